Background: an optimization exercise with open tools, aiming at small area, a short achievable clock period and few clock cycles. Do not read the settings as production practice.
At most, simulation tests tie the RTL to the original design; equivalence was not proved.
The runs stand in the order in which they began. Some may have run side by side, so a run need not build on the results above it, and the first need not be the original design.
Some runs may be left out. An edit can pass the tests and still lose a function that they never use.
The RTL of runs 3 to 9, 16, 19, 26 and 27 was laid out without a check of its function.
No activity file was given, so power comes from the tool's default toggle rates.

==> design/flow/design.v <==
module drawing_rectangle( input  wire        clk,
                      input  wire        rst,
                      input  wire        req,
                      output wire         ack,
                      output wire        busy,
                      input  wire [15:0] r0,  
                      input  wire [15:0] r1,  
                      input  wire [15:0] r2,  
                      input  wire [15:0] r3,  
                      input  wire [15:0] r4,  
                      input  wire [15:0] r5,
                      input  wire [15:0] r6,
                      input  wire [15:0] r7,
                      output wire        de_req,
                      input  wire        de_ack,
                      output reg [17:0] de_addr,
                      output reg  [3:0] de_nbyte,
                      output wire        de_rnw,
                      output reg [31:0] de_w_data,
                      input  wire [31:0] de_r_data );
reg [3:0] state;
reg [15:0] cur_y;
reg [15:0] end_y;
reg [17:0] word_startln;
reg [17:0] word_endln;
reg [7:0] color_and, color_xor;
reg [3:0] nbyte_start, nbyte_end;
wire [31:0] x_color_and, x_color_xor;
wire [19:0] pix_start = ({4'b0, r1} << 9) + ({4'b0, r1} << 7) + {4'b0, r0};
wire [19:0] pix_end = pix_start + {4'b0, r2} - 20'd1;
wire [3:0] mask_start = ~(4'b1111 >> (r0 - ((r0 >> 2) << 2)));
wire [3:0] mask_end = (4'b1111 >> ({1'b0, pix_end[1:0]} + 3'd1));
wire [3:0] mask_first = (pix_start[19:2] == pix_end[19:2]) ? (mask_start | mask_end) : mask_start;
assign ack = (state == 1);
assign busy = (state > 0);
assign de_req = (state == 2 || state == 5);
assign de_rnw = (state < 5);
assign x_color_and = {color_and, color_and, color_and, color_and};
assign x_color_xor = {color_xor, color_xor, color_xor, color_xor};
always @ (posedge clk)  
begin
	if (state == 4)
	begin
		de_w_data <= (de_r_data & x_color_and) ^ x_color_xor;
	end	
end
always @ (posedge clk)
begin
	if (rst) state <= 0; else
	case(state)
		0: if (req) state <= 1;
		1: begin
			state <= 2;
			de_addr <= pix_start[19:2];
			word_startln <= pix_start[19:2];
			word_endln <= pix_end[19:2];
			cur_y <= r1;
			end_y <= r1 + r3 - 1; 
			color_and <= ((r4 >> 8) & 8'hFF);  
			color_xor <= (r4 & 8'hFF);	 
			nbyte_start <= mask_first;
			nbyte_end <= mask_end;
			de_nbyte <= mask_first;
		end
		2: if (de_ack) state <= 3;
		3: state <= 4;
		4: state <= 5;
		5: if (de_ack) state <= 6;
		6: begin
			if (de_addr == word_endln) begin
				if (cur_y == end_y) state <= 0; else
				begin
					cur_y <= cur_y + 1;
					de_addr <= (word_startln + 160);
					word_startln <= word_startln + 160;
					word_endln <= word_endln + 160;
					de_nbyte <= nbyte_start;
					state <= 2;
				end		
			end else
 begin
				if (de_addr + 1 == word_endln)
					de_nbyte <= nbyte_end;
				else
					de_nbyte <= 4'b0000;  
				de_addr <= de_addr + 1;
				state <= 2;
			end
		end
		default: state <= 0;
	endcase
end 
endmodule
==> design/flow/run.sh <==
#!/bin/bash
# synth_recipe.tcl (not shown) runs the flow's synth.tcl, then flattens the netlist and writes it again
# the make line also repeats each setting of config.mk as NAME=value (left out here)
make -C /OpenROAD-flow-scripts/flow DESIGN_CONFIG=/design/flow/config.mk WORK_HOME=/design/flow/orfs CLKGATE_MAP_FILE= SYNTH_SCRIPT=/design/flow/synth_recipe.tcl finish
==> design/flow/config.mk <==
export PLATFORM = sky130hd
export DESIGN_NAME = drawing_rectangle
export DESIGN_NICKNAME = drawing_rectangle
export VERILOG_FILES = /design/flow/design.v
export SDC_FILE = /design/flow/constraint.sdc
export NUM_CORES = 4
export LEC_CHECK = 0
export CAP_MARGIN = 20
export CORE_MARGIN = 2
export CORE_UTILIZATION = 40
export SLEW_MARGIN = 20
==> design/flow/constraint.sdc <==
create_clock -name core_clock -period 5.5 [get_ports {clk}]
set_input_delay 1.1000 -clock core_clock [delete_from_list [all_inputs] [get_ports {clk}]]
set_output_delay 1.1000 -clock core_clock [all_outputs]
set_load 0.01 [all_outputs]
==> flow_summary.yaml, run 1 <==
finish:
  layout-drive-gt1-share_pct: 15.2
  multi_input_area_um2: 6370
  final_common_cell: "clkdlybuf4s50_1"
  n_antenna_cell: 0
  final_cell_mix: "clkdlybuf4s50_1 (166), edfxtp_1 (145), nand2_1 (141), inv_1 (127), xnor2_1 (124)"
  final_util_pct: 55.2
  area_growth_pct: 34.8
  seq_area_um2: 4410
  fill_cells: 2451
  nets: 1686
clocking:
  cts_hold_repair.buffers: 0
  htreeDepth: 4
  clk_latency_ns: 0.42
  clockBufferDepth: 2
  cts_root_buf: "clkbuf_16"
  clk_pin_slew_ns: 0.07
  cts_num_sinks: 148
  cts_tree: "done"
  numCtsBuffers: 17
floorplanning:
  start_util_pct: 40.9
  die_y_um: 171
  ios: 222
  die-width_um: 171
  rows: 60
  core-area_um2: 27100
  die-area_um2: 29100
critical_path:
  crit_fanout: 3
  cp-end-kind: "flip-flop"
  start_kind: "input port"
  worstPathArrival_ns: 5.59
  crit_type: "in2reg"
  required_ns: 5.76
global_route:
  use_met3_pct: 2.91
  antenna_found_initial: 0
  grt_max_degree: 87
  top_usage_layer: "met2"
  grt_pass1_wl_um: 43200
  grtUsageMet2_pct: 30.0
  grt_pass1_vias: 8644
  use_met1_pct: 26.6
  grt-ovfl-total: 0
  grt_usage_pct: 18.7
synthesis:
  ys.warnings.count: 1
  ys_types: 67
  synth.cell_area_um2: 11100
  synthCells: 1179
  synth_fp_nets: 1433
  synth_async_sr_flop_share_pct: 0
  synth_top_area_share_pct: 39.2
  ys.flop_type: "edfxtp_1"
  yosys.area.top_type: "edfxtp_1"
  syn-mean-instance-area_um2: 9.41
  ys_top_cells_by_area: "edfxtp_1 (39%), xnor2_1 (10%), ha_1 (9.0%)"
  synth-edff-count: 145
  yosysSeqAreaShare_pct: 39.8
  ys_seq_elements: 148
route:
  drt_iter0_markers: 535
  drt-total-wl_um: 27200
  vias_per_cell: 4.97
  dr.pass1.iters: 5
  drcViolationCount: 0
  routed-via-count: 9030
  wl_per_cell_um: 15.0
  ant_nets: 0
sta:
  tightest_slew_ns: 1.01
  holdWs_ns: 0.560
  clock-skew-final_ns: 0.0132
  fin_crit_sh_pct: 96.9
  fmax_mhz: 188
  hold_violations: 0
  finalSetupViolCount: 0
  final-max-slew-violation-count: 0
  period_needed_ns: 5.33
  max_slew_margin_pct: 32.5
pwr:
  power_leakage_nw: 6.06
  power_density_nw_per_um2: 351
  peakVddDrop_mv: 0.241
status:
  outcome: "finished clean"
hold_path:
  hp-class: "reg2reg"
placement:
  dp_hpwl_um: 21000
  port_buffers: 173
  gp_congestion: 0.944
flow_run:
  drv_cap: 0
-- area by class of cell --
type | count | share of cell area (%)
multi-input combinational | 851 | 42.6
sequential | 148 | 29.5
timing repair buffer | 279 | 17.2
inverter | 135 | 3.39
tap | 372 | 3.11
clock buffer | 17 | 2.85
clock inverter | 15 | 1.39
-- final timing paths --
check	start	to	slack, ns	depth (start not counted)
setup / recovery	r0[8]	de_nbyte[1]	0.17	21
setup reg to reg	de_addr[3]	word_startln[8]	2.03	8
hold reg to reg	state[1]	state[2]	0.56	2
hold / removal	state[1]	state[2]	0.56	2
-- synthesized netlist by cell type (12+ instances only) --
master and n:
xor2_1 54, nand3_1 33, nor2_1 80, clkbuf_1 41, xnor2_1 128, a31oi_1 12
ha_1 80, and3_1 16, inv_1 135, a21oi_1 38, nand4_1 14, nor3_1 16
o21ai_0 70, edfxtp_1 145, nand2_1 142
-- registers in the layout, summed over array words and instances, names as in the netlist, 4 cells and up --
name,cells
de_nbyte,4
word_endln,18
word_startln,18
cur_y,16
nbyte_start,4
color_and,8
de_w_data,32
end_y,16
color_xor,8
de_addr,18
-- what timing repair did --
action | in CTS | in global routing
pin swaps | 15 | 30
setup buffers | 5 | 7
endpoints found under the hold margin | 0 | 0
endpoints found under the setup margin | 6 | 6
resized for setup | 21 | 53
gates cloned | 0 | 0
-- through the flow --
step           setup slack (ns)  total power, mW  instances  setup TNS [ns]  area [um2]
2_1_floorplan           0.00713             2.81       1179               0       11100
3_3_place_gp             -0.594             3.64       1773           -3.01       13900
3_5_place_dp             -0.656             3.67       1773           -3.30       13900
4_1_cts                 0.00581             5.05       1810               0       14700
5_1_grt                 -0.0145             5.58       1817         -0.0145       15000
6_report                  0.169             5.25       1817               0       15000
-- where the power goes --
group	leakage (nW)	switching, mW	internal (mW)
Sequential	1.34	0.0727	1.39
Combinational	4.40	1.22	1.32
Clock	0.313	0.516	0.738
-- layer usage --
metal	routed length (um)	vias up	share of wire, %
met5	0	-	0
met4	329	0	1.2
met3	1340	25	4.9
met2	12400	234	46
met1	13100	4190	48
li1	-	4581	-
-- logic make-up after synthesis --
group / after synthesis / share of synthesized area, %
simple gates: 367 / 15.7
compound gates: 196 / 11.3
xor+xnor: 186 / 15.2
buf+inv: 180 / 6.17
flops: 148 / 39.8
fa+ha+maj: 90 / 10.8
mux: 12 / 1.09
-- critical path, stage by stage --
cell             delay [ns]
clkdlybuf4s50_1        0.40
ha_1                   0.30
ha_1                   0.24
fa_2                   0.41
buf_6                  0.13
xor2_2                 0.14
inv_2                  0.07
ha_4                   0.26
inv_2                  0.04
ha_4                   0.22
buf_4                  0.14
a21oi_4                0.14
nor2b_1                0.10
a311oi_4               0.30
o21ai_2                0.11
buf_4                  0.14
a31oi_1                0.19
xnor2_1                0.22
xnor2_2                0.15
or4_4                  0.56
a31oi_1                0.20
Testbench counts, summed over its fixed seeds: cycles 4,257,343.
==> run 2, diff against run 1 <==
==> design/flow/design.v (replaced) <==
module drawing_rectangle( input  wire        clk,
                      input  wire        rst,
                      input  wire        req,
                      output wire        ack,
                      output wire        busy,
                      input  wire [15:0] r0,  
                      input  wire [15:0] r1,  
                      input  wire [15:0] r2,  
                      input  wire [15:0] r3,  
                      input  wire [15:0] r4,  
                      input  wire [15:0] r5,
                      input  wire [15:0] r6,
                      input  wire [15:0] r7,
                      output wire        de_req,
                      input  wire        de_ack,
                      output wire [17:0] de_addr,
                      output wire  [3:0] de_nbyte,
                      output wire        de_rnw,
                      output wire [31:0] de_w_data,
                      input  wire [31:0] de_r_data );
reg        run;         
reg        ack_r;       
reg        rnw;         
reg [17:0] addr;        
reg  [7:0] cnt;         
reg  [7:0] n1;          
reg  [8:0] rows;        
reg        first;       
reg  [1:0] xs, xe;      
reg  [7:0] c_and, c_xor;
wire fill = (c_and == 8'd0);
wire last_word = (cnt == 8'd0);
wire last_row = (rows == 9'd1);
wire  [8:0] y = r1[8:0];
wire  [9:0] x = r0[9:0];
wire  [9:0] w = r2[9:0];
wire [11:0] y5 = {3'b000, y} + {1'b0, y, 2'b00};
wire [11:0] ys = y5 + {9'd0, x[9:7]};
wire [17:0] start_addr = {1'b0, ys, x[6:2]};
wire  [9:0] wx = w + {8'd0, x[1:0]} - 10'd1;
wire step = run & de_ack;
wire done = step & ~rnw & last_word & last_row;
wire cap  = req & (~run | done);
assign ack = ack_r;
assign busy = run;
assign de_req = run;
assign de_rnw = rnw;
assign de_addr = addr;
wire [3:0] ms = 4'b1111 << (3'd4 - {1'b0, xs});    
wire [3:0] me = 4'b1111 >> ({1'b0, xe} + 3'd1);    
assign de_nbyte = (first ? ms : 4'b0000) | (last_word ? me : 4'b0000);
assign de_w_data = (de_r_data & {4{c_and}}) ^ {4{c_xor}};
always @(posedge clk) begin
	if (rst) begin
		run <= 1'b0;
		ack_r <= 1'b0;
	end else begin
		ack_r <= cap;
		if (cap) run <= 1'b1;
		else if (done) run <= 1'b0;
	end
end
always @(posedge clk) begin
	if (cap) begin
		addr <= start_addr;
		n1 <= wx[9:2];
		cnt <= wx[9:2];
		rows <= r3[8:0];
		first <= 1'b1;
		xs <= x[1:0];
		xe <= wx[1:0];
		c_and <= r4[15:8];
		c_xor <= r4[7:0];
		rnw <= (r4[15:8] != 8'd0);
	end else if (step) begin
		if (rnw) rnw <= 1'b0;
		else begin
			rnw <= ~fill;
			if (last_word) begin
				rows <= rows - 9'd1;
				cnt <= n1;
				first <= 1'b1;
				addr <= addr + {10'd0, 8'd160 - n1};
			end else begin
				cnt <= cnt - 8'd1;
				first <= 1'b0;
				addr <= addr + 18'd1;
			end
		end
	end
end
endmodule
==> flow_summary.yaml, run 2 <==
synthesis:
  ys_seq_elements: 67
  synthSimpleGateAreaFrac_pct: 17.2
  ys.warnings.count: 1
  synthAdderAreaFrac_pct: 11.4
  synth-xor-area-share_pct: 11.4
  synthCells: 525
  ys_types: 56
  synth_compound_area_share_pct: 15.0
  synth.cell_area_um2: 5000
  synth_top_area_share_pct: 37.9
  yosys-top-cells-count: "nand2_1 (69), edfxtp_1 (63), xnor2_1 (47)"
  synth_async_sr_flop_share_pct: 0
  yosys.area.top_type: "edfxtp_1"
  yosysSeqAreaShare_pct: 39.5
  synth_fp_nets: 732
  yosysMostFrequentCell: "nand2_1"
  synth-edff-count: 63
  synth_top_family_by_area: "simple AND/OR/NAND/NOR gates"
  syn-mean-instance-area_um2: 9.52
  muxShareOfSynthArea_pct: 0.601
  ys_top_cells_by_area: "edfxtp_1 (38%), ha_1 (9.8%), xnor2_1 (8.2%)"
  ys.flop_type: "edfxtp_1"
hold_path:
  hp-class: "reg2reg"
sta:
  finalSetupViolCount: 0
  tns_ns: 0
  fmax_mhz: 251
  period_needed_ns: 3.99
  max_slew_margin_pct: 56.5
  holdWs_ns: 0.488
  final-max-slew-violation-count: 0
  fin_crit_sh_pct: 72.5
  clock-skew-final_ns: 0.0117
  hold_violations: 0
  rsz0062_at_grt: "false"
  tightest_slew_ns: 0.646
critical_path:
  start_kind: "flip-flop"
  cp-end-kind: "output port"
  crit_type: "reg2out"
  worstPathArrival_ns: 2.89
  required_ns: 4.40
  crit_fanout: 19
route:
  drt-total-wl_um: 12500
  dr.pass1.iters: 4
  wl_per_cell_um: 14.8
  ant_nets: 0
  vias_per_cell: 5.16
  routed-via-count: 4345
  drcViolationCount: 0
  drt_iter0_markers: 203
clocking:
  cts_num_sinks: 67
  clockBufferDepth: 2
  post_cts_resized: 0
  clk_latency_ns: 0.34
  cts_setup_buffers: 0
  clk_pin_slew_ns: 0.06
  cts_tree: "done"
  cts_hold_repair.buffers: 0
  numCtsBuffers: 9
  htreeDepth: 3
  cts_root_buf: "clkbuf_16"
placement:
  port_buffers: 147
  gp_congestion: 0.824
  dp_hpwl_um: 9940
finish:
  final_common_cell: "clkdlybuf4s50_1"
  nets: 876
  area_growth_pct: 39.1
  final_cell_mix: "clkdlybuf4s50_1 (147), nand2_1 (69), edfxtp_1 (63), xnor2_1 (47), ha_1 (39)"
  fill_cells: 1115
  n_antenna_cell: 0
  largest_reg_flops: 18
  layout-drive-gt1-share_pct: 4.45
  top_regs: "addr: 18 flops, rows: 9 flops"
  top_register: "addr"
global_route:
  top_usage_layer: "met2"
  grt_max_degree: 39
  use_met1_pct: 23.9
  grt_pass1_vias: 4176
  grt_pass1_wl_um: 19900
  use_met3_pct: 2.98
  grt-ovfl-total: 0
  grt_usage_pct: 18.8
  antenna_found_initial: 0
  grtUsageMet2_pct: 32.4
floorplanning:
  ios: 222
  core-area_um2: 12100
  start_util_pct: 41.3
  rows: 40
  die-width_um: 116
  die_y_um: 116
  die-area_um2: 13400
flow_run:
  drv_cap: 0
pwr:
  peakVddDrop_mv: 0.138
  power_leakage_nw: 2.69
  power_density_nw_per_um2: 256
status:
  outcome: "finished clean"
-- run 2: cell count changes after synthesis, moves of 41 or more --
cell / delta
edfxtp_1: -82
ha_1: -41
inv_1: -97
nand2_1: -73
nor2_1: -47
o21ai_0: -47
xnor2_1: -81
-- run 2: metrics by stage --
stage / instances / cell area [um2] / setup slack, ns / power [mW] / util (%)
6_report: 842 / 6950 / 1.51 / 1.78 / 57.4
5_1_grt: 842 / 6950 / 1.39 / 1.87 / 57.4
4_1_cts: 842 / 6950 / 1.48 / 1.79 / 57.4
3_5_place_dp: 826 / 6630 / 1.62 / 1.16 / 54.7
3_3_place_gp: 826 / 6630 / 1.64 / 1.15 / 54.7
2_1_floorplan: 525 / 5000 / 1.86 / 0.943 / -
-- run 2: cells by family after synthesis --
kind of cell / after synthesis
compound gates: 114
fa+ha+maj: 43
flops: 67
buf+inv: 59
mux: 3
xor+xnor: 65
simple gates: 174
-- run 2: metal layers --
layer  part of all wire, %  wire length, um
met1                    45             5560
met2                    48             6050
met3                   5.8              725
met4                   1.1              142
met5                     0                0
-- run 2: area by class of cell --
| type | instances | area [um2] | share of cell area, % |
|---|---|---|---|
| Timing Repair Buffer | 153 | 1520 | 21.8 |
| Multi-Input combinational cell | 399 | 2780 | 40.0 |
| Tap cell | 168 | 210 | 3.02 |
| Inverter | 39 | 148 | 2.12 |
| Clock inverter | 7 | 100 | 1.44 |
| Clock buffer | 9 | 225 | 3.24 |
| Sequential cell | 67 | 1970 | 28.4 |
-- run 2: worst max-delay path, cell delays in order, from the launching register on --
cell and delay [ns]:
edfxtp_1 0.45, or4_4 0.61, or3_1 0.62, o31ai_1 0.30, clkdlybuf4s50_1 0.58
-- run 2: power by group --
group | leakage [nW] | total (mW) | internal [mW] | switching [mW]
combinational | 1.90 | 0.473 | 0.256 | 0.217
clock | 0.160 | 0.628 | 0.400 | 0.228
sequential | 0.636 | 0.676 | 0.626 | 0.0501
-- run 2: worst paths after layout --
path,from,endpoint,slack [ns],cells past startpoint
setup / recovery,cnt[3],de_nbyte[2],1.51,4
hold / removal,addr[17],addr[17],0.49,2
setup reg to reg,cnt[0],addr[12],1.69,13
hold reg to reg,addr[17],addr[17],0.49,2
Testbench counts for the RTL of run 2, summed over its fixed seeds: cycles 1,855,022.
==> run 3, diff against run 2 <==
--- a/design/flow/design.v
+++ b/design/flow/design.v
@@ -21,31 +21,33 @@
 reg        run;         
 reg        ack_r;       
 reg        rnw;         
-reg [17:0] addr;        
+reg [16:0] addr;        
 reg  [7:0] cnt;         
-reg  [7:0] n1;          
 reg  [8:0] rows;        
 reg        first;       
-reg  [1:0] xs, xe;      
-reg  [7:0] c_and, c_xor;
+wire  [8:0] y = r1[8:0];
+wire  [9:0] x = r0[9:0];
+wire  [9:0] w = r2[9:0];
+wire  [7:0] c_and = r4[15:8];
+wire  [7:0] c_xor = r4[7:0];
+wire [11:0] y5 = {3'b000, y} + {1'b0, y, 2'b00};
+wire [11:0] ys = y5 + {9'd0, x[9:7]};
+wire [16:0] start_addr = {ys, x[6:2]};
+wire  [9:0] wx = w + {8'd0, x[1:0]} - 10'd1;
+wire  [7:0] n1 = wx[9:2];               
+wire  [1:0] xs = x[1:0];
+wire  [1:0] xe = wx[1:0];
 wire fill = (c_and == 8'd0);
 wire last_word = (cnt == 8'd0);
 wire last_row = (rows == 9'd1);
-wire  [8:0] y = r1[8:0];
-wire  [9:0] x = r0[9:0];
-wire  [9:0] w = r2[9:0];
-wire [11:0] y5 = {3'b000, y} + {1'b0, y, 2'b00};
-wire [11:0] ys = y5 + {9'd0, x[9:7]};
-wire [17:0] start_addr = {1'b0, ys, x[6:2]};
-wire  [9:0] wx = w + {8'd0, x[1:0]} - 10'd1;
 wire step = run & de_ack;
 wire done = step & ~rnw & last_word & last_row;
-wire cap  = req & (~run | done);
+wire start = req & ~run & ~ack_r;
 assign ack = ack_r;
 assign busy = run;
 assign de_req = run;
 assign de_rnw = rnw;
-assign de_addr = addr;
+assign de_addr = {1'b0, addr};
 wire [3:0] ms = 4'b1111 << (3'd4 - {1'b0, xs});    
 wire [3:0] me = 4'b1111 >> ({1'b0, xe} + 3'd1);    
 assign de_nbyte = (first ? ms : 4'b0000) | (last_word ? me : 4'b0000);
@@ -55,23 +57,18 @@
 		run <= 1'b0;
 		ack_r <= 1'b0;
 	end else begin
-		ack_r <= cap;
-		if (cap) run <= 1'b1;
+		ack_r <= done;
+		if (start) run <= 1'b1;
 		else if (done) run <= 1'b0;
 	end
 end
 always @(posedge clk) begin
-	if (cap) begin
+	if (start) begin
 		addr <= start_addr;
-		n1 <= wx[9:2];
-		cnt <= wx[9:2];
+		cnt <= n1;
 		rows <= r3[8:0];
 		first <= 1'b1;
-		xs <= x[1:0];
-		xe <= wx[1:0];
-		c_and <= r4[15:8];
-		c_xor <= r4[7:0];
-		rnw <= (r4[15:8] != 8'd0);
+		rnw <= ~fill;
 	end else if (step) begin
 		if (rnw) rnw <= 1'b0;
 		else begin
@@ -80,11 +77,11 @@
 				rows <= rows - 9'd1;
 				cnt <= n1;
 				first <= 1'b1;
-				addr <= addr + {10'd0, 8'd160 - n1};
+				addr <= addr + {9'd0, 8'd160 - n1};
 			end else begin
 				cnt <= cnt - 8'd1;
 				first <= 1'b0;
-				addr <= addr + 18'd1;
+				addr <= addr + 17'd1;
 			end
 		end
 	end
--- a/design/flow/config.mk
+++ b/design/flow/config.mk
@@ -8,4 +8,5 @@
 export CAP_MARGIN = 20
 export CORE_MARGIN = 2
 export CORE_UTILIZATION = 40
+export SETUP_SLACK_MARGIN = 2.5
 export SLEW_MARGIN = 20
==> flow_summary.yaml, run 3 <==
status:
  outcome: "finished clean"
floorplanning:
  start_util_pct: 41.6
  rows: 35
  ios: 222
  die-width_um: 103
  die_y_um: 103
  die-area_um2: 10500
  core-area_um2: 9330
sta:
  rsz0062_at_grt: "true"
  hold_violations: 0
  tightest_slew_ns: 1.04
  clock-skew-final_ns: 0.0113
  tns_ns: 0
  finalSetupViolCount: 0
  final-max-slew-violation-count: 0
  max_slew_margin_pct: 30.3
  fmax_mhz: 223
  fin_crit_sh_pct: 81.4
  holdWs_ns: 0.566
  period_needed_ns: 4.47
synthesis:
  synth-xor-area-share_pct: 16.9
  syn-mean-instance-area_um2: 8.56
  ys_top_cells_by_area: "edfxtp_1 (27%), xnor2_1 (13%), ha_1 (13%)"
  synth_top_area_share_pct: 27.1
  synth_fp_nets: 661
  yosysSeqAreaShare_pct: 28.6
  yosys-top-cells-count: "nand2_1 (63), xnor2_1 (56), nor2_1 (40)"
  ys_types: 55
  synthSimpleGateAreaFrac_pct: 17.9
  synthAdderAreaFrac_pct: 14.6
  ys_seq_elements: 38
  synthCells: 454
  synth.cell_area_um2: 3880
  synth_async_sr_flop_share_pct: 0
  synth_top_family_by_area: "simple AND/OR/NAND/NOR gates"
  yosys.area.top_type: "edfxtp_1"
  yosysMostFrequentCell: "nand2_1"
  ys.flop_type: "edfxtp_1"
  ys.warnings.count: 1
  synth-edff-count: 35
  synth_compound_area_share_pct: 16.3
  muxShareOfSynthArea_pct: 1.03
hold_path:
  hp-class: "reg2reg"
  hold_end: "first"
  min_path_cells: 2
  min-delay-start: "first"
critical_path:
  required_ns: 5.55
  crit_fanout: 5
  r2r_setup_slack_ns: 1.94
  r2r_start: "cnt[0]"
  reg2reg_depth: 13
  reg2reg_to: "addr[7]"
  worstPathArrival_ns: 4.52
  startpoint: "r0[1]"
  cp-end-kind: "flip-flop"
  start_kind: "input port"
  crit_type: "in2reg"
clocking:
  cts_tree: "done"
  cts_num_sinks: 38
  clk_latency_ns: 0.30
  htreeDepth: 2
  clk_pin_slew_ns: 0.08
  clockBufferDepth: 2
  numCtsBuffers: 5
  cts_root_buf: "clkbuf_8"
global_route:
  grt_pass1_wl_um: 17900
  grt_usage_pct: 21.6
  grt_max_degree: 37
  antenna_found_initial: 0
  grt_pass1_vias: 3938
  grt-ovfl-total: 0
finish:
  nets: 830
  layout-drive-gt1-share_pct: 25.3
  n_antenna_cell: 0
  top_regs: "addr: 17 flops, rows: 9 flops, cnt: 8 flops"
  final_cell_mix: "nand2_1 (56), clkdlybuf4s50_1 (54), xnor2_1 (46), dlygate4sd2_1 (42), nor2_1 (36)"
  area_growth_pct: 55.9
  top_register: "addr"
  largest_reg_flops: 17
  fill_cells: 825
  final_common_cell: "nand2_1"
route:
  dr.pass1.iters: 4
  routed-via-count: 3852
  drcViolationCount: 0
  drt_iter0_markers: 124
  drt-total-wl_um: 11700
  vias_per_cell: 5.12
  ant_nets: 0
  wl_per_cell_um: 15.5
pwr:
  power_leakage_nw: 2.63
  power_density_nw_per_um2: 209
  peakVddDrop_mv: 0.115
placement:
  port_buffers: 146
  dp_hpwl_um: 8850
  gp_congestion: 0.869
flow_run:
  drv_cap: 0
-- run 3: cell types whose count changed after synthesis, moves of 4 or more --
cell	delta
or3_1	-4
inv_1	-11
xnor2_1	+9
a211oi_1	-8
o21ai_0	-6
edfxtp_1	-28
nor2_1	+7
nand2_1	-6
clkbuf_1	+4
o211ai_1	-6
-- run 3: critical path, cell delays in order --
cell and delay (ns):
buf_12 0.08, inv_8 0.03, ha_4 0.24, inv_2 0.03
ha_4 0.15, fa_2 0.38, a21o_1 0.25, a221oi_2 0.34
xnor2_2 0.21, buf_4 0.18, xnor2_2 0.11, nor2_1 0.06
ha_1 0.37, o21a_1 0.20, o21a_1 0.22, a2111o_1 0.42
o221ai_1 0.07, nor2_1 0.05
-- run 3: what timing repair did --
item                       in CTS  in global routing
setup endpoints to repair      93                 67
gates resized for setup       253                 40
hold endpoints to repair        0                  0
hold buffers                    0                  0
setup buffers                  23                  8
pin swaps                      62                 38
-- run 3: stage by stage --
stage	setup slack, ns	area (um2)	util [%]	cells	total power [mW]
after floorplan	1.05	3970	-	454	0.689
after global placement	0.197	5540	59.4	714	0.905
after detailed placement	0.140	5540	59.4	714	0.911
after CTS	1.11	5860	62.8	745	1.24
after global routing	0.895	6060	64.9	753	1.34
final	1.03	6060	64.9	753	1.27
-- run 3: final cells by class --
class	count	area, um2	area share (%)
Clock buffer	5	68.8	1.14
Clock inverter	3	68.8	1.14
Inverter	27	114	1.88
Multi-Input combinational cell	371	3000	49.5
Sequential cell	38	1110	18.3
Tap cell	129	161	2.67
Timing Repair Buffer	180	1540	25.4
-- run 3: cell families after synthesis --
kind of cell,Yosys count
AOI/OAI and AO/OA,95
xor gates and xnor gates,75
adders and majority gates,43
buffers and inverters,45
DFF,38
muxes,4
other,1
and+or+nand+nor,153
-- run 3: routing by layer --
metal | GRT usage [%] | vias up | wire length [um]
met1 | 24.0 | 1793 | 4780
met3 | 5.83 | 16 | 786
met2 | 40.7 | 119 | 5920
li1 | - | 1924 | -
met5 | 0 | - | 0
met4 | 5.23 | 0 | 189
-- run 3: worst max-delay path by stage --
| stage | slack [ns] | cells past startpoint | endpoint |
|---|---|---|---|
| floorplan | 1.05 | 17 | addr[11] |
| global placement | 0.20 | 18 | addr[11] |
| detailed placement | 0.14 | 18 | addr[11] |
| CTS | 1.11 | 19 | addr[11] |
| global route | 0.89 | 18 | addr[13] |
| finish | 1.03 | 18 | addr[11] |
-- run 3: where the power goes --
| part | switching [mW] | total, mW | internal, mW | leakage [nW] |
|---|---|---|---|---|
| clock | 0.111 | 0.293 | 0.182 | 0.0683 |
| sequential | 0.0307 | 0.392 | 0.362 | 0.356 |
| combinational | 0.282 | 0.580 | 0.298 | 2.21 |
| total | 0.424 | 1.27 | 0.841 | 2.63 |
==> run 4, diff against run 3 <==
--- a/design/flow/design.v
+++ b/design/flow/design.v
@@ -22,6 +22,7 @@
 reg        ack_r;       
 reg        rnw;         
 reg [16:0] addr;        
+reg  [7:0] stride;      
 reg  [7:0] cnt;         
 reg  [8:0] rows;        
 reg        first;       
@@ -33,16 +34,17 @@
 wire [11:0] y5 = {3'b000, y} + {1'b0, y, 2'b00};
 wire [11:0] ys = y5 + {9'd0, x[9:7]};
 wire [16:0] start_addr = {ys, x[6:2]};
-wire  [9:0] wx = w + {8'd0, x[1:0]} - 10'd1;
-wire  [7:0] n1 = wx[9:2];               
+wire  [9:0] sw = (10'd644 - {8'd0, x[1:0]}) - w;
 wire  [1:0] xs = x[1:0];
-wire  [1:0] xe = wx[1:0];
+wire  [1:0] xe = x[1:0] + w[1:0] - 2'd1;
 wire fill = (c_and == 8'd0);
-wire last_word = (cnt == 8'd0);
+wire last_word = (cnt == 8'd160);
 wire last_row = (rows == 9'd1);
 wire step = run & de_ack;
 wire done = step & ~rnw & last_word & last_row;
 wire start = req & ~run & ~ack_r;
+wire  [7:0] inc = last_word ? stride : 8'd1;
+wire [16:0] addr_next = addr + {9'd0, inc};
 assign ack = ack_r;
 assign busy = run;
 assign de_req = run;
@@ -65,7 +67,8 @@
 always @(posedge clk) begin
 	if (start) begin
 		addr <= start_addr;
-		cnt <= n1;
+		stride <= sw[9:2];
+		cnt <= sw[9:2];
 		rows <= r3[8:0];
 		first <= 1'b1;
 		rnw <= ~fill;
@@ -73,16 +76,10 @@
 		if (rnw) rnw <= 1'b0;
 		else begin
 			rnw <= ~fill;
-			if (last_word) begin
-				rows <= rows - 9'd1;
-				cnt <= n1;
-				first <= 1'b1;
-				addr <= addr + {9'd0, 8'd160 - n1};
-			end else begin
-				cnt <= cnt - 8'd1;
-				first <= 1'b0;
-				addr <= addr + 17'd1;
-			end
+			first <= last_word;
+			addr <= addr_next;
+			cnt <= last_word ? stride : cnt + 8'd1;
+			if (last_word) rows <= rows - 9'd1;
 		end
 	end
 end
==> flow_summary.yaml, run 4 <==
critical_path:
  crit_type: "reg2out"
  start_kind: "flip-flop"
  crit_fanout: 6
  worstPathArrival_ns: 2.05
  reg2reg_to: "addr[8]"
  cp-end-kind: "output port"
  required_ns: 4.40
  reg2reg_depth: 14
  r2r_start: "cnt[1]"
  r2r_setup_slack_ns: 2.37
synthesis:
  synth_top_area_share_pct: 32.4
  syn-mean-instance-area_um2: 8.96
  yosys-top-cells-count: "nand2_1 (73), xnor2_1 (54), edfxtp_1 (43)"
  yosysMostFrequentCell: "nand2_1"
  ys.warnings.count: 1
  yosysSeqAreaShare_pct: 34.0
  ys.flop_type: "edfxtp_1"
  synth.cell_area_um2: 3980
  synth_async_sr_flop_share_pct: 0
  yosys.area.top_type: "edfxtp_1"
  synthCells: 444
  ys_seq_elements: 46
  ys_top_cells_by_area: "edfxtp_1 (32%), ha_1 (12%), xnor2_1 (12%)"
  synth-edff-count: 43
  ys_types: 49
  synth_fp_nets: 651
clocking:
  clk_latency_ns: 0.32
  htreeDepth: 2
  cts_num_sinks: 46
  cts_root_buf: "clkbuf_8"
  cts_tree: "done"
  clk_pin_slew_ns: 0.10
  clockBufferDepth: 2
  numCtsBuffers: 5
  cts_hold_repair.buffers: 0
hold_path:
  min-delay-start: "run"
  min_path_cells: 2
  hp-class: "reg2reg"
  hold_end: "run"
finish:
  final_common_cell: "nand2_1"
  largest_reg_flops: 17
  top_register: "addr"
  finalInstanceArea_um2: 5970
  final_cell_mix: "nand2_1 (72), xnor2_1 (53), clkdlybuf4s50_1 (51), edfxtp_1 (43), dlygate4sd2_1 (40)"
  top_regs: "addr: 17 flops, rows: 9 flops"
  nets: 808
  area_growth_pct: 50.1
  layout-drive-gt1-share_pct: 22.4
flow_run:
  drv_cap: 0
floorplanning:
  die-area_um2: 10800
  rows: 36
  die-width_um: 104
  die_y_um: 104
  ios: 222
  core-area_um2: 9730
  start_util_pct: 40.9
global_route:
  antenna_found_initial: 2
  grt-ovfl-total: 0
  grt_max_degree: 57
  grt_pass1_vias: 3810
  grt_usage_pct: 20.6
  grt_pass1_wl_um: 18100
route:
  drt_iter0_markers: 89
  ant_nets: 0
  drt-total-wl_um: 11200
  drcViolationCount: 0
  vias_per_cell: 5.05
  wl_per_cell_um: 15.2
  routed-via-count: 3716
  dr.pass1.iters: 4
sta:
  hold_violations: 0
  holdWs_ns: 0.574
  tns_ns: 0
  finalSetupViolCount: 0
  fmax_mhz: 318
  tightest_slew_ns: 0.663
  rsz0062_at_grt: "true"
  clock-skew-final_ns: 0.0147
  max_slew_margin_pct: 55.6
  period_needed_ns: 3.15
  fin_crit_sh_pct: 57.2
  final-max-slew-violation-count: 0
placement:
  place_area_um2: 5580
  dp_hpwl_um: 8630
  port_buffers: 146
  gp_congestion: 0.790
status:
  outcome: "finished clean"
pwr:
  power_density_nw_per_um2: 202
  power_leakage_nw: 2.53
  peakVddDrop_mv: 0.114
## run 4: per-stage QoR
stage / utilization, % / total power [mW] / std cells / setup WS (ns)
2_1_floorplan: - / 0.722 / 444 / 2.32
3_3_place_gp: 57.4 / 0.926 / 705 / 1.40
3_5_place_dp: 57.4 / 0.933 / 705 / 1.41
4_1_cts: 59.0 / 1.19 / 728 / 2.37
5_1_grt: 61.4 / 1.28 / 735 / 2.22
6_report: 61.4 / 1.21 / 736 / 2.35
## run 4: logic make-up after synthesis
| family | after synthesis | share of synthesized area [%] |
|---|---|---|
| xor gates and xnor gates | 67 | 14.7 |
| buffers and inverters | 45 | 4.65 |
| AOI/OAI and AO/OA | 103 | 16.3 |
| adders and majority gates | 43 | 14.3 |
| and+or+nand+nor | 137 | 15.5 |
| other | 1 | 0.0942 |
| muxes | 2 | 0.503 |
| DFF | 46 | 34.0 |
## run 4: critical path, cell delays in order, from the launching register on
cell and delay, ns:
edfxtp_1 0.41, inv_1 0.08, ha_2 0.18, nand4b_1 0.18
nor4_4 0.28, buf_4 0.20, buf_6 0.11, a32o_1 0.15
buf_2 0.13
## run 4: what timing repair did
item	in CTS	in global routing
pin swaps	49	33
setup endpoints to repair	101	54
setup buffers	15	7
resized for setup	265	45
hold endpoints to repair	0	0
## run 4: cell type report
cell class | instances | area, um2
clock inverters | 3 | 43.8
multi-input cells | 353 | 2780
diodes | 1 | 2.50
fillers | 898 | 3760
clock buffers | 5 | 68.8
well taps | 133 | 166
flip-flops and latches | 46 | 1350
repair buffers | 170 | 1450
inverters | 25 | 111
## run 4: metal layers
layer	vias up	share of wire, %	GRT usage, %
met4	2	1.7	4.54
met1	1728	40	22.9
met2	97	53	38.5
met3	21	5.7	6.10
li1	1868	-	-
met5	-	0.14	0
## run 4: power by group
group | switching, mW | internal (mW) | total (mW)
Clock | 0.133 | 0.137 | 0.270
Sequential | 0.0381 | 0.440 | 0.478
Combinational | 0.225 | 0.237 | 0.461
Total | 0.396 | 0.814 | 1.21
## run 4: worst max path at each step
stage / start / end / slack (ns)
final: cnt[1] / de_nbyte[2] / 2.35
after global routing: cnt[1] / addr[16] / 2.22
after CTS: cnt[0] / de_nbyte[0] / 2.37
after detailed placement: r1[2] / addr[14] / 1.41
after global placement: r1[2] / addr[14] / 1.40
after floorplan: r1[2] / addr[14] / 2.32
==> run 5, diff against run 4 <==
--- a/design/flow/design.v
+++ b/design/flow/design.v
@@ -25,7 +25,8 @@
 reg  [7:0] stride;      
 reg  [7:0] cnt;         
 reg  [8:0] rows;        
-reg        first;       
+reg        lw;          
+reg  [3:0] nb;          
 wire  [8:0] y = r1[8:0];
 wire  [9:0] x = r0[9:0];
 wire  [9:0] w = r2[9:0];
@@ -38,7 +39,8 @@
 wire  [1:0] xs = x[1:0];
 wire  [1:0] xe = x[1:0] + w[1:0] - 2'd1;
 wire fill = (c_and == 8'd0);
-wire last_word = (cnt == 8'd160);
+wire last_word = lw;
+wire single = (stride == 8'd160);           
 wire last_row = (rows == 9'd1);
 wire step = run & de_ack;
 wire done = step & ~rnw & last_word & last_row;
@@ -52,7 +54,7 @@
 assign de_addr = {1'b0, addr};
 wire [3:0] ms = 4'b1111 << (3'd4 - {1'b0, xs});    
 wire [3:0] me = 4'b1111 >> ({1'b0, xe} + 3'd1);    
-assign de_nbyte = (first ? ms : 4'b0000) | (last_word ? me : 4'b0000);
+assign de_nbyte = nb;
 assign de_w_data = (de_r_data & {4{c_and}}) ^ {4{c_xor}};
 always @(posedge clk) begin
 	if (rst) begin
@@ -70,13 +72,20 @@
 		stride <= sw[9:2];
 		cnt <= sw[9:2];
 		rows <= r3[8:0];
-		first <= 1'b1;
+		lw <= (sw[9:2] == 8'd160);
+		nb <= ms | ((sw[9:2] == 8'd160) ? me : 4'b0000);
 		rnw <= ~fill;
 	end else if (step) begin
 		if (rnw) rnw <= 1'b0;
 		else begin
 			rnw <= ~fill;
-			first <= last_word;
+			if (last_word) begin
+				lw <= single;
+				nb <= ms | (single ? me : 4'b0000);
+			end else begin
+				lw <= (cnt == 8'd159);
+				nb <= (cnt == 8'd159) ? me : 4'b0000;
+			end
 			addr <= addr_next;
 			cnt <= last_word ? stride : cnt + 8'd1;
 			if (last_word) rows <= rows - 9'd1;
==> flow_summary.yaml, run 5 <==
status:
  outcome: "finished clean"
sta:
  fmax_mhz: 325
  final-max-slew-violation-count: 0
  holdWs_ns: 0.601
  rsz0062_at_grt: "true"
  fin_crit_sh_pct: 56.0
  period_needed_ns: 3.08
  max_slew_margin_pct: 67.1
  tns_ns: 0
  tightest_slew_ns: 0.489
  clock-skew-final_ns: 0.0108
  finalSetupViolCount: 0
  hold_violations: 0
route:
  drcViolationCount: 0
  wl_met3_um: 967
  wl_per_cell_um: 16.9
  drt-total-wl_um: 13000
  met1_length_um: 5230
  drt_iter0_markers: 163
  highest_layer: "met4"
  routed-via-count: 4034
  wl_met2_um: 6630
  ant_nets: 0
  vias_per_cell: 5.22
  dr.pass1.iters: 4
clocking:
  cts_tree: "done"
  clk_latency_ns: 0.31
  cts_root_buf: "clkbuf_8"
  numCtsBuffers: 5
  cts_num_sinks: 50
  htreeDepth: 2
  clockBufferDepth: 2
  clk_pin_slew_ns: 0.09
synthesis:
  synth.cell_area_um2: 4290
  yosysMostFrequentCell: "nand2_1"
  yosys.area.top_type: "edfxtp_1"
  yosysSeqAreaShare_pct: 34.5
  ys.flop_type: "edfxtp_1"
  ys_types: 55
  syn-mean-instance-area_um2: 9.04
  synth_fp_nets: 681
  synth-edff-count: 48
  ys_top_cells_by_area: "edfxtp_1 (34%), ha_1 (11%), xnor2_1 (10%)"
  ys_seq_elements: 50
  synthCells: 475
  synth_top_area_share_pct: 33.6
  yosys-top-cells-count: "nand2_1 (77), xnor2_1 (51), edfxtp_1 (48)"
  ys.warnings.count: 1
  synth_async_sr_flop_share_pct: 0
floorplanning:
  rows: 37
  core-area_um2: 10400
  die-width_um: 108
  start_util_pct: 41.4
  ios: 222
  die_y_um: 108
  die-area_um2: 11600
critical_path:
  crit_family: "adder cells"
  start_kind: "input port"
  critical_path.slowest_cell: "or4b_1"
  crit_fanout: 2
  cp_cell_sequence: "buf_6 > fa_1 > ha_1 > a21o_1 > a21oi_4 > o31ai_4 > mux2i_1 > or4b_1 > a21oi_2"
  crit_buf_inv: 1
  cpPeakStageDelay_ns: 0.52
  required_ns: 5.67
  crit_type: "in2reg"
  cp-end-kind: "flip-flop"
  worstPathArrival_ns: 3.25
finish:
  final_common_cell: "nand2_1"
  area_growth_pct: 49.3
  finalInstanceArea_um2: 6410
  fill_cells: 907
  layout-drive-gt1-share_pct: 21.9
  seq_area_um2: 1480
  largest_reg_flops: 17
  final_cell_mix: "nand2_1 (74), edfxtp_1 (48), dlygate4sd2_1 (48), xnor2_1 (47), clkdlybuf4s50_1 (45)"
  top_register: "addr"
  multi_input_area_um2: 3090
  nets: 841
  final_cells: 773
  top_regs: "addr: 17 flops, rows: 9 flops"
pwr:
  switching_share_pct: 34.7
  peakVddDrop_mv: 0.108
  finalPower_mw: 1.37
  p_comb_share_pct: 46.1
  power.share.clock_pct: 15.3
  switching_power_mw: 0.474
  power_leakage_nw: 2.66
  power_density_nw_per_um2: 213
  seq_power_share_pct: 38.6
  p_int_mw: 0.892
placement:
  port_buffers: 146
  gp_congestion: 0.812
  dp_hpwl_um: 9620
  place_area_um2: 5920
  dpl.cell_count: 741
global_route:
  grt-ovfl-total: 0
  grt_pass1_wl_um: 19700
  grt_pass1_vias: 4060
  antenna_found_initial: 1
  grt_usage_pct: 22.0
  grt_max_degree: 29
flow_run:
  drv_cap: 0
hold_path:
  hp-class: "reg2reg"
-- run 5: changes by cell type after synthesis, moves of 4 or more --
cell      before  now
a211oi_1      10    4
a21oi_1       18   29
edfxtp_1      43   48
nand2_1       73   77
nand3_1        8   12
nor3_1         3    8
o21ai_0       38   26
xor2_1        13   19
-- run 5: logic make-up after synthesis --
| group | Yosys count | share of synthesized area [%] |
|---|---|---|
| adder cells (fa/ha/maj) | 42 | 12.9 |
| other | 1 | 0.0874 |
| buffers and inverters | 47 | 4.37 |
| XOR/XNOR | 70 | 14.3 |
| AO/OA/AOI/OAI | 95 | 14.0 |
| multiplexers | 5 | 1.17 |
| AND/OR/NAND/NOR | 165 | 18.6 |
| flip-flops | 50 | 34.5 |
-- run 5: area by class of cell --
| class | count | area share, % |
|---|---|---|
| clock buffers | 8 | 1.25 |
| well taps | 136 | 2.65 |
| repair buffers | 172 | 23.1 |
| diodes | 1 | 0.0390 |
| flip-flops and latches | 50 | 23.1 |
| inverters | 27 | 1.64 |
| multi-input cells | 379 | 48.2 |
-- run 5: metrics by stage --
step	utilization, %	setup slack (ns)
after floorplan	-	2.33
after global placement	57.1	1.57
after detailed placement	57.1	1.55
after CTS	60.1	2.33
after global routing	61.8	2.34
final	61.8	2.42
-- run 5: path summary, 6_finish.rpt --
kind,start,end,slack [ns],depth (start not counted)
min reg2reg,rows[8],ack_r,0.60,2
max,r1[0],addr[15],2.42,9
min,rows[8],ack_r,0.60,2
max reg2reg,lw,addr[16],2.65,11
-- run 5: worst min-delay path: cells and delay by family (launching register included) --
kind	cells	cell delay (ns)
flip-flops	1	0.36
AND/OR/NAND/NOR	2	0.20
-- run 5: repair_timing --
action | 4_1_cts | 5_1_grt
setup buffers | 20 | 2
cloned | 1 | 0
pin swaps | 52 | 35
hold buffers | 0 | 0
gates resized for setup | 263 | 46
endpoints found under the setup margin | 93 | 25
-- run 5: routing by layer --
layer,up-vias,global-route usage [%]
met5,-,0
met4,0,5.22
met3,19,5.63
met2,149,40.1
met1,1880,25.7
li1,1986,-
-- run 5: power by group through the flow --
stage	Combinational, mW	Clock [mW]	Sequential [mW]
global route	0.688	0.227	0.533
finish	0.629	0.209	0.527
detailed placement	0.561	0	0.535
CTS	0.596	0.212	0.527
global placement	0.555	0	0.534
floorplan	0.315	0	0.535
==> run 6, diff against run 5 <==
--- a/design/flow/design.v
+++ b/design/flow/design.v
@@ -25,8 +25,7 @@
 reg  [7:0] stride;      
 reg  [7:0] cnt;         
 reg  [8:0] rows;        
-reg        lw;          
-reg  [3:0] nb;          
+reg        first;       
 wire  [8:0] y = r1[8:0];
 wire  [9:0] x = r0[9:0];
 wire  [9:0] w = r2[9:0];
@@ -39,8 +38,7 @@
 wire  [1:0] xs = x[1:0];
 wire  [1:0] xe = x[1:0] + w[1:0] - 2'd1;
 wire fill = (c_and == 8'd0);
-wire last_word = lw;
-wire single = (stride == 8'd160);           
+wire last_word = (cnt == 8'd160);
 wire last_row = (rows == 9'd1);
 wire step = run & de_ack;
 wire done = step & ~rnw & last_word & last_row;
@@ -54,7 +52,7 @@
 assign de_addr = {1'b0, addr};
 wire [3:0] ms = 4'b1111 << (3'd4 - {1'b0, xs});    
 wire [3:0] me = 4'b1111 >> ({1'b0, xe} + 3'd1);    
-assign de_nbyte = nb;
+assign de_nbyte = (first ? ms : 4'b0000) | (last_word ? me : 4'b0000);
 assign de_w_data = (de_r_data & {4{c_and}}) ^ {4{c_xor}};
 always @(posedge clk) begin
 	if (rst) begin
@@ -72,20 +70,13 @@
 		stride <= sw[9:2];
 		cnt <= sw[9:2];
 		rows <= r3[8:0];
-		lw <= (sw[9:2] == 8'd160);
-		nb <= ms | ((sw[9:2] == 8'd160) ? me : 4'b0000);
+		first <= 1'b1;
 		rnw <= ~fill;
 	end else if (step) begin
 		if (rnw) rnw <= 1'b0;
 		else begin
 			rnw <= ~fill;
-			if (last_word) begin
-				lw <= single;
-				nb <= ms | (single ? me : 4'b0000);
-			end else begin
-				lw <= (cnt == 8'd159);
-				nb <= (cnt == 8'd159) ? me : 4'b0000;
-			end
+			first <= last_word;
 			addr <= addr_next;
 			cnt <= last_word ? stride : cnt + 8'd1;
 			if (last_word) rows <= rows - 9'd1;
==> design/flow/flow/run.sh (new file) <==
#!/bin/bash
set -e
export BUFFER_PORTS_ARGS="-buffer_cell sky130_fd_sc_hd__buf_1"
bash standard.sh finish > standard.log 2>&1
==> design/flow/standard.sh (new file) <==
#!/bin/bash
# synth_recipe.tcl (not shown) runs the flow's synth.tcl, then flattens the netlist and writes it again
# the make line also repeats each setting of config.mk as NAME=value (left out here)
make -C /OpenROAD-flow-scripts/flow DESIGN_CONFIG=/design/flow/config.mk WORK_HOME=/design/flow/orfs CLKGATE_MAP_FILE= SYNTH_SCRIPT=/design/flow/synth_recipe.tcl "${@:-finish}"
removed: design/flow/run.sh
==> flow_summary.yaml, run 6 <==
clocking:
  clk_pin_slew_ns: 0.09
  cts_tree: "done"
  cts_hold_repair.buffers: 0
  clk_latency_ns: 0.31
  htreeDepth: 2
  cts_root_buf: "clkbuf_8"
  clockBufferDepth: 2
  numCtsBuffers: 5
  cts_num_sinks: 46
critical_path:
  required_ns: 4.40
  reg2reg_depth: 14
  r2r_start: "cnt[0]"
  cp_common_cell: "buf_6"
  cpPeakStageDelay_ns: 0.41
  crit_family: "buffers and inverters"
  worstPathArrival_ns: 2.08
  cp_cell_sequence: "inv_1 > ha_2 > nand4b_1 > nor4_4 > buf_4 > buf_6 > buf_6 > a32o_1 > buf_2"
  r2r_setup_slack_ns: 2.41
  critical_path.slowest_cell: "edfxtp_1"
  reg2reg_to: "addr[15]"
  crit_fanout: 3
  cp-end-kind: "output port"
  start_kind: "flip-flop"
  crit_buf_inv: 5
  crit_type: "reg2out"
placement:
  gp_congestion: 0.767
  place_area_um2: 4670
  port_buffers: 146
  dp_hpwl_um: 7500
sta:
  period_needed_ns: 3.18
  clock-skew-final_ns: 0.00683
  holdWs_ns: 0.572
  finalSetupViolCount: 0
  max_slew_margin_pct: 56.2
  rsz0062_at_grt: "true"
  tightest_slew_ns: 0.655
  tns_ns: 0
  fmax_mhz: 315
  fin_crit_sh_pct: 57.8
  hold_violations: 0
  final-max-slew-violation-count: 0
route:
  dr.pass1.iters: 4
  drcViolationCount: 0
  vias_per_cell: 5.05
  wl_per_cell_um: 13.6
  routed-via-count: 3695
  drt-total-wl_um: 9920
  drt_iter0_markers: 131
  ant_nets: 0
floorplanning:
  die_y_um: 104
  start_util_pct: 40.9
  rows: 36
  die-area_um2: 10800
  core-area_um2: 9730
  die-width_um: 104
  ios: 222
synthesis:
  synthSimpleGateAreaFrac_pct: 15.5
  muxShareOfSynthArea_pct: 0.503
  synthCells: 444
  ys_seq_elements: 46
  synth-edff-count: 43
  yosysSeqAreaShare_pct: 34.0
  syn-mean-instance-area_um2: 8.96
  yosys-top-cells-count: "nand2_1 (73), xnor2_1 (54), edfxtp_1 (43)"
  yosys.area.top_type: "edfxtp_1"
  synth_fp_nets: 651
  ys.flop_type: "edfxtp_1"
  ys.warnings.count: 1
  ys_top_cells_by_area: "edfxtp_1 (32%), ha_1 (12%), xnor2_1 (12%)"
  synth_async_sr_flop_share_pct: 0
  synth.cell_area_um2: 3980
  synth_top_family_by_area: "compound AO/OA/AOI/OAI gates"
  synth_compound_area_share_pct: 16.3
  ys_types: 49
  synth-xor-area-share_pct: 14.7
  synth_top_area_share_pct: 32.4
  synthAdderAreaFrac_pct: 14.3
  yosysMostFrequentCell: "nand2_1"
global_route:
  grt_pass1_wl_um: 16400
  grt-ovfl-total: 0
  antenna_found_initial: 1
  grt_max_degree: 57
  grt_usage_pct: 18.2
  grt_pass1_vias: 3690
finish:
  final_common_cell: "buf_1"
  seq_area_um2: 1350
  final_cell_mix: "buf_1 (138), nand2_1 (72), xnor2_1 (53), edfxtp_1 (43), o21ai_0 (30)"
  finalInstanceArea_um2: 5200
  multi_input_area_um2: 2720
  fill_cells: 947
  area_growth_pct: 30.8
  top_regs: "addr: 17 flops, rows: 9 flops"
  top_register: "addr"
  layout-drive-gt1-share_pct: 14.7
  largest_reg_flops: 17
  nets: 803
hold_path:
  hold_end: "run"
  min-delay-start: "run"
  min_path_cells: 2
  hp-class: "reg2reg"
pwr:
  power_leakage_nw: 1.98
  peakVddDrop_mv: 0.0929
  finalPower_mw: 1.14
  power_density_nw_per_um2: 220
status:
  outcome: "finished clean"
flow_run:
  drv_cap: 0
## run 6: how the worst max path moves through the flow
stage                   to  slack (ns)    from  cells past startpoint
3_3_place_gp      addr[14]        1.83   r1[2]                     11
5_1_grt        de_nbyte[2]        2.21  cnt[1]                      9
2_1_floorplan     addr[14]        2.32   r1[2]                     10
3_5_place_dp      addr[14]        1.77   r1[2]                     11
4_1_cts           addr[16]        2.36  cnt[0]                     13
6_report       de_nbyte[2]        2.32  cnt[0]                      9
## run 6: cell families after synthesis
group | count (synthesis)
and+or+nand+nor | 137
adders and majority gates | 43
buffers and inverters | 45
xor gates and xnor gates | 67
DFF | 46
AOI/OAI and AO/OA | 103
muxes | 2
other | 1
## run 6: what timing repair did
action	CTS	global route
pin swaps	22	26
hold endpoints to repair	0	0
setup buffers	8	9
setup endpoints to repair	17	22
resized for setup	39	26
## run 6: where the power goes
part           total (mW)  leakage [nW]  switching, mW  internal [mW]
Combinational       0.392          1.48          0.216          0.176
Clock               0.272        0.0563          0.133          0.139
Sequential          0.479         0.439         0.0390          0.440
## run 6: layer usage
metal	part of all wire, %	up-vias	wire [um]	track usage (%)
met5	0	-	0	0
li1	-	1852	-	-
met4	1.4	0	140	4.15
met3	4.7	13	467	3.90
met2	51	89	5020	33.5
met1	43	1741	4300	21.8
## run 6: area by class of cell
type | instances | area share (%)
Timing Repair Buffer | 165 | 14.2
Antenna cell | 1 | 0.0481
Sequential cell | 46 | 26.0
Tap cell | 133 | 3.20
Clock buffer | 5 | 1.32
Multi-Input combinational cell | 353 | 52.3
Inverter | 25 | 2.00
Clock inverter | 3 | 0.938
## run 6: through the flow
| step | cells | util, % | setup slack (ns) |
|---|---|---|---|
| 2_1_floorplan | 444 | - | 2.32 |
| 3_3_place_gp | 705 | 48.0 | 1.83 |
| 3_5_place_dp | 705 | 48.0 | 1.77 |
| 4_1_cts | 721 | 51.6 | 2.36 |
| 5_1_grt | 730 | 53.5 | 2.21 |
| 6_report | 731 | 53.5 | 2.32 |
## run 6: worst min-delay path: cells and delay by family, from the launching register on
family | cells | cell delay [ns]
flip-flops | 1 | 0.37
AO/OA/AOI/OAI | 1 | 0.13
AND/OR/NAND/NOR | 1 | 0.04
==> run 7, diff against run 6 <==
--- a/design/flow/design.v
+++ b/design/flow/design.v
@@ -18,6 +18,7 @@
                       output wire        de_rnw,
                       output wire [31:0] de_w_data,
                       input  wire [31:0] de_r_data );
+reg        pre;         
 reg        run;         
 reg        ack_r;       
 reg        rnw;         
@@ -25,61 +26,73 @@
 reg  [7:0] stride;      
 reg  [7:0] cnt;         
 reg  [8:0] rows;        
-reg        first;       
-wire  [8:0] y = r1[8:0];
+reg        lw;          
+reg  [3:0] nb;          
 wire  [9:0] x = r0[9:0];
 wire  [9:0] w = r2[9:0];
 wire  [7:0] c_and = r4[15:8];
 wire  [7:0] c_xor = r4[7:0];
-wire [11:0] y5 = {3'b000, y} + {1'b0, y, 2'b00};
-wire [11:0] ys = y5 + {9'd0, x[9:7]};
+wire [11:0] ys = {3'b000, rows} + {1'b0, rows, 2'b00} + {9'd0, x[9:7]};
 wire [16:0] start_addr = {ys, x[6:2]};
 wire  [9:0] sw = (10'd644 - {8'd0, x[1:0]}) - w;
 wire  [1:0] xs = x[1:0];
 wire  [1:0] xe = x[1:0] + w[1:0] - 2'd1;
 wire fill = (c_and == 8'd0);
-wire last_word = (cnt == 8'd160);
+wire single = (stride == 8'd160);           
+wire last_word = lw;
 wire last_row = (rows == 9'd1);
 wire step = run & de_ack;
 wire done = step & ~rnw & last_word & last_row;
-wire start = req & ~run & ~ack_r;
+wire start = req & ~pre & ~run & ~ack_r;
 wire  [7:0] inc = last_word ? stride : 8'd1;
 wire [16:0] addr_next = addr + {9'd0, inc};
 assign ack = ack_r;
-assign busy = run;
+assign busy = pre | run;
 assign de_req = run;
 assign de_rnw = rnw;
 assign de_addr = {1'b0, addr};
 wire [3:0] ms = 4'b1111 << (3'd4 - {1'b0, xs});    
 wire [3:0] me = 4'b1111 >> ({1'b0, xe} + 3'd1);    
-assign de_nbyte = (first ? ms : 4'b0000) | (last_word ? me : 4'b0000);
+assign de_nbyte = nb;
 assign de_w_data = (de_r_data & {4{c_and}}) ^ {4{c_xor}};
 always @(posedge clk) begin
 	if (rst) begin
+		pre <= 1'b0;
 		run <= 1'b0;
 		ack_r <= 1'b0;
 	end else begin
 		ack_r <= done;
-		if (start) run <= 1'b1;
+		pre <= start;
+		if (pre) run <= 1'b1;
 		else if (done) run <= 1'b0;
 	end
 end
 always @(posedge clk) begin
 	if (start) begin
+		stride <= sw[9:2];
+		rows <= r1[8:0];
+	end else if (pre) begin
 		addr <= start_addr;
-		stride <= sw[9:2];
-		cnt <= sw[9:2];
+		cnt <= stride;
 		rows <= r3[8:0];
-		first <= 1'b1;
+		lw <= single;
+		nb <= ms | (single ? me : 4'b0000);
 		rnw <= ~fill;
 	end else if (step) begin
 		if (rnw) rnw <= 1'b0;
 		else begin
 			rnw <= ~fill;
-			first <= last_word;
 			addr <= addr_next;
-			cnt <= last_word ? stride : cnt + 8'd1;
-			if (last_word) rows <= rows - 9'd1;
+			if (last_word) begin
+				cnt <= stride;
+				rows <= rows - 9'd1;
+				lw <= single;
+				nb <= ms | (single ? me : 4'b0000);
+			end else begin
+				cnt <= cnt + 8'd1;
+				lw <= (cnt == 8'd159);
+				nb <= (cnt == 8'd159) ? me : 4'b0000;
+			end
 		end
 	end
 end
--- a/design/flow/config.mk
+++ b/design/flow/config.mk
@@ -5,8 +5,9 @@
 export SDC_FILE = /design/flow/constraint.sdc
 export NUM_CORES = 4
 export LEC_CHECK = 0
+export ABC_CLOCK_PERIOD_IN_PS = 2700
 export CAP_MARGIN = 20
 export CORE_MARGIN = 2
 export CORE_UTILIZATION = 40
-export SETUP_SLACK_MARGIN = 2.5
+export SETUP_SLACK_MARGIN = 2.8
 export SLEW_MARGIN = 20
==> flow_summary.yaml, run 7 <==
clocking:
  cts_root_buf: "clkbuf_8"
  cts_tree: "done"
  clk_pin_slew_ns: 0.10
  clk_latency_ns: 0.31
  clockBufferDepth: 2
  cts_num_sinks: 51
  numCtsBuffers: 5
  htreeDepth: 2
critical_path:
  required_ns: 5.55
  startpoint: "r0[9]"
  cp-end-kind: "flip-flop"
  critical_path.slowest_cell: "fa_1"
  crit_type: "in2reg"
  cp_cell_sequence: "buf_8 > inv_8 > fa_1 > inv_2 > fa_2 > a211oi_4 > o21ai_1 > a31o_2 > xnor2_2 > mux2i_1"
  crit_fanout: 3
  start_kind: "input port"
  r2r_start: "rows[0]"
  worstPathArrival_ns: 3.00
  cpPeakStageDelay_ns: 0.48
hold_path:
  min-delay-start: "run"
  hp-class: "reg2reg"
route:
  dr.pass1.iters: 4
  drcViolationCount: 0
  drt-total-wl_um: 10200
  routed-via-count: 3739
  drt_iter0_markers: 116
  ant_nets: 0
  vias_per_cell: 5.06
  wl_per_cell_um: 13.7
synthesis:
  ys_seq_elements: 51
  ys_top_cells_by_area: "edfxtp_1 (33%), ha_1 (11%), xnor2_1 (10%)"
  yosys.area.top_type: "edfxtp_1"
  ys.warnings.count: 1
  synth_fp_nets: 665
  synthCells: 459
  yosys-top-cells-count: "nand2_1 (70), xnor2_1 (50), edfxtp_1 (48)"
  ys.flop_type: "edfxtp_1"
  yosysMostFrequentCell: "nand2_1"
  yosysSeqAreaShare_pct: 34.8
  synth_async_sr_flop_share_pct: 0
  ys_types: 56
  synth-edff-count: 48
  synth_top_area_share_pct: 33.4
  synth.cell_area_um2: 4320
  syn-mean-instance-area_um2: 9.40
sta:
  period_needed_ns: 2.94
  fmax_mhz: 340
  tightest_slew_ns: 0.563
  clock-skew-final_ns: 0.00947
  fin_crit_sh_pct: 53.5
  tns_ns: 0
  final-max-slew-violation-count: 0
  max_slew_margin_pct: 62.4
  hold_violations: 0
  rsz0062_at_grt: "true"
  finalSetupViolCount: 0
finish:
  final_cells: 739
  nets: 808
  final_cell_mix: "buf_1 (95), nand2_1 (54), edfxtp_1 (48), xnor2_1 (39), ha_1 (35)"
  layout-drive-gt1-share_pct: 23.1
  n_antenna_cell: 0
  top_register: "addr"
  area_growth_pct: 26.7
  top_regs: "addr: 17 flops, rows: 9 flops"
  fill_cells: 979
  final_common_cell: "buf_1"
  largest_reg_flops: 17
pwr:
  switching_share_pct: 37.1
  power.share.clock_pct: 17.0
  switching_power_mw: 0.494
  peakVddDrop_mv: 0.114
  power_density_nw_per_um2: 243
  seq_power_share_pct: 39.6
  p_comb_share_pct: 43.3
  p_int_mw: 0.838
  power_leakage_nw: 2.19
placement:
  dp_hpwl_um: 7850
  port_buffers: 146
  dpl.cell_count: 724
  gp_congestion: 0.819
floorplanning:
  rows: 37
  die-area_um2: 11600
  die-width_um: 108
  die_y_um: 108
  start_util_pct: 41.4
  core-area_um2: 10400
  ios: 222
status:
  outcome: "finished clean"
global_route:
  grt_pass1_wl_um: 16400
  grt_pass1_vias: 3685
  grt-ovfl-total: 0
  grt_usage_pct: 17.5
  antenna_found_initial: 0
  grt_max_degree: 34
flow_run:
  drv_cap: 0
run 7: cell count changes after synthesis, sizes merged, moves of 4 or more:
| cell | previous run | this run |
|---|---|---|
| o211ai | 1 | 11 |
| nand3 | 8 | 15 |
| mux2i | 2 | 9 |
| a211oi | 10 | 6 |
| xnor2 | 54 | 50 |
| nor2 | 25 | 17 |
| a21oi | 19 | 30 |
| edfxtp | 43 | 48 |
| xor2 | 13 | 18 |
| a21o | 7 | 1 |
| o21ai | 38 | 34 |
run 7: final cells by class:
type                       instances  area [um2]  area share, %
timing repair buffer             154         739           13.5
clock inverter                     3        23.8          0.435
multi-input combinational        363        2850           52.0
tap                              136         170           3.11
inverter                          27         121           2.22
clock buffer                       5        68.8           1.26
sequential                        51        1500           27.4
run 7: routing by layer:
| layer | wire length, um | track usage (%) |
|---|---|---|
| met4 | 86 | 3.57 |
| met3 | 431 | 2.42 |
| met5 | 0 | 0 |
| met1 | 4760 | 23.7 |
| met2 | 4870 | 29.7 |
run 7: power groups by stage:
stage	Clock (mW)	Sequential, mW	Combinational, mW
2_1_floorplan	0	0.531	0.374
3_3_place_gp	0	0.536	0.487
3_5_place_dp	0	0.538	0.500
4_1_cts	0.233	0.529	0.530
5_1_grt	0.244	0.535	0.647
6_report	0.227	0.528	0.577
run 7: worst max-delay path: cells and delay by family:
family                     cells  cell delay, ns
adders and majority gates      2            0.85
AOI/OAI and AO/OA              3            0.69
buffers and inverters          3            0.16
xor gates and xnor gates       1            0.12
muxes                          1            0.08
run 7: final timing paths:
kind	to	slack (ns)	cells past startpoint
setup / recovery	addr[14]	2.56	10
hold / removal	run	0.56	2
setup reg to reg	addr[14]	2.78	9
hold reg to reg	run	0.56	2
run 7: repair_timing:
action | in CTS | in global routing
pin swaps | 11 | 31
endpoints found under the hold margin | 0 | 0
buffers inserted | 1 | 5
endpoints found under the setup margin | 49 | 43
gates resized for setup | 46 | 76
hold buffers | 0 | 0
run 7: cell families (layout without fill, tap and decap cells):
group / Yosys count / count (layout) / synth area share, %
DFF: 51 / 51 / 34.8
buffers and inverters: 45 / 189 / 5.01
AOI/OAI and AO/OA: 94 / 94 / 14.0
muxes: 12 / 12 / 2.87
adders and majority gates: 42 / 42 / 12.9
other: 1 / 1 / 0.0869
and+or+nand+nor: 146 / 146 / 16.6
xor gates and xnor gates: 68 / 68 / 13.8
run 7: metrics by stage:
step / setup WS [ns] / total power, mW / hold WS, ns / cell area (um2) / util, %
CTS: 2.57 / 1.29 / 0.572 / 5220 / 50.1
floorplan: 2.45 / 0.905 / 0.527 / 4390 / -
detailed placement: 2.06 / 1.04 / 0.562 / 5010 / 48.1
global route: 2.49 / 1.43 / 0.618 / 5470 / 52.5
finish: 2.56 / 1.33 / 0.564 / 5470 / 52.5
global placement: 2.08 / 1.02 / 0.533 / 5010 / 48.1
==> run 8, diff against run 7 <==
--- a/design/flow/config.mk
+++ b/design/flow/config.mk
@@ -5,7 +5,6 @@
 export SDC_FILE = /design/flow/constraint.sdc
 export NUM_CORES = 4
 export LEC_CHECK = 0
-export ABC_CLOCK_PERIOD_IN_PS = 2700
 export CAP_MARGIN = 20
 export CORE_MARGIN = 2
 export CORE_UTILIZATION = 40
==> flow_summary.yaml, run 8 <==
status:
  outcome: "finished clean"
route:
  ant_nets: 0
  wl_per_cell_um: 13.7
  drt-total-wl_um: 10200
  drt_iter0_markers: 116
  vias_per_cell: 5.06
  routed-via-count: 3739
  dr.pass1.iters: 4
  drcViolationCount: 0
synthesis:
  yosys.area.top_type: "edfxtp_1"
  synth_fp_nets: 665
  synth_top_area_share_pct: 33.4
  yosysSeqAreaShare_pct: 34.8
  ys.flop_type: "edfxtp_1"
  ys.warnings.count: 1
  synth.cell_area_um2: 4320
  ys_top_cells_by_area: "edfxtp_1 (33%), ha_1 (11%), xnor2_1 (10%)"
  ys_seq_elements: 51
  yosysMostFrequentCell: "nand2_1"
  syn-mean-instance-area_um2: 9.40
  yosys-top-cells-count: "nand2_1 (70), xnor2_1 (50), edfxtp_1 (48)"
  synthCells: 459
  ys_types: 56
  synth_async_sr_flop_share_pct: 0
  synth-edff-count: 48
global_route:
  grt-ovfl-total: 0
  grt_pass1_vias: 3685
  grt_max_degree: 34
  antenna_found_initial: 0
  grt_usage_pct: 17.5
  grt_pass1_wl_um: 16400
sta:
  max_slew_margin_pct: 62.4
  rsz0062_at_grt: "true"
  fin_crit_sh_pct: 53.5
  finalSetupViolCount: 0
  period_needed_ns: 2.94
  fmax_mhz: 340
  tns_ns: 0
  holdWs_ns: 0.564
  final-max-slew-violation-count: 0
  clock-skew-final_ns: 0.00947
  tightest_slew_ns: 0.563
  hold_violations: 0
critical_path:
  cp-end-kind: "flip-flop"
  crit_type: "in2reg"
  start_kind: "input port"
  crit_buf_inv: 3
  crit_fanout: 3
  crit_family: "adder cells"
  worstPathArrival_ns: 3.00
  cpPeakStageDelay_ns: 0.48
  cp_cell_sequence: "buf_8 > inv_8 > fa_1 > inv_2 > fa_2 > a211oi_4 > o21ai_1 > a31o_2 > xnor2_2 > mux2i_1"
  critical_path.slowest_cell: "fa_1"
  required_ns: 5.55
finish:
  largest_reg_flops: 17
  n_antenna_cell: 0
  top_regs: "addr: 17 flops, rows: 9 flops"
  final_cell_mix: "buf_1 (95), nand2_1 (54), edfxtp_1 (48), xnor2_1 (39), ha_1 (35)"
  fill_cells: 979
  layout-drive-gt1-share_pct: 23.1
  top_register: "addr"
  area_growth_pct: 26.7
  final_util_pct: 52.5
  final_common_cell: "buf_1"
  nets: 808
floorplanning:
  die-area_um2: 11600
  ios: 222
  die_y_um: 108
  rows: 37
  die-width_um: 108
  start_util_pct: 41.4
  core-area_um2: 10400
pwr:
  seq_power_share_pct: 39.6
  switching_power_mw: 0.494
  finalPower_mw: 1.33
  power_leakage_nw: 2.19
  peakVddDrop_mv: 0.114
  p_int_mw: 0.838
  p_comb_share_pct: 43.3
  switching_share_pct: 37.1
  power.share.clock_pct: 17.0
  power_density_nw_per_um2: 243
clocking:
  cts_hold_repair.buffers: 0
  cts_num_sinks: 51
  numCtsBuffers: 5
  cts_tree: "done"
  clockBufferDepth: 2
  clk_latency_ns: 0.31
  cts_root_buf: "clkbuf_8"
  clk_pin_slew_ns: 0.10
  htreeDepth: 2
flow_run:
  drv_cap: 0
placement:
  gp_congestion: 0.819
  dp_hpwl_um: 7850
  port_buffers: 146
hold_path:
  hp-class: "reg2reg"
[run 8: cell counts after synthesis]
No cell type changed its count.
[run 8: power by group through the flow]
stage / clock network [mW] / registers, mW / logic, mW
2_1_floorplan: 0 / 0.531 / 0.374
3_3_place_gp: 0 / 0.536 / 0.487
3_5_place_dp: 0 / 0.538 / 0.500
4_1_cts: 0.233 / 0.529 / 0.530
5_1_grt: 0.244 / 0.535 / 0.647
6_report: 0.227 / 0.528 / 0.577
[run 8: logic make-up (layout without fill, tap and decap cells)]
kind of cell               after synthesis  count (layout)  share of synthesized area, %
buffers and inverters                   45             189                          5.01
muxes                                   12              12                          2.87
and+or+nand+nor                        146             146                          16.6
xor gates and xnor gates                68              68                          13.8
DFF                                     51              51                          34.8
other                                    1               1                        0.0869
AOI/OAI and AO/OA                       94              94                          14.0
adders and majority gates               42              42                          12.9
[run 8: layout make-up]
class	count	area, um2	share of cell area (%)
clock buffers	5	68.8	1.26
clock inverters	3	23.8	0.435
inverters	27	121	2.22
multi-input cells	363	2850	52.0
flip-flops and latches	51	1500	27.4
well taps	136	170	3.11
repair buffers	154	739	13.5
[run 8: what timing repair did]
item | in CTS | in global routing
pin swaps | 11 | 31
setup endpoints to repair | 49 | 43
gates cloned | 0 | 0
resized for setup | 46 | 76
buffers inserted | 1 | 5
[run 8: path summary, 6_finish.rpt]
check / cells after the start / startpoint / slack [ns] / end
max reg2reg: 9 / rows[0] / 2.78 / addr[14]
min: 2 / run / 0.56 / run
min reg2reg: 2 / run / 0.56 / run
max: 10 / r0[9] / 2.56 / addr[14]
[run 8: stage by stage]
stage / instance area, um2 / instances / worst slack, ns
2_1_floorplan: 4390 / 459 / 2.45
3_3_place_gp: 5010 / 724 / 2.08
3_5_place_dp: 5010 / 724 / 2.06
4_1_cts: 5220 / 733 / 2.57
5_1_grt: 5470 / 739 / 2.49
6_report: 5470 / 739 / 2.56
[run 8: worst min-delay path, stage by stage, from the launching register on]
cell     delay, ns
dfxtp_1       0.35
a21oi_1       0.13
nor2_1        0.04
[run 8: per-layer routing]
layer  routed length [um]  GRT usage, %  up-vias
met2                 4870          29.7      102
met1                 4760          23.7     1715
met4                   86          3.57        0
li1                     -             -     1916
met3                  431          2.42        6
met5                    0             0        -
==> run 9, diff against run 8 <==
--- a/design/flow/design.v
+++ b/design/flow/design.v
@@ -20,7 +20,6 @@
                       input  wire [31:0] de_r_data );
 reg        pre;         
 reg        run;         
-reg        ack_r;       
 reg        rnw;         
 reg [16:0] addr;        
 reg  [7:0] stride;      
@@ -28,40 +27,40 @@
 reg  [8:0] rows;        
 reg        lw;          
 reg  [3:0] nb;          
+reg  [1:0] xs, xe;      
+reg  [7:0] c_and, c_xor;
 wire  [9:0] x = r0[9:0];
 wire  [9:0] w = r2[9:0];
-wire  [7:0] c_and = r4[15:8];
-wire  [7:0] c_xor = r4[7:0];
 wire [11:0] ys = {3'b000, rows} + {1'b0, rows, 2'b00} + {9'd0, x[9:7]};
 wire [16:0] start_addr = {ys, x[6:2]};
 wire  [9:0] sw = (10'd644 - {8'd0, x[1:0]}) - w;
-wire  [1:0] xs = x[1:0];
-wire  [1:0] xe = x[1:0] + w[1:0] - 2'd1;
+wire  [1:0] xs_in = x[1:0];
+wire  [1:0] xe_in = x[1:0] + w[1:0] - 2'd1;
 wire fill = (c_and == 8'd0);
 wire single = (stride == 8'd160);           
 wire last_word = lw;
 wire last_row = (rows == 9'd1);
 wire step = run & de_ack;
 wire done = step & ~rnw & last_word & last_row;
-wire start = req & ~pre & ~run & ~ack_r;
+wire start = req & ~pre & (~run | done);
 wire  [7:0] inc = last_word ? stride : 8'd1;
 wire [16:0] addr_next = addr + {9'd0, inc};
-assign ack = ack_r;
+assign ack = pre;
 assign busy = pre | run;
 assign de_req = run;
 assign de_rnw = rnw;
 assign de_addr = {1'b0, addr};
 wire [3:0] ms = 4'b1111 << (3'd4 - {1'b0, xs});    
 wire [3:0] me = 4'b1111 >> ({1'b0, xe} + 3'd1);    
+wire [3:0] ms_in = 4'b1111 << (3'd4 - {1'b0, xs_in});
+wire [3:0] me_in = 4'b1111 >> ({1'b0, xe_in} + 3'd1);
 assign de_nbyte = nb;
 assign de_w_data = (de_r_data & {4{c_and}}) ^ {4{c_xor}};
 always @(posedge clk) begin
 	if (rst) begin
 		pre <= 1'b0;
 		run <= 1'b0;
-		ack_r <= 1'b0;
 	end else begin
-		ack_r <= done;
 		pre <= start;
 		if (pre) run <= 1'b1;
 		else if (done) run <= 1'b0;
@@ -76,8 +75,12 @@
 		cnt <= stride;
 		rows <= r3[8:0];
 		lw <= single;
-		nb <= ms | (single ? me : 4'b0000);
-		rnw <= ~fill;
+		nb <= ms_in | (single ? me_in : 4'b0000);
+		xs <= xs_in;
+		xe <= xe_in;
+		c_and <= r4[15:8];
+		c_xor <= r4[7:0];
+		rnw <= (r4[15:8] != 8'd0);
 	end else if (step) begin
 		if (rnw) rnw <= 1'b0;
 		else begin
==> flow_summary.yaml, run 9 <==
synthesis:
  synth.cell_area_um2: 4980
  synthCells: 509
  ys_seq_elements: 70
  ys.warnings.count: 1
  synth_async_sr_flop_share_pct: 0
  syn-mean-instance-area_um2: 9.79
  yosysMostFrequentCell: "nand2_1"
  synth_fp_nets: 715
  ys_types: 60
  yosys.area.top_type: "edfxtp_1"
  yosys-top-cells-count: "nand2_1 (77), edfxtp_1 (68), xnor2_1 (50)"
  yosysSeqAreaShare_pct: 41.8
  ys.flop_type: "edfxtp_1"
  synth-edff-count: 68
  ys_top_cells_by_area: "edfxtp_1 (41%), ha_1 (9.5%), xnor2_1 (8.8%)"
  synth_top_area_share_pct: 41.0
sta:
  period_needed_ns: 3.31
  hold_violations: 0
  fmax_mhz: 302
  final-max-slew-violation-count: 0
  tns_ns: 0
  clock-skew-final_ns: 0.00695
  finalSetupViolCount: 0
  rsz0062_at_grt: "true"
  fin_crit_sh_pct: 60.1
finish:
  layout-drive-gt1-share_pct: 16.3
  nets: 875
  final_common_cell: "buf_1"
  area_growth_pct: 28.2
  top_register: "addr"
  n_antenna_cell: 0
  final_cell_mix: "buf_1 (130), nand2_1 (76), edfxtp_1 (68), xnor2_1 (48), o21ai_0 (33)"
  top_regs: "addr: 17 flops, rows: 9 flops"
  largest_reg_flops: 17
clocking:
  htreeDepth: 3
  cts_root_buf: "clkbuf_16"
  clockBufferDepth: 2
  numCtsBuffers: 9
  clk_latency_ns: 0.34
  cts_tree: "done"
  cts_hold_repair.buffers: 0
  clk_pin_slew_ns: 0.06
  cts_num_sinks: 70
placement:
  port_buffers: 146
  dp_hpwl_um: 9220
  gp_congestion: 0.857
critical_path:
  start_kind: "input port"
  reg2reg_to: "addr[10]"
  crit_end: "addr[10]"
  crit_cells: 16
  reg2reg_depth: 16
  r2r_setup_slack_ns: 2.40
  startpoint: "r0[8]"
  worstPathArrival_ns: 3.39
  required_ns: 5.58
  r2r_start: "rows[2]"
  crit_buf_inv: 8
  crit_fanout: 3
  critical_path.slowest_cell: "fa_2"
  crit_family: "adder cells"
  cpPeakStageDelay_ns: 0.41
  cp_cell_sequence: "buf_1 > ha_1 > ha_4 > fa_2 > a21oi_4 > buf_6 > buf_4 > buf_4 > buf_4 > buf_4 > buf_4 > buf_4 > nor2b_1 > nor3_2 > o21ai_1 > a21boi_2"
  crit_type: "in2reg"
  cp-end-kind: "flip-flop"
  cp_common_cell: "buf_4"
flow_run:
  drv_cap: 0
route:
  ant_nets: 0
  wl_per_cell_um: 15.0
  vias_per_cell: 5.01
  dr.pass1.iters: 4
  routed-via-count: 4217
  drt-total-wl_um: 12600
  drt_iter0_markers: 161
  drcViolationCount: 0
hold_path:
  hp-class: "reg2reg"
pwr:
  power_leakage_nw: 2.36
  finalPower_mw: 1.96
  power_density_nw_per_um2: 307
  peakVddDrop_mv: 0.133
floorplanning:
  core-area_um2: 12100
  die-area_um2: 13400
  rows: 40
  die_y_um: 116
  ios: 222
  start_util_pct: 41.3
  die-width_um: 116
global_route:
  grt_max_degree: 63
  grt_usage_pct: 18.9
  grt_pass1_vias: 4034
  grt_pass1_wl_um: 19400
  antenna_found_initial: 0
  grt-ovfl-total: 0
status:
  outcome: "finished clean"
-- run 9: metal layers --
metal  up-vias  track usage [%]  wire, um
met3        19             3.45       817
met5         -                0         0
li1       2126                -         -
met2       152             32.5      6080
met4         0             9.00       300
met1      1920             22.9      5400
-- run 9: cells by family (layout without fill, tap and decap cells) --
| group | Yosys count | after routing | synth area share, % |
|---|---|---|---|
| AND/OR/NAND/NOR | 169 | 169 | 16.4 |
| AO/OA/AOI/OAI | 105 | 105 | 12.8 |
| flip-flops | 70 | 70 | 41.8 |
| XOR/XNOR | 68 | 68 | 12.0 |
| buffers and inverters | 47 | 212 | 4.27 |
| adder cells (fa/ha/maj) | 42 | 42 | 11.2 |
| multiplexers | 7 | 7 | 1.53 |
| other | 1 | 1 | 0.0753 |
-- run 9: cell type report --
class / count / area [um2]
clock buffer: 9 / 225
clock inverter: 7 / 88.8
fill: 1148 / 5680
inverter: 24 / 97.6
multi-input combinational: 392 / 2890
sequential: 70 / 2080
tap: 168 / 210
timing repair buffer: 172 / 793
-- run 9: power breakdown --
| part | switching, mW | leakage (nW) | internal [mW] |
|---|---|---|---|
| sequential | 0.0539 | 0.655 | 0.652 |
| combinational | 0.334 | 1.55 | 0.303 |
| clock | 0.222 | 0.159 | 0.394 |
| total | 0.610 | 2.36 | 1.35 |
-- run 9: worst min path at each step --
stage          slack (ns)  endpoint  cells after the start      start
4_1_cts              0.59    cnt[0]                      2  stride[0]
5_1_grt              0.63    cnt[0]                      2  stride[0]
6_report             0.60    cnt[0]                      2  stride[0]
3_5_place_dp         0.58    cnt[0]                      2  stride[0]
2_1_floorplan        0.53    cnt[0]                      2  stride[0]
3_3_place_gp         0.58    cnt[0]                      2  stride[0]
-- run 9: worst reg2reg max path: stages, from the launching register on --
cell	delay, ns
edfxtp_1	0.49
inv_1	0.10
fa_1	0.56
inv_2	0.05
fa_2	0.36
a21oi_4	0.16
buf_6	0.12
buf_4	0.10
buf_4	0.09
buf_4	0.09
buf_4	0.09
buf_4	0.09
buf_4	0.09
nor2b_1	0.05
nor3_2	0.15
o21ai_1	0.07
a21boi_2	0.17
-- run 9: timing repair --
action	4_1_cts	5_1_grt
buffers inserted	15	9
pin swaps	12	21
endpoints found under the hold margin	0	0
gates resized for setup	18	45
endpoints found under the setup margin	42	32
-- run 9: metrics by stage --
step,worst slack (ns),std cells,instance area (um2),hold WS [ns],utilization [%]
floorplan,2.15,509,5030,0.527,-
global placement,1.76,802,5680,0.577,47.1
detailed placement,1.70,802,5680,0.577,47.1
CTS,2.21,833,6180,0.594,51.3
global route,2.14,842,6380,0.627,52.9
finish,2.19,842,6380,0.600,52.9
==> run 10, diff against run 9 <==
--- a/design/flow/design.v
+++ b/design/flow/design.v
@@ -20,6 +20,7 @@
                       input  wire [31:0] de_r_data );
 reg        pre;         
 reg        run;         
+reg        ack_r;       
 reg        rnw;         
 reg [16:0] addr;        
 reg  [7:0] stride;      
@@ -27,40 +28,40 @@
 reg  [8:0] rows;        
 reg        lw;          
 reg  [3:0] nb;          
-reg  [1:0] xs, xe;      
-reg  [7:0] c_and, c_xor;
 wire  [9:0] x = r0[9:0];
 wire  [9:0] w = r2[9:0];
-wire [11:0] ys = {3'b000, rows} + {1'b0, rows, 2'b00} + {9'd0, x[9:7]};
+wire  [7:0] c_and = r4[15:8];
+wire  [7:0] c_xor = r4[7:0];
+wire [11:0] ys = {3'b000, rows} + {1'b0, rows, 2'b00} + {9'd0, cnt[2:0]};
 wire [16:0] start_addr = {ys, x[6:2]};
 wire  [9:0] sw = (10'd644 - {8'd0, x[1:0]}) - w;
-wire  [1:0] xs_in = x[1:0];
-wire  [1:0] xe_in = x[1:0] + w[1:0] - 2'd1;
+wire  [1:0] xs = x[1:0];
+wire  [1:0] xe = x[1:0] + w[1:0] - 2'd1;
 wire fill = (c_and == 8'd0);
 wire single = (stride == 8'd160);           
 wire last_word = lw;
 wire last_row = (rows == 9'd1);
 wire step = run & de_ack;
 wire done = step & ~rnw & last_word & last_row;
-wire start = req & ~pre & (~run | done);
+wire start = req & ~pre & ~run & ~ack_r;
 wire  [7:0] inc = last_word ? stride : 8'd1;
 wire [16:0] addr_next = addr + {9'd0, inc};
-assign ack = pre;
+assign ack = ack_r;
 assign busy = pre | run;
 assign de_req = run;
 assign de_rnw = rnw;
 assign de_addr = {1'b0, addr};
 wire [3:0] ms = 4'b1111 << (3'd4 - {1'b0, xs});    
 wire [3:0] me = 4'b1111 >> ({1'b0, xe} + 3'd1);    
-wire [3:0] ms_in = 4'b1111 << (3'd4 - {1'b0, xs_in});
-wire [3:0] me_in = 4'b1111 >> ({1'b0, xe_in} + 3'd1);
 assign de_nbyte = nb;
 assign de_w_data = (de_r_data & {4{c_and}}) ^ {4{c_xor}};
 always @(posedge clk) begin
 	if (rst) begin
 		pre <= 1'b0;
 		run <= 1'b0;
+		ack_r <= 1'b0;
 	end else begin
+		ack_r <= done;
 		pre <= start;
 		if (pre) run <= 1'b1;
 		else if (done) run <= 1'b0;
@@ -70,17 +71,14 @@
 	if (start) begin
 		stride <= sw[9:2];
 		rows <= r1[8:0];
+		cnt <= {5'd0, x[9:7]};
 	end else if (pre) begin
 		addr <= start_addr;
 		cnt <= stride;
 		rows <= r3[8:0];
 		lw <= single;
-		nb <= ms_in | (single ? me_in : 4'b0000);
-		xs <= xs_in;
-		xe <= xe_in;
-		c_and <= r4[15:8];
-		c_xor <= r4[7:0];
-		rnw <= (r4[15:8] != 8'd0);
+		nb <= ms | (single ? me : 4'b0000);
+		rnw <= ~fill;
 	end else if (step) begin
 		if (rnw) rnw <= 1'b0;
 		else begin
==> flow_summary.yaml, run 10 <==
critical_path:
  worstPathArrival_ns: 1.61
  required_ns: 4.40
  crit_buf_inv: 2
  crit_family: "buffers and inverters"
  start_kind: "input port"
  r2r_start: "cnt[2]"
  cpPeakStageDelay_ns: 0.19
  critical_path.slowest_cell: "xnor2_1"
  startpoint: "r4[0]"
  crit_type: "in2out"
  cp-end-kind: "output port"
  cp_cell_sequence: "buf_2 > xnor2_1 > clkbuf_2"
  crit_fanout: 4
pwr:
  power_density_nw_per_um2: 241
  peakVddDrop_mv: 0.131
  power_leakage_nw: 2.17
clocking:
  cts_hold_repair.buffers: 0
  clockBufferDepth: 2
  clk_latency_ns: 0.31
  cts_root_buf: "clkbuf_8"
  numCtsBuffers: 5
  cts_tree: "done"
  clk_pin_slew_ns: 0.10
  cts_num_sinks: 51
  htreeDepth: 2
floorplanning:
  start_util_pct: 41.5
  die-area_um2: 11700
  ios: 222
  core-area_um2: 10400
  rows: 37
  die_y_um: 108
  die-width_um: 108
sta:
  fin_crit_sh_pct: 49.3
  tns_ns: 0
  final-max-slew-violation-count: 0
  finalSetupViolCount: 0
  tightest_slew_ns: 0.731
  max_slew_margin_pct: 51.2
  rsz0062_at_grt: "true"
  fmax_mhz: 369
  period_needed_ns: 2.71
  clock-skew-final_ns: 0.0101
  hold_violations: 0
synthesis:
  yosysMostFrequentCell: "nand2_1"
  synth_async_sr_flop_share_pct: 0
  ys_seq_elements: 51
  syn-mean-instance-area_um2: 8.97
  yosys.area.top_type: "edfxtp_1"
  synth_top_area_share_pct: 29.9
  ys.warnings.count: 1
  ys.flop_type: "edfxtp_1"
  synthCells: 482
  synth-edff-count: 43
  synth_fp_nets: 688
  ys_types: 65
  yosysSeqAreaShare_pct: 33.6
  ys_top_cells_by_area: "edfxtp_1 (30%), ha_1 (11%), xnor2_1 (9.1%)"
  synth.cell_area_um2: 4320
  yosys-top-cells-count: "nand2_1 (64), xnor2_1 (45), edfxtp_1 (43)"
placement:
  port_buffers: 146
  dp_hpwl_um: 8860
  dpl.cell_count: 744
  gp_congestion: 0.795
route:
  wl_met3_um: 697
  drt-total-wl_um: 11400
  routed-via-count: 3987
  drcViolationCount: 0
  drt_iter0_markers: 205
  dr.pass1.iters: 5
  vias_per_cell: 5.22
  highest_layer: "met4"
  wl_per_cell_um: 14.9
  wl_met2_um: 5900
  met1_length_um: 4730
  ant_nets: 0
finish:
  top_regs: "addr: 17 flops, rows: 9 flops"
  fill_cells: 1044
  final_cells: 764
  layout-drive-gt1-share_pct: 18.0
  nets: 832
  area_growth_pct: 24.8
  final_common_cell: "buf_1"
  largest_reg_flops: 17
  final_util_pct: 51.8
  final_cell_mix: "buf_1 (97), nand2_1 (55), edfxtp_1 (43), xnor2_1 (40), ha_1 (36)"
  top_register: "addr"
hold_path:
  min-delay-start: "cnt[3]"
  hp-class: "reg2reg"
global_route:
  grt_max_degree: 42
  grt-ovfl-total: 0
  grt_pass1_wl_um: 18000
  antenna_found_initial: 0
  grt_pass1_vias: 3911
  grt_usage_pct: 19.2
flow_run:
  drv_cap: 0
status:
  outcome: "finished clean"
run 10: cell count changes in the layout (fill, tap and decap cells not counted), moves of 7 or more:
cell       previous run  this run
buf_1               130        97
buf_2                 5        31
clkbuf_16             9         0
dfxtp_1               1         8
edfxtp_1             68        43
ha_1                 29        36
nand2_1              76        55
nand2_2               1         8
nor2_1               24        31
o211ai_1              1        11
xnor2_1              48        40
run 10: path summary, 6_finish.rpt:
path | slack (ns) | endpoint | depth (start not counted)
setup / recovery | 2.79 | de_w_data[0] | 3
hold / removal | 0.53 | cnt[3] | 2
setup reg to reg | 2.87 | addr[14] | 9
hold reg to reg | 0.53 | cnt[3] | 2
run 10: final cells by class:
cell class | count | area [um2] | share of cell area, %
Multi-Input combinational cell | 381 | 2810 | 52.1
Sequential cell | 51 | 1450 | 26.9
Timing Repair Buffer | 159 | 757 | 14.0
Tap cell | 136 | 170 | 3.16
Inverter | 28 | 110 | 2.04
Clock buffer | 6 | 72.6 | 1.35
Clock inverter | 2 | 16.3 | 0.302
Antenna cell | 1 | 2.50 | 0.0464
run 10: what timing repair did:
action | 4_1_cts | 5_1_grt
pin swaps | 7 | 15
setup endpoints to repair | 72 | 33
resized for setup | 55 | 46
setup buffers | 4 | 7
run 10: cells by family (layout without fill, tap and decap cells):
group | after synthesis | after routing | share of synthesized area (%)
compound gates | 114 | 114 | 17.4
xor+xnor | 58 | 58 | 11.8
fa+ha+maj | 42 | 42 | 12.9
buf+inv | 50 | 195 | 4.72
flops | 51 | 51 | 33.6
mux | 6 | 6 | 1.45
other cells | 1 | 2 | 0.0868
simple gates | 160 | 160 | 18.1
run 10: metrics by stage:
| stage | hold slack (ns) | power (mW) | worst slack [ns] | instance area, um2 |
|---|---|---|---|---|
| final | 0.531 | 1.30 | 2.79 | 5390 |
| after global routing | 0.567 | 1.38 | 2.75 | 5390 |
| after CTS | 0.538 | 1.28 | 2.80 | 5250 |
| after detailed placement | 0.516 | 1.03 | 2.03 | 5000 |
| after global placement | 0.493 | 1.02 | 2.11 | 5000 |
| after floorplan | 0.477 | 0.886 | 2.76 | 4370 |
run 10: worst min-delay path, cell delays in order (launching register included):
cell	delay, ns
dfxtp_1	0.34
o21ai_0	0.07
o21ai_0	0.07
run 10: where the power goes:
group | switching (mW) | internal [mW] | leakage [nW]
clock network | 0.138 | 0.0919 | 0.0418
logic | 0.303 | 0.252 | 1.66
registers | 0.0375 | 0.474 | 0.472
run 10: per-layer routing:
metal / up-vias / track usage (%)
met5: - / 0
met4: 0 / 4.58
met3: 6 / 3.01
met2: 136 / 36.0
met1: 1832 / 22.9
li1: 2013 / -
Testbench counts for the RTL of run 10, summed over its fixed seeds: cycles 1,857,174.
==> run 11, diff against run 10 <==
--- a/design/flow/config.mk
+++ b/design/flow/config.mk
@@ -8,5 +8,5 @@
 export CAP_MARGIN = 20
 export CORE_MARGIN = 2
 export CORE_UTILIZATION = 40
-export SETUP_SLACK_MARGIN = 2.8
+export SETUP_SLACK_MARGIN = 3.2
 export SLEW_MARGIN = 20
==> flow_summary.yaml, run 11 <==
clocking:
  htreeDepth: 2
  cts_hold_repair.buffers: 0
  clockBufferDepth: 2
  clk_latency_ns: 0.33
  numCtsBuffers: 5
  cts_root_buf: "clkbuf_8"
  clk_pin_slew_ns: 0.11
  cts_num_sinks: 51
  cts_tree: "done"
synthesis:
  ys_top_cells_by_area: "edfxtp_1 (30%), ha_1 (11%), xnor2_1 (9.1%)"
  yosysSeqAreaShare_pct: 33.6
  syn-mean-instance-area_um2: 8.97
  synth_fp_nets: 688
  synth_compound_area_share_pct: 17.4
  yosys.area.top_type: "edfxtp_1"
  synthAdderAreaFrac_pct: 12.9
  yosys-top-cells-count: "nand2_1 (64), xnor2_1 (45), edfxtp_1 (43)"
  ys.flop_type: "edfxtp_1"
  muxShareOfSynthArea_pct: 1.45
  synthSimpleGateAreaFrac_pct: 18.1
  synth_top_family_by_area: "simple AND/OR/NAND/NOR gates"
  synth-xor-area-share_pct: 11.8
  synth_top_area_share_pct: 29.9
  synth-edff-count: 43
  ys_seq_elements: 51
  synth_async_sr_flop_share_pct: 0
  yosysMostFrequentCell: "nand2_1"
  synth.cell_area_um2: 4320
  ys.warnings.count: 1
  synthCells: 482
  ys_types: 65
finish:
  area_growth_pct: 71.2
  n_antenna_cell: 0
  top_regs: "addr: 17 flops, rows: 9 flops"
  top_register: "addr"
  final_cell_mix: "buf_1 (62), buf_4 (59), edfxtp_1 (43), buf_6 (34)"
  final_common_cell: "buf_1"
  largest_reg_flops: 17
  layout-drive-gt1-share_pct: 38.4
  nets: 856
pwr:
  p_int_mw: 0.981
  p_comb_share_pct: 51.7
  power_density_nw_per_um2: 213
  finalPower_mw: 1.58
  switching_share_pct: 37.7
  power.share.clock_pct: 15.6
  power_leakage_nw: 2.89
  peakVddDrop_mv: 0.131
  seq_power_share_pct: 32.8
  switching_power_mw: 0.594
floorplanning:
  core-area_um2: 10400
  start_util_pct: 41.5
  die-area_um2: 11700
  rows: 37
  ios: 222
  die_y_um: 108
  die-width_um: 108
critical_path:
  r2r_setup_slack_ns: 2.80
  start_kind: "flip-flop"
  cp-end-kind: "flip-flop"
  cpPeakStageDelay_ns: 0.52
  reg2reg_to: "addr[14]"
  worstPathArrival_ns: 2.76
  crit_fanout: 5
  cp_cell_sequence: "inv_2 > fa_1 > inv_2 > fa_2 > a21o_1 > a221o_1 > nand2_1 > xor2_1 > o211ai_1"
  critical_path.slowest_cell: "fa_1"
  reg2reg_depth: 9
  crit_type: "reg2reg"
  r2r_start: "rows[0]"
  cp_common_cell: "inv_2"
  required_ns: 5.56
global_route:
  grt-ovfl-total: 0
  grt_usage_pct: 22.6
  antenna_found_initial: 0
  grt_pass1_vias: 4267
  grt_max_degree: 21
  grt_pass1_wl_um: 20800
sta:
  fmax_mhz: 370
  fin_crit_sh_pct: 49.1
  rsz0062_at_grt: "true"
  tns_ns: 0
  tightest_slew_ns: 0.811
  hold_violations: 0
  max_slew_margin_pct: 45.9
  finalSetupViolCount: 0
  final-max-slew-violation-count: 0
  clock-skew-final_ns: 0.0100
  period_needed_ns: 2.70
route:
  routed-via-count: 4247
  dr.pass1.iters: 4
  vias_per_cell: 5.40
  wl_per_cell_um: 17.1
  ant_nets: 0
  drt_iter0_markers: 177
  drcViolationCount: 0
  drt-total-wl_um: 13500
placement:
  port_buffers: 146
  dp_hpwl_um: 8690
  gp_congestion: 0.809
hold_path:
  hp-class: "reg2reg"
  min-delay-start: "cnt[4]"
  min_path_cells: 2
  hold_end: "cnt[4]"
status:
  outcome: "finished clean"
flow_run:
  drv_cap: 0
## run 11: power groups by stage
stage	registers (mW)	clock network [mW]	logic [mW]
2_1_floorplan	0.517	0	0.465
3_3_place_gp	0.526	0	0.577
3_5_place_dp	0.528	0	0.590
4_1_cts	0.515	0.251	0.747
5_1_grt	0.521	0.262	0.883
6_report	0.516	0.245	0.814
## run 11: timing repair
item	in CTS	in global routing
gates resized for setup	281	41
buffers inserted	22	9
pin swaps	76	19
endpoints found under the setup margin	70	60
cloned	5	0
## run 11: per-stage QoR
| step | hold slack (ns) | cell area (um2) | setup WS [ns] | utilization, % | cells |
|---|---|---|---|---|---|
| 3_3_place_gp | 0.493 | 5730 | 2.36 | 55.0 | 743 |
| 4_1_cts | 0.523 | 7090 | 2.82 | 68.1 | 778 |
| 2_1_floorplan | 0.477 | 5280 | 2.76 | - | 482 |
| 5_1_grt | 0.570 | 7400 | 2.72 | 71.0 | 787 |
| 6_report | 0.527 | 7400 | 2.80 | 71.0 | 787 |
| 3_5_place_dp | 0.512 | 5730 | 2.33 | 55.0 | 743 |
## run 11: worst max path at each step
stage                       start  slack (ns)             to  depth (start not counted)
after floorplan             r2[1]        2.76      stride[7]                          8
after global placement      r4[6]        2.36  de_w_data[30]                          3
after detailed placement    r4[6]        2.33  de_w_data[14]                          3
after CTS                  r4[14]        2.82  de_w_data[14]                          4
after global routing      rows[0]        2.72       addr[14]                          9
final                     rows[0]        2.80       addr[14]                          9
## run 11: cells by family (layout without fill, tap and decap cells)
group,after synthesis,in the layout
AO/OA/AOI/OAI,114,114
XOR/XNOR,58,58
adder cells (fa/ha/maj),42,42
buffers and inverters,50,219
flip-flops,51,51
multiplexers,6,6
other,1,1
AND/OR/NAND/NOR,160,160
## run 11: layout make-up
cell class	instances	area (um2)
well taps	136	170
clock inverters	3	27.5
multi-input cells	381	4050
repair buffers	181	1500
repair inverters	2	12.5
clock buffers	5	68.8
flip-flops and latches	51	1460
inverters	28	116
fillers	767	3020
## run 11: worst max-delay path, delay by kind of cell, from the launching register on
| family | cells | cell delay, ns |
|---|---|---|
| adder cells (fa/ha/maj) | 2 | 0.86 |
| AO/OA/AOI/OAI | 3 | 0.65 |
| flip-flops | 1 | 0.51 |
| XOR/XNOR | 1 | 0.18 |
| buffers and inverters | 2 | 0.15 |
| AND/OR/NAND/NOR | 1 | 0.09 |
## run 11: per-layer routing
layer  wire length (um)  up-vias  part of all wire, %  global-route usage (%)
met3                573       15                  4.3                    3.44
met1               5180     2050                   38                    26.6
met2               7520      109                   56                    42.7
met4                201        0                  1.5                    5.40
met5                  0        -                    0                       0
li1                   -     2073                    -                       -
==> run 12, diff against run 11 <==
--- a/design/flow/config.mk
+++ b/design/flow/config.mk
@@ -7,6 +7,6 @@
 export LEC_CHECK = 0
 export CAP_MARGIN = 20
 export CORE_MARGIN = 2
-export CORE_UTILIZATION = 40
-export SETUP_SLACK_MARGIN = 3.2
+export CORE_UTILIZATION = 60
+export SETUP_SLACK_MARGIN = 2.8
 export SLEW_MARGIN = 20
==> flow_summary.yaml, run 12 <==
synthesis:
  yosysSeqAreaShare_pct: 33.6
  syn-mean-instance-area_um2: 8.97
  synth.cell_area_um2: 4320
  synth_async_sr_flop_share_pct: 0
  synth_fp_nets: 688
  yosys-top-cells-count: "nand2_1 (64), xnor2_1 (45), edfxtp_1 (43)"
  ys_seq_elements: 51
  ys_top_cells_by_area: "edfxtp_1 (30%), ha_1 (11%), xnor2_1 (9.1%)"
  synth_top_area_share_pct: 29.9
  ys.flop_type: "edfxtp_1"
  ys_types: 65
  yosysMostFrequentCell: "nand2_1"
  yosys.area.top_type: "edfxtp_1"
  ys.warnings.count: 1
  synth-edff-count: 43
  synthCells: 482
route:
  routed-via-count: 4143
  dr.pass1.iters: 4
  drt_iter0_markers: 181
  wl_per_cell_um: 16.2
  drcViolationCount: 0
  drt-total-wl_um: 11700
  ant_nets: 0
  vias_per_cell: 5.75
sta:
  final-max-slew-violation-count: 0
  rsz0062_at_grt: "true"
  hold_violations: 0
  max_slew_margin_pct: 52.1
  tns_ns: 0
  clock-skew-final_ns: 0.0142
  finalSetupViolCount: 0
  period_needed_ns: 2.72
  fmax_mhz: 368
  holdWs_ns: 0.520
  tightest_slew_ns: 0.718
  fin_crit_sh_pct: 49.5
pwr:
  finalPower_mw: 1.34
  switching_share_pct: 35.2
  switching_power_mw: 0.472
  seq_power_share_pct: 38.3
  power_density_nw_per_um2: 250
  power_leakage_nw: 2.20
  p_int_mw: 0.868
  p_comb_share_pct: 40.7
  peakVddDrop_mv: 0.118
  power.share.clock_pct: 20.9
clocking:
  cts_num_sinks: 51
  htreeDepth: 2
  cts_tree: "done"
  clk_pin_slew_ns: 0.10
  clk_latency_ns: 0.31
  numCtsBuffers: 5
  cts_root_buf: "clkbuf_8"
  clockBufferDepth: 2
floorplanning:
  die_y_um: 88.9
  rows: 30
  core-area_um2: 6870
  ios: 222
  die-width_um: 88.9
  start_util_pct: 62.9
  die-area_um2: 7900
critical_path:
  required_ns: 5.55
  start_kind: "input port"
  crit_buf_inv: 1
  crit_fanout: 4
  critical_path.slowest_cell: "fa_2"
  worstPathArrival_ns: 2.77
  crit_type: "in2reg"
  cp_cell_sequence: "buf_2 > ha_4 > nor2b_4 > fa_2 > a211oi_4 > o21ai_2 > a21oi_2 > or4_1 > nand3_2"
  crit_cells: 9
  reg2reg_depth: 9
  cp-end-kind: "flip-flop"
  crit_family: "adder cells"
  cpPeakStageDelay_ns: 0.37
finish:
  n_antenna_cell: 0
  finalInstanceArea_um2: 5370
  fill_cells: 499
  layout-drive-gt1-share_pct: 17.3
  area_growth_pct: 24.2
  final_cell_mix: "buf_1 (99), nand2_1 (57), edfxtp_1 (43), xnor2_1 (38), ha_1 (36)"
  largest_reg_flops: 17
  nets: 830
  top_regs: "addr: 17 flops, rows: 9 flops"
  final_cells: 721
  final_common_cell: "buf_1"
  top_register: "addr"
flow_run:
  drv_cap: 0
placement:
  dp_hpwl_um: 8700
  place_area_um2: 4950
  dpl.cell_count: 704
  gp_congestion: 0.891
  port_buffers: 146
global_route:
  grt-ovfl-total: 0
  antenna_found_initial: 1
  grt_pass1_vias: 4005
  grt_max_degree: 40
  grt_usage_pct: 28.8
  grt_pass1_wl_um: 17800
hold_path:
  min_path_cells: 2
  hp-class: "reg2reg"
status:
  outcome: "finished clean"
[run 12: cell counts after synthesis]
No cell type changed its count.
[run 12: area by class of cell]
class                           instances  area (um2)  area share, %
Timing Repair Buffer                  157         742           13.8
Sequential cell                        51        1450           27.0
Tap cell                               96         120           2.24
Clock buffer                            6        82.6           1.54
Clock inverter                          2        38.8          0.722
Inverter                               28         111           2.07
Multi-Input combinational cell        381        2820           52.6
[run 12: stage by stage]
| step | setup slack [ns] | util (%) |
|---|---|---|
| after floorplan | 2.76 | - |
| after global placement | 2.10 | 72.1 |
| after detailed placement | 2.10 | 72.1 |
| after CTS | 2.80 | 75.4 |
| after global routing | 2.75 | 78.2 |
| final | 2.78 | 78.2 |
[run 12: worst register-to-register path: cells and delay by family (launching register included)]
family | cells | cell delay, ns
buf+inv | 2 | 0.16
compound gates | 3 | 0.61
xor+xnor | 1 | 0.16
flops | 1 | 0.40
simple gates | 1 | 0.08
fa+ha+maj | 2 | 0.90
[run 12: kinds of logic (layout without fill, tap and decap cells)]
kind of cell	Yosys count	in the layout	share of synthesized area, %
adders and majority gates	42	42	12.9
xor gates and xnor gates	58	58	11.8
DFF	51	51	33.6
other	1	1	0.0868
buffers and inverters	50	193	4.72
and+or+nand+nor	160	160	18.1
muxes	6	6	1.45
AOI/OAI and AO/OA	114	114	17.4
[run 12: path summary, 6_finish.rpt]
check / startpoint / to / slack (ns)
setup / recovery: r0[1] / stride[7] / 2.78
hold / removal: cnt[4] / cnt[4] / 0.52
setup reg to reg: rows[0] / addr[14] / 2.91
hold reg to reg: cnt[4] / cnt[4] / 0.52
[run 12: what timing repair did]
action,4_1_cts,5_1_grt
gates resized for setup,42,54
pin swaps,5,17
hold buffers,0,0
endpoints found under the setup margin,71,39
buffers inserted,3,6
gates cloned,0,0
[run 12: routing by layer]
metal	GRT usage, %	part of all wire (%)	vias to the layer above
met5	0	0.10	-
met4	12.0	3.6	2
met3	4.76	6.4	37
met2	52.3	51	191
met1	33.4	39	1895
li1	-	-	2018
[run 12: power by group through the flow]
stage	combinational [mW]	clock [mW]	sequential, mW
6_report	0.546	0.281	0.514
5_1_grt	0.608	0.301	0.519
4_1_cts	0.517	0.284	0.513
3_5_place_dp	0.496	0	0.525
3_3_place_gp	0.484	0	0.523
2_1_floorplan	0.369	0	0.517
==> run 13, diff against run 12 <==
--- a/design/flow/design.v
+++ b/design/flow/design.v
@@ -20,7 +20,6 @@
                       input  wire [31:0] de_r_data );
 reg        pre;         
 reg        run;         
-reg        ack_r;       
 reg        rnw;         
 reg [16:0] addr;        
 reg  [7:0] stride;      
@@ -28,40 +27,40 @@
 reg  [8:0] rows;        
 reg        lw;          
 reg  [3:0] nb;          
+reg  [1:0] xs, xe;      
+reg  [7:0] c_and, c_xor;
 wire  [9:0] x = r0[9:0];
 wire  [9:0] w = r2[9:0];
-wire  [7:0] c_and = r4[15:8];
-wire  [7:0] c_xor = r4[7:0];
 wire [11:0] ys = {3'b000, rows} + {1'b0, rows, 2'b00} + {9'd0, cnt[2:0]};
 wire [16:0] start_addr = {ys, x[6:2]};
 wire  [9:0] sw = (10'd644 - {8'd0, x[1:0]}) - w;
-wire  [1:0] xs = x[1:0];
-wire  [1:0] xe = x[1:0] + w[1:0] - 2'd1;
+wire  [1:0] xs_in = x[1:0];
+wire  [1:0] xe_in = x[1:0] + w[1:0] - 2'd1;
 wire fill = (c_and == 8'd0);
 wire single = (stride == 8'd160);           
 wire last_word = lw;
 wire last_row = (rows == 9'd1);
 wire step = run & de_ack;
 wire done = step & ~rnw & last_word & last_row;
-wire start = req & ~pre & ~run & ~ack_r;
+wire start = req & ~pre & (~run | done);
 wire  [7:0] inc = last_word ? stride : 8'd1;
 wire [16:0] addr_next = addr + {9'd0, inc};
-assign ack = ack_r;
+assign ack = pre;
 assign busy = pre | run;
 assign de_req = run;
 assign de_rnw = rnw;
 assign de_addr = {1'b0, addr};
 wire [3:0] ms = 4'b1111 << (3'd4 - {1'b0, xs});    
 wire [3:0] me = 4'b1111 >> ({1'b0, xe} + 3'd1);    
+wire [3:0] ms_in = 4'b1111 << (3'd4 - {1'b0, xs_in});
+wire [3:0] me_in = 4'b1111 >> ({1'b0, xe_in} + 3'd1);
 assign de_nbyte = nb;
 assign de_w_data = (de_r_data & {4{c_and}}) ^ {4{c_xor}};
 always @(posedge clk) begin
 	if (rst) begin
 		pre <= 1'b0;
 		run <= 1'b0;
-		ack_r <= 1'b0;
 	end else begin
-		ack_r <= done;
 		pre <= start;
 		if (pre) run <= 1'b1;
 		else if (done) run <= 1'b0;
@@ -77,8 +76,12 @@
 		cnt <= stride;
 		rows <= r3[8:0];
 		lw <= single;
-		nb <= ms | (single ? me : 4'b0000);
-		rnw <= ~fill;
+		nb <= ms_in | (single ? me_in : 4'b0000);
+		xs <= xs_in;
+		xe <= xe_in;
+		c_and <= r4[15:8];
+		c_xor <= r4[7:0];
+		rnw <= (r4[15:8] != 8'd0);
 	end else if (step) begin
 		if (rnw) rnw <= 1'b0;
 		else begin
--- a/design/flow/config.mk
+++ b/design/flow/config.mk
@@ -7,6 +7,6 @@
 export LEC_CHECK = 0
 export CAP_MARGIN = 20
 export CORE_MARGIN = 2
-export CORE_UTILIZATION = 60
+export CORE_UTILIZATION = 40
 export SETUP_SLACK_MARGIN = 2.8
 export SLEW_MARGIN = 20
==> flow_summary.yaml, run 13 <==
status:
  outcome: "finished clean"
hold_path:
  hp-class: "reg2reg"
  hold_end: "cnt[7]"
  min-delay-start: "cnt[7]"
  min_path_cells: 2
critical_path:
  crit_family: "buffers and inverters"
  critical_path.slowest_cell: "xnor2_1"
  r2r_setup_slack_ns: 2.88
  cpPeakStageDelay_ns: 0.18
  reg2reg_to: "addr[16]"
  crit_type: "in2out"
  reg2reg_depth: 9
  cp-end-kind: "output port"
  crit_buf_inv: 2
  worstPathArrival_ns: 1.58
  crit_fanout: 1
  start_kind: "input port"
  r2r_start: "rows[2]"
  required_ns: 4.40
  cp_cell_sequence: "buf_1 > nand2_1 > xnor2_1 > buf_2"
finish:
  top_regs: "addr: 17 flops, rows: 9 flops"
  final_cells: 854
  fill_cells: 1196
  seq_area_um2: 2030
  multi_input_area_um2: 2910
  final_util_pct: 50.3
  layout-drive-gt1-share_pct: 12.0
  final_cell_mix: "buf_1 (127), nand2_1 (72), edfxtp_1 (63), xnor2_1 (44), ha_1 (36)"
  final_common_cell: "buf_1"
  nets: 883
  area_growth_pct: 23.9
  top_register: "addr"
  largest_reg_flops: 17
  n_antenna_cell: 0
synthesis:
  ys.warnings.count: 1
  synth_async_sr_flop_share_pct: 0
  yosys-top-cells-count: "nand2_1 (72), edfxtp_1 (63), xnor2_1 (45)"
  ys.flop_type: "edfxtp_1"
  ys_types: 65
  yosysMostFrequentCell: "nand2_1"
  yosysSeqAreaShare_pct: 40.0
  ys_seq_elements: 70
  synth_fp_nets: 736
  synth-edff-count: 63
  synth_top_area_share_pct: 37.3
  synth.cell_area_um2: 5080
  synthCells: 530
  ys_top_cells_by_area: "edfxtp_1 (37%), ha_1 (9.4%), xnor2_1 (7.8%)"
  syn-mean-instance-area_um2: 9.58
  yosys.area.top_type: "edfxtp_1"
placement:
  dp_hpwl_um: 9210
  dpl.cell_count: 823
  port_buffers: 146
  gp_congestion: 0.878
sta:
  clock-skew-final_ns: 0.00683
  rsz0062_at_grt: "true"
  tns_ns: 0
  fmax_mhz: 373
  tightest_slew_ns: 0.703
  hold_violations: 0
  final-max-slew-violation-count: 0
  max_slew_margin_pct: 53.0
  period_needed_ns: 2.68
  finalSetupViolCount: 0
  holdWs_ns: 0.522
  fin_crit_sh_pct: 48.8
route:
  wl_met3_um: 751
  drt_iter0_markers: 192
  ant_nets: 0
  wl_per_cell_um: 14.3
  vias_per_cell: 5.14
  dr.pass1.iters: 4
  drcViolationCount: 0
  met1_length_um: 5360
  routed-via-count: 4390
  wl_met2_um: 5900
  drt-total-wl_um: 12200
  highest_layer: "met4"
floorplanning:
  die_y_um: 117
  die-area_um2: 13600
  core-area_um2: 12500
  rows: 41
  die-width_um: 117
  ios: 222
  start_util_pct: 40.6
clocking:
  cts_root_buf: "clkbuf_16"
  clockBufferDepth: 2
  clk_latency_ns: 0.33
  clk_pin_slew_ns: 0.05
  cts_hold_repair.buffers: 0
  numCtsBuffers: 9
  cts_tree: "done"
  cts_num_sinks: 70
  htreeDepth: 3
pwr:
  p_int_mw: 1.30
  power_density_nw_per_um2: 296
  p_comb_share_pct: 29.0
  peakVddDrop_mv: 0.159
  power_leakage_nw: 2.45
  switching_share_pct: 30.2
  power.share.clock_pct: 33.3
  switching_power_mw: 0.563
  seq_power_share_pct: 37.7
global_route:
  grt_pass1_wl_um: 18200
  grt_usage_pct: 17.0
  antenna_found_initial: 0
  grt_max_degree: 42
  grt-ovfl-total: 0
  grt_pass1_vias: 3893
flow_run:
  drv_cap: 0
-- run 13: changes by cell type after synthesis, sizes merged, moves of 4 or more --
cell    before  now
edfxtp      43   63
nand2       64   72
a21oi       25   21
clkbuf      15   19
o21ai       31   35
-- run 13: kinds of logic after synthesis --
kind of cell / Yosys count / share of synthesized area [%]
compound gates: 124 / 16.3
other cells: 1 / 0.0738
xor+xnor: 56 / 9.66
flops: 70 / 40.0
simple gates: 172 / 16.5
buf+inv: 56 / 4.66
fa+ha+maj: 42 / 10.9
mux: 9 / 1.85
-- run 13: worst max path at each step --
stage                               end  cells after the start     startpoint
after floorplan               stride[7]                      8          r0[1]
after global placement        stride[7]                      9          r0[1]
after detailed placement      stride[7]                      9          r0[1]
after CTS                 de_w_data[16]                      4  de_r_data[16]
after global routing       de_w_data[9]                      4   de_r_data[9]
final                      de_w_data[9]                      4   de_r_data[9]
-- run 13: layout make-up --
type,count,share of cell area (%)
Timing Repair Buffer,163,11.3
Inverter,29,1.75
Clock buffer,12,3.92
Multi-Input combinational cell,404,46.2
Clock inverter,4,1.11
Tap cell,172,3.42
Sequential cell,70,32.3
-- run 13: worst register-to-register path, delay by kind of cell, from the launching register on --
kind	cells	cell delay [ns]
adder cells (fa/ha/maj)	2	0.88
AO/OA/AOI/OAI	5	0.87
flip-flops	1	0.45
buffers and inverters	2	0.16
-- run 13: power groups by stage --
stage | Sequential, mW | Clock (mW) | Combinational, mW
finish | 0.703 | 0.621 | 0.540
global route | 0.709 | 0.651 | 0.611
CTS | 0.702 | 0.631 | 0.519
detailed placement | 0.716 | 0 | 0.503
global placement | 0.713 | 0 | 0.494
floorplan | 0.695 | 0 | 0.386
-- run 13: layer usage --
layer / GRT usage (%) / vias to the layer above
met1: 20.5 / 2014
met4: 6.27 / 0
met2: 30.5 / 149
met3: 2.91 / 14
met5: 0 / -
li1: - / 2213
-- run 13: timing repair --
action / 4_1_cts / 5_1_grt
pin swaps: 3 / 8
endpoints found under the setup margin: 17 / 34
hold endpoints to repair: 0 / 0
buffers inserted: 7 / 8
cloned: 0 / 0
resized for setup: 6 / 37
-- run 13: through the flow --
| stage | area (um2) | total power, mW | setup WS [ns] |
|---|---|---|---|
| floorplan | 5110 | 1.08 | 2.67 |
| global placement | 5760 | 1.21 | 2.31 |
| detailed placement | 5760 | 1.22 | 2.25 |
| CTS | 6150 | 1.85 | 2.80 |
| global route | 6290 | 1.97 | 2.73 |
| finish | 6290 | 1.86 | 2.82 |
Testbench counts for the RTL of run 13, summed over its fixed seeds: cycles 1,855,742.
==> run 14, diff against run 13 <==
--- a/design/flow/design.v
+++ b/design/flow/design.v
@@ -20,6 +20,7 @@
                       input  wire [31:0] de_r_data );
 reg        pre;         
 reg        run;         
+reg        ack_r;       
 reg        rnw;         
 reg [16:0] addr;        
 reg  [7:0] stride;      
@@ -27,40 +28,40 @@
 reg  [8:0] rows;        
 reg        lw;          
 reg  [3:0] nb;          
-reg  [1:0] xs, xe;      
-reg  [7:0] c_and, c_xor;
 wire  [9:0] x = r0[9:0];
 wire  [9:0] w = r2[9:0];
+wire  [7:0] c_and = r4[15:8];
+wire  [7:0] c_xor = r4[7:0];
 wire [11:0] ys = {3'b000, rows} + {1'b0, rows, 2'b00} + {9'd0, cnt[2:0]};
 wire [16:0] start_addr = {ys, x[6:2]};
 wire  [9:0] sw = (10'd644 - {8'd0, x[1:0]}) - w;
-wire  [1:0] xs_in = x[1:0];
-wire  [1:0] xe_in = x[1:0] + w[1:0] - 2'd1;
+wire  [1:0] xs = x[1:0];
+wire  [1:0] xe = x[1:0] + w[1:0] - 2'd1;
 wire fill = (c_and == 8'd0);
 wire single = (stride == 8'd160);           
 wire last_word = lw;
 wire last_row = (rows == 9'd1);
 wire step = run & de_ack;
 wire done = step & ~rnw & last_word & last_row;
-wire start = req & ~pre & (~run | done);
+wire start = req & ~pre & ~run & ~ack_r;
 wire  [7:0] inc = last_word ? stride : 8'd1;
 wire [16:0] addr_next = addr + {9'd0, inc};
-assign ack = pre;
+assign ack = ack_r;
 assign busy = pre | run;
 assign de_req = run;
 assign de_rnw = rnw;
 assign de_addr = {1'b0, addr};
 wire [3:0] ms = 4'b1111 << (3'd4 - {1'b0, xs});    
 wire [3:0] me = 4'b1111 >> ({1'b0, xe} + 3'd1);    
-wire [3:0] ms_in = 4'b1111 << (3'd4 - {1'b0, xs_in});
-wire [3:0] me_in = 4'b1111 >> ({1'b0, xe_in} + 3'd1);
 assign de_nbyte = nb;
 assign de_w_data = (de_r_data & {4{c_and}}) ^ {4{c_xor}};
 always @(posedge clk) begin
 	if (rst) begin
 		pre <= 1'b0;
 		run <= 1'b0;
+		ack_r <= 1'b0;
 	end else begin
+		ack_r <= done;
 		pre <= start;
 		if (pre) run <= 1'b1;
 		else if (done) run <= 1'b0;
@@ -76,12 +77,8 @@
 		cnt <= stride;
 		rows <= r3[8:0];
 		lw <= single;
-		nb <= ms_in | (single ? me_in : 4'b0000);
-		xs <= xs_in;
-		xe <= xe_in;
-		c_and <= r4[15:8];
-		c_xor <= r4[7:0];
-		rnw <= (r4[15:8] != 8'd0);
+		nb <= ms | (single ? me : 4'b0000);
+		rnw <= ~fill;
 	end else if (step) begin
 		if (rnw) rnw <= 1'b0;
 		else begin
--- a/design/flow/config.mk
+++ b/design/flow/config.mk
@@ -8,5 +8,5 @@
 export CAP_MARGIN = 20
 export CORE_MARGIN = 2
 export CORE_UTILIZATION = 40
-export SETUP_SLACK_MARGIN = 2.8
+export SETUP_SLACK_MARGIN = 2.6
 export SLEW_MARGIN = 20
==> flow_summary.yaml, run 14 <==
status:
  outcome: "finished clean"
floorplanning:
  die-width_um: 108
  rows: 37
  start_util_pct: 41.5
  die-area_um2: 11700
  core-area_um2: 10400
  die_y_um: 108
  ios: 222
route:
  drt_iter0_markers: 178
  wl_per_cell_um: 14.4
  drcViolationCount: 0
  dr.pass1.iters: 4
  ant_nets: 0
  vias_per_cell: 5.20
  drt-total-wl_um: 11000
  routed-via-count: 3952
clocking:
  cts_num_sinks: 51
  numCtsBuffers: 5
  htreeDepth: 2
  cts_tree: "done"
  clockBufferDepth: 2
  cts_root_buf: "clkbuf_8"
  cts_hold_repair.buffers: 0
  clk_pin_slew_ns: 0.11
  clk_latency_ns: 0.32
global_route:
  grt-ovfl-total: 0
  grt_pass1_wl_um: 17600
  grt_pass1_vias: 3782
  antenna_found_initial: 0
  grt_max_degree: 41
  grt_usage_pct: 18.9
finish:
  final_common_cell: "buf_1"
  multi_input_area_um2: 2680
  layout-drive-gt1-share_pct: 5.93
  top_regs: "addr: 17 flops, rows: 9 flops"
  final_cell_mix: "buf_1 (142), nand2_1 (64), xnor2_1 (45), edfxtp_1 (43), ha_1 (38)"
  finalInstanceArea_um2: 5170
  fill_cells: 1036
  area_growth_pct: 19.6
  largest_reg_flops: 17
  top_register: "addr"
  final_util_pct: 49.6
  final_cells: 760
  seq_area_um2: 1450
  nets: 829
  n_antenna_cell: 0
critical_path:
  crit_type: "in2out"
  crit_fanout: 4
  worstPathArrival_ns: 1.73
  required_ns: 4.40
  start_kind: "input port"
  cp-end-kind: "output port"
sta:
  fmax_mhz: 354
  holdWs_ns: 0.528
  period_needed_ns: 2.83
  finalSetupViolCount: 0
  rsz0062_at_grt: "true"
  hold_violations: 0
  max_slew_margin_pct: 42.3
  fin_crit_sh_pct: 51.4
  tns_ns: 0
  setup_slack_ns: 2.67
  tightest_slew_ns: 0.865
  clock-skew-final_ns: 0.0133
  final-max-slew-violation-count: 0
synthesis:
  yosysSeqAreaShare_pct: 33.6
  ys_seq_elements: 51
  ys_top_cells_by_area: "edfxtp_1 (30%), ha_1 (11%), xnor2_1 (9.1%)"
  synth-edff-count: 43
  ys_types: 65
  synth_compound_area_share_pct: 17.4
  muxShareOfSynthArea_pct: 1.45
  synth_fp_nets: 688
  synth_async_sr_flop_share_pct: 0
  ys.flop_type: "edfxtp_1"
  ys.warnings.count: 1
  synth_top_area_share_pct: 29.9
  synthAdderAreaFrac_pct: 12.9
  synthCells: 482
  syn-mean-instance-area_um2: 8.97
  synth_top_family_by_area: "simple AND/OR/NAND/NOR gates"
  synth.cell_area_um2: 4320
  yosys-top-cells-count: "nand2_1 (64), xnor2_1 (45), edfxtp_1 (43)"
  yosys.area.top_type: "edfxtp_1"
  synthSimpleGateAreaFrac_pct: 18.1
  synth-xor-area-share_pct: 11.8
  yosysMostFrequentCell: "nand2_1"
pwr:
  power_density_nw_per_um2: 259
  peakVddDrop_mv: 0.107
  power_leakage_nw: 2.00
  finalPower_mw: 1.34
placement:
  dp_slack_ns: 2.29
  place_area_um2: 4970
  port_buffers: 146
  gp_congestion: 0.813
  dp_hpwl_um: 8760
  dpl.cell_count: 745
flow_run:
  drv_cap: 0
hold_path:
  hp-class: "reg2reg"
[run 14: cell types whose count changed in the layout (fill, tap and decap cells not counted), moves of 7 or more]
cell / change
buf_4: -7
nand2_1: -8
clkbuf_2: -9
buf_1: +15
clkbuf_16: -9
edfxtp_1: -20
[run 14: report_power, final]
group          switching (mW)  internal [mW]
combinational           0.287          0.221
clock                   0.137          0.182
sequential             0.0408          0.474
total                   0.464          0.877
[run 14: repair_timing]
item,in CTS,in global routing
setup buffers,0,7
endpoints found under the setup margin,0,16
gates resized for setup,0,6
[run 14: routing by layer]
| metal | GRT usage, % | vias up | part of all wire, % |
|---|---|---|---|
| met5 | 0 | - | 0 |
| met4 | 5.40 | 0 | 1.6 |
| met3 | 3.01 | 10 | 5.6 |
| met2 | 32.4 | 139 | 48 |
| met1 | 24.6 | 1793 | 45 |
| li1 | - | 2010 | - |
[run 14: final cells by class]
class	count	share of cell area (%)
clock buffers	5	1.33
clock inverters	3	1.31
inverters	28	2.03
multi-input cells	381	51.8
flip-flops and latches	51	28.1
well taps	136	3.29
repair buffers	156	12.1
[run 14: critical path: stages]
cell and delay [ns]:
buf_1 0.26, xnor2_1 0.16, buf_1 0.20
[run 14: final timing paths]
kind	startpoint	endpoint	slack [ns]	cells after the start
worst max-delay path	r4[2]	de_w_data[2]	2.67	3
worst min-delay path	cnt[4]	cnt[4]	0.53	2
worst max register to register	rows[2]	addr[14]	2.79	9
worst min register to register	cnt[4]	cnt[4]	0.53	2
[run 14: cells by family (layout without fill, tap and decap cells)]
| group | Yosys count | after routing |
|---|---|---|
| other | 1 | 1 |
| adders and majority gates | 42 | 42 |
| muxes | 6 | 6 |
| xor gates and xnor gates | 58 | 58 |
| AOI/OAI and AO/OA | 114 | 114 |
| and+or+nand+nor | 160 | 160 |
| buffers and inverters | 50 | 192 |
| DFF | 51 | 51 |
Testbench counts for the RTL of run 14, summed over its fixed seeds: cycles 1,857,174.
==> run 15, diff against run 14 <==
--- a/design/flow/config.mk
+++ b/design/flow/config.mk
@@ -8,5 +8,5 @@
 export CAP_MARGIN = 20
 export CORE_MARGIN = 2
 export CORE_UTILIZATION = 40
-export SETUP_SLACK_MARGIN = 2.6
+export SETUP_SLACK_MARGIN = 2.4
 export SLEW_MARGIN = 20
==> flow_summary.yaml, run 15 <==
floorplanning:
  ios: 222
  die_y_um: 108
  die-width_um: 108
  start_util_pct: 41.5
  die-area_um2: 11700
  core-area_um2: 10400
  rows: 37
finish:
  finalInstanceArea_um2: 5080
  final_cell_mix: "buf_1 (146), nand2_1 (64), xnor2_1 (45), edfxtp_1 (43), ha_1 (38)"
  final_util_pct: 48.8
  final_common_cell: "buf_1"
  area_growth_pct: 17.6
  nets: 821
  largest_reg_flops: 17
  n_antenna_cell: 0
  top_register: "addr"
  layout-drive-gt1-share_pct: 4.06
  top_regs: "addr: 17 flops, rows: 9 flops"
  final_cells: 752
synthesis:
  syn-mean-instance-area_um2: 8.97
  synth_fp_nets: 688
  yosys.area.top_type: "edfxtp_1"
  yosys-top-cells-count: "nand2_1 (64), xnor2_1 (45), edfxtp_1 (43)"
  synth_async_sr_flop_share_pct: 0
  ys_top_cells_by_area: "edfxtp_1 (30%), ha_1 (11%), xnor2_1 (9.1%)"
  yosysMostFrequentCell: "nand2_1"
  ys_seq_elements: 51
  synth.cell_area_um2: 4320
  synth_top_area_share_pct: 29.9
  synth-edff-count: 43
  ys.flop_type: "edfxtp_1"
  yosysSeqAreaShare_pct: 33.6
  synthCells: 482
  ys.warnings.count: 1
  ys_types: 65
critical_path:
  worstPathArrival_ns: 1.77
  cp_cell_sequence: "buf_1 > nand2_1 > xnor2_1 > buf_1"
  r2r_setup_slack_ns: 2.66
  cp-end-kind: "output port"
  crit_fanout: 5
  crit_type: "in2out"
  start_kind: "input port"
  cp_common_cell: "buf_1"
  startpoint: "r4[8]"
  r2r_start: "rows[0]"
  critical_path.slowest_cell: "buf_1"
  required_ns: 4.40
  cpPeakStageDelay_ns: 0.21
route:
  dr.pass1.iters: 4
  ant_nets: 0
  drcViolationCount: 0
  vias_per_cell: 5.24
  drt_iter0_markers: 251
  routed-via-count: 3939
  wl_per_cell_um: 14.3
  drt-total-wl_um: 10800
sta:
  tns_ns: 0
  hold_violations: 0
  fmax_mhz: 349
  holdWs_ns: 0.529
  setup_slack_ns: 2.63
  period_needed_ns: 2.87
  fin_crit_sh_pct: 52.1
  final-max-slew-violation-count: 0
  max_slew_margin_pct: 44.0
  tightest_slew_ns: 0.839
  rsz0062_at_grt: "false"
  clock-skew-final_ns: 0.0136
  finalSetupViolCount: 0
clocking:
  clockBufferDepth: 2
  clk_latency_ns: 0.32
  clk_pin_slew_ns: 0.10
  cts_num_sinks: 51
  cts_tree: "done"
  numCtsBuffers: 5
  cts_hold_repair.buffers: 0
  htreeDepth: 2
  cts_root_buf: "clkbuf_8"
placement:
  place_area_um2: 4960
  gp_congestion: 0.819
  port_buffers: 146
  dp_hpwl_um: 8580
  dp_slack_ns: 2.00
  dpl.cell_count: 744
pwr:
  switching_share_pct: 35.8
  p_int_mw: 0.826
  p_comb_share_pct: 38.4
  finalPower_mw: 1.29
  seq_power_share_pct: 40.3
  power_density_nw_per_um2: 253
  power_leakage_nw: 1.94
  peakVddDrop_mv: 0.123
  power.share.clock_pct: 21.4
  switching_power_mw: 0.461
hold_path:
  hp-class: "reg2reg"
  min-delay-start: "cnt[4]"
global_route:
  grt_pass1_wl_um: 17500
  grt_usage_pct: 18.5
  grt_max_degree: 41
  grt_pass1_vias: 3810
  antenna_found_initial: 0
  grt-ovfl-total: 0
flow_run:
  drv_cap: 0
status:
  outcome: "finished clean"
-- run 15: cell count changes in the layout (fill, tap and decap cells not counted), sizes merged --
cell / delta
buf: -4
bufinv: -1
inv: +1
clkbuf: -4
-- run 15: power groups by stage --
stage          Sequential [mW]  Clock, mW  Combinational [mW]
6_report                 0.518      0.275               0.494
5_1_grt                  0.524      0.289               0.557
4_1_cts                  0.517      0.279               0.496
3_5_place_dp             0.526          0               0.490
3_3_place_gp             0.525          0               0.485
2_1_floorplan            0.517          0               0.365
-- run 15: layout make-up --
class                   instances  area, um2
clock buffers                   5       68.8
well taps                     136        170
inverters                      28        106
flip-flops and latches         51       1450
multi-input cells             381       2680
clock inverters                 3       46.3
fillers                      1030       5340
repair buffers                148        563
-- run 15: kinds of logic after synthesis --
family                   count (synthesis)  synth area share (%)
AND/OR/NAND/NOR                        160                  18.1
AO/OA/AOI/OAI                          114                  17.4
XOR/XNOR                                58                  11.8
flip-flops                              51                  33.6
buffers and inverters                   50                  4.72
adder cells (fa/ha/maj)                 42                  12.9
multiplexers                             6                  1.45
other                                    1                0.0868
-- run 15: worst max-delay path, delay by kind of cell --
family / cells / cell delay [ns]
buf+inv: 2 / 0.38
xor+xnor: 1 / 0.18
simple gates: 1 / 0.10
-- run 15: repair_timing --
item,in CTS,in global routing
setup endpoints to repair,3,2
gates cloned,0,0
gates resized for setup,1,2
buffers inserted,0,0
-- run 15: metal layers --
metal,track usage [%],routed length [um]
met3,2.95,624
met2,32.8,5120
met5,0,0
met1,23.2,4820
met4,5.13,193
-- run 15: path summary, 6_finish.rpt --
check,endpoint,depth (start not counted)
max,de_w_data[8],4
min,cnt[4],2
max reg2reg,addr[14],9
min reg2reg,cnt[4],2
==> run 16, diff against run 15 <==
--- a/design/flow/design.v
+++ b/design/flow/design.v
@@ -23,7 +23,6 @@
 reg        ack_r;       
 reg        rnw;         
 reg [16:0] addr;        
-reg  [7:0] stride;      
 reg  [7:0] cnt;         
 reg  [8:0] rows;        
 reg        lw;          
@@ -35,16 +34,17 @@
 wire [11:0] ys = {3'b000, rows} + {1'b0, rows, 2'b00} + {9'd0, cnt[2:0]};
 wire [16:0] start_addr = {ys, x[6:2]};
 wire  [9:0] sw = (10'd644 - {8'd0, x[1:0]}) - w;
+wire  [7:0] stride = sw[9:2];
 wire  [1:0] xs = x[1:0];
 wire  [1:0] xe = x[1:0] + w[1:0] - 2'd1;
 wire fill = (c_and == 8'd0);
-wire single = (stride == 8'd160);           
+wire single = (cnt == 8'd160);              
 wire last_word = lw;
 wire last_row = (rows == 9'd1);
 wire step = run & de_ack;
 wire done = step & ~rnw & last_word & last_row;
 wire start = req & ~pre & ~run & ~ack_r;
-wire  [7:0] inc = last_word ? stride : 8'd1;
+wire  [7:0] inc = last_word ? cnt : 8'd1;
 wire [16:0] addr_next = addr + {9'd0, inc};
 assign ack = ack_r;
 assign busy = pre | run;
@@ -69,15 +69,14 @@
 end
 always @(posedge clk) begin
 	if (start) begin
-		stride <= sw[9:2];
 		rows <= r1[8:0];
 		cnt <= {5'd0, x[9:7]};
 	end else if (pre) begin
 		addr <= start_addr;
 		cnt <= stride;
 		rows <= r3[8:0];
-		lw <= single;
-		nb <= ms | (single ? me : 4'b0000);
+		lw <= (stride == 8'd160);
+		nb <= ms | ((stride == 8'd160) ? me : 4'b0000);
 		rnw <= ~fill;
 	end else if (step) begin
 		if (rnw) rnw <= 1'b0;
@@ -85,12 +84,11 @@
 			rnw <= ~fill;
 			addr <= addr_next;
 			if (last_word) begin
-				cnt <= stride;
 				rows <= rows - 9'd1;
 				lw <= single;
 				nb <= ms | (single ? me : 4'b0000);
 			end else begin
-				cnt <= cnt + 8'd1;
+				cnt <= (cnt == 8'd159) ? stride : cnt + 8'd1;
 				lw <= (cnt == 8'd159);
 				nb <= (cnt == 8'd159) ? me : 4'b0000;
 			end
--- a/design/flow/config.mk
+++ b/design/flow/config.mk
@@ -8,5 +8,5 @@
 export CAP_MARGIN = 20
 export CORE_MARGIN = 2
 export CORE_UTILIZATION = 40
-export SETUP_SLACK_MARGIN = 2.4
+export SETUP_SLACK_MARGIN = 2.6
 export SLEW_MARGIN = 20
==> flow_summary.yaml, run 16 <==
status:
  outcome: "finished clean"
global_route:
  grt_pass1_wl_um: 17100
  grt_usage_pct: 18.7
  antenna_found_initial: 0
  grt_max_degree: 59
  grt_pass1_vias: 3778
  grt-ovfl-total: 0
sta:
  fin_crit_sh_pct: 57.7
  tightest_slew_ns: 1.01
  finalSetupViolCount: 0
  rsz0062_at_grt: "true"
  period_needed_ns: 3.17
  max_slew_margin_pct: 32.3
  fmax_mhz: 315
  setup_slack_ns: 2.33
  holdWs_ns: 0.515
  tns_ns: 0
  final-max-slew-violation-count: 0
  hold_violations: 0
  clock-skew-final_ns: 0.00834
synthesis:
  yosysMostFrequentCell: "nand2_1"
  syn-mean-instance-area_um2: 8.52
  yosys-top-cells-count: "nand2_1 (66), xnor2_1 (49), ha_1 (39)"
  ys_types: 53
  ys_top_cells_by_area: "edfxtp_1 (26%), ha_1 (12%), xnor2_1 (10%)"
  synth-edff-count: 35
  yosys.area.top_type: "edfxtp_1"
  synth_fp_nets: 687
  ys_seq_elements: 43
  synth_top_area_share_pct: 25.7
  synth_async_sr_flop_share_pct: 0
  ys.flop_type: "edfxtp_1"
  synth.cell_area_um2: 4090
  ys.warnings.count: 1
  synthCells: 480
  yosysSeqAreaShare_pct: 29.6
clocking:
  cts_num_sinks: 43
  clockBufferDepth: 2
  cts_root_buf: "clkbuf_8"
  cts_tree: "done"
  htreeDepth: 2
  cts_hold_repair.buffers: 0
  clk_pin_slew_ns: 0.08
  clk_latency_ns: 0.30
  numCtsBuffers: 5
hold_path:
  hp-class: "reg2reg"
  min_path_cells: 2
finish:
  final_common_cell: "buf_1"
  final_cells: 762
  largest_reg_flops: 17
  layout-drive-gt1-share_pct: 8.90
  area_growth_pct: 24.9
  fill_cells: 1002
  top_register: "addr"
  n_antenna_cell: 0
  top_regs: "addr: 17 flops, rows: 9 flops, cnt: 8 flops"
  nets: 835
  final_cell_mix: "buf_1 (139), nand2_1 (66), xnor2_1 (47)"
route:
  drcViolationCount: 0
  drt-total-wl_um: 10400
  dr.pass1.iters: 4
  drt_iter0_markers: 242
  ant_nets: 0
  vias_per_cell: 5.08
  routed-via-count: 3870
  wl_per_cell_um: 13.6
pwr:
  power_density_nw_per_um2: 242
  power_leakage_nw: 1.94
  peakVddDrop_mv: 0.109
floorplanning:
  core-area_um2: 9860
  die_y_um: 105
  die-width_um: 105
  die-area_um2: 11100
  rows: 36
  ios: 222
  start_util_pct: 41.5
critical_path:
  reg2reg_depth: 8
  crit_type: "in2reg"
  start_kind: "input port"
  cp-end-kind: "flip-flop"
  worstPathArrival_ns: 3.31
  crit_fanout: 4
  required_ns: 5.64
placement:
  dp_hpwl_um: 7980
  gp_congestion: 0.899
  dpl.cell_count: 741
  port_buffers: 146
  dp_slack_ns: 1.82
flow_run:
  drv_cap: 0
run 16: changes by cell type after synthesis, sizes merged, moves of 6 or more:
cell,before,now
a21oi,25,35
nor3,7,13
o211ai,11,3
edfxtp,43,35
run 16: worst paths after layout:
path                               from       end  slack (ns)
worst max register to register  rows[2]  addr[15]        2.80
worst max-delay path              r0[1]     nb[2]        2.33
worst min-delay path                pre       run        0.52
worst min register to register      pre       run        0.52
run 16: stage by stage:
step                      area, um2  total power [mW]  util (%)
final                          5110              1.24      51.8
after global placement         4790             0.952      48.6
after CTS                      5000              1.22      50.7
after floorplan                4130             0.825         -
after detailed placement       4790             0.963      48.6
after global routing           5110              1.33      51.8
run 16: timing repair:
action / in CTS / in global routing
pin swaps: 11 / 10
buffers inserted: 5 / 8
gates cloned: 0 / 0
gates resized for setup: 18 / 9
endpoints found under the setup margin: 4 / 16
run 16: cells by family (layout without fill, tap and decap cells):
family / count (synthesis) / after routing / synth area share [%]
AOI/OAI and AO/OA: 109 / 109 / 16.8
xor gates and xnor gates: 67 / 67 / 14.3
adders and majority gates: 43 / 43 / 13.9
buffers and inverters: 47 / 196 / 4.40
DFF: 43 / 43 / 29.6
muxes: 7 / 7 / 1.77
other: 1 / 1 / 0.0917
and+or+nand+nor: 163 / 163 / 19.1
run 16: final cells by class:
cell class,instances,area [um2],share of cell area (%)
multi-input combinational,390,2830,55.4
sequential,43,1210,23.7
clock buffer,7,76.3,1.49
tap,133,166,3.26
timing repair buffer,161,688,13.5
inverter,27,104,2.03
clock inverter,1,30.0,0.588
run 16: where the power goes:
group	total, mW	switching [mW]	leakage, nW	internal (mW)
logic	0.541	0.294	1.49	0.247
registers	0.445	0.0423	0.399	0.403
clock network	0.250	0.114	0.0524	0.136
total	1.24	0.450	1.94	0.786
run 16: worst max-delay path, stage by stage:
cell	delay, ns
buf_6	0.10
ha_4	0.27
nor2b_4	0.04
fa_2	0.36
a211oi_4	0.33
or3b_4	0.20
a31oi_4	0.08
xnor2_2	0.16
o41a_1	0.46
o31ai_2	0.20
run 16: metal layers:
metal	track usage, %	part of all wire, %	vias up
li1	-	-	1984
met1	23.5	44	1773
met2	33.4	51	105
met3	2.43	3.8	8
met4	4.95	1.3	0
met5	0	0	-
==> run 17, diff against run 16 <==
--- a/design/flow/design.v
+++ b/design/flow/design.v
@@ -23,6 +23,7 @@
 reg        ack_r;       
 reg        rnw;         
 reg [16:0] addr;        
+reg  [7:0] stride;      
 reg  [7:0] cnt;         
 reg  [8:0] rows;        
 reg        lw;          
@@ -34,17 +35,16 @@
 wire [11:0] ys = {3'b000, rows} + {1'b0, rows, 2'b00} + {9'd0, cnt[2:0]};
 wire [16:0] start_addr = {ys, x[6:2]};
 wire  [9:0] sw = (10'd644 - {8'd0, x[1:0]}) - w;
-wire  [7:0] stride = sw[9:2];
 wire  [1:0] xs = x[1:0];
 wire  [1:0] xe = x[1:0] + w[1:0] - 2'd1;
 wire fill = (c_and == 8'd0);
-wire single = (cnt == 8'd160);              
+wire single = (stride == 8'd160);           
 wire last_word = lw;
 wire last_row = (rows == 9'd1);
 wire step = run & de_ack;
 wire done = step & ~rnw & last_word & last_row;
 wire start = req & ~pre & ~run & ~ack_r;
-wire  [7:0] inc = last_word ? cnt : 8'd1;
+wire  [7:0] inc = last_word ? stride : 8'd1;
 wire [16:0] addr_next = addr + {9'd0, inc};
 assign ack = ack_r;
 assign busy = pre | run;
@@ -69,14 +69,15 @@
 end
 always @(posedge clk) begin
 	if (start) begin
+		stride <= sw[9:2];
 		rows <= r1[8:0];
 		cnt <= {5'd0, x[9:7]};
 	end else if (pre) begin
 		addr <= start_addr;
 		cnt <= stride;
 		rows <= r3[8:0];
-		lw <= (stride == 8'd160);
-		nb <= ms | ((stride == 8'd160) ? me : 4'b0000);
+		lw <= single;
+		nb <= ms | (single ? me : 4'b0000);
 		rnw <= ~fill;
 	end else if (step) begin
 		if (rnw) rnw <= 1'b0;
@@ -84,11 +85,12 @@
 			rnw <= ~fill;
 			addr <= addr_next;
 			if (last_word) begin
+				cnt <= stride;
 				rows <= rows - 9'd1;
 				lw <= single;
 				nb <= ms | (single ? me : 4'b0000);
 			end else begin
-				cnt <= (cnt == 8'd159) ? stride : cnt + 8'd1;
+				cnt <= cnt + 8'd1;
 				lw <= (cnt == 8'd159);
 				nb <= (cnt == 8'd159) ? me : 4'b0000;
 			end
--- a/design/flow/config.mk
+++ b/design/flow/config.mk
@@ -5,8 +5,8 @@
 export SDC_FILE = /design/flow/constraint.sdc
 export NUM_CORES = 4
 export LEC_CHECK = 0
-export CAP_MARGIN = 20
+export CAP_MARGIN = 0
 export CORE_MARGIN = 2
 export CORE_UTILIZATION = 40
 export SETUP_SLACK_MARGIN = 2.6
-export SLEW_MARGIN = 20
+export SLEW_MARGIN = 0
==> flow_summary.yaml, run 17 <==
synthesis:
  synth_top_area_share_pct: 29.9
  ys.warnings.count: 1
  synth_fp_nets: 688
  ys_types: 65
  synth_async_sr_flop_share_pct: 0
  ys_top_cells_by_area: "edfxtp_1 (30%), ha_1 (11%), xnor2_1 (9.1%)"
  yosys.area.top_type: "edfxtp_1"
  synth.cell_area_um2: 4320
  syn-mean-instance-area_um2: 8.97
  ys_seq_elements: 51
  yosysMostFrequentCell: "nand2_1"
  ys.flop_type: "edfxtp_1"
  synth-edff-count: 43
  yosys-top-cells-count: "nand2_1 (64), xnor2_1 (45), edfxtp_1 (43)"
  synthCells: 482
  yosysSeqAreaShare_pct: 33.6
hold_path:
  hold_end: "cnt[4]"
  min_path_cells: 2
  hp-class: "reg2reg"
  min-delay-start: "cnt[4]"
floorplanning:
  start_util_pct: 41.5
  die-width_um: 108
  core-area_um2: 10400
  die-area_um2: 11700
  die_y_um: 108
  rows: 37
  ios: 222
clocking:
  cts_num_sinks: 51
  numCtsBuffers: 5
  htreeDepth: 2
  cts_hold_repair.buffers: 0
  cts_tree: "done"
  clk_pin_slew_ns: 0.11
  clk_latency_ns: 0.32
  clockBufferDepth: 2
  cts_root_buf: "clkbuf_8"
sta:
  finalSetupViolCount: 0
  hold_violations: 0
  tightest_slew_ns: 0.865
  setup_slack_ns: 2.67
  max_slew_margin_pct: 42.3
  fmax_mhz: 354
  rsz0062_at_grt: "true"
  clock-skew-final_ns: 0.0133
  period_needed_ns: 2.83
  final-max-slew-violation-count: 0
  tns_ns: 0
  fin_crit_sh_pct: 51.4
finish:
  area_growth_pct: 19.6
  top_register: "addr"
  n_antenna_cell: 0
  final_common_cell: "buf_1"
  layout-drive-gt1-share_pct: 5.93
  multi_input_area_um2: 2680
  nets: 829
  seq_area_um2: 1450
  fill_cells: 1036
  top_regs: "addr: 17 flops, rows: 9 flops"
  largest_reg_flops: 17
  final_cell_mix: "buf_1 (142), nand2_1 (64), xnor2_1 (45), edfxtp_1 (43), ha_1 (38)"
status:
  outcome: "finished clean"
route:
  drt-total-wl_um: 11000
  routed-via-count: 3952
  ant_nets: 0
  vias_per_cell: 5.20
  drcViolationCount: 0
  dr.pass1.iters: 4
  drt_iter0_markers: 178
  wl_per_cell_um: 14.4
global_route:
  grt_pass1_wl_um: 17600
  grt_pass1_vias: 3782
  grt-ovfl-total: 0
  antenna_found_initial: 0
  grt_usage_pct: 18.9
  grt_max_degree: 41
pwr:
  power_leakage_nw: 2.00
  power_density_nw_per_um2: 259
  peakVddDrop_mv: 0.107
placement:
  gp_congestion: 0.813
  dp_slack_ns: 2.29
  dp_hpwl_um: 8760
  port_buffers: 146
critical_path:
  start_kind: "input port"
  critical_path.slowest_cell: "buf_1"
  crit_type: "in2out"
  cpPeakStageDelay_ns: 0.26
  reg2reg_depth: 9
  cp_cell_sequence: "buf_1 > xnor2_1 > buf_1"
  crit_fanout: 4
  worstPathArrival_ns: 1.73
  reg2reg_to: "addr[14]"
  crit_buf_inv: 2
  crit_family: "buffers and inverters"
  r2r_start: "rows[2]"
  cp-end-kind: "output port"
  cp_common_cell: "buf_1"
  r2r_setup_slack_ns: 2.79
  required_ns: 4.40
flow_run:
  drv_cap: 0
-- run 17: where the power goes --
part	leakage [nW]	internal [mW]	switching (mW)
Clock	0.0644	0.182	0.137
Combinational	1.47	0.221	0.287
Sequential	0.472	0.474	0.0408
-- run 17: worst register-to-register path, stage by stage (launching register included) --
cell and delay, ns:
edfxtp_1 0.49, inv_1 0.09, fa_1 0.48, inv_1 0.07, fa_1 0.45, a21o_1 0.21
a221o_1 0.32, nand2_1 0.08, xor2_1 0.17, o211ai_1 0.09
-- run 17: cell type report --
class	instances	area share, %
sequential	51	28.1
inverter	28	2.03
tap	136	3.29
multi-input combinational	381	51.8
clock buffer	5	1.33
timing repair buffer	156	12.1
clock inverter	3	1.31
-- run 17: layer usage --
metal / global-route usage, % / up-vias / wire, um
li1: - / 2010 / -
met1: 24.6 / 1793 / 4910
met2: 32.4 / 139 / 5270
met3: 3.01 / 10 / 609
met4: 5.40 / 0 / 180
met5: 0 / - / 0
-- run 17: cell families after synthesis --
family	count (synthesis)	share of synthesized area, %
AND/OR/NAND/NOR	160	18.1
AO/OA/AOI/OAI	114	17.4
XOR/XNOR	58	11.8
flip-flops	51	33.6
buffers and inverters	50	4.72
adder cells (fa/ha/maj)	42	12.9
multiplexers	6	1.45
other	1	0.0868
-- run 17: how the worst max path moves through the flow --
stage,to,slack [ns],from,depth (start not counted)
floorplan,stride[7],2.65,r0[0],9
global placement,stride[7],2.35,r0[0],10
detailed placement,stride[7],2.29,r0[0],10
CTS,de_w_data[7],2.61,r4[15],4
global route,addr[14],2.57,rows[2],9
finish,de_w_data[2],2.67,r4[2],3
-- run 17: repair_timing --
item                       CTS  global route
setup endpoints to repair    0            16
setup buffers                0             7
gates resized for setup      0             6
-- run 17: metrics by stage --
stage / utilization, % / power [mW] / area (um2) / std cells / hold slack, ns
final: 49.6 / 1.34 / 5170 / 760 / 0.528
after global routing: 49.6 / 1.43 / 5170 / 760 / 0.543
after detailed placement: 47.7 / 1.02 / 4970 / 745 / 0.508
after floorplan: - / 0.883 / 4330 / 482 / 0.477
after CTS: 49.0 / 1.34 / 5100 / 753 / 0.523
after global placement: 47.7 / 1.01 / 4970 / 745 / 0.496
Testbench counts for the RTL of run 17, summed over its fixed seeds: cycles 1,857,174.
==> run 18, diff against run 17 <==
--- a/design/flow/config.mk
+++ b/design/flow/config.mk
@@ -5,8 +5,9 @@
 export SDC_FILE = /design/flow/constraint.sdc
 export NUM_CORES = 4
 export LEC_CHECK = 0
-export CAP_MARGIN = 0
+export CAP_MARGIN = 20
 export CORE_MARGIN = 2
 export CORE_UTILIZATION = 40
+export GPL_TIMING_DRIVEN = 0
 export SETUP_SLACK_MARGIN = 2.6
-export SLEW_MARGIN = 0
+export SLEW_MARGIN = 20
==> flow_summary.yaml, run 18 <==
clocking:
  htreeDepth: 2
  clk_latency_ns: 0.31
  cts_root_buf: "clkbuf_8"
  cts_tree: "done"
  clk_pin_slew_ns: 0.10
  cts_num_sinks: 51
  numCtsBuffers: 5
  clockBufferDepth: 2
route:
  drt_iter0_markers: 227
  wl_per_cell_um: 14.9
  met1_length_um: 5000
  highest_layer: "met4"
  routed-via-count: 4020
  drcViolationCount: 0
  dr.pass1.iters: 4
  wl_met2_um: 5520
  ant_nets: 0
  drt-total-wl_um: 11400
  vias_per_cell: 5.23
  wl_met3_um: 679
sta:
  max_slew_margin_pct: 44.5
  finalSetupViolCount: 0
  holdWs_ns: 0.537
  period_needed_ns: 2.85
  fin_crit_sh_pct: 51.9
  rsz0062_at_grt: "true"
  fmax_mhz: 350
  final-max-slew-violation-count: 0
  tns_ns: 0
  clock-skew-final_ns: 0.00566
  tightest_slew_ns: 0.827
  hold_violations: 0
finish:
  nets: 838
  area_growth_pct: 19.5
  n_antenna_cell: 0
  multi_input_area_um2: 2680
  finalInstanceArea_um2: 5170
  final_cell_mix: "buf_1 (134), nand2_1 (64), xnor2_1 (45), edfxtp_1 (43), ha_1 (38)"
  fill_cells: 1041
  top_register: "addr"
  layout-drive-gt1-share_pct: 6.64
  seq_area_um2: 1450
  final_common_cell: "buf_1"
  largest_reg_flops: 17
  top_regs: "addr: 17 flops, rows: 9 flops"
synthesis:
  synthCells: 482
  ys.flop_type: "edfxtp_1"
  synth_async_sr_flop_share_pct: 0
  yosys.area.top_type: "edfxtp_1"
  synth_top_area_share_pct: 29.9
  yosysMostFrequentCell: "nand2_1"
  synth.cell_area_um2: 4320
  yosys-top-cells-count: "nand2_1 (64), xnor2_1 (45), edfxtp_1 (43)"
  synth-edff-count: 43
  yosysSeqAreaShare_pct: 33.6
  ys.warnings.count: 1
  ys_top_cells_by_area: "edfxtp_1 (30%), ha_1 (11%), xnor2_1 (9.1%)"
  synth_fp_nets: 688
  ys_types: 65
  syn-mean-instance-area_um2: 8.97
  ys_seq_elements: 51
global_route:
  grt_pass1_wl_um: 18600
  grt_usage_pct: 19.9
  grt_pass1_vias: 4074
  antenna_found_initial: 0
  grt-ovfl-total: 0
  grt_max_degree: 30
placement:
  dp_hpwl_um: 9330
  port_buffers: 138
  place_area_um2: 5010
  gp_congestion: 0.853
critical_path:
  start_kind: "input port"
  cp-end-kind: "output port"
  crit_type: "in2out"
  required_ns: 4.40
  worstPathArrival_ns: 1.75
  crit_fanout: 5
status:
  outcome: "finished clean"
floorplanning:
  core-area_um2: 10400
  die-area_um2: 11700
  rows: 37
  start_util_pct: 41.5
  die_y_um: 108
  die-width_um: 108
  ios: 222
pwr:
  peakVddDrop_mv: 0.114
  power_density_nw_per_um2: 245
  power_leakage_nw: 2.00
hold_path:
  hp-class: "reg2reg"
flow_run:
  drv_cap: 0
[run 18: path summary, 6_finish.rpt]
| path | start | slack (ns) | depth (start not counted) | endpoint |
|---|---|---|---|---|
| setup / recovery | r4[14] | 2.65 | 4 | de_w_data[6] |
| hold / removal | cnt[3] | 0.54 | 2 | cnt[3] |
| setup reg to reg | rows[0] | 2.78 | 9 | addr[15] |
| hold reg to reg | cnt[3] | 0.54 | 2 | cnt[3] |
[run 18: layer usage]
| metal | up-vias | GRT usage, % |
|---|---|---|
| li1 | 2030 | - |
| met1 | 1817 | 24.6 |
| met4 | 0 | 6.50 |
| met5 | - | 0 |
| met2 | 154 | 35.1 |
| met3 | 19 | 3.56 |
[run 18: kinds of logic after synthesis]
kind of cell               count (synthesis)  synth area share (%)
AOI/OAI and AO/OA                        114                  17.4
buffers and inverters                     50                  4.72
adders and majority gates                 42                  12.9
and+or+nand+nor                          160                  18.1
xor gates and xnor gates                  58                  11.8
muxes                                      6                  1.45
other                                      1                0.0868
DFF                                       51                  33.6
[run 18: where the power goes]
part           total [mW]  internal, mW  leakage (nW)  switching [mW]
combinational       0.519         0.226          1.49           0.292
clock               0.231        0.0914        0.0408           0.139
sequential          0.515         0.475         0.472          0.0409
total                1.26         0.792          2.00           0.472
[run 18: stage by stage]
| step | power, mW | std cells | util (%) | setup slack (ns) |
|---|---|---|---|---|
| 4_1_cts | 1.26 | 764 | 49.1 | 2.61 |
| 5_1_grt | 1.36 | 769 | 49.6 | 2.59 |
| 6_report | 1.26 | 769 | 49.6 | 2.65 |
| 3_3_place_gp | 1.02 | 756 | 48.1 | 2.00 |
| 3_5_place_dp | 1.03 | 756 | 48.1 | 2.04 |
| 2_1_floorplan | 0.883 | 482 | - | 2.65 |
[run 18: final cells by class]
type	count	area share, %
Tap cell	136	3.29
Buffer	22	1.94
Timing Repair Buffer	143	10.9
Sequential cell	51	28.1
Clock inverter	3	0.460
Inverter	28	2.06
Clock buffer	5	1.33
Multi-Input combinational cell	381	51.9
[run 18: worst max-delay path, cell delays in order]
cell and delay [ns]:
buf_1 0.19, nand2_1 0.09, xnor2_1 0.20, buf_1 0.17
[run 18: repair_timing]
item                       CTS  global route
setup endpoints to repair   12            20
hold buffers                 0             0
pin swaps                    0             2
hold endpoints to repair     0             0
resized for setup            2            10
setup buffers                0             5
==> run 19, diff against run 18 <==
--- a/design/flow/design.v
+++ b/design/flow/design.v
@@ -54,7 +54,9 @@
 wire [3:0] ms = 4'b1111 << (3'd4 - {1'b0, xs});    
 wire [3:0] me = 4'b1111 >> ({1'b0, xe} + 3'd1);    
 assign de_nbyte = nb;
-assign de_w_data = (de_r_data & {4{c_and}}) ^ {4{c_xor}};
+reg [31:0] wd;
+always @(posedge clk) wd <= (de_r_data & {4{c_and}}) ^ {4{c_xor}};
+assign de_w_data = wd;
 always @(posedge clk) begin
 	if (rst) begin
 		pre <= 1'b0;
--- a/design/flow/config.mk
+++ b/design/flow/config.mk
@@ -8,6 +8,5 @@
 export CAP_MARGIN = 20
 export CORE_MARGIN = 2
 export CORE_UTILIZATION = 40
-export GPL_TIMING_DRIVEN = 0
-export SETUP_SLACK_MARGIN = 2.6
+export SETUP_SLACK_MARGIN = 3.2
 export SLEW_MARGIN = 20
==> flow_summary.yaml, run 19 <==
status:
  outcome: "finished clean"
critical_path:
  cp-end-kind: "flip-flop"
  reg2reg_to: "addr[14]"
  crit_fanout: 2
  worstPathArrival_ns: 2.64
  r2r_start: "rows[2]"
  crit_type: "reg2reg"
  start_kind: "flip-flop"
  required_ns: 5.57
  startpoint: "rows[2]"
  r2r_setup_slack_ns: 2.93
  reg2reg_depth: 9
clocking:
  cts_num_sinks: 83
  numCtsBuffers: 9
  cts_tree: "done"
  clk_latency_ns: 0.35
  clockBufferDepth: 2
  htreeDepth: 3
  clk_pin_slew_ns: 0.07
  cts_root_buf: "clkbuf_16"
synthesis:
  yosysSeqAreaShare_pct: 42.1
  ys.flop_type: "edfxtp_1"
  syn-mean-instance-area_um2: 9.68
  synthCells: 513
  synth_async_sr_flop_share_pct: 0
  synth_fp_nets: 719
  ys_top_cells_by_area: "edfxtp_1 (26%), dfxtp_1 (16%), ha_1 (9.6%)"
  ys.warnings.count: 1
  yosys.area.top_type: "edfxtp_1"
  synth.cell_area_um2: 4970
  ys_seq_elements: 83
  ys_types: 67
  yosysMostFrequentCell: "nand2_1"
  synth_top_area_share_pct: 26.0
  yosys-top-cells-count: "nand2_1 (64), xnor2_1 (45), edfxtp_1 (43)"
  synth-edff-count: 43
global_route:
  use_met1_pct: 21.9
  top_usage_layer: "met2"
  use_met3_pct: 5.65
  antenna_found_initial: 0
  grtUsageMet2_pct: 32.5
  grt_max_degree: 41
  grt_pass1_vias: 4294
  grt_usage_pct: 18.6
  grt_pass1_wl_um: 19700
  grt-ovfl-total: 0
route:
  drt-total-wl_um: 12400
  vias_per_cell: 5.16
  routed-via-count: 4403
  ant_nets: 0
  wl_per_cell_um: 14.5
  drt_iter0_markers: 165
  drcViolationCount: 0
  dr.pass1.iters: 6
finish:
  area_growth_pct: 31.2
  final_cell_mix: "buf_1 (143), nand2_1 (64), xnor2_1 (43), edfxtp_1 (43), dfxtp_1 (40)"
  top_regs: "wd: 32 flops, addr: 17 flops, rows: 9 flops"
  final_common_cell: "buf_1"
  nets: 887
  finalInstanceArea_um2: 6520
  layout-drive-gt1-share_pct: 16.0
  n_antenna_cell: 0
  top_register: "wd"
  final_cells: 854
  largest_reg_flops: 32
sta:
  max_slew_margin_pct: 46.8
  fmax_mhz: 389
  clock-skew-final_ns: 0.00933
  rsz0062_at_grt: "true"
  fin_crit_sh_pct: 46.7
  hold_violations: 0
  finalSetupViolCount: 0
  tns_ns: 0
  tightest_slew_ns: 0.796
  holdWs_ns: 0.546
  final-max-slew-violation-count: 0
  period_needed_ns: 2.57
hold_path:
  min_path_cells: 2
  hp-class: "reg2reg"
  min-delay-start: "cnt[4]"
  hold_end: "cnt[4]"
floorplanning:
  start_util_pct: 41.2
  die-width_um: 115
  ios: 222
  core-area_um2: 12100
  rows: 40
  die-area_um2: 13300
  die_y_um: 115
pwr:
  power_density_nw_per_um2: 312
  power_leakage_nw: 2.53
  peakVddDrop_mv: 0.153
placement:
  place_area_um2: 5750
  dp_hpwl_um: 9180
  port_buffers: 146
  gp_congestion: 0.830
  dpl.cell_count: 806
flow_run:
  drv_cap: 0
==> run 19: changes by cell type in the layout (fill, tap and decap cells not counted), sizes merged, moves of 2 or more <==
cell    before  now
dfxtp        8   40
nor2        32   36
buf        145  178
inv         28   26
a211oi       7    5
clkinv       1    5
clkbuf      25    9
o21ai       31   28
a22o         0    2
==> run 19: area by class of cell <==
type	instances	area (um2)
Clock buffer	9	225
Timing Repair inverter	1	7.51
Inverter	25	105
Clock inverter	7	51.3
Fill cell	1124	5550
Timing Repair Buffer	178	860
Sequential cell	83	2090
Tap cell	168	210
Multi-Input combinational cell	383	2960
==> run 19: where the power goes <==
part / leakage [nW] / internal [mW] / switching (mW) / total (mW)
clock network: 0.140 / 0.309 / 0.262 / 0.572
registers: 0.745 / 0.738 / 0.0542 / 0.793
logic: 1.65 / 0.317 / 0.352 / 0.668
==> run 19: layer usage <==
| metal | wire length [um] | share of wire, % |
|---|---|---|
| met1 | 5220 | 42 |
| met3 | 807 | 6.5 |
| met5 | 0 | 0 |
| met4 | 173 | 1.4 |
| met2 | 6220 | 50 |
==> run 19: cells by family (layout without fill, tap and decap cells) <==
group                    count (synthesis)  after routing  share of synthesized area (%)
adder cells (fa/ha/maj)                 42             42                           11.2
multiplexers                             6              6                           1.26
XOR/XNOR                                58             58                           10.2
AO/OA/AOI/OAI                          110            110                           14.8
AND/OR/NAND/NOR                        166            166                           16.4
other                                    1              1                         0.0755
buffers and inverters                   47            220                           3.88
flip-flops                              83             83                           42.1
==> run 19: worst max-delay path by stage <==
stage | endpoint
floorplan | stride[7]
finish | addr[14]
detailed placement | stride[7]
global route | addr[13]
CTS | addr[14]
global placement | stride[7]
==> run 19: per-stage QoR <==
step,setup WS [ns],utilization (%),total power [mW]
2_1_floorplan,2.76,-,1.21
3_3_place_gp,2.47,47.7,1.35
3_5_place_dp,2.46,47.7,1.36
4_1_cts,2.90,52.3,2.00
5_1_grt,2.84,54.0,2.16
6_report,2.93,54.0,2.03
==> run 19: worst max-delay path, stage by stage, from the launching register on <==
cell      delay [ns]
edfxtp_1        0.39
inv_2           0.05
fa_1            0.55
inv_2           0.06
fa_2            0.35
a21o_1          0.21
a221o_1         0.32
nand2_1         0.09
xor2_1          0.18
o211ai_1        0.10
==> run 19: timing repair <==
item / in CTS / in global routing
setup endpoints to repair: 33 / 18
resized for setup: 29 / 27
pin swaps: 25 / 22
hold buffers: 0 / 0
gates cloned: 1 / 0
setup buffers: 22 / 9
==> run 20, diff against run 19 <==
--- a/design/flow/design.v
+++ b/design/flow/design.v
@@ -54,9 +54,7 @@
 wire [3:0] ms = 4'b1111 << (3'd4 - {1'b0, xs});    
 wire [3:0] me = 4'b1111 >> ({1'b0, xe} + 3'd1);    
 assign de_nbyte = nb;
-reg [31:0] wd;
-always @(posedge clk) wd <= (de_r_data & {4{c_and}}) ^ {4{c_xor}};
-assign de_w_data = wd;
+assign de_w_data = (de_r_data & {4{c_and}}) ^ {4{c_xor}};
 always @(posedge clk) begin
 	if (rst) begin
 		pre <= 1'b0;
--- a/design/flow/config.mk
+++ b/design/flow/config.mk
@@ -8,5 +8,5 @@
 export CAP_MARGIN = 20
 export CORE_MARGIN = 2
 export CORE_UTILIZATION = 40
-export SETUP_SLACK_MARGIN = 3.2
+export SETUP_SLACK_MARGIN = 1.5
 export SLEW_MARGIN = 20
==> flow_summary.yaml, run 20 <==
route:
  dr.pass1.iters: 4
  ant_nets: 0
  wl_per_cell_um: 14.2
  drt_iter0_markers: 208
  routed-via-count: 3928
  drt-total-wl_um: 10700
  vias_per_cell: 5.22
  drcViolationCount: 0
clocking:
  clk_latency_ns: 0.32
  post_cts_resized: 0
  cts_setup_buffers: 0
  cts_hold_repair.buffers: 0
  clockBufferDepth: 2
  htreeDepth: 2
  numCtsBuffers: 5
  cts_tree: "done"
  clk_pin_slew_ns: 0.10
  cts_num_sinks: 51
  cts_root_buf: "clkbuf_8"
critical_path:
  start_kind: "input port"
  crit_fanout: 3
  required_ns: 5.57
  worstPathArrival_ns: 2.99
  cp-end-kind: "flip-flop"
  crit_type: "in2reg"
global_route:
  antenna_found_initial: 0
  grt_pass1_wl_um: 17500
  grt_max_degree: 41
  grt_usage_pct: 18.5
  grt-ovfl-total: 0
  grt_pass1_vias: 3810
finish:
  layout-drive-gt1-share_pct: 3.73
  top_register: "addr"
  nets: 822
  fill_cells: 1026
  final_cells: 753
  largest_reg_flops: 17
  area_growth_pct: 18.0
  final_cell_mix: "buf_1 (146), nand2_1 (64), xnor2_1 (45), edfxtp_1 (43), ha_1 (38)"
  final_common_cell: "buf_1"
  finalInstanceArea_um2: 5100
  n_antenna_cell: 0
  top_regs: "addr: 17 flops, rows: 9 flops"
synthesis:
  synth_top_area_share_pct: 29.9
  ys.warnings.count: 1
  syn-mean-instance-area_um2: 8.97
  yosys-top-cells-count: "nand2_1 (64), xnor2_1 (45), edfxtp_1 (43)"
  synth_fp_nets: 688
  synthCells: 482
  yosysMostFrequentCell: "nand2_1"
  synth_async_sr_flop_share_pct: 0
  yosys.area.top_type: "edfxtp_1"
  synth-edff-count: 43
  yosysSeqAreaShare_pct: 33.6
  synth.cell_area_um2: 4320
  ys.flop_type: "edfxtp_1"
  ys_types: 65
  ys_seq_elements: 51
  ys_top_cells_by_area: "edfxtp_1 (30%), ha_1 (11%), xnor2_1 (9.1%)"
floorplanning:
  die_y_um: 108
  core-area_um2: 10400
  ios: 222
  rows: 37
  start_util_pct: 41.5
  die-width_um: 108
  die-area_um2: 11700
placement:
  dp_hpwl_um: 8580
  place_area_um2: 4960
  dp_slack_ns: 2.00
  gp_congestion: 0.819
  dpl.cell_count: 744
  port_buffers: 146
sta:
  max_slew_margin_pct: 44.4
  rsz0062_at_grt: "false"
  tightest_slew_ns: 0.834
  period_needed_ns: 2.92
  final-max-slew-violation-count: 0
  hold_violations: 0
  fin_crit_sh_pct: 53.1
  finalSetupViolCount: 0
  tns_ns: 0
  setup_slack_ns: 2.58
  fmax_mhz: 342
  clock-skew-final_ns: 0.0128
pwr:
  finalPower_mw: 1.29
  power_leakage_nw: 1.95
  peakVddDrop_mv: 0.128
  power_density_nw_per_um2: 252
hold_path:
  hp-class: "reg2reg"
flow_run:
  drv_cap: 0
status:
  outcome: "finished clean"
run 20: path summary, 6_finish.rpt:
| path | cells after the start | endpoint | slack, ns | start |
|---|---|---|---|---|
| worst min-delay path | 2 | cnt[4] | 0.53 | cnt[4] |
| worst max register to register | 8 | addr[8] | 2.62 | lw |
| worst max-delay path | 10 | stride[7] | 2.58 | r0[0] |
| worst min register to register | 2 | cnt[4] | 0.53 | cnt[4] |
run 20: through the flow:
| stage | hold slack (ns) | utilization, % |
|---|---|---|
| floorplan | 0.477 | - |
| global placement | 0.495 | 47.6 |
| detailed placement | 0.509 | 47.6 |
| CTS | 0.525 | 48.7 |
| global route | 0.570 | 48.9 |
| finish | 0.530 | 48.9 |
run 20: kinds of logic after synthesis:
family / count (synthesis) / share of synthesized area [%]
other: 1 / 0.0868
XOR/XNOR: 58 / 11.8
adder cells (fa/ha/maj): 42 / 12.9
buffers and inverters: 50 / 4.72
multiplexers: 6 / 1.45
flip-flops: 51 / 33.6
AND/OR/NAND/NOR: 160 / 18.1
AO/OA/AOI/OAI: 114 / 17.4
run 20: routing by layer:
layer | part of all wire, % | track usage, % | up-vias | wire [um]
li1 | - | - | 1997 | -
met1 | 45 | 23.2 | 1780 | 4770
met2 | 48 | 32.8 | 140 | 5100
met3 | 6.0 | 2.95 | 11 | 642
met4 | 1.8 | 5.13 | 0 | 189
met5 | 0 | 0 | - | 0
run 20: final cells by class:
type	count	area, um2	area share, %
Sequential cell	51	1450	28.5
Inverter	28	105	2.06
Clock buffer	5	68.8	1.35
Timing Repair Buffer	149	591	11.6
Tap cell	136	170	3.34
Clock inverter	3	46.3	0.908
Multi-Input combinational cell	381	2670	52.3
run 20: where the power goes:
group          switching (mW)  leakage [nW]  internal, mW  total (mW)
clock network           0.137        0.0548         0.137       0.274
registers              0.0434         0.472         0.474       0.518
logic                   0.279          1.42         0.216       0.495
run 20: critical path, stage by stage:
cell and delay (ns):
buf_1 0.14, inv_1 0.08, ha_1 0.21, nor2b_1 0.14, fa_1 0.40, a211oi_1 0.32
o21ai_0 0.13, a21oi_1 0.25, or4_1 0.15, nand3_1 0.08
Testbench counts for the RTL of run 20, summed over its fixed seeds: cycles 1,857,174.
==> run 21, diff against run 20 <==
--- a/design/flow/config.mk
+++ b/design/flow/config.mk
@@ -7,6 +7,6 @@
 export LEC_CHECK = 0
 export CAP_MARGIN = 20
 export CORE_MARGIN = 2
-export CORE_UTILIZATION = 40
-export SETUP_SLACK_MARGIN = 1.5
+export CORE_UTILIZATION = 50
+export SETUP_SLACK_MARGIN = 2.6
 export SLEW_MARGIN = 20
==> flow_summary.yaml, run 21 <==
floorplanning:
  die-area_um2: 9400
  ios: 222
  start_util_pct: 52.1
  rows: 33
  die-width_um: 97.0
  core-area_um2: 8300
  die_y_um: 97.0
finish:
  nets: 826
  largest_reg_flops: 17
  final_common_cell: "buf_1"
  layout-drive-gt1-share_pct: 5.96
  n_antenna_cell: 0
  final_cell_mix: "buf_1 (141), nand2_1 (64), xnor2_1 (44), edfxtp_1 (43), ha_1 (38)"
  top_register: "addr"
  top_regs: "addr: 17 flops, rows: 9 flops"
  area_growth_pct: 17.5
synthesis:
  synth-xor-area-share_pct: 11.8
  ys_seq_elements: 51
  ys.warnings.count: 1
  yosysMostFrequentCell: "nand2_1"
  synth_compound_area_share_pct: 17.4
  yosys.area.top_type: "edfxtp_1"
  synthAdderAreaFrac_pct: 12.9
  syn-mean-instance-area_um2: 8.97
  synth_top_family_by_area: "simple AND/OR/NAND/NOR gates"
  yosysSeqAreaShare_pct: 33.6
  synth_async_sr_flop_share_pct: 0
  yosys-top-cells-count: "nand2_1 (64), xnor2_1 (45), edfxtp_1 (43)"
  synthSimpleGateAreaFrac_pct: 18.1
  synth-edff-count: 43
  ys_top_cells_by_area: "edfxtp_1 (30%), ha_1 (11%), xnor2_1 (9.1%)"
  muxShareOfSynthArea_pct: 1.45
  synth_top_area_share_pct: 29.9
  synth_fp_nets: 688
  ys_types: 65
  ys.flop_type: "edfxtp_1"
  synthCells: 482
  synth.cell_area_um2: 4320
global_route:
  antenna_found_initial: 0
  grt_usage_pct: 23.4
  grt-ovfl-total: 0
  grt_pass1_vias: 4032
  grt_pass1_wl_um: 18400
  grt_max_degree: 41
placement:
  dp_slack_ns: 2.27
  dp_hpwl_um: 8740
  gp_congestion: 0.830
  port_buffers: 146
pwr:
  power_leakage_nw: 1.97
  finalPower_mw: 1.26
  peakVddDrop_mv: 0.155
  power_density_nw_per_um2: 247
hold_path:
  min_path_cells: 2
  hp-class: "reg2reg"
  hold_end: "cnt[3]"
  min-delay-start: "cnt[3]"
critical_path:
  worstPathArrival_ns: 1.75
  crit_family: "buffers and inverters"
  reg2reg_to: "addr[14]"
  reg2reg_depth: 9
  r2r_setup_slack_ns: 2.76
  cpPeakStageDelay_ns: 0.21
  start_kind: "input port"
  critical_path.slowest_cell: "xnor2_1"
  crit_buf_inv: 2
  cp_common_cell: "buf_1"
  required_ns: 4.40
  crit_type: "in2out"
  cp-end-kind: "output port"
  crit_fanout: 5
  startpoint: "r4[9]"
  r2r_start: "rows[0]"
  cp_cell_sequence: "buf_1 > nand2_1 > xnor2_1 > buf_1"
sta:
  fmax_mhz: 351
  tightest_slew_ns: 0.791
  clock-skew-final_ns: 0.00655
  rsz0062_at_grt: "false"
  final-max-slew-violation-count: 0
  fin_crit_sh_pct: 51.8
  period_needed_ns: 2.85
  setup_slack_ns: 2.65
  finalSetupViolCount: 0
  max_slew_margin_pct: 47.2
  tns_ns: 0
  hold_violations: 0
route:
  routed-via-count: 3938
  drcViolationCount: 0
  drt-total-wl_um: 11000
  ant_nets: 0
  vias_per_cell: 5.42
  dr.pass1.iters: 5
  wl_per_cell_um: 15.1
  drt_iter0_markers: 136
clocking:
  cts_tree: "done"
  cts_num_sinks: 51
  clk_pin_slew_ns: 0.11
  numCtsBuffers: 5
  clk_latency_ns: 0.31
  cts_hold_repair.buffers: 0
  clockBufferDepth: 2
  htreeDepth: 2
  cts_root_buf: "clkbuf_8"
flow_run:
  drv_cap: 0
status:
  outcome: "finished clean"
[run 21: per-layer routing]
layer	global-route usage [%]	part of all wire (%)	vias up
met5	0	0	-
met4	6.61	1.6	0
met3	4.19	5.9	17
met2	42.9	51	133
met1	27.9	41	1788
li1	-	-	2000
[run 21: report_power, final]
group / leakage (nW) / switching (mW) / internal, mW
Sequential: 0.472 / 0.0406 / 0.474
Combinational: 1.45 / 0.284 / 0.220
Clock: 0.0452 / 0.144 / 0.0932
[run 21: stage by stage]
step                      instances  util (%)  hold slack [ns]  cell area, um2
after floorplan                 482         -            0.477            4330
after global placement          714      59.4            0.495            4930
after detailed placement        714      59.4            0.514            4930
after CTS                       722      60.7            0.529            5030
after global routing            726      61.2            0.585            5080
final                           726      61.2            0.533            5080
[run 21: how the worst max path moves through the flow]
stage                         end  slack [ns]  depth (start not counted)
global placement        stride[7]        2.27                         10
global route             addr[16]        2.58                          8
CTS                     stride[7]        2.61                         10
floorplan               stride[7]        2.65                          9
detailed placement      stride[7]        2.27                         10
finish              de_w_data[17]        2.65                          4
[run 21: worst reg2reg max path, cell delays in order (launching register included)]
cell and delay (ns):
edfxtp_1 0.45, inv_1 0.11, fa_1 0.50, inv_1 0.07
fa_1 0.45, a21o_1 0.20, a221o_1 0.33, nand2_1 0.08
xor2_1 0.18, o211ai_1 0.10
[run 21: final cells by class]
| type | count | area (um2) |
|---|---|---|
| clock buffers | 5 | 68.8 |
| fillers | 721 | 3220 |
| well taps | 105 | 131 |
| clock inverters | 3 | 25.0 |
| repair buffers | 153 | 607 |
| inverters | 28 | 109 |
| multi-input cells | 381 | 2690 |
| flip-flops and latches | 51 | 1450 |
[run 21: what timing repair did]
item,4_1_cts,5_1_grt
endpoints found under the setup margin,2,14
gates resized for setup,3,7
buffers inserted,0,4
pin swaps,1,2
gates cloned,0,0
[run 21: cell families after synthesis]
group,Yosys count
fa+ha+maj,42
xor+xnor,58
mux,6
buf+inv,50
simple gates,160
other cells,1
flops,51
compound gates,114
==> run 22, diff against run 21 <==
--- a/design/flow/config.mk
+++ b/design/flow/config.mk
@@ -7,6 +7,6 @@
 export LEC_CHECK = 0
 export CAP_MARGIN = 20
 export CORE_MARGIN = 2
-export CORE_UTILIZATION = 50
+export CORE_UTILIZATION = 30
 export SETUP_SLACK_MARGIN = 2.6
 export SLEW_MARGIN = 20
==> flow_summary.yaml, run 22 <==
placement:
  dp_slack_ns: 2.10
  port_buffers: 146
  gp_congestion: 0.767
  dp_hpwl_um: 8750
finish:
  final_common_cell: "buf_1"
  top_register: "addr"
  largest_reg_flops: 17
  nets: 824
  layout-drive-gt1-share_pct: 5.65
  final_cell_mix: "buf_1 (142), nand2_1 (64), xnor2_1 (43), edfxtp_1 (43), ha_1 (38)"
  area_growth_pct: 21.7
  n_antenna_cell: 0
  top_regs: "addr: 17 flops, rows: 9 flops"
synthesis:
  synth-xor-area-share_pct: 11.8
  yosys-top-cells-count: "nand2_1 (64), xnor2_1 (45), edfxtp_1 (43)"
  ys.warnings.count: 1
  synth_compound_area_share_pct: 17.4
  synth.cell_area_um2: 4320
  yosysSeqAreaShare_pct: 33.6
  muxShareOfSynthArea_pct: 1.45
  syn-mean-instance-area_um2: 8.97
  synth_top_area_share_pct: 29.9
  yosys.area.top_type: "edfxtp_1"
  yosysMostFrequentCell: "nand2_1"
  synthAdderAreaFrac_pct: 12.9
  ys_top_cells_by_area: "edfxtp_1 (30%), ha_1 (11%), xnor2_1 (9.1%)"
  synth-edff-count: 43
  ys_seq_elements: 51
  synth_top_family_by_area: "simple AND/OR/NAND/NOR gates"
  synth_fp_nets: 688
  synth_async_sr_flop_share_pct: 0
  synthSimpleGateAreaFrac_pct: 18.1
  synthCells: 482
  ys_types: 65
  ys.flop_type: "edfxtp_1"
global_route:
  grt-ovfl-total: 0
  grt_max_degree: 41
  grt_pass1_wl_um: 17600
  grt_pass1_vias: 3791
  antenna_found_initial: 0
  grt_usage_pct: 14.2
route:
  drt_iter0_markers: 186
  routed-via-count: 3902
  drcViolationCount: 0
  vias_per_cell: 4.88
  wl_per_cell_um: 13.7
  ant_nets: 0
  drt-total-wl_um: 11000
  dr.pass1.iters: 4
critical_path:
  worstPathArrival_ns: 1.73
  reg2reg_to: "addr[14]"
  start_kind: "input port"
  r2r_start: "cnt[2]"
  cp-end-kind: "output port"
  crit_type: "in2out"
  r2r_setup_slack_ns: 2.78
  reg2reg_depth: 9
  required_ns: 4.40
  crit_fanout: 5
clocking:
  clk_latency_ns: 0.29
  cts_num_sinks: 51
  clockBufferDepth: 2
  numCtsBuffers: 5
  htreeDepth: 2
  cts_root_buf: "clkbuf_16"
  cts_tree: "done"
  clk_pin_slew_ns: 0.07
sta:
  tightest_slew_ns: 0.732
  clock-skew-final_ns: 0.00704
  fmax_mhz: 354
  hold_violations: 0
  rsz0062_at_grt: "true"
  period_needed_ns: 2.83
  fin_crit_sh_pct: 51.4
  final-max-slew-violation-count: 0
  max_slew_margin_pct: 51.2
  tns_ns: 0
  finalSetupViolCount: 0
  setup_slack_ns: 2.67
pwr:
  power_leakage_nw: 2.01
  seq_power_share_pct: 36.3
  power.share.clock_pct: 28.3
  p_comb_share_pct: 35.4
  peakVddDrop_mv: 0.122
  switching_power_mw: 0.466
  switching_share_pct: 32.8
  p_int_mw: 0.955
  power_density_nw_per_um2: 270
floorplanning:
  die_y_um: 124
  die-area_um2: 15400
  core-area_um2: 14000
  rows: 43
  start_util_pct: 30.9
  ios: 222
  die-width_um: 124
status:
  outcome: "finished clean"
hold_path:
  min-delay-start: "cnt[4]"
  hp-class: "reg2reg"
  min_path_cells: 2
  hold_end: "cnt[4]"
flow_run:
  drv_cap: 0
-- run 22: cell type report --
cell class / count / area [um2]
Inverter: 28 / 110
Multi-Input combinational cell: 381 / 2690
Sequential cell: 51 / 1450
Clock inverter: 2 / 60.1
Fill cell: 1440 / 8730
Timing Repair Buffer: 151 / 591
Tap cell: 180 / 225
Clock buffer: 6 / 129
-- run 22: worst max path at each step --
stage	from	end	slack, ns	depth (start not counted)
finish	r4[8]	de_w_data[16]	2.67	4
global route	r0[0]	stride[7]	2.52	10
CTS	r4[15]	de_w_data[15]	2.61	4
detailed placement	de_ack	cnt[2]	2.10	6
global placement	de_ack	cnt[0]	2.14	6
floorplan	r0[0]	stride[7]	2.65	9
-- run 22: cells by family (layout without fill, tap and decap cells) --
logic type,count (synthesis),in the layout
AO/OA/AOI/OAI,114,114
XOR/XNOR,58,58
adder cells (fa/ha/maj),42,42
buffers and inverters,50,187
flip-flops,51,51
multiplexers,6,6
other,1,1
AND/OR/NAND/NOR,160,160
-- run 22: power by group through the flow --
stage,combinational (mW),clock [mW],sequential (mW)
6_report,0.503,0.403,0.515
5_1_grt,0.571,0.424,0.521
3_5_place_dp,0.493,0,0.526
4_1_cts,0.498,0.410,0.517
3_3_place_gp,0.482,0,0.525
2_1_floorplan,0.366,0,0.517
-- run 22: repair_timing --
item                                    4_1_cts  5_1_grt
resized for setup                             3        7
pin swaps                                     0        2
hold buffers                                  0        0
buffers inserted                              0        3
endpoints found under the setup margin       13       22
-- run 22: worst max-delay path, stage by stage --
cell     delay [ns]
buf_1          0.17
nand2_1        0.10
xnor2_1        0.19
buf_1          0.17
-- run 22: per-stage QoR --
stage | power [mW] | instance area (um2) | util (%) | hold WS (ns) | std cells
CTS | 1.43 | 5220 | 37.3 | 0.518 | 796
finish | 1.42 | 5260 | 37.6 | 0.520 | 799
floorplan | 0.883 | 4330 | - | 0.477 | 482
global route | 1.52 | 5260 | 37.6 | 0.551 | 799
global placement | 1.01 | 5020 | 35.9 | 0.498 | 788
detailed placement | 1.02 | 5020 | 35.9 | 0.512 | 788
-- run 22: layer usage --
metal	vias up	part of all wire, %	GRT usage (%)
li1	1999	-	-
met3	7	5.5	2.79
met4	0	0.91	3.51
met2	96	48	24.1
met1	1800	45	18.5
met5	-	0	0
==> run 23, diff against run 22 <==
--- a/design/flow/design.v
+++ b/design/flow/design.v
@@ -23,7 +23,6 @@
 reg        ack_r;       
 reg        rnw;         
 reg [16:0] addr;        
-reg  [7:0] stride;      
 reg  [7:0] cnt;         
 reg  [8:0] rows;        
 reg        lw;          
@@ -32,19 +31,20 @@
 wire  [9:0] w = r2[9:0];
 wire  [7:0] c_and = r4[15:8];
 wire  [7:0] c_xor = r4[7:0];
-wire [11:0] ys = {3'b000, rows} + {1'b0, rows, 2'b00} + {9'd0, cnt[2:0]};
+wire [11:0] ys = {3'b000, rows} + {1'b0, rows, 2'b00} + {9'd0, nb[2:0]};
 wire [16:0] start_addr = {ys, x[6:2]};
 wire  [9:0] sw = (10'd644 - {8'd0, x[1:0]}) - w;
+wire  [7:0] stride = sw[9:2];
 wire  [1:0] xs = x[1:0];
 wire  [1:0] xe = x[1:0] + w[1:0] - 2'd1;
 wire fill = (c_and == 8'd0);
-wire single = (stride == 8'd160);           
+wire single = (cnt == 8'd160);              
 wire last_word = lw;
 wire last_row = (rows == 9'd1);
 wire step = run & de_ack;
 wire done = step & ~rnw & last_word & last_row;
 wire start = req & ~pre & ~run & ~ack_r;
-wire  [7:0] inc = last_word ? stride : 8'd1;
+wire  [7:0] inc = last_word ? cnt : 8'd1;
 wire [16:0] addr_next = addr + {9'd0, inc};
 assign ack = ack_r;
 assign busy = pre | run;
@@ -69,12 +69,11 @@
 end
 always @(posedge clk) begin
 	if (start) begin
-		stride <= sw[9:2];
 		rows <= r1[8:0];
-		cnt <= {5'd0, x[9:7]};
+		nb <= {1'b0, x[9:7]};
+		cnt <= stride;
 	end else if (pre) begin
 		addr <= start_addr;
-		cnt <= stride;
 		rows <= r3[8:0];
 		lw <= single;
 		nb <= ms | (single ? me : 4'b0000);
@@ -85,12 +84,11 @@
 			rnw <= ~fill;
 			addr <= addr_next;
 			if (last_word) begin
-				cnt <= stride;
 				rows <= rows - 9'd1;
 				lw <= single;
 				nb <= ms | (single ? me : 4'b0000);
 			end else begin
-				cnt <= cnt + 8'd1;
+				cnt <= (cnt == 8'd159) ? stride : cnt + 8'd1;
 				lw <= (cnt == 8'd159);
 				nb <= (cnt == 8'd159) ? me : 4'b0000;
 			end
--- a/design/flow/config.mk
+++ b/design/flow/config.mk
@@ -7,6 +7,6 @@
 export LEC_CHECK = 0
 export CAP_MARGIN = 20
 export CORE_MARGIN = 2
-export CORE_UTILIZATION = 30
-export SETUP_SLACK_MARGIN = 2.6
+export CORE_UTILIZATION = 40
+export SETUP_SLACK_MARGIN = 2.8
 export SLEW_MARGIN = 20
==> flow_summary.yaml, run 23 <==
critical_path:
  required_ns: 4.40
  worstPathArrival_ns: 1.59
  crit_family: "buffers and inverters"
  crit_buf_inv: 2
  critical_path.slowest_cell: "buf_2"
  cpPeakStageDelay_ns: 0.19
  cp-end-kind: "output port"
  startpoint: "r4[4]"
  crit_type: "in2out"
  cp_cell_sequence: "buf_2 > xnor2_1 > buf_1"
  crit_fanout: 4
  start_kind: "input port"
  r2r_start: "rows[0]"
pwr:
  switching_power_mw: 0.500
  switching_share_pct: 37.5
  p_int_mw: 0.835
  power.share.clock_pct: 19.8
  p_comb_share_pct: 45.5
  power_density_nw_per_um2: 248
  seq_power_share_pct: 34.7
  peakVddDrop_mv: 0.110
  finalPower_mw: 1.33
  power_leakage_nw: 2.21
route:
  routed-via-count: 3930
  drt_iter0_markers: 172
  wl_per_cell_um: 15.1
  vias_per_cell: 5.14
  ant_nets: 0
  dr.pass1.iters: 4
  drcViolationCount: 0
  drt-total-wl_um: 11500
finish:
  top_register: "addr"
  n_antenna_cell: 0
  fill_cells: 983
  final_common_cell: "buf_1"
  layout-drive-gt1-share_pct: 20.3
  multi_input_area_um2: 2950
  final_util_pct: 52.4
  top_regs: "addr: 17 flops, rows: 9 flops, cnt: 8 flops"
  area_growth_pct: 28.1
  nets: 835
  final_cell_mix: "buf_1 (96), nand2_1 (58), xnor2_1 (39), edfxtp_1 (39), ha_1 (36)"
  largest_reg_flops: 17
  seq_area_um2: 1250
synthesis:
  synth-edff-count: 39
  yosysSeqAreaShare_pct: 29.8
  yosysMostFrequentCell: "nand2_1"
  ys_top_cells_by_area: "edfxtp_1 (28%), ha_1 (12%), xnor2_1 (10%)"
  syn-mean-instance-area_um2: 8.77
  synth.cell_area_um2: 4200
  yosys-top-cells-count: "nand2_1 (74), xnor2_1 (49), edfxtp_1 (39), ha_1 (39), o21ai_0 (31)"
  synthCells: 479
  ys_types: 60
  synth_fp_nets: 686
  yosys.area.top_type: "edfxtp_1"
  synth_top_area_share_pct: 27.9
  ys.flop_type: "edfxtp_1"
  synth_async_sr_flop_share_pct: 0
  ys.warnings.count: 1
  ys_seq_elements: 43
placement:
  dp_hpwl_um: 8950
  gp_congestion: 0.856
  port_buffers: 146
  dp_slack_ns: 2.42
status:
  outcome: "finished clean"
sta:
  finalSetupViolCount: 0
  hold_violations: 0
  tightest_slew_ns: 0.718
  period_needed_ns: 2.69
  final-max-slew-violation-count: 0
  fin_crit_sh_pct: 49.0
  rsz0062_at_grt: "true"
  clock-skew-final_ns: 0.00476
  setup_slack_ns: 2.81
  tns_ns: 0
  fmax_mhz: 371
  max_slew_margin_pct: 52.1
global_route:
  grt_usage_pct: 19.7
  antenna_found_initial: 0
  grtUsageMet2_pct: 35.7
  top_usage_layer: "met2"
  grt_max_degree: 42
  grt_pass1_wl_um: 17900
  use_met3_pct: 2.88
  use_met1_pct: 24.2
  grt_pass1_vias: 3825
  grt-ovfl-total: 0
floorplanning:
  ios: 222
  start_util_pct: 40.9
  die-width_um: 107
  die-area_um2: 11300
  die_y_um: 107
  rows: 37
  core-area_um2: 10300
clocking:
  cts_tree: "done"
  cts_root_buf: "clkbuf_8"
  htreeDepth: 2
  cts_num_sinks: 43
  clk_latency_ns: 0.31
  clk_pin_slew_ns: 0.08
  numCtsBuffers: 5
  clockBufferDepth: 2
  cts_hold_repair.buffers: 0
hold_path:
  hp-class: "reg2reg"
  min-delay-start: "nb[3]"
flow_run:
  drv_cap: 0
[run 23: metrics by stage]
step,cell area (um2),hold WS [ns],std cells
2_1_floorplan,4240,0.494,479
3_3_place_gp,4880,0.482,744
3_5_place_dp,4880,0.499,744
4_1_cts,5150,0.507,761
5_1_grt,5380,0.539,765
6_report,5380,0.506,765
[run 23: power groups by stage]
stage	clock, mW	sequential (mW)	combinational, mW
floorplan	0	0.465	0.399
global placement	0	0.473	0.533
detailed placement	0	0.474	0.541
CTS	0.266	0.463	0.576
global route	0.281	0.469	0.680
finish	0.264	0.463	0.608
[run 23: final timing paths]
| path | to | slack (ns) | depth (start not counted) |
|---|---|---|---|
| worst max-delay path | de_w_data[4] | 2.81 | 3 |
| worst min-delay path | nb[3] | 0.51 | 2 |
| worst max register to register | addr[14] | 2.84 | 9 |
| worst min register to register | nb[3] | 0.51 | 2 |
[run 23: logic make-up after synthesis]
kind of cell | Yosys count | synth area share (%)
AOI/OAI and AO/OA | 108 | 17.1
xor gates and xnor gates | 67 | 14.0
adders and majority gates | 43 | 13.5
buffers and inverters | 46 | 4.61
DFF | 43 | 29.8
muxes | 10 | 2.47
other | 1 | 0.0892
and+or+nand+nor | 161 | 18.5
[run 23: repair_timing]
action / in CTS / in global routing
buffers inserted: 9 / 4
resized for setup: 47 / 67
setup endpoints to repair: 37 / 47
pin swaps: 9 / 21
[run 23: final cells by class]
cell class / instances / share of cell area [%]
Clock buffer: 6 / 1.53
Multi-Input combinational cell: 390 / 54.9
Timing Repair Buffer: 162 / 14.7
Sequential cell: 43 / 23.2
Tap cell: 136 / 3.16
Inverter: 26 / 1.88
Clock inverter: 2 / 0.651
[run 23: worst reg2reg max path: cells and delay by family (launching register included)]
family	cells	cell delay, ns
AO/OA/AOI/OAI	5	1.03
adder cells (fa/ha/maj)	2	0.87
flip-flops	1	0.38
buffers and inverters	2	0.14
[run 23: metal layers]
metal	part of all wire, %	vias up
li1	-	2000
met1	44	1792
met2	51	125
met3	4.2	13
met4	1.5	0
met5	0	-
Testbench counts for the RTL of run 23, summed over its fixed seeds: cycles 1,857,174.
==> run 24, diff against run 23 <==
--- a/design/flow/config.mk
+++ b/design/flow/config.mk
@@ -8,5 +8,5 @@
 export CAP_MARGIN = 20
 export CORE_MARGIN = 2
 export CORE_UTILIZATION = 40
-export SETUP_SLACK_MARGIN = 2.8
+export SETUP_SLACK_MARGIN = 2.6
 export SLEW_MARGIN = 20
==> flow_summary.yaml, run 24 <==
status:
  outcome: "finished clean"
hold_path:
  hp-class: "reg2reg"
  min_path_cells: 2
pwr:
  power_leakage_nw: 1.94
  peakVddDrop_mv: 0.110
  power_density_nw_per_um2: 252
synthesis:
  ys_top_cells_by_area: "edfxtp_1 (28%), ha_1 (12%), xnor2_1 (10%)"
  synth-edff-count: 39
  ys.warnings.count: 1
  yosys-top-cells-count: "nand2_1 (74), xnor2_1 (49), edfxtp_1 (39), ha_1 (39), o21ai_0 (31)"
  yosysMostFrequentCell: "nand2_1"
  yosys.area.top_type: "edfxtp_1"
  syn-mean-instance-area_um2: 8.77
  yosysSeqAreaShare_pct: 29.8
  ys_seq_elements: 43
  synth.cell_area_um2: 4200
  synthCells: 479
  synth_top_area_share_pct: 27.9
  ys.flop_type: "edfxtp_1"
  synth_fp_nets: 686
  ys_types: 60
  synth_async_sr_flop_share_pct: 0
route:
  routed-via-count: 3872
  vias_per_cell: 5.13
  drt-total-wl_um: 10900
  ant_nets: 0
  dr.pass1.iters: 4
  wl_per_cell_um: 14.4
  drt_iter0_markers: 143
  drcViolationCount: 0
sta:
  clock-skew-final_ns: 0.0107
  tns_ns: 0
  fin_crit_sh_pct: 51.3
  final-max-slew-violation-count: 0
  hold_violations: 0
  tightest_slew_ns: 0.797
  fmax_mhz: 354
  rsz0062_at_grt: "true"
  max_slew_margin_pct: 46.8
  finalSetupViolCount: 0
  period_needed_ns: 2.82
  setup_slack_ns: 2.68
finish:
  nets: 825
  final_common_cell: "buf_1"
  area_growth_pct: 18.8
  final_cell_mix: "buf_1 (143), nand2_1 (74), xnor2_1 (49), ha_1 (39), edfxtp_1 (39)"
  layout-drive-gt1-share_pct: 5.33
  largest_reg_flops: 17
  top_register: "addr"
  top_regs: "addr: 17 flops, rows: 9 flops, cnt: 8 flops"
  n_antenna_cell: 0
placement:
  dp_slack_ns: 2.28
  port_buffers: 146
  gp_congestion: 0.851
  dp_hpwl_um: 8870
clocking:
  cts_root_buf: "clkbuf_8"
  numCtsBuffers: 5
  htreeDepth: 2
  clk_latency_ns: 0.30
  cts_num_sinks: 43
  cts_tree: "done"
  clk_pin_slew_ns: 0.08
  cts_hold_repair.buffers: 0
  clockBufferDepth: 2
flow_run:
  drv_cap: 0
global_route:
  grt_pass1_wl_um: 17200
  antenna_found_initial: 0
  grt_pass1_vias: 3669
  grt-ovfl-total: 0
  grt_usage_pct: 19.0
  grt_max_degree: 42
critical_path:
  worstPathArrival_ns: 1.72
  required_ns: 4.40
  cp-end-kind: "output port"
  reg2reg_depth: 9
  crit_type: "in2out"
  crit_fanout: 5
  start_kind: "input port"
floorplanning:
  start_util_pct: 40.9
  rows: 37
  ios: 222
  die_y_um: 107
  die-width_um: 107
  die-area_um2: 11300
  core-area_um2: 10300
## run 24: cell counts after synthesis
Identical to the previous run, type by type.
## run 24: final timing paths
path         startpoint             to  slack [ns]
min reg2reg       nb[3]          nb[3]        0.49
max              r4[12]  de_w_data[12]        2.68
min               nb[3]          nb[3]        0.49
max reg2reg       nb[2]       addr[14]        2.75
## run 24: per-layer routing
layer | GRT usage (%) | vias to the layer above | wire length [um]
met4 | 4.45 | 0 | 131
met1 | 23.5 | 1746 | 4820
met5 | 0 | - | 0
met3 | 3.68 | 11 | 631
li1 | - | 1981 | -
met2 | 34.2 | 134 | 5280
## run 24: final cells by class
cell class	count	area, um2
Clock inverter	3	38.8
Fill cell	1084	5280
Tap cell	136	170
Inverter	26	97.6
Multi-Input combinational cell	390	2770
Timing Repair Buffer	152	597
Clock buffer	5	68.8
Sequential cell	43	1250
## run 24: repair_timing
| item | 4_1_cts | 5_1_grt |
|---|---|---|
| gates resized for setup | 0 | 6 |
| pin swaps | 0 | 5 |
| buffers inserted | 2 | 1 |
| setup endpoints to repair | 2 | 11 |
## run 24: where the power goes
group | total, mW | internal, mW | leakage (nW) | switching [mW]
registers | 0.464 | 0.416 | 0.406 | 0.0480
clock network | 0.245 | 0.133 | 0.0556 | 0.112
logic | 0.549 | 0.233 | 1.48 | 0.316
## run 24: metrics by stage
stage	area [um2]	util, %	total power, mW	hold WS (ns)	cells
3_5_place_dp	4850	47.2	1.01	0.489	744
6_report	4990	48.6	1.26	0.491	755
5_1_grt	4990	48.6	1.36	0.514	755
4_1_cts	4970	48.4	1.26	0.499	754
2_1_floorplan	4210	-	0.859	0.494	479
3_3_place_gp	4850	47.2	0.999	0.485	744
## run 24: cell families after synthesis
kind of cell,share of synthesized area (%)
mux,2.47
fa+ha+maj,13.5
simple gates,18.5
buf+inv,4.61
flops,29.8
other cells,0.0892
xor+xnor,14.0
compound gates,17.1
## run 24: worst max-delay path, cell delays in order
cell and delay [ns]:
buf_1 0.19, nand2_1 0.11, xnor2_1 0.15, buf_1 0.17
==> run 25, diff against run 24 <==
--- a/design/flow/config.mk
+++ b/design/flow/config.mk
@@ -8,5 +8,5 @@
 export CAP_MARGIN = 20
 export CORE_MARGIN = 2
 export CORE_UTILIZATION = 40
-export SETUP_SLACK_MARGIN = 2.6
+export SETUP_SLACK_MARGIN = 2.7
 export SLEW_MARGIN = 20
==> flow_summary.yaml, run 25 <==
status:
  outcome: "finished clean"
route:
  highest_layer: "met4"
  met1_length_um: 4790
  routed-via-count: 3882
  drt_iter0_markers: 141
  ant_nets: 0
  wl_met3_um: 689
  wl_met2_um: 5450
  wl_per_cell_um: 14.6
  drcViolationCount: 0
  drt-total-wl_um: 11000
  vias_per_cell: 5.13
  dr.pass1.iters: 5
sta:
  tightest_slew_ns: 0.775
  clock-skew-final_ns: 0.00887
  finalSetupViolCount: 0
  rsz0062_at_grt: "true"
  fin_crit_sh_pct: 50.3
  hold_violations: 0
  setup_slack_ns: 2.73
  period_needed_ns: 2.77
  final-max-slew-violation-count: 0
  fmax_mhz: 362
  tns_ns: 0
  max_slew_margin_pct: 48.3
critical_path:
  cpPeakStageDelay_ns: 0.53
  cp_common_cell: "inv_1"
  reg2reg_to: "addr[14]"
  crit_buf_inv: 2
  worstPathArrival_ns: 2.82
  critical_path.slowest_cell: "fa_1"
  crit_family: "compound AO/OA/AOI/OAI gates"
  cp_cell_sequence: "inv_1 > fa_1 > inv_1 > fa_2 > a21oi_2 > o21ai_1 > a2111o_1 > a211o_1 > o221a_1"
  cp-end-kind: "flip-flop"
  reg2reg_depth: 9
  crit_fanout: 2
  required_ns: 5.55
  start_kind: "flip-flop"
  crit_type: "reg2reg"
  r2r_start: "nb[2]"
  r2r_setup_slack_ns: 2.73
synthesis:
  yosysMostFrequentCell: "nand2_1"
  synthCells: 479
  yosys-top-cells-count: "nand2_1 (74), xnor2_1 (49), edfxtp_1 (39), ha_1 (39), o21ai_0 (31)"
  ys.warnings.count: 1
  yosys.area.top_type: "edfxtp_1"
  yosysSeqAreaShare_pct: 29.8
  synth_async_sr_flop_share_pct: 0
  synth.cell_area_um2: 4200
  ys_types: 60
  ys.flop_type: "edfxtp_1"
  ys_top_cells_by_area: "edfxtp_1 (28%), ha_1 (12%), xnor2_1 (10%)"
  ys_seq_elements: 43
  syn-mean-instance-area_um2: 8.77
  synth_top_area_share_pct: 27.9
  synth-edff-count: 39
  synth_fp_nets: 686
global_route:
  grt_pass1_vias: 3798
  antenna_found_initial: 1
  grt_usage_pct: 19.6
  grt_pass1_wl_um: 17700
  grt-ovfl-total: 0
  grt_max_degree: 42
finish:
  nets: 826
  final_util_pct: 49.8
  finalInstanceArea_um2: 5110
  largest_reg_flops: 17
  final_common_cell: "buf_1"
  top_register: "addr"
  final_cell_mix: "buf_1 (123), nand2_1 (73), xnor2_1 (46), edfxtp_1 (39), ha_1 (37)"
  seq_area_um2: 1250
  layout-drive-gt1-share_pct: 10.5
  area_growth_pct: 21.7
  top_regs: "addr: 17 flops, rows: 9 flops, cnt: 8 flops"
  fill_cells: 1026
  multi_input_area_um2: 2840
floorplanning:
  die-width_um: 107
  die-area_um2: 11300
  rows: 37
  start_util_pct: 40.9
  ios: 222
  core-area_um2: 10300
  die_y_um: 107
clocking:
  cts_tree: "done"
  numCtsBuffers: 5
  clk_latency_ns: 0.30
  cts_num_sinks: 43
  htreeDepth: 2
  cts_root_buf: "clkbuf_8"
  clockBufferDepth: 2
  cts_hold_repair.buffers: 0
  clk_pin_slew_ns: 0.08
flow_run:
  drv_cap: 0
placement:
  port_buffers: 146
  gp_congestion: 0.896
  place_area_um2: 4850
  dp_hpwl_um: 8920
  dp_slack_ns: 2.37
pwr:
  power_density_nw_per_um2: 253
  peakVddDrop_mv: 0.117
  power_leakage_nw: 2.04
hold_path:
  hp-class: "reg2reg"
  min_path_cells: 2
  min-delay-start: "nb[3]"
  hold_end: "nb[3]"
==> run 25: metal layers <==
metal	vias to the layer above	track usage (%)
li1	1986	-
met1	1756	23.5
met2	131	36.0
met3	9	3.80
met4	0	4.55
met5	-	0
==> run 25: layout make-up <==
class                      instances  share of cell area (%)
antenna                            1                  0.0489
clock buffer                       6                    1.61
clock inverter                     2                   0.685
inverter                          26                    1.91
multi-input combinational        390                    55.6
sequential                        43                    24.5
tap                              136                    3.33
timing repair buffer             153                    12.4
==> run 25: logic make-up after synthesis <==
family	share of synthesized area [%]
multiplexers	2.47
XOR/XNOR	14.0
other	0.0892
adder cells (fa/ha/maj)	13.5
buffers and inverters	4.61
AO/OA/AOI/OAI	17.1
AND/OR/NAND/NOR	18.5
flip-flops	29.8
==> run 25: worst min-delay path, delay by kind of cell, from the launching register on <==
family | cells | cell delay (ns)
AOI/OAI and AO/OA | 1 | 0.07
DFF | 1 | 0.33
and+or+nand+nor | 1 | 0.06
==> run 25: worst max-delay path by stage <==
stage,startpoint,end,slack [ns],cells after the start
2_1_floorplan,r0[0],cnt[7],2.71,9
3_3_place_gp,r0[1],cnt[7],2.42,9
3_5_place_dp,r0[0],cnt[7],2.37,10
4_1_cts,nb[2],addr[14],2.70,9
5_1_grt,nb[2],addr[14],2.65,9
6_report,nb[2],addr[14],2.73,9
==> run 25: where the power goes <==
part	switching, mW	total [mW]	internal, mW
logic	0.323	0.566	0.242
registers	0.0469	0.463	0.416
clock network	0.117	0.264	0.147
==> run 25: repair_timing <==
| action | CTS | global route |
|---|---|---|
| endpoints found under the setup margin | 26 | 19 |
| hold endpoints to repair | 0 | 0 |
| gates resized for setup | 20 | 19 |
| buffers inserted | 3 | 1 |
| pin swaps | 0 | 8 |
==> run 25: metrics by stage <==
step	total power, mW	cells	hold slack, ns
floorplan	0.859	479	0.494
global placement	0.999	744	0.482
detailed placement	1.01	744	0.495
CTS	1.29	755	0.507
global route	1.39	757	0.538
finish	1.29	757	0.498
==> run 26, diff against run 25 <==
--- a/design/flow/design.v
+++ b/design/flow/design.v
@@ -31,8 +31,6 @@
 wire  [9:0] w = r2[9:0];
 wire  [7:0] c_and = r4[15:8];
 wire  [7:0] c_xor = r4[7:0];
-wire [11:0] ys = {3'b000, rows} + {1'b0, rows, 2'b00} + {9'd0, nb[2:0]};
-wire [16:0] start_addr = {ys, x[6:2]};
 wire  [9:0] sw = (10'd644 - {8'd0, x[1:0]}) - w;
 wire  [7:0] stride = sw[9:2];
 wire  [1:0] xs = x[1:0];
@@ -44,8 +42,10 @@
 wire step = run & de_ack;
 wire done = step & ~rnw & last_word & last_row;
 wire start = req & ~pre & ~run & ~ack_r;
-wire  [7:0] inc = last_word ? cnt : 8'd1;
-wire [16:0] addr_next = addr + {9'd0, inc};
+wire hi = (rows[8:4] != 5'd0);
+wire lo = (rows[3:0] != 4'd0);
+wire  [7:0] inc = pre ? (hi ? 8'd0 : 8'd160) : (last_word ? cnt : 8'd1);
+wire [16:0] addr_next = addr + {5'd0, (pre & hi) ? 4'd10 : 4'd0, inc};
 assign ack = ack_r;
 assign busy = pre | run;
 assign de_req = run;
@@ -62,22 +62,30 @@
 		ack_r <= 1'b0;
 	end else begin
 		ack_r <= done;
-		pre <= start;
-		if (pre) run <= 1'b1;
+		if (start) pre <= 1'b1;
+		else if (~hi & ~lo) pre <= 1'b0;
+		if (pre & ~hi & ~lo) run <= 1'b1;
 		else if (done) run <= 1'b0;
 	end
 end
 always @(posedge clk) begin
 	if (start) begin
+		addr <= {9'd0, x[9:2]};
 		rows <= r1[8:0];
-		nb <= {1'b0, x[9:7]};
 		cnt <= stride;
 	end else if (pre) begin
-		addr <= start_addr;
-		rows <= r3[8:0];
-		lw <= single;
-		nb <= ms | (single ? me : 4'b0000);
-		rnw <= ~fill;
+		if (hi) begin
+			addr <= addr_next;
+			rows[8:4] <= rows[8:4] - 5'd1;
+		end else if (lo) begin
+			addr <= addr_next;
+			rows <= rows - 9'd1;
+		end else begin
+			rows <= r3[8:0];
+			lw <= single;
+			nb <= ms | (single ? me : 4'b0000);
+			rnw <= ~fill;
+		end
 	end else if (step) begin
 		if (rnw) rnw <= 1'b0;
 		else begin
--- a/design/flow/config.mk
+++ b/design/flow/config.mk
@@ -8,5 +8,5 @@
 export CAP_MARGIN = 20
 export CORE_MARGIN = 2
 export CORE_UTILIZATION = 40
-export SETUP_SLACK_MARGIN = 2.7
+export SETUP_SLACK_MARGIN = 2.6
 export SLEW_MARGIN = 20
==> flow_summary.yaml, run 26 <==
synthesis:
  synth_fp_nets: 656
  yosysSeqAreaShare_pct: 30.0
  synth_async_sr_flop_share_pct: 0
  yosysMostFrequentCell: "nand2_1"
  yosys.area.top_type: "edfxtp_1"
  ys.flop_type: "edfxtp_1"
  synthCells: 462
  synth.cell_area_um2: 3900
  ys.warnings.count: 1
  yosys-top-cells-count: "nand2_1 (71), xnor2_1 (45), edfxtp_1 (31)"
  synth-edff-count: 31
  ys_seq_elements: 43
  ys_top_cells_by_area: "edfxtp_1 (24%), xnor2_1 (10%), ha_1 (9.0%)"
  ys_types: 67
  synth_top_area_share_pct: 23.8
  syn-mean-instance-area_um2: 8.45
floorplanning:
  die-width_um: 103
  core-area_um2: 9640
  ios: 222
  die-area_um2: 10600
  rows: 36
  die_y_um: 103
  start_util_pct: 40.5
hold_path:
  hp-class: "reg2reg"
  min_path_cells: 1
  hold_end: "addr[16]"
  min-delay-start: "addr[16]"
placement:
  dp_hpwl_um: 8600
  gp_congestion: 0.838
  place_area_um2: 4540
  dpl.cell_count: 723
  port_buffers: 146
critical_path:
  reg2reg_depth: 10
  required_ns: 5.70
  worstPathArrival_ns: 3.06
  crit_type: "reg2reg"
  start_kind: "flip-flop"
  r2r_start: "rows[4]"
  crit_fanout: 4
  r2r_setup_slack_ns: 2.64
  cp-end-kind: "flip-flop"
  reg2reg_to: "addr[12]"
clocking:
  htreeDepth: 2
  cts_num_sinks: 43
  clockBufferDepth: 2
  numCtsBuffers: 5
  cts_tree: "done"
  clk_pin_slew_ns: 0.09
  cts_root_buf: "clkbuf_8"
  clk_latency_ns: 0.31
finish:
  final_cell_mix: "buf_1 (139), nand2_1 (70), xnor2_1 (42), edfxtp_1 (31), a21oi_1 (29)"
  top_regs: "addr: 17 flops, rows: 9 flops, cnt: 8 flops"
  final_common_cell: "buf_1"
  top_register: "addr"
  largest_reg_flops: 17
  area_growth_pct: 25.2
  final_util_pct: 50.7
  final_cells: 740
  nets: 799
  finalInstanceArea_um2: 4890
  layout-drive-gt1-share_pct: 11.1
global_route:
  antenna_found_initial: 0
  grt_pass1_wl_um: 18200
  grt-ovfl-total: 0
  grt_max_degree: 33
  grt_usage_pct: 21.7
  grt_pass1_vias: 3845
route:
  vias_per_cell: 5.23
  routed-via-count: 3868
  ant_nets: 0
  drcViolationCount: 0
  wl_per_cell_um: 14.9
  dr.pass1.iters: 4
  drt-total-wl_um: 11000
  drt_iter0_markers: 165
sta:
  rsz0062_at_grt: "false"
  max_slew_margin_pct: 36.5
  tightest_slew_ns: 0.953
  fmax_mhz: 350
  fin_crit_sh_pct: 52.0
  tns_ns: 0
  hold_violations: 0
  final-max-slew-violation-count: 0
  finalSetupViolCount: 0
  clock-skew-final_ns: 0.00763
  period_needed_ns: 2.86
pwr:
  peakVddDrop_mv: 0.106
  power_leakage_nw: 1.78
  finalPower_mw: 1.18
  power_density_nw_per_um2: 242
status:
  outcome: "finished clean"
flow_run:
  drv_cap: 0
## run 26: worst max path at each step
stage | startpoint | to | slack, ns
after floorplan | r0[0] | cnt[7] | 2.60
after global placement | r0[0] | cnt[7] | 2.23
after CTS | rows[4] | addr[15] | 2.60
final | rows[4] | addr[12] | 2.64
after global routing | rows[4] | addr[12] | 2.58
after detailed placement | r0[0] | cnt[7] | 2.20
## run 26: cell families after synthesis
group                    share of synthesized area [%]
flip-flops                                        30.0
adder cells (fa/ha/maj)                           10.0
buffers and inverters                             5.10
multiplexers                                      1.79
XOR/XNOR                                          11.7
other                                           0.0961
AND/OR/NAND/NOR                                   21.8
AO/OA/AOI/OAI                                     19.5
## run 26: timing repair
action / 4_1_cts / 5_1_grt
hold buffers: 0 / 0
endpoints found under the setup margin: 11 / 19
endpoints found under the hold margin: 0 / 0
gates resized for setup: 16 / 24
pin swaps: 5 / 11
buffers inserted: 6 / 2
## run 26: critical path, cell delays in order (launching register included)
cell,delay (ns)
edfxtp_1,0.44
inv_2,0.13
ha_2,0.19
or4b_4,0.52
o21ai_4,0.18
ha_1,0.26
a21o_1,0.20
a311o_1,0.39
a21oi_2,0.20
nor3_1,0.10
mux2i_1,0.15
## run 26: cell type report
cell class                 count  area (um2)
antenna                        1        2.50
inverter                      23        86.3
clock inverter                 3        43.8
sequential                    43        1170
timing repair buffer         158         644
tap                          133         166
fill                         965        4750
multi-input combinational    374        2700
clock buffer                   5        68.8
## run 26: per-layer routing
layer | wire length, um | global-route usage, % | up-vias
met3 | 707 | 4.00 | 9
met4 | 144 | 4.55 | 0
met5 | 0 | 0 | -
met2 | 5370 | 38.3 | 139
li1 | - | - | 1941
met1 | 4790 | 27.8 | 1779
## run 26: through the flow
step / hold WS, ns / setup WS [ns]
6_report: 0.468 / 2.64
5_1_grt: 0.534 / 2.58
4_1_cts: 0.473 / 2.60
3_5_place_dp: 0.460 / 2.20
3_3_place_gp: 0.448 / 2.23
2_1_floorplan: 0.484 / 2.60
## run 26: power breakdown
part / leakage [nW] / internal (mW) / switching [mW]
Sequential: 0.392 / 0.399 / 0.0481
Clock: 0.0581 / 0.136 / 0.124
Combinational: 1.33 / 0.205 / 0.272
==> run 27, diff against run 26 <==
--- a/design/flow/config.mk
+++ b/design/flow/config.mk
@@ -8,5 +8,5 @@
 export CAP_MARGIN = 20
 export CORE_MARGIN = 2
 export CORE_UTILIZATION = 40
-export SETUP_SLACK_MARGIN = 2.6
+export SETUP_SLACK_MARGIN = 2.8
 export SLEW_MARGIN = 20
==> flow_summary.yaml, run 27 <==
clocking:
  clockBufferDepth: 2
  clk_latency_ns: 0.31
  clk_pin_slew_ns: 0.10
  htreeDepth: 2
  cts_root_buf: "clkbuf_8"
  numCtsBuffers: 5
  cts_num_sinks: 43
  cts_tree: "done"
synthesis:
  yosysSeqAreaShare_pct: 30.0
  ys_top_cells_by_area: "edfxtp_1 (24%), xnor2_1 (10%), ha_1 (9.0%)"
  ys_types: 67
  synthCells: 462
  ys.flop_type: "edfxtp_1"
  yosysMostFrequentCell: "nand2_1"
  yosys.area.top_type: "edfxtp_1"
  synth-edff-count: 31
  yosys-top-cells-count: "nand2_1 (71), xnor2_1 (45), edfxtp_1 (31)"
  synth_top_area_share_pct: 23.8
  syn-mean-instance-area_um2: 8.45
  ys.warnings.count: 1
  synth_fp_nets: 656
  synth_async_sr_flop_share_pct: 0
  synth.cell_area_um2: 3900
  ys_seq_elements: 43
floorplanning:
  ios: 222
  die-width_um: 103
  die_y_um: 103
  core-area_um2: 9640
  die-area_um2: 10600
  start_util_pct: 40.5
  rows: 36
finish:
  fill_cells: 945
  nets: 801
  layout-drive-gt1-share_pct: 24.2
  multi_input_area_um2: 2870
  largest_reg_flops: 17
  final_cell_mix: "buf_1 (94), nand2_1 (56), xnor2_1 (37), buf_2 (33), edfxtp_1 (31)"
  final_common_cell: "buf_1"
  top_register: "addr"
  top_regs: "addr: 17 flops, rows: 9 flops, cnt: 8 flops"
  area_growth_pct: 32.9
  final_util_pct: 53.8
  seq_area_um2: 1170
route:
  ant_nets: 0
  vias_per_cell: 5.29
  wl_per_cell_um: 15.3
  drcViolationCount: 0
  drt_iter0_markers: 142
  dr.pass1.iters: 4
  drt-total-wl_um: 11400
  routed-via-count: 3922
sta:
  hold_violations: 0
  tns_ns: 0
  clock-skew-final_ns: 0.0120
  max_slew_margin_pct: 28.7
  fin_crit_sh_pct: 49.9
  tightest_slew_ns: 1.06
  setup_slack_ns: 2.76
  final-max-slew-violation-count: 0
  rsz0062_at_grt: "true"
  finalSetupViolCount: 0
  fmax_mhz: 365
  period_needed_ns: 2.74
critical_path:
  crit_type: "in2reg"
  startpoint: "r0[1]"
  crit_buf_inv: 2
  cp_cell_sequence: "buf_6 > ha_4 > nor2b_4 > fa_2 > a211oi_4 > buf_4 > o21bai_1 > a211oi_1 > o21a_1 > a21oi_1"
  required_ns: 5.55
  cpPeakStageDelay_ns: 0.36
  worstPathArrival_ns: 2.79
  start_kind: "input port"
  reg2reg_depth: 11
  crit_family: "compound AO/OA/AOI/OAI gates"
  cp-end-kind: "flip-flop"
  crit_fanout: 4
  crit_cells: 10
  reg2reg_to: "addr[13]"
  critical_path.slowest_cell: "fa_2"
  crit_end: "cnt[5]"
  r2r_setup_slack_ns: 2.79
  r2r_start: "rows[5]"
global_route:
  grt_usage_pct: 21.5
  antenna_found_initial: 1
  grt_pass1_vias: 3779
  grt_max_degree: 33
  grt-ovfl-total: 0
  grt_pass1_wl_um: 18000
placement:
  dp_hpwl_um: 8730
  gp_congestion: 0.883
  port_buffers: 146
  dp_slack_ns: 2.25
pwr:
  power_density_nw_per_um2: 234
  power_leakage_nw: 1.97
  p_comb_share_pct: 42.4
  power.share.clock_pct: 20.6
  seq_power_share_pct: 37.0
  switching_share_pct: 37.4
  switching_power_mw: 0.454
  peakVddDrop_mv: 0.105
  p_int_mw: 0.760
hold_path:
  min_path_cells: 1
  hp-class: "reg2reg"
flow_run:
  drv_cap: 0
status:
  outcome: "finished clean"
run 27: cell types whose count changed in the layout (fill, tap and decap cells not counted), moves of 3 or more:
cell | before | now
ha_4 | 4 | 7
buf_2 | 1 | 33
buf_1 | 139 | 94
buf_6 | 0 | 8
nand2_2 | 0 | 12
xnor2_1 | 42 | 37
nand2_1 | 70 | 56
xnor2_2 | 3 | 8
buf_4 | 11 | 18
run 27: cell families after synthesis:
| kind of cell | share of synthesized area [%] |
|---|---|
| simple gates | 21.8 |
| compound gates | 19.5 |
| xor+xnor | 11.7 |
| buf+inv | 5.10 |
| flops | 30.0 |
| fa+ha+maj | 10.0 |
| mux | 1.79 |
| other cells | 0.0961 |
run 27: what timing repair did:
action	CTS	global route
endpoints found under the setup margin	50	41
endpoints found under the hold margin	0	0
cloned	0	0
hold buffers	0	0
buffers inserted	10	1
pin swaps	17	21
resized for setup	74	65
run 27: per-layer routing:
layer / global-route usage, % / part of all wire (%) / up-vias
met3: 3.80 / 6.4 / 8
li1: - / - / 1933
met2: 39.2 / 51 / 143
met1: 26.5 / 42 / 1838
met5: 0 / 0 / -
met4: 5.06 / 0.94 / 0
run 27: worst min-delay path by stage:
stage / from / slack, ns / end
after CTS: addr[16] / 0.48 / addr[16]
final: addr[16] / 0.47 / addr[16]
after global routing: addr[16] / 0.51 / addr[16]
after detailed placement: addr[16] / 0.47 / addr[16]
after floorplan: addr[16] / 0.48 / addr[16]
after global placement: addr[16] / 0.46 / addr[16]
run 27: area by class of cell:
cell class              instances  area share (%)
flip-flops and latches         43            22.6
multi-input cells             374            55.3
inverters                      23            1.66
well taps                     133            3.21
repair buffers                160            15.0
clock inverters                 1          0.0964
clock buffers                   7            2.07
diodes                          1          0.0482
run 27: power by group through the flow:
stage | Sequential (mW) | Clock, mW | Combinational [mW]
after detailed placement | 0.454 | 0 | 0.449
after CTS | 0.448 | 0.256 | 0.493
after global placement | 0.452 | 0 | 0.441
after floorplan | 0.442 | 0 | 0.330
after global routing | 0.456 | 0.267 | 0.572
final | 0.449 | 0.250 | 0.515
run 27: worst register-to-register path: cells and delay by family, from the launching register on:
family | cells | cell delay [ns]
AOI/OAI and AO/OA | 2 | 0.61
buffers and inverters | 2 | 0.28
muxes | 1 | 0.14
and+or+nand+nor | 4 | 0.75
DFF | 1 | 0.43
adders and majority gates | 2 | 0.40
run 27: through the flow:
step	instance area (um2)	hold slack, ns	power [mW]	cells
detailed placement	4600	0.466	0.903	722
finish	5190	0.473	1.21	742
floorplan	3970	0.484	0.773	462
CTS	5000	0.480	1.20	740
global route	5190	0.510	1.30	742
global placement	4600	0.457	0.893	722

## what the ideal ports hide
Ports are ideal in the flow. The routed layouts listed here were re-timed in OpenROAD. Step 1, drivers: a clkbuf_16 drives clk and a buf_2 each remaining input, both assumed. Step 2 also shifts input and output timing later by t, the mid clock arrival at the registers, as if the neighbouring blocks saw the same clock. Slacks: ideal ports / drivers / drivers and shift; pairs: ideal ports / drivers.
| run | t, ns | setup WS [ns] | worst slew at a driven data input, ns | cell pins on the clock port's net |
|---|---|---|---|---|
| run 1 | 0.467 | 0.169 / 0.196 / -0.271 | 0.06 | 1 |
| run 2 | 0.368 | 1.514 / 1.478 / 1.600 | 0.07 | 1 |
| run 3 | 0.323 | 1.025 / 0.993 / 0.671 | 0.06 | 1 |
| run 4 | 0.339 | 2.353 / 2.324 / 2.072 | 0.07 | 1 |
| run 5 | 0.333 | 2.422 / 2.416 / 2.083 | 0.08 | 1 |
| run 6 | 0.338 | 2.322 / 2.292 / 2.024 | 0.06 | 1 |
| run 7 | 0.338 | 2.555 / 2.532 / 2.194 | 0.06 | 1 |
| run 8 | 0.338 | 2.555 / 2.532 / 2.194 | 0.06 | 1 |
| run 9 | 0.373 | 2.193 / 2.182 / 1.809 | 0.06 | 1 |
| run 10 | 0.339 | 2.791 / 2.750 / 2.561 | 0.06 | 1 |
| run 11 | 0.350 | 2.798 / 2.728 / 2.685 | 0.09 | 1 |
| run 12 | 0.335 | 2.780 / 2.752 / 2.450 | 0.07 | 1 |
| run 13 | 0.368 | 2.818 / 2.794 / 2.489 | 0.05 | 1 |
| run 14 | 0.345 | 2.673 / 2.618 / 2.375 | 0.06 | 1 |
| run 15 | 0.337 | 2.635 / 2.572 / 2.317 | 0.06 | 1 |
| run 16 | 0.328 | 2.327 / 2.323 / 1.995 | 0.05 | 1 |
| run 17 | 0.345 | 2.673 / 2.618 / 2.375 | 0.06 | 1 |
| run 18 | 0.339 | 2.646 / 2.611 / 2.414 | 0.07 | 1 |
| run 19 | 0.378 | 2.930 / 2.930 / 2.681 | 0.05 | 1 |
| run 20 | 0.337 | 2.579 / 2.578 / 2.248 | 0.05 | 1 |
| run 21 | 0.342 | 2.651 / 2.601 / 2.348 | 0.06 | 1 |
| run 22 | 0.326 | 2.672 / 2.650 / 2.362 | 0.05 | 1 |
| run 23 | 0.334 | 2.807 / 2.764 / 2.514 | 0.07 | 1 |
| run 24 | 0.328 | 2.678 / 2.643 / 2.397 | 0.06 | 1 |
| run 25 | 0.330 | 2.734 / 2.707 / 2.437 | 0.06 | 1 |
| run 26 | 0.336 | 2.642 / 2.599 / 2.382 | 0.07 | 1 |
| run 27 | 0.337 | 2.758 / 2.744 / 2.420 | 0.07 | 1 |
With both steps, setup timing fails in run 1, where it was met with ideal ports. For run 1, which loses most, drivers alone change the setup slack by +0.027 ns; drivers and shift together by -0.440 ns.
